What follows belongs to an exercise in optimizing a design on an open flow for small area, a short achievable clock period and few clock cycles; a production flow would make more cautious choices. The RTL was checked by simulation tests, not by an equivalence proof against the original design. Order is by start time. A run may have started before the one above it ended, and the first run may already hold edits. Some runs may be left out. An edit can pass the tests and still lose a function that they never use.

==> design.v <==
`timescale 1ns / 1ps
module adder_v( a, b, y );
parameter WIDTH = 8;
input [WIDTH-1:0] a, b;
output [WIDTH-1:0] y;
assign y = a + b;
endmodule
`timescale 1ns / 1ps
module mux2x1_v(s, d0, d1, y);
parameter WIDTH = 8;
input wire s;
input wire [WIDTH-1:0] d0, d1;
output wire [WIDTH-1:0] y;
assign y = s ? d1 : d0;
endmodule
`timescale 1ns / 1ps
module flopr_v(clk, reset, d, q);
parameter WIDTH = 8;
input wire clk;
input wire reset;
input wire [WIDTH-1:0] d;
output wire [WIDTH-1:0] q;
reg [WIDTH-1:0] temp;
always@(posedge clk, posedge reset) begin
	if(reset) temp <= 0;
	else temp <= d;
end
assign q = temp;
endmodule
`timescale 1ns / 1ps
module flopenr_v(clk, reset, en, d, q);
parameter WIDTH = 8;
input wire clk;
input wire reset;
input wire en;
input wire [WIDTH-1:0] d;
output reg [WIDTH-1:0] q;
always@(posedge clk, posedge reset) begin
	if(reset) q <= 0;
	else if(en) q <= d;
end
endmodule
`timescale 1ns / 1ps
module extend_v(
	input wire [23:0] Instr,
	input wire [1:0] ImmSrc,
	output wire [31:0] ExtImm
);
reg [31:0] temp_ExtImm;
always@(*) begin
	case( ImmSrc )
		2'b00: temp_ExtImm = {24'b0,Instr[7:0]};
		2'b01: temp_ExtImm = {20'b0,Instr[11:0]};
		2'b10: temp_ExtImm = {{6{Instr[23]}}, Instr[23:0], 2'b00};
		default: temp_ExtImm = 32'b0;  
	endcase
end
assign ExtImm = temp_ExtImm;
endmodule
`timescale 1ns / 1ps
module regfile_v(
	input wire clk,
	input wire we3,
	input wire [3:0] ra1,
	input wire [3:0] ra2,
	input wire [3:0] wa3,
	input wire [31:0] wd3,
	input wire [31:0] r15,
	output wire [31:0] rd1,
	output wire [31:0] rd2
);
reg [31:0] rf[14:0];
always@(posedge clk) begin
	if( we3 ) rf[wa3] <= wd3;
end
assign rd1 = (ra1 == 4'b1111) ? r15 : rf[ra1];
assign rd2 = (ra2 == 4'b1111) ? r15 : rf[ra2];
endmodule
`timescale 1ns / 1ps
module alu_v(
    input wire [31:0] A,
    input wire [31:0] B,
    input wire [2:0] CtrlFunc,
    output wire [31:0] Result,
    output wire [3:0] Flags
	 );
reg [31:0] Result_temp;
wire [32:0] Sum;
wire Sub;
assign Sub = (CtrlFunc == 3'b010) | (CtrlFunc == 3'b100);
assign Sum = {1'b0, A} + {1'b0, (Sub ? ~B : B)} + {32'd0, Sub};
always@(*) begin
	case( CtrlFunc )
		3'b000: Result_temp = A & B;    
		3'b101: Result_temp = A | B;    
		3'b011: Result_temp = Sum[31:0];  
		3'b001: Result_temp = A ^ B;    
		3'b010: Result_temp = Sum[31:0];  
		3'b110: Result_temp = A * B;    
		3'b100: Result_temp = Sum[31:0];  
		default: Result_temp = Sum[31:0];
	endcase
end
assign Flags[3] = Result_temp[31];
assign Flags[2] = (Result_temp == 32'd0);
assign Flags[1] = Sum[32];
assign Flags[0] = (A[31] == (Sub ? ~B[31] : B[31])) & (Sum[31] != A[31]);
assign Result = Result_temp;
endmodule
`timescale 1ns / 1ps
module condcheck_v(
	input wire [3:0] Cond,
	input wire [3:0] Flags,
	output wire CondEx
);
wire neg, zero, carry, overflow, ge;
reg CondEx_temp;
assign {neg, zero, carry, overflow} = Flags;
assign ge = (neg == overflow);
always@(*) begin
	case( Cond )
		4'b0000: CondEx_temp = zero; 					 
		4'b0001: CondEx_temp = ~zero; 				 
		4'b0010: CondEx_temp = carry; 				 
		4'b0011: CondEx_temp = ~carry; 				 
		4'b0100: CondEx_temp = neg; 					 
		4'b0101: CondEx_temp = ~neg; 					 
		4'b0110: CondEx_temp = overflow; 			 
		4'b0111: CondEx_temp = ~overflow; 			 
		4'b1000: CondEx_temp = carry & ~zero; 		 
		4'b1001: CondEx_temp = ~(carry & ~zero); 	 
		4'b1010: CondEx_temp = ge; 					 
		4'b1011: CondEx_temp = ~ge; 					 
		4'b1100: CondEx_temp = ~zero & ge; 			 
		4'b1101: CondEx_temp = ~(~zero & ge); 		 
		4'b1110: CondEx_temp = 1'b1; 					 
		default: CondEx_temp = 1'b0; 					 
	endcase
end
assign CondEx = CondEx_temp;
endmodule
`timescale 1ns / 1ps
module condlogic_v(
	input wire clk,
	input wire reset,
	input wire [3:0] Cond,
	input wire [3:0] ALUFlags,
	input wire [1:0] FlagW,
	input wire PCS,
	input wire RegW,
	input wire MemW,
	output wire PCSrc,
	output wire RegWrite,
	output wire MemWrite
);
wire [1:0] FlagWrite;
wire [3:0] Flags;
wire CondEx;
flopenr_v #(2) flagreg1(clk, reset, FlagWrite[1],
							  ALUFlags[3:2], Flags[3:2]);
flopenr_v #(2) flagreg0(clk, reset, FlagWrite[0],
							  ALUFlags[1:0], Flags[1:0]);
condcheck_v cc(Cond, Flags, CondEx);
assign FlagWrite = FlagW & {2{CondEx}};
assign RegWrite = RegW & CondEx;
assign MemWrite = MemW & CondEx;
assign PCSrc = PCS & CondEx;
endmodule
`timescale 1ns / 1ps
module decoder_v(
	input wire [1:0] Op,
	input wire [5:0] Funct,
	input wire [3:0] Rd,
	output wire [1:0] FlagW,
	output wire PCS,
	output wire RegW,
	output wire MemW,
	output wire MemtoReg,
	output wire ALUSrc,
	output wire [1:0] ImmSrc,
	output wire [1:0] RegSrc,
	output wire [2:0] ALUControl
);
reg [9:0] controls;
wire Branch;
wire ALUOp;
wire NoWrite;
wire RegW_temp;
reg [2:0] ALUControl_temp;
reg [1:0] FlagW_temp;
always@(*) begin
	case( Op )
		2'b00: 	        
			controls = (Funct[5]) ? 10'b0000101001 : 10'b0000001001;
		2'b01:  	controls = (Funct[0]) ? 10'b0001111000 : 10'b1001110100;
		2'b10:	controls = 10'b0110100010;  
		default: controls = 10'b0000000000;  
	endcase
end
assign {RegSrc, ImmSrc, ALUSrc, MemtoReg,
	RegW_temp, MemW, Branch, ALUOp} = controls;
always@(*) begin
	if( ALUOp ) begin   
		case( Funct[4:1] )
			4'b0100: ALUControl_temp = 3'b011;  
			4'b0010: ALUControl_temp = 3'b010;  
			4'b0000: ALUControl_temp = 3'b000;  
			4'b1100: ALUControl_temp = 3'b101;  
			4'b0001: ALUControl_temp = 3'b110;  
			4'b1111: ALUControl_temp = 3'b100;  
			default: ALUControl_temp = 3'b011;  
		endcase
		FlagW_temp[1] = Funct[0];
		FlagW_temp[0] = Funct[0] &
				(ALUControl_temp==3'b011 | ALUControl_temp==3'b010 |
				 ALUControl_temp==3'b100);
	end 
	else begin
		ALUControl_temp = 3'b011;  
		FlagW_temp = 2'b00;  
	end
end
assign NoWrite = ALUOp & (Funct[4:1] == 4'b1111);
assign RegW = RegW_temp & ~NoWrite;
assign PCS = ((Rd==4'b1111) & RegW) | Branch;
assign ALUControl = ALUControl_temp;
assign FlagW = FlagW_temp;
endmodule
`timescale 1ns / 1ps
module controller_v(
	input wire clk,
	input wire reset,
	input wire [31:12] Instr,
	input wire [3:0] ALUFlags,
	output wire [1:0] RegSrc,
	output wire RegWrite,
	output wire [1:0] ImmSrc,
	output wire ALUSrc,
	output wire [2:0] ALUControl,
	output wire MemWrite,
	output wire MemtoReg,
	output wire PCSrc 
);
wire [1:0] FlagW;
wire PCS, RegW, MemW;
decoder_v dec( .Op(Instr[27:26]), 
					.Funct(Instr[25:20]), 
					.Rd(Instr[15:12]),
					.FlagW(FlagW), 
					.PCS(PCS), 
					.RegW(RegW), 
					.MemW(MemW),
					.MemtoReg(MemtoReg), 
					.ALUSrc(ALUSrc), 
					.ImmSrc(ImmSrc), 
					.RegSrc(RegSrc), 
					.ALUControl(ALUControl) );
condlogic_v cl( .clk(clk), 
					 .reset(reset), 
					 .Cond(Instr[31:28]), 
					 .ALUFlags(ALUFlags),
					 .FlagW(FlagW), 
					 .PCS(PCS), 
					 .RegW(RegW), 
					 .MemW(MemW), 
					 .PCSrc(PCSrc), 
					 .RegWrite(RegWrite), 
					 .MemWrite(MemWrite) );
endmodule
`timescale 1ns / 1ps
module datapath_v(
	input wire clk,
	input wire reset,
	input wire [1:0] RegSrc,
	input wire RegWrite,
	input wire [1:0] ImmSrc,
	input wire ALUSrc,
	input wire [2:0] ALUControl,
	input wire MemtoReg,
	input wire PCSrc,
	input wire [31:0] Instr,
	input wire [31:0] ReadData,
	output wire [3:0] ALUFlags,
	output wire [31:0] PC,
	output wire [31:0] ALUResult,
	output wire [31:0] WriteData
);
wire [31:0] PCNext, PCPlus4, PCPlus8;
wire [31:0] ExtImm, SrcA, SrcB, Result;
wire [3:0] RA1, RA2;
mux2x1_v #(32) pcmux(PCSrc, PCPlus4, Result, PCNext);
flopr_v #(32) pcreg(clk, reset, PCNext, PC);
adder_v #(32) pcadd1(PC, 32'b100, PCPlus4);
adder_v #(32) pcadd2(PCPlus4, 32'b100, PCPlus8);
mux2x1_v #(4) ra1mux(RegSrc[0], Instr[19:16], 4'b1111, RA1);
mux2x1_v #(4) ra2mux(RegSrc[1], Instr[3:0], Instr[15:12], RA2);
regfile_v rf(clk, RegWrite, RA1, RA2, 
			  Instr[15:12], Result, PCPlus8,
			  SrcA, WriteData);
mux2x1_v #(32) resmux(MemtoReg, ALUResult, ReadData, Result);
extend_v ext(Instr[23:0], ImmSrc, ExtImm);
mux2x1_v #(32) srcBmux(ALUSrc, WriteData, ExtImm, SrcB);
alu_v ALU(SrcA, SrcB, ALUControl, ALUResult, ALUFlags);
endmodule
`timescale 1ns / 1ps
module arm_v(
	input wire clk,
	input wire reset,
	input wire [31:0] Instr,
	input wire [31:0] ReadData,
	output wire MemWrite,
	output wire [31:0] PC,
	output wire [31:0] DataAdr,
	output wire [31:0] WriteData
);
wire [3:0] ALUFlags;
wire RegWrite, ALUSrc, MemtoReg, PCSrc;
wire [1:0] RegSrc, ImmSrc;
wire [2:0] ALUControl;
controller_v c( .clk(clk), 
					 .reset(reset), 
					 .Instr(Instr[31:12]), 
					 .ALUFlags(ALUFlags),
					 .RegSrc(RegSrc), 
					 .RegWrite(RegWrite),
					 .ImmSrc(ImmSrc), 
					 .ALUSrc(ALUSrc),
					 .ALUControl(ALUControl), 
					 .MemWrite(MemWrite), 
					 .MemtoReg(MemtoReg), 
					 .PCSrc(PCSrc) );
datapath_v dp( .clk(clk), 
					.reset(reset),					
					.RegSrc(RegSrc),
					.RegWrite(RegWrite), 
					.ImmSrc(ImmSrc), 
					.ALUSrc(ALUSrc), 
					.ALUControl(ALUControl),
					.MemtoReg(MemtoReg), 
					.PCSrc(PCSrc), 
					.ALUFlags(ALUFlags), 
					.PC(PC), 
					.Instr(Instr),
					.ALUResult(DataAdr), 
					.WriteData(WriteData), 
					.ReadData(ReadData) );
endmodule
==> run.sh <==
#!/bin/bash
# synth_recipe.tcl (not shown) runs the flow's synth.tcl, then flattens the netlist and writes it again
# the make line also repeats each setting of config.mk as NAME=value (left out here)
make -C /OpenROAD-flow-scripts/flow DESIGN_CONFIG=/design/flow/config.mk WORK_HOME=/design/flow/orfs CLKGATE_MAP_FILE= SYNTH_SCRIPT=/design/flow/synth_recipe.tcl finish
==> config.mk <==
export PLATFORM = sky130hd
export DESIGN_NAME = arm_v
export DESIGN_NICKNAME = arm_v
export VERILOG_FILES = /design/flow/design.v
export SDC_FILE = /design/flow/constraint.sdc
export NUM_CORES = 4
export LEC_CHECK = 0
export CAP_MARGIN = 20
export CORE_MARGIN = 2
export CORE_UTILIZATION = 40
export SLEW_MARGIN = 20
==> constraint.sdc <==
create_clock -name core_clock -period 20.0 [get_ports {clk}]
set_input_delay 4.0000 -clock core_clock [delete_from_list [all_inputs] [get_ports {clk}]]
set_output_delay 4.0000 -clock core_clock [all_outputs]
set_load 0.01 [all_outputs]
==> impl_metrics.yaml, run 1 <==
floorplan:
  core_region_area_mm2: 0.1164
  io_pins: 163
  placementRows: 125
  die_height_um: 346.7
  dieArea_mm2: 0.1202
  die_w_um: 346.7
  initial_core_util_pct: 40.38
layout:
  area.sequential_mm2: 0.01531
  drive_gt1_share_pct: 10.83
  utilization_pct: 46.25
  multi_input_area_mm2: 0.02882
  final_nets: 5699
  nFillCells: 11010
  syn_to_final_growth_pct: 14.55
setup_path:
  path_delay_family: "adder cells"
  max_stage_delay_ns: 0.59
  crit_path_start: "Instr[27]"
  crit_buf_inv: 10
  reg2reg_depth: 36
  reg2reg_slack_ns: 5.57
  worstReg2RegStart: "dp.pcreg.temp[3]"
  reg2reg_to: "c.cl.flagreg1.q[0]"
  startpoint_type: "primary input"
  critPathCapture: "DataAdr[31]"
  path_class: "in2out"
  crit_fanout: 79
  crit_slowest_cell: "mux4_2"
  cp.depth: 38
  cpMostUsedCell: "fa_1"
  cp_data_required_time_ns: 16.00
  end_kind: "output port"
  cp.arrival_ns: 15.78
hold_path:
  hp-class: "reg2reg"
global_routing:
  antenna_found_initial: 11
  grt_pass1_vias: 40010
  grt.total_usage_pct: 33.63
  grt_max_degree: 80
  grt-ovfl-total: 0
  grt_pass1_wl_mm: 291.4
sta:
  grt_setup_unrepaired: "false"
  drv_slew: 0
  slew_headroom_pct: 17.55
  fmax_ghz: 0.05056
  worst_slew_pin_slew_ns: 1.228
  hold_viol: 0
  min_period_ns: 19.78
  fin_crit_sh_pct: 98.89
  fin_skew_ns: 0.04370
  setup_viol: 0
  tns_ns: 0
synth:
  synth_edf_count: 480
  yosysWarnings: 7
  async_reset_ff_share_pct: 6.977
  yosysSeqAreaShare_pct: 32.60
  ys_seq_elements: 516
  syn-num-nets: 5501
  avgSynthCellArea_um2: 9.792
  ys.flop_type: "edfxtp_1"
  synth_area_mm2: 0.04698
  netlist_instances: 4798
  synth_cell_types: 103
clock_network:
  cts_max_path_buffers: 3
  cts_buffers: 53
  cts-htree-levels: 2
  cts.clk_slew.worst_paths_ns: 0.05
  worstSkewPairLatency_ns: 0.66
  root_buffer: "clkbuf_16"
  cts_tree: "done"
  cts.sinks: 516
route:
  wirelength_mm: 204.9
  drt_first_pass_iters: 8
  vias_per_cell: 6.202
  drc: 0
  num_vias: 40740
  post_drt_wl_per_cell_um: 31.20
  postRouteAntennaNets: 0
  dr.first_iter.drc_count: 5550
placement:
  hpwl_mm: 154.9
  gp_congestion: 1.011
  port_buffers: 162
run_status:
  outcome: "complete, no violations"
flow_run:
  maxCapViolations: 0
registers in the layout, indices dropped and copies added (netlist names):
name / cells
c.cl.flagreg1.q: 2
dp.pcreg.temp: 32
c.cl.flagreg0.q: 2
dp.rf.rf: 480
final cells by class:
| type | count | area share, % |
|---|---|---|
| diodes | 5 | 0.02325 |
| flip-flops and latches | 516 | 28.46 |
| clock buffers | 64 | 2.578 |
| clock inverters | 35 | 1.053 |
| inverters | 540 | 3.773 |
| well taps | 1524 | 3.543 |
| repair buffers | 432 | 7.028 |
| multi-input cells | 3453 | 53.55 |
worst min path at each step:
stage	start	endpoint	slack (ns)	cells past startpoint
2_1_floorplan	c.cl.flagreg1.q[0]	c.cl.flagreg1.q[0]	0.48	2
4_1_cts	c.cl.flagreg1.q[0]	c.cl.flagreg1.q[0]	0.54	2
6_report	c.cl.flagreg1.q[0]	c.cl.flagreg1.q[0]	0.53	2
3_5_place_dp	c.cl.flagreg1.q[0]	c.cl.flagreg1.q[0]	0.52	2
3_3_place_gp	c.cl.flagreg1.q[0]	c.cl.flagreg1.q[0]	0.52	2
5_1_grt	c.cl.flagreg1.q[1]	c.cl.flagreg1.q[1]	0.57	1
routing by layer:
layer	routed length (µm)	vias up	share of wire [%]	GRT usage, %
met5	78	-	0.038	0
li1	-	16950	-	-
met4	14500	14	7.1	19.42
met1	78040	20350	38	44.42
met3	25180	628	12	8.213
met2	87130	2804	43	50.33
per-stage QoR:
stage	std cells	cell area (µm²)	hold slack, ns	worst slack [ns]
after global routing	6564	53810	0.5750	0.001059
after floorplan	4798	46980	0.4751	1.419
after CTS	6558	53720	0.5361	0.07579
final	6569	53820	0.5333	0.2229
after detailed placement	6459	51760	0.5240	0.1402
after global placement	6459	51750	0.5170	0.4249
worst reg2reg max path: cells and delay by family, from the launching register on:
| kind | cells | cell delay [ns] |
|---|---|---|
| xor+xnor | 2 | 1.31 |
| buf+inv | 4 | 0.20 |
| fa+ha+maj | 10 | 4.20 |
| simple gates | 9 | 3.66 |
| compound gates | 11 | 4.34 |
| flops | 1 | 0.56 |
timing repair:
action | 4_1_cts | 5_1_grt
hold buffers | 0 | 0
gates resized for setup | 0 | 9
buffers inserted | 0 | 5
setup endpoints to repair | 0 | 4
logic make-up (layout without fill, tap and decap cells):
kind of cell | count (synthesis) | after routing | share of synthesized area [%]
compound gates | 783 | 783 | 11.63
xor+xnor | 176 | 176 | 3.537
fa+ha+maj | 637 | 637 | 23.50
buf+inv | 829 | 1071 | 6.812
flops | 516 | 516 | 32.60
mux | 288 | 288 | 7.518
other cells | 0 | 5 | 0
simple gates | 1569 | 1569 | 14.41
synthesized netlist by cell type (28+ instances only):
master	number	area, µm²
dfrtp_1	36	900.9
a21oi_1	194	970.9
xnor2_1	121	1060
ha_1	228	2853
nand3_1	144	720.7
a221oi_1	29	254.0
mux2_2	45	506.7
a311oi_1	48	420.4
inv_1	523	1963
nor2_1	469	1760
o21ai_0	105	525.5
fa_1	409	8188
buf_1	40	150.1
nand2_1	689	2586
and3_1	35	219.0
xor2_1	46	402.9
o221ai_1	28	245.2
mux2i_1	195	1952
edfxtp_1	480	14410
nor3_1	52	260.3
a31oi_1	34	212.7
buf_2	47	235.2
a21o_1	45	337.8
a211oi_1	62	465.5
a22oi_1	30	225.2
mux4_2	46	1036
clkbuf_1	195	732.0
cell usage in the layout, fill, tap and decap left out, types with 102 or more instances in the layout:
master,count
nand3_1,144
buf_4,259
nand2_1,688
a21oi_1,183
xnor2_1,121
fa_1,409
inv_1,522
edfxtp_1,480
nor2_1,452
ha_1,228
mux2i_1,190
o21ai_0,102
clkdlybuf4s50_1,160
Testbench counts, summed over its fixed seeds: cycles 28,262.
Power of run 1 is left out: the tool's default activity adds up to more than one toggle a clock period on the data nets, which glitch-free logic cannot reach.
==> run 2, diff against run 1 <==
==> design.v (replaced) <==
`timescale 1ns / 1ps
module alu_v(
	input wire [31:0] A,
	input wire [31:0] B,
	output wire [31:0] S,
	output wire [31:0] C
);
wire one0, two0, neg0;
wire [31:0] pp0;
wire one1, two1, neg1;
wire [29:0] pp1;
wire one2, two2, neg2;
wire [27:0] pp2;
wire one3, two3, neg3;
wire [25:0] pp3;
wire one4, two4, neg4;
wire [23:0] pp4;
wire one5, two5, neg5;
wire [21:0] pp5;
wire one6, two6, neg6;
wire [19:0] pp6;
wire one7, two7, neg7;
wire [17:0] pp7;
wire one8, two8, neg8;
wire [15:0] pp8;
wire one9, two9, neg9;
wire [13:0] pp9;
wire one10, two10, neg10;
wire [11:0] pp10;
wire one11, two11, neg11;
wire [9:0] pp11;
wire one12, two12, neg12;
wire [7:0] pp12;
wire one13, two13, neg13;
wire [5:0] pp13;
wire one14, two14, neg14;
wire [3:0] pp14;
wire one15, two15, neg15;
wire [1:0] pp15;
wire s1, c2;
wire s3, c4;
wire s5, c6;
wire s7, c8;
wire s9, c10;
wire s11, c12;
wire s13, c14;
wire s15, c16;
wire s17, c18;
wire s19, c20;
wire s21, c22;
wire s23, c24;
wire s25, c26;
wire s27, c28;
wire s29, c30;
wire s31, c32;
wire s33, c34;
wire s35, c36;
wire s37, c38;
wire s39, c40;
wire s41, c42;
wire s43, c44;
wire s45, c46;
wire s47, c48;
wire s49, c50;
wire s51, c52;
wire s53, c54;
wire s55, c56;
wire s57, c58;
wire s59, c60;
wire s61, c62;
wire s63, c64;
wire s65, c66;
wire s67, c68;
wire s69, c70;
wire s71, c72;
wire s73, c74;
wire s75, c76;
wire s77, c78;
wire s79, c80;
wire s81, c82;
wire s83, c84;
wire s85, c86;
wire s87, c88;
wire s89, c90;
wire s91, c92;
wire s93, c94;
wire s95, c96;
wire s97, c98;
wire s99, c100;
wire s101, c102;
wire s103, c104;
wire s105, c106;
wire s107, c108;
wire s109, c110;
wire s111, c112;
wire s113, c114;
wire s115, c116;
wire s117, c118;
wire s119, c120;
wire s121, c122;
wire s123, c124;
wire s125, c126;
wire s127, c128;
wire s129, c130;
wire s131, c132;
wire s133, c134;
wire s135, c136;
wire s137, c138;
wire s139, c140;
wire s141, c142;
wire s143, c144;
wire s145, c146;
wire s147, c148;
wire s149, c150;
wire s151, c152;
wire s153, c154;
wire s155, c156;
wire s157, c158;
wire s159, c160;
wire s161, c162;
wire s163, c164;
wire s165, c166;
wire s167, c168;
wire s169, c170;
wire s171, c172;
wire s173, c174;
wire s175, c176;
wire s177, c178;
wire s179, c180;
wire s181, c182;
wire s183, c184;
wire s185, c186;
wire s187, c188;
wire s189, c190;
wire s191, c192;
wire s193, c194;
wire s195, c196;
wire s197, c198;
wire s199, c200;
wire s201, c202;
wire s203, c204;
wire s205, c206;
wire s207, c208;
wire s209, c210;
wire s211, c212;
wire s213, c214;
wire s215, c216;
wire s217, c218;
wire s219, c220;
wire s221, c222;
wire s223, c224;
wire s225, c226;
wire s227, c228;
wire s229, c230;
wire s231, c232;
wire s233, c234;
wire s235, c236;
wire s237, c238;
wire s239, c240;
wire s241, c242;
wire s243, c244;
wire s245, c246;
wire s247, c248;
wire s249, c250;
wire s251, c252;
wire s253, c254;
wire s255, c256;
wire s257, c258;
wire s259, c260;
wire s261, c262;
wire s263, c264;
wire s265, c266;
wire s267, c268;
wire s269, c270;
wire s271, c272;
wire s273, c274;
wire s275, c276;
wire s277, c278;
wire s279, c280;
wire s281, c282;
wire s283, c284;
wire s285, c286;
wire s287, c288;
wire s289, c290;
wire s291, c292;
wire s293, c294;
wire s295, c296;
wire s297, c298;
wire s299, c300;
wire s301, c302;
wire s303, c304;
wire s305, c306;
wire s307, c308;
wire s309, c310;
wire s311, c312;
wire s313, c314;
wire s315, c316;
wire s317, c318;
wire s319, c320;
wire s321, c322;
wire s323, c324;
wire s325, c326;
wire s327, c328;
wire s329, c330;
wire s331, c332;
wire s333, c334;
wire s335, c336;
wire s337, c338;
wire s339, c340;
wire s341, c342;
wire s343, c344;
wire s345, c346;
wire s347, c348;
wire s349, c350;
wire s351, c352;
wire s353, c354;
wire s355, c356;
wire s357, c358;
wire s359, c360;
wire s361, c362;
wire s363, c364;
wire s365, c366;
wire s367, c368;
wire s369, c370;
wire s371, c372;
wire s373, c374;
wire s375, c376;
wire s377, c378;
wire s379, c380;
wire s381, c382;
wire s383, c384;
wire s385, c386;
wire s387, c388;
wire s389, c390;
wire s391, c392;
wire s393, c394;
wire s395, c396;
wire s397, c398;
wire s399, c400;
wire s401, c402;
wire s403, c404;
wire s405, c406;
wire s407, c408;
wire s409, c410;
wire s411, c412;
wire s413, c414;
wire s415, c416;
wire s417, c418;
wire s419, c420;
wire s421, c422;
wire s423, c424;
wire s425, c426;
wire s427, c428;
wire s429, c430;
wire s431, c432;
wire s433, c434;
wire s435, c436;
wire s437, c438;
wire s439, c440;
wire s441, c442;
wire s443, c444;
wire s445, c446;
wire s447, c448;
wire s449, c450;
wire s451, c452;
wire s453, c454;
wire s455, c456;
wire s457, c458;
wire s459, c460;
wire s461, c462;
wire s463, c464;
wire s465, c466;
wire s467, c468;
wire s469, c470;
wire s471, c472;
wire s473, c474;
wire s475, c476;
wire s477, c478;
wire s479, c480;
assign one0 = B[0] ^ 1'b0;
assign two0 = (B[1] & ~B[0] & ~1'b0) | (~B[1] & B[0] & 1'b0);
assign neg0 = B[1];
assign pp0[0] = (one0 & A[0]) ^ neg0;
assign pp0[1] = ((one0 & A[1]) | (two0 & A[0])) ^ neg0;
assign pp0[2] = ((one0 & A[2]) | (two0 & A[1])) ^ neg0;
assign pp0[3] = ((one0 & A[3]) | (two0 & A[2])) ^ neg0;
assign pp0[4] = ((one0 & A[4]) | (two0 & A[3])) ^ neg0;
assign pp0[5] = ((one0 & A[5]) | (two0 & A[4])) ^ neg0;
assign pp0[6] = ((one0 & A[6]) | (two0 & A[5])) ^ neg0;
assign pp0[7] = ((one0 & A[7]) | (two0 & A[6])) ^ neg0;
assign pp0[8] = ((one0 & A[8]) | (two0 & A[7])) ^ neg0;
assign pp0[9] = ((one0 & A[9]) | (two0 & A[8])) ^ neg0;
assign pp0[10] = ((one0 & A[10]) | (two0 & A[9])) ^ neg0;
assign pp0[11] = ((one0 & A[11]) | (two0 & A[10])) ^ neg0;
assign pp0[12] = ((one0 & A[12]) | (two0 & A[11])) ^ neg0;
assign pp0[13] = ((one0 & A[13]) | (two0 & A[12])) ^ neg0;
assign pp0[14] = ((one0 & A[14]) | (two0 & A[13])) ^ neg0;
assign pp0[15] = ((one0 & A[15]) | (two0 & A[14])) ^ neg0;
assign pp0[16] = ((one0 & A[16]) | (two0 & A[15])) ^ neg0;
assign pp0[17] = ((one0 & A[17]) | (two0 & A[16])) ^ neg0;
assign pp0[18] = ((one0 & A[18]) | (two0 & A[17])) ^ neg0;
assign pp0[19] = ((one0 & A[19]) | (two0 & A[18])) ^ neg0;
assign pp0[20] = ((one0 & A[20]) | (two0 & A[19])) ^ neg0;
assign pp0[21] = ((one0 & A[21]) | (two0 & A[20])) ^ neg0;
assign pp0[22] = ((one0 & A[22]) | (two0 & A[21])) ^ neg0;
assign pp0[23] = ((one0 & A[23]) | (two0 & A[22])) ^ neg0;
assign pp0[24] = ((one0 & A[24]) | (two0 & A[23])) ^ neg0;
assign pp0[25] = ((one0 & A[25]) | (two0 & A[24])) ^ neg0;
assign pp0[26] = ((one0 & A[26]) | (two0 & A[25])) ^ neg0;
assign pp0[27] = ((one0 & A[27]) | (two0 & A[26])) ^ neg0;
assign pp0[28] = ((one0 & A[28]) | (two0 & A[27])) ^ neg0;
assign pp0[29] = ((one0 & A[29]) | (two0 & A[28])) ^ neg0;
assign pp0[30] = ((one0 & A[30]) | (two0 & A[29])) ^ neg0;
assign pp0[31] = ((one0 & A[31]) | (two0 & A[30])) ^ neg0;
assign one1 = B[2] ^ B[1];
assign two1 = (B[3] & ~B[2] & ~B[1]) | (~B[3] & B[2] & B[1]);
assign neg1 = B[3];
assign pp1[0] = (one1 & A[0]) ^ neg1;
assign pp1[1] = ((one1 & A[1]) | (two1 & A[0])) ^ neg1;
assign pp1[2] = ((one1 & A[2]) | (two1 & A[1])) ^ neg1;
assign pp1[3] = ((one1 & A[3]) | (two1 & A[2])) ^ neg1;
assign pp1[4] = ((one1 & A[4]) | (two1 & A[3])) ^ neg1;
assign pp1[5] = ((one1 & A[5]) | (two1 & A[4])) ^ neg1;
assign pp1[6] = ((one1 & A[6]) | (two1 & A[5])) ^ neg1;
assign pp1[7] = ((one1 & A[7]) | (two1 & A[6])) ^ neg1;
assign pp1[8] = ((one1 & A[8]) | (two1 & A[7])) ^ neg1;
assign pp1[9] = ((one1 & A[9]) | (two1 & A[8])) ^ neg1;
assign pp1[10] = ((one1 & A[10]) | (two1 & A[9])) ^ neg1;
assign pp1[11] = ((one1 & A[11]) | (two1 & A[10])) ^ neg1;
assign pp1[12] = ((one1 & A[12]) | (two1 & A[11])) ^ neg1;
assign pp1[13] = ((one1 & A[13]) | (two1 & A[12])) ^ neg1;
assign pp1[14] = ((one1 & A[14]) | (two1 & A[13])) ^ neg1;
assign pp1[15] = ((one1 & A[15]) | (two1 & A[14])) ^ neg1;
assign pp1[16] = ((one1 & A[16]) | (two1 & A[15])) ^ neg1;
assign pp1[17] = ((one1 & A[17]) | (two1 & A[16])) ^ neg1;
assign pp1[18] = ((one1 & A[18]) | (two1 & A[17])) ^ neg1;
assign pp1[19] = ((one1 & A[19]) | (two1 & A[18])) ^ neg1;
assign pp1[20] = ((one1 & A[20]) | (two1 & A[19])) ^ neg1;
assign pp1[21] = ((one1 & A[21]) | (two1 & A[20])) ^ neg1;
assign pp1[22] = ((one1 & A[22]) | (two1 & A[21])) ^ neg1;
assign pp1[23] = ((one1 & A[23]) | (two1 & A[22])) ^ neg1;
assign pp1[24] = ((one1 & A[24]) | (two1 & A[23])) ^ neg1;
assign pp1[25] = ((one1 & A[25]) | (two1 & A[24])) ^ neg1;
assign pp1[26] = ((one1 & A[26]) | (two1 & A[25])) ^ neg1;
assign pp1[27] = ((one1 & A[27]) | (two1 & A[26])) ^ neg1;
assign pp1[28] = ((one1 & A[28]) | (two1 & A[27])) ^ neg1;
assign pp1[29] = ((one1 & A[29]) | (two1 & A[28])) ^ neg1;
assign one2 = B[4] ^ B[3];
assign two2 = (B[5] & ~B[4] & ~B[3]) | (~B[5] & B[4] & B[3]);
assign neg2 = B[5];
assign pp2[0] = (one2 & A[0]) ^ neg2;
assign pp2[1] = ((one2 & A[1]) | (two2 & A[0])) ^ neg2;
assign pp2[2] = ((one2 & A[2]) | (two2 & A[1])) ^ neg2;
assign pp2[3] = ((one2 & A[3]) | (two2 & A[2])) ^ neg2;
assign pp2[4] = ((one2 & A[4]) | (two2 & A[3])) ^ neg2;
assign pp2[5] = ((one2 & A[5]) | (two2 & A[4])) ^ neg2;
assign pp2[6] = ((one2 & A[6]) | (two2 & A[5])) ^ neg2;
assign pp2[7] = ((one2 & A[7]) | (two2 & A[6])) ^ neg2;
assign pp2[8] = ((one2 & A[8]) | (two2 & A[7])) ^ neg2;
assign pp2[9] = ((one2 & A[9]) | (two2 & A[8])) ^ neg2;
assign pp2[10] = ((one2 & A[10]) | (two2 & A[9])) ^ neg2;
assign pp2[11] = ((one2 & A[11]) | (two2 & A[10])) ^ neg2;
assign pp2[12] = ((one2 & A[12]) | (two2 & A[11])) ^ neg2;
assign pp2[13] = ((one2 & A[13]) | (two2 & A[12])) ^ neg2;
assign pp2[14] = ((one2 & A[14]) | (two2 & A[13])) ^ neg2;
assign pp2[15] = ((one2 & A[15]) | (two2 & A[14])) ^ neg2;
assign pp2[16] = ((one2 & A[16]) | (two2 & A[15])) ^ neg2;
assign pp2[17] = ((one2 & A[17]) | (two2 & A[16])) ^ neg2;
assign pp2[18] = ((one2 & A[18]) | (two2 & A[17])) ^ neg2;
assign pp2[19] = ((one2 & A[19]) | (two2 & A[18])) ^ neg2;
assign pp2[20] = ((one2 & A[20]) | (two2 & A[19])) ^ neg2;
assign pp2[21] = ((one2 & A[21]) | (two2 & A[20])) ^ neg2;
assign pp2[22] = ((one2 & A[22]) | (two2 & A[21])) ^ neg2;
assign pp2[23] = ((one2 & A[23]) | (two2 & A[22])) ^ neg2;
assign pp2[24] = ((one2 & A[24]) | (two2 & A[23])) ^ neg2;
assign pp2[25] = ((one2 & A[25]) | (two2 & A[24])) ^ neg2;
assign pp2[26] = ((one2 & A[26]) | (two2 & A[25])) ^ neg2;
assign pp2[27] = ((one2 & A[27]) | (two2 & A[26])) ^ neg2;
assign one3 = B[6] ^ B[5];
assign two3 = (B[7] & ~B[6] & ~B[5]) | (~B[7] & B[6] & B[5]);
assign neg3 = B[7];
assign pp3[0] = (one3 & A[0]) ^ neg3;
assign pp3[1] = ((one3 & A[1]) | (two3 & A[0])) ^ neg3;
assign pp3[2] = ((one3 & A[2]) | (two3 & A[1])) ^ neg3;
assign pp3[3] = ((one3 & A[3]) | (two3 & A[2])) ^ neg3;
assign pp3[4] = ((one3 & A[4]) | (two3 & A[3])) ^ neg3;
assign pp3[5] = ((one3 & A[5]) | (two3 & A[4])) ^ neg3;
assign pp3[6] = ((one3 & A[6]) | (two3 & A[5])) ^ neg3;
assign pp3[7] = ((one3 & A[7]) | (two3 & A[6])) ^ neg3;
assign pp3[8] = ((one3 & A[8]) | (two3 & A[7])) ^ neg3;
assign pp3[9] = ((one3 & A[9]) | (two3 & A[8])) ^ neg3;
assign pp3[10] = ((one3 & A[10]) | (two3 & A[9])) ^ neg3;
assign pp3[11] = ((one3 & A[11]) | (two3 & A[10])) ^ neg3;
assign pp3[12] = ((one3 & A[12]) | (two3 & A[11])) ^ neg3;
assign pp3[13] = ((one3 & A[13]) | (two3 & A[12])) ^ neg3;
assign pp3[14] = ((one3 & A[14]) | (two3 & A[13])) ^ neg3;
assign pp3[15] = ((one3 & A[15]) | (two3 & A[14])) ^ neg3;
assign pp3[16] = ((one3 & A[16]) | (two3 & A[15])) ^ neg3;
assign pp3[17] = ((one3 & A[17]) | (two3 & A[16])) ^ neg3;
assign pp3[18] = ((one3 & A[18]) | (two3 & A[17])) ^ neg3;
assign pp3[19] = ((one3 & A[19]) | (two3 & A[18])) ^ neg3;
assign pp3[20] = ((one3 & A[20]) | (two3 & A[19])) ^ neg3;
assign pp3[21] = ((one3 & A[21]) | (two3 & A[20])) ^ neg3;
assign pp3[22] = ((one3 & A[22]) | (two3 & A[21])) ^ neg3;
assign pp3[23] = ((one3 & A[23]) | (two3 & A[22])) ^ neg3;
assign pp3[24] = ((one3 & A[24]) | (two3 & A[23])) ^ neg3;
assign pp3[25] = ((one3 & A[25]) | (two3 & A[24])) ^ neg3;
assign one4 = B[8] ^ B[7];
assign two4 = (B[9] & ~B[8] & ~B[7]) | (~B[9] & B[8] & B[7]);
assign neg4 = B[9];
assign pp4[0] = (one4 & A[0]) ^ neg4;
assign pp4[1] = ((one4 & A[1]) | (two4 & A[0])) ^ neg4;
assign pp4[2] = ((one4 & A[2]) | (two4 & A[1])) ^ neg4;
assign pp4[3] = ((one4 & A[3]) | (two4 & A[2])) ^ neg4;
assign pp4[4] = ((one4 & A[4]) | (two4 & A[3])) ^ neg4;
assign pp4[5] = ((one4 & A[5]) | (two4 & A[4])) ^ neg4;
assign pp4[6] = ((one4 & A[6]) | (two4 & A[5])) ^ neg4;
assign pp4[7] = ((one4 & A[7]) | (two4 & A[6])) ^ neg4;
assign pp4[8] = ((one4 & A[8]) | (two4 & A[7])) ^ neg4;
assign pp4[9] = ((one4 & A[9]) | (two4 & A[8])) ^ neg4;
assign pp4[10] = ((one4 & A[10]) | (two4 & A[9])) ^ neg4;
assign pp4[11] = ((one4 & A[11]) | (two4 & A[10])) ^ neg4;
assign pp4[12] = ((one4 & A[12]) | (two4 & A[11])) ^ neg4;
assign pp4[13] = ((one4 & A[13]) | (two4 & A[12])) ^ neg4;
assign pp4[14] = ((one4 & A[14]) | (two4 & A[13])) ^ neg4;
assign pp4[15] = ((one4 & A[15]) | (two4 & A[14])) ^ neg4;
assign pp4[16] = ((one4 & A[16]) | (two4 & A[15])) ^ neg4;
assign pp4[17] = ((one4 & A[17]) | (two4 & A[16])) ^ neg4;
assign pp4[18] = ((one4 & A[18]) | (two4 & A[17])) ^ neg4;
assign pp4[19] = ((one4 & A[19]) | (two4 & A[18])) ^ neg4;
assign pp4[20] = ((one4 & A[20]) | (two4 & A[19])) ^ neg4;
assign pp4[21] = ((one4 & A[21]) | (two4 & A[20])) ^ neg4;
assign pp4[22] = ((one4 & A[22]) | (two4 & A[21])) ^ neg4;
assign pp4[23] = ((one4 & A[23]) | (two4 & A[22])) ^ neg4;
assign one5 = B[10] ^ B[9];
assign two5 = (B[11] & ~B[10] & ~B[9]) | (~B[11] & B[10] & B[9]);
assign neg5 = B[11];
assign pp5[0] = (one5 & A[0]) ^ neg5;
assign pp5[1] = ((one5 & A[1]) | (two5 & A[0])) ^ neg5;
assign pp5[2] = ((one5 & A[2]) | (two5 & A[1])) ^ neg5;
assign pp5[3] = ((one5 & A[3]) | (two5 & A[2])) ^ neg5;
assign pp5[4] = ((one5 & A[4]) | (two5 & A[3])) ^ neg5;
assign pp5[5] = ((one5 & A[5]) | (two5 & A[4])) ^ neg5;
assign pp5[6] = ((one5 & A[6]) | (two5 & A[5])) ^ neg5;
assign pp5[7] = ((one5 & A[7]) | (two5 & A[6])) ^ neg5;
assign pp5[8] = ((one5 & A[8]) | (two5 & A[7])) ^ neg5;
assign pp5[9] = ((one5 & A[9]) | (two5 & A[8])) ^ neg5;
assign pp5[10] = ((one5 & A[10]) | (two5 & A[9])) ^ neg5;
assign pp5[11] = ((one5 & A[11]) | (two5 & A[10])) ^ neg5;
assign pp5[12] = ((one5 & A[12]) | (two5 & A[11])) ^ neg5;
assign pp5[13] = ((one5 & A[13]) | (two5 & A[12])) ^ neg5;
assign pp5[14] = ((one5 & A[14]) | (two5 & A[13])) ^ neg5;
assign pp5[15] = ((one5 & A[15]) | (two5 & A[14])) ^ neg5;
assign pp5[16] = ((one5 & A[16]) | (two5 & A[15])) ^ neg5;
assign pp5[17] = ((one5 & A[17]) | (two5 & A[16])) ^ neg5;
assign pp5[18] = ((one5 & A[18]) | (two5 & A[17])) ^ neg5;
assign pp5[19] = ((one5 & A[19]) | (two5 & A[18])) ^ neg5;
assign pp5[20] = ((one5 & A[20]) | (two5 & A[19])) ^ neg5;
assign pp5[21] = ((one5 & A[21]) | (two5 & A[20])) ^ neg5;
assign one6 = B[12] ^ B[11];
assign two6 = (B[13] & ~B[12] & ~B[11]) | (~B[13] & B[12] & B[11]);
assign neg6 = B[13];
assign pp6[0] = (one6 & A[0]) ^ neg6;
assign pp6[1] = ((one6 & A[1]) | (two6 & A[0])) ^ neg6;
assign pp6[2] = ((one6 & A[2]) | (two6 & A[1])) ^ neg6;
assign pp6[3] = ((one6 & A[3]) | (two6 & A[2])) ^ neg6;
assign pp6[4] = ((one6 & A[4]) | (two6 & A[3])) ^ neg6;
assign pp6[5] = ((one6 & A[5]) | (two6 & A[4])) ^ neg6;
assign pp6[6] = ((one6 & A[6]) | (two6 & A[5])) ^ neg6;
assign pp6[7] = ((one6 & A[7]) | (two6 & A[6])) ^ neg6;
assign pp6[8] = ((one6 & A[8]) | (two6 & A[7])) ^ neg6;
assign pp6[9] = ((one6 & A[9]) | (two6 & A[8])) ^ neg6;
assign pp6[10] = ((one6 & A[10]) | (two6 & A[9])) ^ neg6;
assign pp6[11] = ((one6 & A[11]) | (two6 & A[10])) ^ neg6;
assign pp6[12] = ((one6 & A[12]) | (two6 & A[11])) ^ neg6;
assign pp6[13] = ((one6 & A[13]) | (two6 & A[12])) ^ neg6;
assign pp6[14] = ((one6 & A[14]) | (two6 & A[13])) ^ neg6;
assign pp6[15] = ((one6 & A[15]) | (two6 & A[14])) ^ neg6;
assign pp6[16] = ((one6 & A[16]) | (two6 & A[15])) ^ neg6;
assign pp6[17] = ((one6 & A[17]) | (two6 & A[16])) ^ neg6;
assign pp6[18] = ((one6 & A[18]) | (two6 & A[17])) ^ neg6;
assign pp6[19] = ((one6 & A[19]) | (two6 & A[18])) ^ neg6;
assign one7 = B[14] ^ B[13];
assign two7 = (B[15] & ~B[14] & ~B[13]) | (~B[15] & B[14] & B[13]);
assign neg7 = B[15];
assign pp7[0] = (one7 & A[0]) ^ neg7;
assign pp7[1] = ((one7 & A[1]) | (two7 & A[0])) ^ neg7;
assign pp7[2] = ((one7 & A[2]) | (two7 & A[1])) ^ neg7;
assign pp7[3] = ((one7 & A[3]) | (two7 & A[2])) ^ neg7;
assign pp7[4] = ((one7 & A[4]) | (two7 & A[3])) ^ neg7;
assign pp7[5] = ((one7 & A[5]) | (two7 & A[4])) ^ neg7;
assign pp7[6] = ((one7 & A[6]) | (two7 & A[5])) ^ neg7;
assign pp7[7] = ((one7 & A[7]) | (two7 & A[6])) ^ neg7;
assign pp7[8] = ((one7 & A[8]) | (two7 & A[7])) ^ neg7;
assign pp7[9] = ((one7 & A[9]) | (two7 & A[8])) ^ neg7;
assign pp7[10] = ((one7 & A[10]) | (two7 & A[9])) ^ neg7;
assign pp7[11] = ((one7 & A[11]) | (two7 & A[10])) ^ neg7;
assign pp7[12] = ((one7 & A[12]) | (two7 & A[11])) ^ neg7;
assign pp7[13] = ((one7 & A[13]) | (two7 & A[12])) ^ neg7;
assign pp7[14] = ((one7 & A[14]) | (two7 & A[13])) ^ neg7;
assign pp7[15] = ((one7 & A[15]) | (two7 & A[14])) ^ neg7;
assign pp7[16] = ((one7 & A[16]) | (two7 & A[15])) ^ neg7;
assign pp7[17] = ((one7 & A[17]) | (two7 & A[16])) ^ neg7;
assign one8 = B[16] ^ B[15];
assign two8 = (B[17] & ~B[16] & ~B[15]) | (~B[17] & B[16] & B[15]);
assign neg8 = B[17];
assign pp8[0] = (one8 & A[0]) ^ neg8;
assign pp8[1] = ((one8 & A[1]) | (two8 & A[0])) ^ neg8;
assign pp8[2] = ((one8 & A[2]) | (two8 & A[1])) ^ neg8;
assign pp8[3] = ((one8 & A[3]) | (two8 & A[2])) ^ neg8;
assign pp8[4] = ((one8 & A[4]) | (two8 & A[3])) ^ neg8;
assign pp8[5] = ((one8 & A[5]) | (two8 & A[4])) ^ neg8;
assign pp8[6] = ((one8 & A[6]) | (two8 & A[5])) ^ neg8;
assign pp8[7] = ((one8 & A[7]) | (two8 & A[6])) ^ neg8;
assign pp8[8] = ((one8 & A[8]) | (two8 & A[7])) ^ neg8;
assign pp8[9] = ((one8 & A[9]) | (two8 & A[8])) ^ neg8;
assign pp8[10] = ((one8 & A[10]) | (two8 & A[9])) ^ neg8;
assign pp8[11] = ((one8 & A[11]) | (two8 & A[10])) ^ neg8;
assign pp8[12] = ((one8 & A[12]) | (two8 & A[11])) ^ neg8;
assign pp8[13] = ((one8 & A[13]) | (two8 & A[12])) ^ neg8;
assign pp8[14] = ((one8 & A[14]) | (two8 & A[13])) ^ neg8;
assign pp8[15] = ((one8 & A[15]) | (two8 & A[14])) ^ neg8;
assign one9 = B[18] ^ B[17];
assign two9 = (B[19] & ~B[18] & ~B[17]) | (~B[19] & B[18] & B[17]);
assign neg9 = B[19];
assign pp9[0] = (one9 & A[0]) ^ neg9;
assign pp9[1] = ((one9 & A[1]) | (two9 & A[0])) ^ neg9;
assign pp9[2] = ((one9 & A[2]) | (two9 & A[1])) ^ neg9;
assign pp9[3] = ((one9 & A[3]) | (two9 & A[2])) ^ neg9;
assign pp9[4] = ((one9 & A[4]) | (two9 & A[3])) ^ neg9;
assign pp9[5] = ((one9 & A[5]) | (two9 & A[4])) ^ neg9;
assign pp9[6] = ((one9 & A[6]) | (two9 & A[5])) ^ neg9;
assign pp9[7] = ((one9 & A[7]) | (two9 & A[6])) ^ neg9;
assign pp9[8] = ((one9 & A[8]) | (two9 & A[7])) ^ neg9;
assign pp9[9] = ((one9 & A[9]) | (two9 & A[8])) ^ neg9;
assign pp9[10] = ((one9 & A[10]) | (two9 & A[9])) ^ neg9;
assign pp9[11] = ((one9 & A[11]) | (two9 & A[10])) ^ neg9;
assign pp9[12] = ((one9 & A[12]) | (two9 & A[11])) ^ neg9;
assign pp9[13] = ((one9 & A[13]) | (two9 & A[12])) ^ neg9;
assign one10 = B[20] ^ B[19];
assign two10 = (B[21] & ~B[20] & ~B[19]) | (~B[21] & B[20] & B[19]);
assign neg10 = B[21];
assign pp10[0] = (one10 & A[0]) ^ neg10;
assign pp10[1] = ((one10 & A[1]) | (two10 & A[0])) ^ neg10;
assign pp10[2] = ((one10 & A[2]) | (two10 & A[1])) ^ neg10;
assign pp10[3] = ((one10 & A[3]) | (two10 & A[2])) ^ neg10;
assign pp10[4] = ((one10 & A[4]) | (two10 & A[3])) ^ neg10;
assign pp10[5] = ((one10 & A[5]) | (two10 & A[4])) ^ neg10;
assign pp10[6] = ((one10 & A[6]) | (two10 & A[5])) ^ neg10;
assign pp10[7] = ((one10 & A[7]) | (two10 & A[6])) ^ neg10;
assign pp10[8] = ((one10 & A[8]) | (two10 & A[7])) ^ neg10;
assign pp10[9] = ((one10 & A[9]) | (two10 & A[8])) ^ neg10;
assign pp10[10] = ((one10 & A[10]) | (two10 & A[9])) ^ neg10;
assign pp10[11] = ((one10 & A[11]) | (two10 & A[10])) ^ neg10;
assign one11 = B[22] ^ B[21];
assign two11 = (B[23] & ~B[22] & ~B[21]) | (~B[23] & B[22] & B[21]);
assign neg11 = B[23];
assign pp11[0] = (one11 & A[0]) ^ neg11;
assign pp11[1] = ((one11 & A[1]) | (two11 & A[0])) ^ neg11;
assign pp11[2] = ((one11 & A[2]) | (two11 & A[1])) ^ neg11;
assign pp11[3] = ((one11 & A[3]) | (two11 & A[2])) ^ neg11;
assign pp11[4] = ((one11 & A[4]) | (two11 & A[3])) ^ neg11;
assign pp11[5] = ((one11 & A[5]) | (two11 & A[4])) ^ neg11;
assign pp11[6] = ((one11 & A[6]) | (two11 & A[5])) ^ neg11;
assign pp11[7] = ((one11 & A[7]) | (two11 & A[6])) ^ neg11;
assign pp11[8] = ((one11 & A[8]) | (two11 & A[7])) ^ neg11;
assign pp11[9] = ((one11 & A[9]) | (two11 & A[8])) ^ neg11;
assign one12 = B[24] ^ B[23];
assign two12 = (B[25] & ~B[24] & ~B[23]) | (~B[25] & B[24] & B[23]);
assign neg12 = B[25];
assign pp12[0] = (one12 & A[0]) ^ neg12;
assign pp12[1] = ((one12 & A[1]) | (two12 & A[0])) ^ neg12;
assign pp12[2] = ((one12 & A[2]) | (two12 & A[1])) ^ neg12;
assign pp12[3] = ((one12 & A[3]) | (two12 & A[2])) ^ neg12;
assign pp12[4] = ((one12 & A[4]) | (two12 & A[3])) ^ neg12;
assign pp12[5] = ((one12 & A[5]) | (two12 & A[4])) ^ neg12;
assign pp12[6] = ((one12 & A[6]) | (two12 & A[5])) ^ neg12;
assign pp12[7] = ((one12 & A[7]) | (two12 & A[6])) ^ neg12;
assign one13 = B[26] ^ B[25];
assign two13 = (B[27] & ~B[26] & ~B[25]) | (~B[27] & B[26] & B[25]);
assign neg13 = B[27];
assign pp13[0] = (one13 & A[0]) ^ neg13;
assign pp13[1] = ((one13 & A[1]) | (two13 & A[0])) ^ neg13;
assign pp13[2] = ((one13 & A[2]) | (two13 & A[1])) ^ neg13;
assign pp13[3] = ((one13 & A[3]) | (two13 & A[2])) ^ neg13;
assign pp13[4] = ((one13 & A[4]) | (two13 & A[3])) ^ neg13;
assign pp13[5] = ((one13 & A[5]) | (two13 & A[4])) ^ neg13;
assign one14 = B[28] ^ B[27];
assign two14 = (B[29] & ~B[28] & ~B[27]) | (~B[29] & B[28] & B[27]);
assign neg14 = B[29];
assign pp14[0] = (one14 & A[0]) ^ neg14;
assign pp14[1] = ((one14 & A[1]) | (two14 & A[0])) ^ neg14;
assign pp14[2] = ((one14 & A[2]) | (two14 & A[1])) ^ neg14;
assign pp14[3] = ((one14 & A[3]) | (two14 & A[2])) ^ neg14;
assign one15 = B[30] ^ B[29];
assign two15 = (B[31] & ~B[30] & ~B[29]) | (~B[31] & B[30] & B[29]);
assign neg15 = B[31];
assign pp15[0] = (one15 & A[0]) ^ neg15;
assign pp15[1] = ((one15 & A[1]) | (two15 & A[0])) ^ neg15;
assign s1 = pp0[24] ^ pp1[22];
assign c2 = pp0[24] & pp1[22];
assign s3 = pp0[25] ^ pp1[23];
assign c4 = pp0[25] & pp1[23];
assign s5 = pp0[26] ^ pp1[24] ^ pp2[22];
assign c6 = (pp0[26] & pp1[24]) | (pp0[26] & pp2[22]) | (pp1[24] & pp2[22]);
assign s7 = pp3[20] ^ pp4[18];
assign c8 = pp3[20] & pp4[18];
assign s9 = pp0[27] ^ pp1[25] ^ pp2[23];
assign c10 = (pp0[27] & pp1[25]) | (pp0[27] & pp2[23]) | (pp1[25] & pp2[23]);
assign s11 = pp3[21] ^ pp4[19];
assign c12 = pp3[21] & pp4[19];
assign s13 = pp0[28] ^ pp1[26] ^ pp2[24];
assign c14 = (pp0[28] & pp1[26]) | (pp0[28] & pp2[24]) | (pp1[26] & pp2[24]);
assign s15 = pp3[22] ^ pp4[20] ^ pp5[18];
assign c16 = (pp3[22] & pp4[20]) | (pp3[22] & pp5[18]) | (pp4[20] & pp5[18]);
assign s17 = pp6[16] ^ pp7[14];
assign c18 = pp6[16] & pp7[14];
assign s19 = pp0[29] ^ pp1[27] ^ pp2[25];
assign c20 = (pp0[29] & pp1[27]) | (pp0[29] & pp2[25]) | (pp1[27] & pp2[25]);
assign s21 = pp3[23] ^ pp4[21] ^ pp5[19];
assign c22 = (pp3[23] & pp4[21]) | (pp3[23] & pp5[19]) | (pp4[21] & pp5[19]);
assign s23 = pp6[17] ^ pp7[15];
assign c24 = pp6[17] & pp7[15];
assign s25 = pp0[30] ^ pp1[28] ^ pp2[26];
assign c26 = (pp0[30] & pp1[28]) | (pp0[30] & pp2[26]) | (pp1[28] & pp2[26]);
assign s27 = pp3[24] ^ pp4[22] ^ pp5[20];
assign c28 = (pp3[24] & pp4[22]) | (pp3[24] & pp5[20]) | (pp4[22] & pp5[20]);
assign s29 = pp6[18] ^ pp7[16] ^ pp8[14];
assign c30 = (pp6[18] & pp7[16]) | (pp6[18] & pp8[14]) | (pp7[16] & pp8[14]);
assign s31 = pp9[12] ^ pp10[10];
assign c32 = pp9[12] & pp10[10];
assign s33 = pp0[31] ^ pp1[29] ^ pp2[27];
assign c34 = (pp0[31] & pp1[29]) | (pp0[31] & pp2[27]) | (pp1[29] & pp2[27]);
assign s35 = pp3[25] ^ pp4[23] ^ pp5[21];
assign c36 = (pp3[25] & pp4[23]) | (pp3[25] & pp5[21]) | (pp4[23] & pp5[21]);
assign s37 = pp6[19] ^ pp7[17] ^ pp8[15];
assign c38 = (pp6[19] & pp7[17]) | (pp6[19] & pp8[15]) | (pp7[17] & pp8[15]);
assign s39 = pp9[13] ^ pp10[11];
assign c40 = pp9[13] & pp10[11];
assign s41 = pp0[16] ^ pp1[14];
assign c42 = pp0[16] & pp1[14];
assign s43 = pp0[17] ^ pp1[15];
assign c44 = pp0[17] & pp1[15];
assign s45 = pp0[18] ^ pp1[16] ^ pp2[14];
assign c46 = (pp0[18] & pp1[16]) | (pp0[18] & pp2[14]) | (pp1[16] & pp2[14]);
assign s47 = pp3[12] ^ pp4[10];
assign c48 = pp3[12] & pp4[10];
assign s49 = pp0[19] ^ pp1[17] ^ pp2[15];
assign c50 = (pp0[19] & pp1[17]) | (pp0[19] & pp2[15]) | (pp1[17] & pp2[15]);
assign s51 = pp3[13] ^ pp4[11];
assign c52 = pp3[13] & pp4[11];
assign s53 = pp0[20] ^ pp1[18] ^ pp2[16];
assign c54 = (pp0[20] & pp1[18]) | (pp0[20] & pp2[16]) | (pp1[18] & pp2[16]);
assign s55 = pp3[14] ^ pp4[12] ^ pp5[10];
assign c56 = (pp3[14] & pp4[12]) | (pp3[14] & pp5[10]) | (pp4[12] & pp5[10]);
assign s57 = pp6[8] ^ pp7[6];
assign c58 = pp6[8] & pp7[6];
assign s59 = pp0[21] ^ pp1[19] ^ pp2[17];
assign c60 = (pp0[21] & pp1[19]) | (pp0[21] & pp2[17]) | (pp1[19] & pp2[17]);
assign s61 = pp3[15] ^ pp4[13] ^ pp5[11];
assign c62 = (pp3[15] & pp4[13]) | (pp3[15] & pp5[11]) | (pp4[13] & pp5[11]);
assign s63 = pp6[9] ^ pp7[7];
assign c64 = pp6[9] & pp7[7];
assign s65 = pp0[22] ^ pp1[20] ^ pp2[18];
assign c66 = (pp0[22] & pp1[20]) | (pp0[22] & pp2[18]) | (pp1[20] & pp2[18]);
assign s67 = pp3[16] ^ pp4[14] ^ pp5[12];
assign c68 = (pp3[16] & pp4[14]) | (pp3[16] & pp5[12]) | (pp4[14] & pp5[12]);
assign s69 = pp6[10] ^ pp7[8] ^ pp8[6];
assign c70 = (pp6[10] & pp7[8]) | (pp6[10] & pp8[6]) | (pp7[8] & pp8[6]);
assign s71 = pp9[4] ^ pp10[2];
assign c72 = pp9[4] & pp10[2];
assign s73 = pp0[23] ^ pp1[21] ^ pp2[19];
assign c74 = (pp0[23] & pp1[21]) | (pp0[23] & pp2[19]) | (pp1[21] & pp2[19]);
assign s75 = pp3[17] ^ pp4[15] ^ pp5[13];
assign c76 = (pp3[17] & pp4[15]) | (pp3[17] & pp5[13]) | (pp4[15] & pp5[13]);
assign s77 = pp6[11] ^ pp7[9] ^ pp8[7];
assign c78 = (pp6[11] & pp7[9]) | (pp6[11] & pp8[7]) | (pp7[9] & pp8[7]);
assign s79 = pp9[5] ^ pp10[3];
assign c80 = pp9[5] & pp10[3];
assign s81 = s1 ^ pp2[20] ^ pp3[18];
assign c82 = (s1 & pp2[20]) | (s1 & pp3[18]) | (pp2[20] & pp3[18]);
assign s83 = pp4[16] ^ pp5[14] ^ pp6[12];
assign c84 = (pp4[16] & pp5[14]) | (pp4[16] & pp6[12]) | (pp5[14] & pp6[12]);
assign s85 = pp7[10] ^ pp8[8] ^ pp9[6];
assign c86 = (pp7[10] & pp8[8]) | (pp7[10] & pp9[6]) | (pp8[8] & pp9[6]);
assign s87 = pp10[4] ^ pp11[2] ^ pp12[0];
assign c88 = (pp10[4] & pp11[2]) | (pp10[4] & pp12[0]) | (pp11[2] & pp12[0]);
assign s89 = s3 ^ pp2[21] ^ pp3[19];
assign c90 = (s3 & pp2[21]) | (s3 & pp3[19]) | (pp2[21] & pp3[19]);
assign s91 = pp4[17] ^ pp5[15] ^ pp6[13];
assign c92 = (pp4[17] & pp5[15]) | (pp4[17] & pp6[13]) | (pp5[15] & pp6[13]);
assign s93 = pp7[11] ^ pp8[9] ^ pp9[7];
assign c94 = (pp7[11] & pp8[9]) | (pp7[11] & pp9[7]) | (pp8[9] & pp9[7]);
assign s95 = pp10[5] ^ pp11[3] ^ pp12[1];
assign c96 = (pp10[5] & pp11[3]) | (pp10[5] & pp12[1]) | (pp11[3] & pp12[1]);
assign s97 = s5 ^ s7 ^ pp5[16];
assign c98 = (s5 & s7) | (s5 & pp5[16]) | (s7 & pp5[16]);
assign s99 = pp6[14] ^ pp7[12] ^ pp8[10];
assign c100 = (pp6[14] & pp7[12]) | (pp6[14] & pp8[10]) | (pp7[12] & pp8[10]);
assign s101 = pp9[8] ^ pp10[6] ^ pp11[4];
assign c102 = (pp9[8] & pp10[6]) | (pp9[8] & pp11[4]) | (pp10[6] & pp11[4]);
assign s103 = pp12[2] ^ pp13[0] ^ neg13;
assign c104 = (pp12[2] & pp13[0]) | (pp12[2] & neg13) | (pp13[0] & neg13);
assign s105 = s9 ^ s11 ^ pp5[17];
assign c106 = (s9 & s11) | (s9 & pp5[17]) | (s11 & pp5[17]);
assign s107 = pp6[15] ^ pp7[13] ^ pp8[11];
assign c108 = (pp6[15] & pp7[13]) | (pp6[15] & pp8[11]) | (pp7[13] & pp8[11]);
assign s109 = pp9[9] ^ pp10[7] ^ pp11[5];
assign c110 = (pp9[9] & pp10[7]) | (pp9[9] & pp11[5]) | (pp10[7] & pp11[5]);
assign s111 = pp12[3] ^ pp13[1] ^ c6;
assign c112 = (pp12[3] & pp13[1]) | (pp12[3] & c6) | (pp13[1] & c6);
assign s113 = s13 ^ s15 ^ s17;
assign c114 = (s13 & s15) | (s13 & s17) | (s15 & s17);
assign s115 = pp8[12] ^ pp9[10] ^ pp10[8];
assign c116 = (pp8[12] & pp9[10]) | (pp8[12] & pp10[8]) | (pp9[10] & pp10[8]);
assign s117 = pp11[6] ^ pp12[4] ^ pp13[2];
assign c118 = (pp11[6] & pp12[4]) | (pp11[6] & pp13[2]) | (pp12[4] & pp13[2]);
assign s119 = pp14[0] ^ neg14 ^ c10;
assign c120 = (pp14[0] & neg14) | (pp14[0] & c10) | (neg14 & c10);
assign s121 = s19 ^ s21 ^ s23;
assign c122 = (s19 & s21) | (s19 & s23) | (s21 & s23);
assign s123 = pp8[13] ^ pp9[11] ^ pp10[9];
assign c124 = (pp8[13] & pp9[11]) | (pp8[13] & pp10[9]) | (pp9[11] & pp10[9]);
assign s125 = pp11[7] ^ pp12[5] ^ pp13[3];
assign c126 = (pp11[7] & pp12[5]) | (pp11[7] & pp13[3]) | (pp12[5] & pp13[3]);
assign s127 = pp14[1] ^ c14 ^ c16;
assign c128 = (pp14[1] & c14) | (pp14[1] & c16) | (c14 & c16);
assign s129 = s25 ^ s27 ^ s29;
assign c130 = (s25 & s27) | (s25 & s29) | (s27 & s29);
assign s131 = s31 ^ pp11[8] ^ pp12[6];
assign c132 = (s31 & pp11[8]) | (s31 & pp12[6]) | (pp11[8] & pp12[6]);
assign s133 = pp13[4] ^ pp14[2] ^ pp15[0];
assign c134 = (pp13[4] & pp14[2]) | (pp13[4] & pp15[0]) | (pp14[2] & pp15[0]);
assign s135 = neg15 ^ c20 ^ c22;
assign c136 = (neg15 & c20) | (neg15 & c22) | (c20 & c22);
assign s137 = s33 ^ s35 ^ s37;
assign c138 = (s33 & s35) | (s33 & s37) | (s35 & s37);
assign s139 = s39 ^ pp11[9] ^ pp12[7];
assign c140 = (s39 & pp11[9]) | (s39 & pp12[7]) | (pp11[9] & pp12[7]);
assign s141 = pp13[5] ^ pp14[3] ^ pp15[1];
assign c142 = (pp13[5] & pp14[3]) | (pp13[5] & pp15[1]) | (pp14[3] & pp15[1]);
assign s143 = c26 ^ c28 ^ c30;
assign c144 = (c26 & c28) | (c26 & c30) | (c28 & c30);
assign s145 = pp0[10] ^ pp1[8];
assign c146 = pp0[10] & pp1[8];
assign s147 = pp0[11] ^ pp1[9];
assign c148 = pp0[11] & pp1[9];
assign s149 = pp0[12] ^ pp1[10] ^ pp2[8];
assign c150 = (pp0[12] & pp1[10]) | (pp0[12] & pp2[8]) | (pp1[10] & pp2[8]);
assign s151 = pp3[6] ^ pp4[4];
assign c152 = pp3[6] & pp4[4];
assign s153 = pp0[13] ^ pp1[11] ^ pp2[9];
assign c154 = (pp0[13] & pp1[11]) | (pp0[13] & pp2[9]) | (pp1[11] & pp2[9]);
assign s155 = pp3[7] ^ pp4[5];
assign c156 = pp3[7] & pp4[5];
assign s157 = pp0[14] ^ pp1[12] ^ pp2[10];
assign c158 = (pp0[14] & pp1[12]) | (pp0[14] & pp2[10]) | (pp1[12] & pp2[10]);
assign s159 = pp3[8] ^ pp4[6] ^ pp5[4];
assign c160 = (pp3[8] & pp4[6]) | (pp3[8] & pp5[4]) | (pp4[6] & pp5[4]);
assign s161 = pp6[2] ^ pp7[0];
assign c162 = pp6[2] & pp7[0];
assign s163 = pp0[15] ^ pp1[13] ^ pp2[11];
assign c164 = (pp0[15] & pp1[13]) | (pp0[15] & pp2[11]) | (pp1[13] & pp2[11]);
assign s165 = pp3[9] ^ pp4[7] ^ pp5[5];
assign c166 = (pp3[9] & pp4[7]) | (pp3[9] & pp5[5]) | (pp4[7] & pp5[5]);
assign s167 = pp6[3] ^ pp7[1];
assign c168 = pp6[3] & pp7[1];
assign s169 = s41 ^ pp2[12] ^ pp3[10];
assign c170 = (s41 & pp2[12]) | (s41 & pp3[10]) | (pp2[12] & pp3[10]);
assign s171 = pp4[8] ^ pp5[6] ^ pp6[4];
assign c172 = (pp4[8] & pp5[6]) | (pp4[8] & pp6[4]) | (pp5[6] & pp6[4]);
assign s173 = pp7[2] ^ pp8[0] ^ neg8;
assign c174 = (pp7[2] & pp8[0]) | (pp7[2] & neg8) | (pp8[0] & neg8);
assign s175 = s43 ^ pp2[13] ^ pp3[11];
assign c176 = (s43 & pp2[13]) | (s43 & pp3[11]) | (pp2[13] & pp3[11]);
assign s177 = pp4[9] ^ pp5[7] ^ pp6[5];
assign c178 = (pp4[9] & pp5[7]) | (pp4[9] & pp6[5]) | (pp5[7] & pp6[5]);
assign s179 = pp7[3] ^ pp8[1] ^ c42;
assign c180 = (pp7[3] & pp8[1]) | (pp7[3] & c42) | (pp8[1] & c42);
assign s181 = s45 ^ s47 ^ pp5[8];
assign c182 = (s45 & s47) | (s45 & pp5[8]) | (s47 & pp5[8]);
assign s183 = pp6[6] ^ pp7[4] ^ pp8[2];
assign c184 = (pp6[6] & pp7[4]) | (pp6[6] & pp8[2]) | (pp7[4] & pp8[2]);
assign s185 = pp9[0] ^ neg9 ^ c44;
assign c186 = (pp9[0] & neg9) | (pp9[0] & c44) | (neg9 & c44);
assign s187 = s49 ^ s51 ^ pp5[9];
assign c188 = (s49 & s51) | (s49 & pp5[9]) | (s51 & pp5[9]);
assign s189 = pp6[7] ^ pp7[5] ^ pp8[3];
assign c190 = (pp6[7] & pp7[5]) | (pp6[7] & pp8[3]) | (pp7[5] & pp8[3]);
assign s191 = pp9[1] ^ c46 ^ c48;
assign c192 = (pp9[1] & c46) | (pp9[1] & c48) | (c46 & c48);
assign s193 = s53 ^ s55 ^ s57;
assign c194 = (s53 & s55) | (s53 & s57) | (s55 & s57);
assign s195 = pp8[4] ^ pp9[2] ^ pp10[0];
assign c196 = (pp8[4] & pp9[2]) | (pp8[4] & pp10[0]) | (pp9[2] & pp10[0]);
assign s197 = neg10 ^ c50 ^ c52;
assign c198 = (neg10 & c50) | (neg10 & c52) | (c50 & c52);
assign s199 = s59 ^ s61 ^ s63;
assign c200 = (s59 & s61) | (s59 & s63) | (s61 & s63);
assign s201 = pp8[5] ^ pp9[3] ^ pp10[1];
assign c202 = (pp8[5] & pp9[3]) | (pp8[5] & pp10[1]) | (pp9[3] & pp10[1]);
assign s203 = c54 ^ c56 ^ c58;
assign c204 = (c54 & c56) | (c54 & c58) | (c56 & c58);
assign s205 = s65 ^ s67 ^ s69;
assign c206 = (s65 & s67) | (s65 & s69) | (s67 & s69);
assign s207 = s71 ^ pp11[0] ^ neg11;
assign c208 = (s71 & pp11[0]) | (s71 & neg11) | (pp11[0] & neg11);
assign s209 = c60 ^ c62 ^ c64;
assign c210 = (c60 & c62) | (c60 & c64) | (c62 & c64);
assign s211 = s73 ^ s75 ^ s77;
assign c212 = (s73 & s75) | (s73 & s77) | (s75 & s77);
assign s213 = s79 ^ pp11[1] ^ c66;
assign c214 = (s79 & pp11[1]) | (s79 & c66) | (pp11[1] & c66);
assign s215 = c68 ^ c70 ^ c72;
assign c216 = (c68 & c70) | (c68 & c72) | (c70 & c72);
assign s217 = s81 ^ s83 ^ s85;
assign c218 = (s81 & s83) | (s81 & s85) | (s83 & s85);
assign s219 = s87 ^ neg12 ^ c74;
assign c220 = (s87 & neg12) | (s87 & c74) | (neg12 & c74);
assign s221 = c76 ^ c78 ^ c80;
assign c222 = (c76 & c78) | (c76 & c80) | (c78 & c80);
assign s223 = s89 ^ s91 ^ s93;
assign c224 = (s89 & s91) | (s89 & s93) | (s91 & s93);
assign s225 = s95 ^ c2 ^ c82;
assign c226 = (s95 & c2) | (s95 & c82) | (c2 & c82);
assign s227 = c84 ^ c86 ^ c88;
assign c228 = (c84 & c86) | (c84 & c88) | (c86 & c88);
assign s229 = s97 ^ s99 ^ s101;
assign c230 = (s97 & s99) | (s97 & s101) | (s99 & s101);
assign s231 = s103 ^ c4 ^ c90;
assign c232 = (s103 & c4) | (s103 & c90) | (c4 & c90);
assign s233 = c92 ^ c94 ^ c96;
assign c234 = (c92 & c94) | (c92 & c96) | (c94 & c96);
assign s235 = s105 ^ s107 ^ s109;
assign c236 = (s105 & s107) | (s105 & s109) | (s107 & s109);
assign s237 = s111 ^ c8 ^ c98;
assign c238 = (s111 & c8) | (s111 & c98) | (c8 & c98);
assign s239 = c100 ^ c102 ^ c104;
assign c240 = (c100 & c102) | (c100 & c104) | (c102 & c104);
assign s241 = s113 ^ s115 ^ s117;
assign c242 = (s113 & s115) | (s113 & s117) | (s115 & s117);
assign s243 = s119 ^ c12 ^ c106;
assign c244 = (s119 & c12) | (s119 & c106) | (c12 & c106);
assign s245 = c108 ^ c110 ^ c112;
assign c246 = (c108 & c110) | (c108 & c112) | (c110 & c112);
assign s247 = s121 ^ s123 ^ s125;
assign c248 = (s121 & s123) | (s121 & s125) | (s123 & s125);
assign s249 = s127 ^ c18 ^ c114;
assign c250 = (s127 & c18) | (s127 & c114) | (c18 & c114);
assign s251 = c116 ^ c118 ^ c120;
assign c252 = (c116 & c118) | (c116 & c120) | (c118 & c120);
assign s253 = s129 ^ s131 ^ s133;
assign c254 = (s129 & s131) | (s129 & s133) | (s131 & s133);
assign s255 = s135 ^ c24 ^ c122;
assign c256 = (s135 & c24) | (s135 & c122) | (c24 & c122);
assign s257 = c124 ^ c126 ^ c128;
assign c258 = (c124 & c126) | (c124 & c128) | (c126 & c128);
assign s259 = s137 ^ s139 ^ s141;
assign c260 = (s137 & s139) | (s137 & s141) | (s139 & s141);
assign s261 = s143 ^ c32 ^ c130;
assign c262 = (s143 & c32) | (s143 & c130) | (c32 & c130);
assign s263 = c132 ^ c134 ^ c136;
assign c264 = (c132 & c134) | (c132 & c136) | (c134 & c136);
assign s265 = pp0[6] ^ pp1[4];
assign c266 = pp0[6] & pp1[4];
assign s267 = pp0[7] ^ pp1[5];
assign c268 = pp0[7] & pp1[5];
assign s269 = pp0[8] ^ pp1[6] ^ pp2[4];
assign c270 = (pp0[8] & pp1[6]) | (pp0[8] & pp2[4]) | (pp1[6] & pp2[4]);
assign s271 = pp3[2] ^ pp4[0];
assign c272 = pp3[2] & pp4[0];
assign s273 = pp0[9] ^ pp1[7] ^ pp2[5];
assign c274 = (pp0[9] & pp1[7]) | (pp0[9] & pp2[5]) | (pp1[7] & pp2[5]);
assign s275 = pp3[3] ^ pp4[1];
assign c276 = pp3[3] & pp4[1];
assign s277 = s145 ^ pp2[6] ^ pp3[4];
assign c278 = (s145 & pp2[6]) | (s145 & pp3[4]) | (pp2[6] & pp3[4]);
assign s279 = pp4[2] ^ pp5[0] ^ neg5;
assign c280 = (pp4[2] & pp5[0]) | (pp4[2] & neg5) | (pp5[0] & neg5);
assign s281 = s147 ^ pp2[7] ^ pp3[5];
assign c282 = (s147 & pp2[7]) | (s147 & pp3[5]) | (pp2[7] & pp3[5]);
assign s283 = pp4[3] ^ pp5[1] ^ c146;
assign c284 = (pp4[3] & pp5[1]) | (pp4[3] & c146) | (pp5[1] & c146);
assign s285 = s149 ^ s151 ^ pp5[2];
assign c286 = (s149 & s151) | (s149 & pp5[2]) | (s151 & pp5[2]);
assign s287 = pp6[0] ^ neg6 ^ c148;
assign c288 = (pp6[0] & neg6) | (pp6[0] & c148) | (neg6 & c148);
assign s289 = s153 ^ s155 ^ pp5[3];
assign c290 = (s153 & s155) | (s153 & pp5[3]) | (s155 & pp5[3]);
assign s291 = pp6[1] ^ c150 ^ c152;
assign c292 = (pp6[1] & c150) | (pp6[1] & c152) | (c150 & c152);
assign s293 = s157 ^ s159 ^ s161;
assign c294 = (s157 & s159) | (s157 & s161) | (s159 & s161);
assign s295 = neg7 ^ c154 ^ c156;
assign c296 = (neg7 & c154) | (neg7 & c156) | (c154 & c156);
assign s297 = s163 ^ s165 ^ s167;
assign c298 = (s163 & s165) | (s163 & s167) | (s165 & s167);
assign s299 = c158 ^ c160 ^ c162;
assign c300 = (c158 & c160) | (c158 & c162) | (c160 & c162);
assign s301 = s169 ^ s171 ^ s173;
assign c302 = (s169 & s171) | (s169 & s173) | (s171 & s173);
assign s303 = c164 ^ c166 ^ c168;
assign c304 = (c164 & c166) | (c164 & c168) | (c166 & c168);
assign s305 = s175 ^ s177 ^ s179;
assign c306 = (s175 & s177) | (s175 & s179) | (s177 & s179);
assign s307 = c170 ^ c172 ^ c174;
assign c308 = (c170 & c172) | (c170 & c174) | (c172 & c174);
assign s309 = s181 ^ s183 ^ s185;
assign c310 = (s181 & s183) | (s181 & s185) | (s183 & s185);
assign s311 = c176 ^ c178 ^ c180;
assign c312 = (c176 & c178) | (c176 & c180) | (c178 & c180);
assign s313 = s187 ^ s189 ^ s191;
assign c314 = (s187 & s189) | (s187 & s191) | (s189 & s191);
assign s315 = c182 ^ c184 ^ c186;
assign c316 = (c182 & c184) | (c182 & c186) | (c184 & c186);
assign s317 = s193 ^ s195 ^ s197;
assign c318 = (s193 & s195) | (s193 & s197) | (s195 & s197);
assign s319 = c188 ^ c190 ^ c192;
assign c320 = (c188 & c190) | (c188 & c192) | (c190 & c192);
assign s321 = s199 ^ s201 ^ s203;
assign c322 = (s199 & s201) | (s199 & s203) | (s201 & s203);
assign s323 = c194 ^ c196 ^ c198;
assign c324 = (c194 & c196) | (c194 & c198) | (c196 & c198);
assign s325 = s205 ^ s207 ^ s209;
assign c326 = (s205 & s207) | (s205 & s209) | (s207 & s209);
assign s327 = c200 ^ c202 ^ c204;
assign c328 = (c200 & c202) | (c200 & c204) | (c202 & c204);
assign s329 = s211 ^ s213 ^ s215;
assign c330 = (s211 & s213) | (s211 & s215) | (s213 & s215);
assign s331 = c206 ^ c208 ^ c210;
assign c332 = (c206 & c208) | (c206 & c210) | (c208 & c210);
assign s333 = s217 ^ s219 ^ s221;
assign c334 = (s217 & s219) | (s217 & s221) | (s219 & s221);
assign s335 = c212 ^ c214 ^ c216;
assign c336 = (c212 & c214) | (c212 & c216) | (c214 & c216);
assign s337 = s223 ^ s225 ^ s227;
assign c338 = (s223 & s225) | (s223 & s227) | (s225 & s227);
assign s339 = c218 ^ c220 ^ c222;
assign c340 = (c218 & c220) | (c218 & c222) | (c220 & c222);
assign s341 = s229 ^ s231 ^ s233;
assign c342 = (s229 & s231) | (s229 & s233) | (s231 & s233);
assign s343 = c224 ^ c226 ^ c228;
assign c344 = (c224 & c226) | (c224 & c228) | (c226 & c228);
assign s345 = s235 ^ s237 ^ s239;
assign c346 = (s235 & s237) | (s235 & s239) | (s237 & s239);
assign s347 = c230 ^ c232 ^ c234;
assign c348 = (c230 & c232) | (c230 & c234) | (c232 & c234);
assign s349 = s241 ^ s243 ^ s245;
assign c350 = (s241 & s243) | (s241 & s245) | (s243 & s245);
assign s351 = c236 ^ c238 ^ c240;
assign c352 = (c236 & c238) | (c236 & c240) | (c238 & c240);
assign s353 = s247 ^ s249 ^ s251;
assign c354 = (s247 & s249) | (s247 & s251) | (s249 & s251);
assign s355 = c242 ^ c244 ^ c246;
assign c356 = (c242 & c244) | (c242 & c246) | (c244 & c246);
assign s357 = s253 ^ s255 ^ s257;
assign c358 = (s253 & s255) | (s253 & s257) | (s255 & s257);
assign s359 = c248 ^ c250 ^ c252;
assign c360 = (c248 & c250) | (c248 & c252) | (c250 & c252);
assign s361 = s259 ^ s261 ^ s263;
assign c362 = (s259 & s261) | (s259 & s263) | (s261 & s263);
assign s363 = c254 ^ c256 ^ c258;
assign c364 = (c254 & c256) | (c254 & c258) | (c256 & c258);
assign s365 = pp0[4] ^ pp1[2];
assign c366 = pp0[4] & pp1[2];
assign s367 = pp0[5] ^ pp1[3];
assign c368 = pp0[5] & pp1[3];
assign s369 = s265 ^ pp2[2] ^ pp3[0];
assign c370 = (s265 & pp2[2]) | (s265 & pp3[0]) | (pp2[2] & pp3[0]);
assign s371 = s267 ^ pp2[3] ^ pp3[1];
assign c372 = (s267 & pp2[3]) | (s267 & pp3[1]) | (pp2[3] & pp3[1]);
assign s373 = s269 ^ s271 ^ neg4;
assign c374 = (s269 & s271) | (s269 & neg4) | (s271 & neg4);
assign s375 = s273 ^ s275 ^ c270;
assign c376 = (s273 & s275) | (s273 & c270) | (s275 & c270);
assign s377 = s277 ^ s279 ^ c274;
assign c378 = (s277 & s279) | (s277 & c274) | (s279 & c274);
assign s379 = s281 ^ s283 ^ c278;
assign c380 = (s281 & s283) | (s281 & c278) | (s283 & c278);
assign s381 = s285 ^ s287 ^ c282;
assign c382 = (s285 & s287) | (s285 & c282) | (s287 & c282);
assign s383 = s289 ^ s291 ^ c286;
assign c384 = (s289 & s291) | (s289 & c286) | (s291 & c286);
assign s385 = s293 ^ s295 ^ c290;
assign c386 = (s293 & s295) | (s293 & c290) | (s295 & c290);
assign s387 = s297 ^ s299 ^ c294;
assign c388 = (s297 & s299) | (s297 & c294) | (s299 & c294);
assign s389 = s301 ^ s303 ^ c298;
assign c390 = (s301 & s303) | (s301 & c298) | (s303 & c298);
assign s391 = s305 ^ s307 ^ c302;
assign c392 = (s305 & s307) | (s305 & c302) | (s307 & c302);
assign s393 = s309 ^ s311 ^ c306;
assign c394 = (s309 & s311) | (s309 & c306) | (s311 & c306);
assign s395 = s313 ^ s315 ^ c310;
assign c396 = (s313 & s315) | (s313 & c310) | (s315 & c310);
assign s397 = s317 ^ s319 ^ c314;
assign c398 = (s317 & s319) | (s317 & c314) | (s319 & c314);
assign s399 = s321 ^ s323 ^ c318;
assign c400 = (s321 & s323) | (s321 & c318) | (s323 & c318);
assign s401 = s325 ^ s327 ^ c322;
assign c402 = (s325 & s327) | (s325 & c322) | (s327 & c322);
assign s403 = s329 ^ s331 ^ c326;
assign c404 = (s329 & s331) | (s329 & c326) | (s331 & c326);
assign s405 = s333 ^ s335 ^ c330;
assign c406 = (s333 & s335) | (s333 & c330) | (s335 & c330);
assign s407 = s337 ^ s339 ^ c334;
assign c408 = (s337 & s339) | (s337 & c334) | (s339 & c334);
assign s409 = s341 ^ s343 ^ c338;
assign c410 = (s341 & s343) | (s341 & c338) | (s343 & c338);
assign s411 = s345 ^ s347 ^ c342;
assign c412 = (s345 & s347) | (s345 & c342) | (s347 & c342);
assign s413 = s349 ^ s351 ^ c346;
assign c414 = (s349 & s351) | (s349 & c346) | (s351 & c346);
assign s415 = s353 ^ s355 ^ c350;
assign c416 = (s353 & s355) | (s353 & c350) | (s355 & c350);
assign s417 = s357 ^ s359 ^ c354;
assign c418 = (s357 & s359) | (s357 & c354) | (s359 & c354);
assign s419 = s361 ^ s363 ^ c358;
assign c420 = (s361 & s363) | (s361 & c358) | (s363 & c358);
assign s421 = pp0[2] ^ pp1[0];
assign c422 = pp0[2] & pp1[0];
assign s423 = pp0[3] ^ pp1[1];
assign c424 = pp0[3] & pp1[1];
assign s425 = s365 ^ pp2[0] ^ neg2;
assign c426 = (s365 & pp2[0]) | (s365 & neg2) | (pp2[0] & neg2);
assign s427 = s367 ^ pp2[1] ^ c366;
assign c428 = (s367 & pp2[1]) | (s367 & c366) | (pp2[1] & c366);
assign s429 = s369 ^ neg3 ^ c368;
assign c430 = (s369 & neg3) | (s369 & c368) | (neg3 & c368);
assign s431 = s371 ^ c266 ^ c370;
assign c432 = (s371 & c266) | (s371 & c370) | (c266 & c370);
assign s433 = s373 ^ c268 ^ c372;
assign c434 = (s373 & c268) | (s373 & c372) | (c268 & c372);
assign s435 = s375 ^ c272 ^ c374;
assign c436 = (s375 & c272) | (s375 & c374) | (c272 & c374);
assign s437 = s377 ^ c276 ^ c376;
assign c438 = (s377 & c276) | (s377 & c376) | (c276 & c376);
assign s439 = s379 ^ c280 ^ c378;
assign c440 = (s379 & c280) | (s379 & c378) | (c280 & c378);
assign s441 = s381 ^ c284 ^ c380;
assign c442 = (s381 & c284) | (s381 & c380) | (c284 & c380);
assign s443 = s383 ^ c288 ^ c382;
assign c444 = (s383 & c288) | (s383 & c382) | (c288 & c382);
assign s445 = s385 ^ c292 ^ c384;
assign c446 = (s385 & c292) | (s385 & c384) | (c292 & c384);
assign s447 = s387 ^ c296 ^ c386;
assign c448 = (s387 & c296) | (s387 & c386) | (c296 & c386);
assign s449 = s389 ^ c300 ^ c388;
assign c450 = (s389 & c300) | (s389 & c388) | (c300 & c388);
assign s451 = s391 ^ c304 ^ c390;
assign c452 = (s391 & c304) | (s391 & c390) | (c304 & c390);
assign s453 = s393 ^ c308 ^ c392;
assign c454 = (s393 & c308) | (s393 & c392) | (c308 & c392);
assign s455 = s395 ^ c312 ^ c394;
assign c456 = (s395 & c312) | (s395 & c394) | (c312 & c394);
assign s457 = s397 ^ c316 ^ c396;
assign c458 = (s397 & c316) | (s397 & c396) | (c316 & c396);
assign s459 = s399 ^ c320 ^ c398;
assign c460 = (s399 & c320) | (s399 & c398) | (c320 & c398);
assign s461 = s401 ^ c324 ^ c400;
assign c462 = (s401 & c324) | (s401 & c400) | (c324 & c400);
assign s463 = s403 ^ c328 ^ c402;
assign c464 = (s403 & c328) | (s403 & c402) | (c328 & c402);
assign s465 = s405 ^ c332 ^ c404;
assign c466 = (s405 & c332) | (s405 & c404) | (c332 & c404);
assign s467 = s407 ^ c336 ^ c406;
assign c468 = (s407 & c336) | (s407 & c406) | (c336 & c406);
assign s469 = s409 ^ c340 ^ c408;
assign c470 = (s409 & c340) | (s409 & c408) | (c340 & c408);
assign s471 = s411 ^ c344 ^ c410;
assign c472 = (s411 & c344) | (s411 & c410) | (c344 & c410);
assign s473 = s413 ^ c348 ^ c412;
assign c474 = (s413 & c348) | (s413 & c412) | (c348 & c412);
assign s475 = s415 ^ c352 ^ c414;
assign c476 = (s415 & c352) | (s415 & c414) | (c352 & c414);
assign s477 = s417 ^ c356 ^ c416;
assign c478 = (s417 & c356) | (s417 & c416) | (c356 & c416);
assign s479 = s419 ^ c360 ^ c418;
assign c480 = (s419 & c360) | (s419 & c418) | (c360 & c418);
assign S = {s479, s477, s475, s473, s471, s469, s467, s465, s463, s461, s459, s457, s455, s453, s451, s449, s447, s445, s443, s441, s439, s437, s435, s433, s431, s429, s427, s425, s423, s421, pp0[1], pp0[0]};
assign C = {c478, c476, c474, c472, c470, c468, c466, c464, c462, c460, c458, c456, c454, c452, c450, c448, c446, c444, c442, c440, c438, c436, c434, c432, c430, c428, c426, c424, c422, neg1, 1'b0, neg0};
endmodule
`timescale 1ns / 1ps
module arm_v(
	input wire clk,
	input wire reset,
	input wire [31:0] Instr,
	input wire [31:0] ReadData,
	output wire MemWrite,
	output wire [31:0] PC,
	output wire [31:0] DataAdr,
	output wire [31:0] WriteData
);
reg  [31:0] pcF;             
reg         vD;
reg  [31:0] irD;
reg  [31:0] A, B;            
reg         xWr;             
reg         xPc;             
reg         xLd;             
reg         xMul1;           
reg         xSub, xAnd, xOrr;
reg         xNZ, xCV;        
reg         xMemW;
reg  [3:0]  xRd;
reg  [3:0]  flags;           
reg  [31:0] rf [0:14];
wire [31:0] Bx  = xSub ? ~B : B;
wire [32:0] sum = {1'b0, A} + {1'b0, Bx} + {32'd0, xSub};
wire [31:0] alu = xAnd ? (A & B) : (xOrr ? (A | B) : sum[31:0]);
wire [31:0] res = xLd ? ReadData : alu;
wire fN = alu[31];
wire fZ = (alu == 32'd0);
wire fC = sum[32];
wire fV = (A[31] == Bx[31]) & (sum[31] != A[31]);
wire [3:0] flagsN = { xNZ ? fN : flags[3], xNZ ? fZ : flags[2],
                      xCV ? fC : flags[1], xCV ? fV : flags[0] };
wire [31:0] mS, mC;
alu_v mul( .A(A), .B(B), .S(mS), .C(mC) );
wire xPcEff = xPc & ~xMul1;
wire [3:0] cond = irD[31:28];
wire [1:0] op   = irD[27:26];
wire       dI   = irD[25];
wire [3:0] cmd  = irD[24:21];
wire       dS   = irD[20];
wire [3:0] rn   = irD[19:16];
wire [3:0] rd   = irD[15:12];
wire [3:0] rm   = irD[3:0];
wire dDP  = (op == 2'b00);
wire dMem = (op == 2'b01);
wire dBr  = (op == 2'b10);
wire dLdr = dMem & irD[20];
wire dStr = dMem & ~irD[20];
wire cMul = (cmd == 4'b0001);
wire cCmp = (cmd == 4'b1111);
wire cSub = (cmd == 4'b0010);
wire cAnd = (cmd == 4'b0000);
wire cOrr = (cmd == 4'b1100);
wire dRegW = (dDP & ~cCmp) | dLdr;
wire [3:0] rb = dStr ? rd : rm;
wire useRn = dDP | dMem;
wire useRb = (dDP & ~dI) | dStr;
wire gN = flagsN[3], gZ = flagsN[2], gC = flagsN[1], gV = flagsN[0];
reg condD;
always @(*) begin
	case (cond)
		4'b0000: condD = gZ;
		4'b0001: condD = ~gZ;
		4'b0010: condD = gC;
		4'b0011: condD = ~gC;
		4'b0100: condD = gN;
		4'b0101: condD = ~gN;
		4'b0110: condD = gV;
		4'b0111: condD = ~gV;
		4'b1000: condD = gC & ~gZ;
		4'b1001: condD = ~(gC & ~gZ);
		4'b1010: condD = (gN == gV);
		4'b1011: condD = (gN != gV);
		4'b1100: condD = ~gZ & (gN == gV);
		4'b1101: condD = ~(~gZ & (gN == gV));
		4'b1110: condD = 1'b1;
		default: condD = 1'b0;
	endcase
end
wire [31:0] pcF4 = pcF + 32'd4;
wire [31:0] rnRf = (rn == 4'd15) ? pcF4 : rf[rn];
wire [31:0] rbRf = (rb == 4'd15) ? pcF4 : rf[rb];
wire fwdA = xWr & (xRd == rn);
wire fwdB = xWr & (xRd == rb);
wire [31:0] adr  = rnRf + {20'd0, irD[11:0]};
wire [31:0] aNew = dMem ? adr : (fwdA ? alu : rnRf);
wire [31:0] bNew = (dDP & dI) ? {24'd0, irD[7:0]} : (fwdB ? alu : rbRf);
wire stall = vD & ( xMul1
                  | (xWr & xLd & ((useRn & (rn == xRd)) | (useRb & (rb == xRd))))
                  | (xWr & dMem & (rn == xRd)) );
wire advD  = vD & ~stall & ~xPcEff;
wire brTk  = vD & dBr & condD & ~xMul1 & ~xPcEff;
wire [31:0] target = pcF4 + {{6{irD[23]}}, irD[23:0], 2'b00};
always @(posedge clk, posedge reset) begin
	if (reset) begin
		pcF   <= 32'd0;
		vD    <= 1'b0;
		xWr   <= 1'b0;
		xPc   <= 1'b0;
		xMul1 <= 1'b0;
		xNZ   <= 1'b0;
		xCV   <= 1'b0;
		xMemW <= 1'b0;
		flags <= 4'd0;
	end else begin
		if (xPcEff) begin
			pcF <= res;
			vD  <= 1'b0;
		end else if (!stall) begin
			if (brTk) begin
				pcF <= target;
				vD  <= 1'b0;
			end else begin
				pcF <= pcF4;
				vD  <= 1'b1;
			end
		end
		if (~xMul1) begin
			if (xNZ) flags[3:2] <= {fN, fZ};
			if (xCV) flags[1:0] <= {fC, fV};
		end
		if (xMul1) begin
			xMul1 <= 1'b0;
		end else if (advD) begin
			xWr   <= dRegW & condD & (rd != 4'd15);
			xPc   <= dRegW & condD & (rd == 4'd15);
			xMul1 <= dDP & cMul & condD;
			xNZ   <= dDP & dS & condD;
			xCV   <= dDP & dS & condD & ~(cMul | cAnd | cOrr);
			xMemW <= dStr & condD;
		end else begin
			xWr   <= 1'b0;
			xPc   <= 1'b0;
			xNZ   <= 1'b0;
			xCV   <= 1'b0;
			xMemW <= 1'b0;
		end
	end
end
always @(posedge clk) begin
	if (~stall) irD <= Instr;
	if (xMul1) begin
		A <= mS;
		B <= mC;
	end else if (advD) begin
		A    <= aNew;
		B    <= bNew;
		xRd  <= rd;
		xLd  <= dLdr;
		xSub <= dDP & (cSub | cCmp);
		xAnd <= dDP & cAnd;
		xOrr <= dDP & cOrr;
	end
	if (xWr & ~xMul1) rf[xRd] <= res;
end
assign PC        = pcF;
assign DataAdr   = A;
assign WriteData = B;
assign MemWrite  = xMemW;
endmodule
==> impl_metrics.yaml, run 2 <==
route:
  post_drt_wl_per_cell_um: 26.85
  vias_per_cell: 6.225
  wirelength_mm: 212.7
  drt_first_pass_iters: 6
  postRouteAntennaNets: 0
  drc: 0
  num_vias: 49320
  dr.first_iter.drc_count: 5757
setup_path:
  cp.arrival_ns: 7.52
  startpoint_type: "register"
  path_delay_family: "compound AO/OA/AOI/OAI gates"
  crit_slowest_cell: "o311ai_1"
  cpMostUsedCell: "nand3_1"
  max_stage_delay_ns: 0.89
  crit_fanout: 27
  cp_cell_sequence: "buf_4 -> ha_1 -> nand2_1 -> o21bai_1 -> nand3_1 -> o2bb2ai_1 -> o31a_1 -> o311ai_1 -> nand3_1 -> or4b_1 -> nor4b_2 -> a2111oi_1 -> and3_1 -> a31oi_4 -> inv_2 -> and2_1 -> o32a_1"
  cp_data_required_time_ns: 20.52
  end_kind: "register"
  path_class: "reg2reg"
  crit_buf_inv: 2
clock_network:
  cts_max_path_buffers: 3
  cts_tree: "done"
  worstSkewPairLatency_ns: 0.64
  cts_buffers: 72
  postCtsSetupBuffers: 0
  cts.clk_slew.worst_paths_ns: 0.07
  cts.repair.resized: 0
  cts.sinks: 631
  hold_buffers: 0
  cts-htree-levels: 3
  root_buffer: "clkbuf_16"
synth:
  synth_top_area_share_pct: 31.97
  async_reset_ff_share_pct: 6.815
  ys_seq_elements: 631
  yosysWarnings: 1
  netlist_instances: 6289
  avgSynthCellArea_um2: 8.707
  yosysSeqAreaShare_pct: 34.12
  synth_cell_types: 90
  synth_most_common_cell: "nand2_1"
  synth_common_cells: "nand2_1, o21ai_0, edfxtp_1"
  yosys.area.top_type: "edfxtp_1"
  synthTopCellsByArea: "edfxtp_1, nand2_1, fa_1"
  syn-num-nets: 6650
  ys.flop_type: "edfxtp_1"
  synth_area_mm2: 0.05476
  synth_edf_count: 583
layout:
  final_cell_mix: "nand2_1, o21ai_0, edfxtp_1"
  nFillCells: 12920
  area.sequential_mm2: 0.01870
  largest_reg_flops: 480
  stdcell_area_mm2: 0.06031
  utilization_pct: 44.46
  final_common_cell: "nand2_1"
  multi_input_area_mm2: 0.03303
  largest_register: "rf"
  drive_gt1_share_pct: 8.662
  syn_to_final_growth_pct: 10.14
  final_nets: 6448
global_routing:
  grt_max_degree: 172
  grt.total_usage_pct: 29.57
  antenna_found_initial: 15
  grt_pass1_wl_mm: 310.0
  grt-ovfl-total: 0
  grt_pass1_vias: 45260
sta:
  fin_crit_sh_pct: 34.98
  grt_setup_unrepaired: "false"
  fin_skew_ns: 0.03511
  tns_ns: 0
  min_period_ns: 6.997
  worst_slew_pin_slew_ns: 1.199
  setup_viol: 0
  fmax_ghz: 0.1429
  hold_viol: 0
  drv_slew: 0
  slew_headroom_pct: 19.21
floorplan:
  dieArea_mm2: 0.1399
  io_pins: 163
  placementRows: 135
  core_region_area_mm2: 0.1356
  die_height_um: 374.0
  initial_core_util_pct: 40.37
  die_w_um: 374.0
placement:
  hpwl_mm: 146.4
  gp_congestion: 1.005
  placed_cell_area_mm2: 0.05787
  port_buffers: 162
run_status:
  outcome: "complete, no violations"
flow_run:
  maxCapViolations: 0
hold_path:
  hp-class: "reg2reg"
==> run 2: cell types whose count changed in the layout (fill, tap and decap cells not counted), moves of 184 or more <==
cell	delta
inv_1	-279
fa_1	-218
maj3_1	+184
nand2_1	+421
a21oi_1	+304
o21ai_0	+509
==> run 2: final timing paths <==
kind	start	endpoint	slack (ns)	depth (start not counted)
min reg2reg	flags[1]	flags[1]	0.49	2
min in group asynchronous	reset	xMemW	3.88	3
max in group asynchronous	reset	pcF[1]	15.62	3
min	flags[1]	flags[1]	0.49	2
max reg2reg	A[12]	pcF[30]	13.00	17
max	A[12]	pcF[30]	13.00	17
==> run 2: area by class of cell <==
cell class | instances | area share [%]
Clock inverter | 46 | 0.9647
Antenna cell | 1 | 0.004149
Clock buffer | 83 | 3.056
Inverter | 247 | 1.537
Sequential cell | 631 | 31.00
Multi-Input combinational cell | 4798 | 54.77
Timing Repair Buffer | 337 | 4.967
Tap cell | 1781 | 3.695
==> run 2: per-layer routing <==
metal / track usage, % / share of wire, %
met5: 0 / 0.050
met4: 13.05 / 5.0
met3: 6.004 / 9.8
met2: 46.44 / 45
met1: 39.46 / 40
==> run 2: kinds of logic (layout without fill, tap and decap cells) <==
kind of cell	count (synthesis)	after routing	synth area share, %
and+or+nand+nor	2068	2068	15.91
AOI/OAI and AO/OA	1759	1759	19.37
buffers and inverters	860	713	5.982
DFF	631	631	34.12
adders and majority gates	479	479	12.72
muxes	250	250	8.027
xor gates and xnor gates	242	242	3.871
other	0	1	0
==> run 2: metrics by stage <==
stage | instances | hold slack (ns) | worst slack [ns]
6_report | 7924 | 0.4912 | 13.00
5_1_grt | 7923 | 0.5177 | 12.82
3_5_place_dp | 7794 | 0.4799 | 13.22
3_3_place_gp | 7793 | 0.4722 | 13.33
2_1_floorplan | 6289 | 0.4496 | 13.82
4_1_cts | 7923 | 0.4937 | 13.04
==> run 2: worst min-delay path, delay by kind of cell (launching register included) <==
kind,cells,cell delay (ns)
AND/OR/NAND/NOR,1,0.05
AO/OA/AOI/OAI,1,0.06
flip-flops,1,0.35
Testbench counts for the RTL of run 2, summed over its fixed seeds: cycles 33,642.
Power of run 2 is left out for the same reason.
==> run 3, diff against run 2 <==
--- a/design.v
+++ b/design.v
@@ -263,19 +263,33 @@
 wire s447, c448;
 wire s449, c450;
-wire s451, c452;
-wire s453, c454;
-wire s455, c456;
-wire s457, c458;
-wire s459, c460;
-wire s461, c462;
-wire s463, c464;
-wire s465, c466;
-wire s467, c468;
-wire s469, c470;
-wire s471, c472;
-wire s473, c474;
-wire s475, c476;
-wire s477, c478;
-wire s479, c480;
+wire x451;
+wire x452;
+wire x453;
+wire x454;
+wire x455;
+wire x456;
+wire x457;
+wire x458;
+wire x459;
+wire x460;
+wire x461;
+wire x462;
+wire x463;
+wire x464;
+wire x465;
+wire x466;
+wire x467;
+wire x468;
+wire x469;
+wire x470;
+wire x471;
+wire x472;
+wire x473;
+wire x474;
+wire x475;
+wire x476;
+wire x477;
+wire x478;
+wire x479;
 assign one0 = B[0] ^ 1'b0;
 assign two0 = (B[1] & ~B[0] & ~1'b0) | (~B[1] & B[0] & 1'b0);
@@ -630,454 +644,453 @@
 assign s31 = pp9[12] ^ pp10[10];
 assign c32 = pp9[12] & pp10[10];
-assign s33 = pp0[31] ^ pp1[29] ^ pp2[27];
-assign c34 = (pp0[31] & pp1[29]) | (pp0[31] & pp2[27]) | (pp1[29] & pp2[27]);
-assign s35 = pp3[25] ^ pp4[23] ^ pp5[21];
-assign c36 = (pp3[25] & pp4[23]) | (pp3[25] & pp5[21]) | (pp4[23] & pp5[21]);
-assign s37 = pp6[19] ^ pp7[17] ^ pp8[15];
-assign c38 = (pp6[19] & pp7[17]) | (pp6[19] & pp8[15]) | (pp7[17] & pp8[15]);
-assign s39 = pp9[13] ^ pp10[11];
-assign c40 = pp9[13] & pp10[11];
-assign s41 = pp0[16] ^ pp1[14];
-assign c42 = pp0[16] & pp1[14];
-assign s43 = pp0[17] ^ pp1[15];
-assign c44 = pp0[17] & pp1[15];
-assign s45 = pp0[18] ^ pp1[16] ^ pp2[14];
-assign c46 = (pp0[18] & pp1[16]) | (pp0[18] & pp2[14]) | (pp1[16] & pp2[14]);
-assign s47 = pp3[12] ^ pp4[10];
-assign c48 = pp3[12] & pp4[10];
-assign s49 = pp0[19] ^ pp1[17] ^ pp2[15];
-assign c50 = (pp0[19] & pp1[17]) | (pp0[19] & pp2[15]) | (pp1[17] & pp2[15]);
-assign s51 = pp3[13] ^ pp4[11];
-assign c52 = pp3[13] & pp4[11];
-assign s53 = pp0[20] ^ pp1[18] ^ pp2[16];
-assign c54 = (pp0[20] & pp1[18]) | (pp0[20] & pp2[16]) | (pp1[18] & pp2[16]);
-assign s55 = pp3[14] ^ pp4[12] ^ pp5[10];
-assign c56 = (pp3[14] & pp4[12]) | (pp3[14] & pp5[10]) | (pp4[12] & pp5[10]);
-assign s57 = pp6[8] ^ pp7[6];
-assign c58 = pp6[8] & pp7[6];
-assign s59 = pp0[21] ^ pp1[19] ^ pp2[17];
-assign c60 = (pp0[21] & pp1[19]) | (pp0[21] & pp2[17]) | (pp1[19] & pp2[17]);
-assign s61 = pp3[15] ^ pp4[13] ^ pp5[11];
-assign c62 = (pp3[15] & pp4[13]) | (pp3[15] & pp5[11]) | (pp4[13] & pp5[11]);
-assign s63 = pp6[9] ^ pp7[7];
-assign c64 = pp6[9] & pp7[7];
-assign s65 = pp0[22] ^ pp1[20] ^ pp2[18];
-assign c66 = (pp0[22] & pp1[20]) | (pp0[22] & pp2[18]) | (pp1[20] & pp2[18]);
-assign s67 = pp3[16] ^ pp4[14] ^ pp5[12];
-assign c68 = (pp3[16] & pp4[14]) | (pp3[16] & pp5[12]) | (pp4[14] & pp5[12]);
-assign s69 = pp6[10] ^ pp7[8] ^ pp8[6];
-assign c70 = (pp6[10] & pp7[8]) | (pp6[10] & pp8[6]) | (pp7[8] & pp8[6]);
-assign s71 = pp9[4] ^ pp10[2];
-assign c72 = pp9[4] & pp10[2];
-assign s73 = pp0[23] ^ pp1[21] ^ pp2[19];
-assign c74 = (pp0[23] & pp1[21]) | (pp0[23] & pp2[19]) | (pp1[21] & pp2[19]);
-assign s75 = pp3[17] ^ pp4[15] ^ pp5[13];
-assign c76 = (pp3[17] & pp4[15]) | (pp3[17] & pp5[13]) | (pp4[15] & pp5[13]);
-assign s77 = pp6[11] ^ pp7[9] ^ pp8[7];
-assign c78 = (pp6[11] & pp7[9]) | (pp6[11] & pp8[7]) | (pp7[9] & pp8[7]);
-assign s79 = pp9[5] ^ pp10[3];
-assign c80 = pp9[5] & pp10[3];
-assign s81 = s1 ^ pp2[20] ^ pp3[18];
-assign c82 = (s1 & pp2[20]) | (s1 & pp3[18]) | (pp2[20] & pp3[18]);
-assign s83 = pp4[16] ^ pp5[14] ^ pp6[12];
-assign c84 = (pp4[16] & pp5[14]) | (pp4[16] & pp6[12]) | (pp5[14] & pp6[12]);
-assign s85 = pp7[10] ^ pp8[8] ^ pp9[6];
-assign c86 = (pp7[10] & pp8[8]) | (pp7[10] & pp9[6]) | (pp8[8] & pp9[6]);
-assign s87 = pp10[4] ^ pp11[2] ^ pp12[0];
-assign c88 = (pp10[4] & pp11[2]) | (pp10[4] & pp12[0]) | (pp11[2] & pp12[0]);
-assign s89 = s3 ^ pp2[21] ^ pp3[19];
-assign c90 = (s3 & pp2[21]) | (s3 & pp3[19]) | (pp2[21] & pp3[19]);
-assign s91 = pp4[17] ^ pp5[15] ^ pp6[13];
-assign c92 = (pp4[17] & pp5[15]) | (pp4[17] & pp6[13]) | (pp5[15] & pp6[13]);
-assign s93 = pp7[11] ^ pp8[9] ^ pp9[7];
-assign c94 = (pp7[11] & pp8[9]) | (pp7[11] & pp9[7]) | (pp8[9] & pp9[7]);
-assign s95 = pp10[5] ^ pp11[3] ^ pp12[1];
-assign c96 = (pp10[5] & pp11[3]) | (pp10[5] & pp12[1]) | (pp11[3] & pp12[1]);
-assign s97 = s5 ^ s7 ^ pp5[16];
-assign c98 = (s5 & s7) | (s5 & pp5[16]) | (s7 & pp5[16]);
-assign s99 = pp6[14] ^ pp7[12] ^ pp8[10];
-assign c100 = (pp6[14] & pp7[12]) | (pp6[14] & pp8[10]) | (pp7[12] & pp8[10]);
-assign s101 = pp9[8] ^ pp10[6] ^ pp11[4];
-assign c102 = (pp9[8] & pp10[6]) | (pp9[8] & pp11[4]) | (pp10[6] & pp11[4]);
-assign s103 = pp12[2] ^ pp13[0] ^ neg13;
-assign c104 = (pp12[2] & pp13[0]) | (pp12[2] & neg13) | (pp13[0] & neg13);
-assign s105 = s9 ^ s11 ^ pp5[17];
-assign c106 = (s9 & s11) | (s9 & pp5[17]) | (s11 & pp5[17]);
-assign s107 = pp6[15] ^ pp7[13] ^ pp8[11];
-assign c108 = (pp6[15] & pp7[13]) | (pp6[15] & pp8[11]) | (pp7[13] & pp8[11]);
-assign s109 = pp9[9] ^ pp10[7] ^ pp11[5];
-assign c110 = (pp9[9] & pp10[7]) | (pp9[9] & pp11[5]) | (pp10[7] & pp11[5]);
-assign s111 = pp12[3] ^ pp13[1] ^ c6;
-assign c112 = (pp12[3] & pp13[1]) | (pp12[3] & c6) | (pp13[1] & c6);
-assign s113 = s13 ^ s15 ^ s17;
-assign c114 = (s13 & s15) | (s13 & s17) | (s15 & s17);
-assign s115 = pp8[12] ^ pp9[10] ^ pp10[8];
-assign c116 = (pp8[12] & pp9[10]) | (pp8[12] & pp10[8]) | (pp9[10] & pp10[8]);
-assign s117 = pp11[6] ^ pp12[4] ^ pp13[2];
-assign c118 = (pp11[6] & pp12[4]) | (pp11[6] & pp13[2]) | (pp12[4] & pp13[2]);
-assign s119 = pp14[0] ^ neg14 ^ c10;
-assign c120 = (pp14[0] & neg14) | (pp14[0] & c10) | (neg14 & c10);
-assign s121 = s19 ^ s21 ^ s23;
-assign c122 = (s19 & s21) | (s19 & s23) | (s21 & s23);
-assign s123 = pp8[13] ^ pp9[11] ^ pp10[9];
-assign c124 = (pp8[13] & pp9[11]) | (pp8[13] & pp10[9]) | (pp9[11] & pp10[9]);
-assign s125 = pp11[7] ^ pp12[5] ^ pp13[3];
-assign c126 = (pp11[7] & pp12[5]) | (pp11[7] & pp13[3]) | (pp12[5] & pp13[3]);
-assign s127 = pp14[1] ^ c14 ^ c16;
-assign c128 = (pp14[1] & c14) | (pp14[1] & c16) | (c14 & c16);
-assign s129 = s25 ^ s27 ^ s29;
-assign c130 = (s25 & s27) | (s25 & s29) | (s27 & s29);
-assign s131 = s31 ^ pp11[8] ^ pp12[6];
-assign c132 = (s31 & pp11[8]) | (s31 & pp12[6]) | (pp11[8] & pp12[6]);
-assign s133 = pp13[4] ^ pp14[2] ^ pp15[0];
-assign c134 = (pp13[4] & pp14[2]) | (pp13[4] & pp15[0]) | (pp14[2] & pp15[0]);
-assign s135 = neg15 ^ c20 ^ c22;
-assign c136 = (neg15 & c20) | (neg15 & c22) | (c20 & c22);
-assign s137 = s33 ^ s35 ^ s37;
-assign c138 = (s33 & s35) | (s33 & s37) | (s35 & s37);
-assign s139 = s39 ^ pp11[9] ^ pp12[7];
-assign c140 = (s39 & pp11[9]) | (s39 & pp12[7]) | (pp11[9] & pp12[7]);
-assign s141 = pp13[5] ^ pp14[3] ^ pp15[1];
-assign c142 = (pp13[5] & pp14[3]) | (pp13[5] & pp15[1]) | (pp14[3] & pp15[1]);
-assign s143 = c26 ^ c28 ^ c30;
-assign c144 = (c26 & c28) | (c26 & c30) | (c28 & c30);
-assign s145 = pp0[10] ^ pp1[8];
-assign c146 = pp0[10] & pp1[8];
-assign s147 = pp0[11] ^ pp1[9];
-assign c148 = pp0[11] & pp1[9];
-assign s149 = pp0[12] ^ pp1[10] ^ pp2[8];
-assign c150 = (pp0[12] & pp1[10]) | (pp0[12] & pp2[8]) | (pp1[10] & pp2[8]);
-assign s151 = pp3[6] ^ pp4[4];
-assign c152 = pp3[6] & pp4[4];
-assign s153 = pp0[13] ^ pp1[11] ^ pp2[9];
-assign c154 = (pp0[13] & pp1[11]) | (pp0[13] & pp2[9]) | (pp1[11] & pp2[9]);
-assign s155 = pp3[7] ^ pp4[5];
-assign c156 = pp3[7] & pp4[5];
-assign s157 = pp0[14] ^ pp1[12] ^ pp2[10];
-assign c158 = (pp0[14] & pp1[12]) | (pp0[14] & pp2[10]) | (pp1[12] & pp2[10]);
-assign s159 = pp3[8] ^ pp4[6] ^ pp5[4];
-assign c160 = (pp3[8] & pp4[6]) | (pp3[8] & pp5[4]) | (pp4[6] & pp5[4]);
-assign s161 = pp6[2] ^ pp7[0];
-assign c162 = pp6[2] & pp7[0];
-assign s163 = pp0[15] ^ pp1[13] ^ pp2[11];
-assign c164 = (pp0[15] & pp1[13]) | (pp0[15] & pp2[11]) | (pp1[13] & pp2[11]);
-assign s165 = pp3[9] ^ pp4[7] ^ pp5[5];
-assign c166 = (pp3[9] & pp4[7]) | (pp3[9] & pp5[5]) | (pp4[7] & pp5[5]);
-assign s167 = pp6[3] ^ pp7[1];
-assign c168 = pp6[3] & pp7[1];
-assign s169 = s41 ^ pp2[12] ^ pp3[10];
-assign c170 = (s41 & pp2[12]) | (s41 & pp3[10]) | (pp2[12] & pp3[10]);
-assign s171 = pp4[8] ^ pp5[6] ^ pp6[4];
-assign c172 = (pp4[8] & pp5[6]) | (pp4[8] & pp6[4]) | (pp5[6] & pp6[4]);
-assign s173 = pp7[2] ^ pp8[0] ^ neg8;
-assign c174 = (pp7[2] & pp8[0]) | (pp7[2] & neg8) | (pp8[0] & neg8);
-assign s175 = s43 ^ pp2[13] ^ pp3[11];
-assign c176 = (s43 & pp2[13]) | (s43 & pp3[11]) | (pp2[13] & pp3[11]);
-assign s177 = pp4[9] ^ pp5[7] ^ pp6[5];
-assign c178 = (pp4[9] & pp5[7]) | (pp4[9] & pp6[5]) | (pp5[7] & pp6[5]);
-assign s179 = pp7[3] ^ pp8[1] ^ c42;
-assign c180 = (pp7[3] & pp8[1]) | (pp7[3] & c42) | (pp8[1] & c42);
-assign s181 = s45 ^ s47 ^ pp5[8];
-assign c182 = (s45 & s47) | (s45 & pp5[8]) | (s47 & pp5[8]);
-assign s183 = pp6[6] ^ pp7[4] ^ pp8[2];
-assign c184 = (pp6[6] & pp7[4]) | (pp6[6] & pp8[2]) | (pp7[4] & pp8[2]);
-assign s185 = pp9[0] ^ neg9 ^ c44;
-assign c186 = (pp9[0] & neg9) | (pp9[0] & c44) | (neg9 & c44);
-assign s187 = s49 ^ s51 ^ pp5[9];
-assign c188 = (s49 & s51) | (s49 & pp5[9]) | (s51 & pp5[9]);
-assign s189 = pp6[7] ^ pp7[5] ^ pp8[3];
-assign c190 = (pp6[7] & pp7[5]) | (pp6[7] & pp8[3]) | (pp7[5] & pp8[3]);
-assign s191 = pp9[1] ^ c46 ^ c48;
-assign c192 = (pp9[1] & c46) | (pp9[1] & c48) | (c46 & c48);
-assign s193 = s53 ^ s55 ^ s57;
-assign c194 = (s53 & s55) | (s53 & s57) | (s55 & s57);
-assign s195 = pp8[4] ^ pp9[2] ^ pp10[0];
-assign c196 = (pp8[4] & pp9[2]) | (pp8[4] & pp10[0]) | (pp9[2] & pp10[0]);
-assign s197 = neg10 ^ c50 ^ c52;
-assign c198 = (neg10 & c50) | (neg10 & c52) | (c50 & c52);
-assign s199 = s59 ^ s61 ^ s63;
-assign c200 = (s59 & s61) | (s59 & s63) | (s61 & s63);
-assign s201 = pp8[5] ^ pp9[3] ^ pp10[1];
-assign c202 = (pp8[5] & pp9[3]) | (pp8[5] & pp10[1]) | (pp9[3] & pp10[1]);
-assign s203 = c54 ^ c56 ^ c58;
-assign c204 = (c54 & c56) | (c54 & c58) | (c56 & c58);
-assign s205 = s65 ^ s67 ^ s69;
-assign c206 = (s65 & s67) | (s65 & s69) | (s67 & s69);
-assign s207 = s71 ^ pp11[0] ^ neg11;
-assign c208 = (s71 & pp11[0]) | (s71 & neg11) | (pp11[0] & neg11);
-assign s209 = c60 ^ c62 ^ c64;
-assign c210 = (c60 & c62) | (c60 & c64) | (c62 & c64);
-assign s211 = s73 ^ s75 ^ s77;
-assign c212 = (s73 & s75) | (s73 & s77) | (s75 & s77);
-assign s213 = s79 ^ pp11[1] ^ c66;
-assign c214 = (s79 & pp11[1]) | (s79 & c66) | (pp11[1] & c66);
-assign s215 = c68 ^ c70 ^ c72;
-assign c216 = (c68 & c70) | (c68 & c72) | (c70 & c72);
-assign s217 = s81 ^ s83 ^ s85;
-assign c218 = (s81 & s83) | (s81 & s85) | (s83 & s85);
-assign s219 = s87 ^ neg12 ^ c74;
-assign c220 = (s87 & neg12) | (s87 & c74) | (neg12 & c74);
-assign s221 = c76 ^ c78 ^ c80;
-assign c222 = (c76 & c78) | (c76 & c80) | (c78 & c80);
-assign s223 = s89 ^ s91 ^ s93;
-assign c224 = (s89 & s91) | (s89 & s93) | (s91 & s93);
-assign s225 = s95 ^ c2 ^ c82;
-assign c226 = (s95 & c2) | (s95 & c82) | (c2 & c82);
-assign s227 = c84 ^ c86 ^ c88;
-assign c228 = (c84 & c86) | (c84 & c88) | (c86 & c88);
-assign s229 = s97 ^ s99 ^ s101;
-assign c230 = (s97 & s99) | (s97 & s101) | (s99 & s101);
-assign s231 = s103 ^ c4 ^ c90;
-assign c232 = (s103 & c4) | (s103 & c90) | (c4 & c90);
-assign s233 = c92 ^ c94 ^ c96;
-assign c234 = (c92 & c94) | (c92 & c96) | (c94 & c96);
-assign s235 = s105 ^ s107 ^ s109;
-assign c236 = (s105 & s107) | (s105 & s109) | (s107 & s109);
-assign s237 = s111 ^ c8 ^ c98;
-assign c238 = (s111 & c8) | (s111 & c98) | (c8 & c98);
-assign s239 = c100 ^ c102 ^ c104;
-assign c240 = (c100 & c102) | (c100 & c104) | (c102 & c104);
-assign s241 = s113 ^ s115 ^ s117;
-assign c242 = (s113 & s115) | (s113 & s117) | (s115 & s117);
-assign s243 = s119 ^ c12 ^ c106;
-assign c244 = (s119 & c12) | (s119 & c106) | (c12 & c106);
-assign s245 = c108 ^ c110 ^ c112;
-assign c246 = (c108 & c110) | (c108 & c112) | (c110 & c112);
-assign s247 = s121 ^ s123 ^ s125;
-assign c248 = (s121 & s123) | (s121 & s125) | (s123 & s125);
-assign s249 = s127 ^ c18 ^ c114;
-assign c250 = (s127 & c18) | (s127 & c114) | (c18 & c114);
-assign s251 = c116 ^ c118 ^ c120;
-assign c252 = (c116 & c118) | (c116 & c120) | (c118 & c120);
-assign s253 = s129 ^ s131 ^ s133;
-assign c254 = (s129 & s131) | (s129 & s133) | (s131 & s133);
-assign s255 = s135 ^ c24 ^ c122;
-assign c256 = (s135 & c24) | (s135 & c122) | (c24 & c122);
-assign s257 = c124 ^ c126 ^ c128;
-assign c258 = (c124 & c126) | (c124 & c128) | (c126 & c128);
-assign s259 = s137 ^ s139 ^ s141;
-assign c260 = (s137 & s139) | (s137 & s141) | (s139 & s141);
-assign s261 = s143 ^ c32 ^ c130;
-assign c262 = (s143 & c32) | (s143 & c130) | (c32 & c130);
-assign s263 = c132 ^ c134 ^ c136;
-assign c264 = (c132 & c134) | (c132 & c136) | (c134 & c136);
-assign s265 = pp0[6] ^ pp1[4];
-assign c266 = pp0[6] & pp1[4];
-assign s267 = pp0[7] ^ pp1[5];
-assign c268 = pp0[7] & pp1[5];
-assign s269 = pp0[8] ^ pp1[6] ^ pp2[4];
-assign c270 = (pp0[8] & pp1[6]) | (pp0[8] & pp2[4]) | (pp1[6] & pp2[4]);
-assign s271 = pp3[2] ^ pp4[0];
-assign c272 = pp3[2] & pp4[0];
-assign s273 = pp0[9] ^ pp1[7] ^ pp2[5];
-assign c274 = (pp0[9] & pp1[7]) | (pp0[9] & pp2[5]) | (pp1[7] & pp2[5]);
-assign s275 = pp3[3] ^ pp4[1];
-assign c276 = pp3[3] & pp4[1];
-assign s277 = s145 ^ pp2[6] ^ pp3[4];
-assign c278 = (s145 & pp2[6]) | (s145 & pp3[4]) | (pp2[6] & pp3[4]);
-assign s279 = pp4[2] ^ pp5[0] ^ neg5;
-assign c280 = (pp4[2] & pp5[0]) | (pp4[2] & neg5) | (pp5[0] & neg5);
-assign s281 = s147 ^ pp2[7] ^ pp3[5];
-assign c282 = (s147 & pp2[7]) | (s147 & pp3[5]) | (pp2[7] & pp3[5]);
-assign s283 = pp4[3] ^ pp5[1] ^ c146;
-assign c284 = (pp4[3] & pp5[1]) | (pp4[3] & c146) | (pp5[1] & c146);
-assign s285 = s149 ^ s151 ^ pp5[2];
-assign c286 = (s149 & s151) | (s149 & pp5[2]) | (s151 & pp5[2]);
-assign s287 = pp6[0] ^ neg6 ^ c148;
-assign c288 = (pp6[0] & neg6) | (pp6[0] & c148) | (neg6 & c148);
-assign s289 = s153 ^ s155 ^ pp5[3];
-assign c290 = (s153 & s155) | (s153 & pp5[3]) | (s155 & pp5[3]);
-assign s291 = pp6[1] ^ c150 ^ c152;
-assign c292 = (pp6[1] & c150) | (pp6[1] & c152) | (c150 & c152);
-assign s293 = s157 ^ s159 ^ s161;
-assign c294 = (s157 & s159) | (s157 & s161) | (s159 & s161);
-assign s295 = neg7 ^ c154 ^ c156;
-assign c296 = (neg7 & c154) | (neg7 & c156) | (c154 & c156);
-assign s297 = s163 ^ s165 ^ s167;
-assign c298 = (s163 & s165) | (s163 & s167) | (s165 & s167);
-assign s299 = c158 ^ c160 ^ c162;
-assign c300 = (c158 & c160) | (c158 & c162) | (c160 & c162);
-assign s301 = s169 ^ s171 ^ s173;
-assign c302 = (s169 & s171) | (s169 & s173) | (s171 & s173);
-assign s303 = c164 ^ c166 ^ c168;
-assign c304 = (c164 & c166) | (c164 & c168) | (c166 & c168);
-assign s305 = s175 ^ s177 ^ s179;
-assign c306 = (s175 & s177) | (s175 & s179) | (s177 & s179);
-assign s307 = c170 ^ c172 ^ c174;
-assign c308 = (c170 & c172) | (c170 & c174) | (c172 & c174);
-assign s309 = s181 ^ s183 ^ s185;
-assign c310 = (s181 & s183) | (s181 & s185) | (s183 & s185);
-assign s311 = c176 ^ c178 ^ c180;
-assign c312 = (c176 & c178) | (c176 & c180) | (c178 & c180);
-assign s313 = s187 ^ s189 ^ s191;
-assign c314 = (s187 & s189) | (s187 & s191) | (s189 & s191);
-assign s315 = c182 ^ c184 ^ c186;
-assign c316 = (c182 & c184) | (c182 & c186) | (c184 & c186);
-assign s317 = s193 ^ s195 ^ s197;
-assign c318 = (s193 & s195) | (s193 & s197) | (s195 & s197);
-assign s319 = c188 ^ c190 ^ c192;
-assign c320 = (c188 & c190) | (c188 & c192) | (c190 & c192);
-assign s321 = s199 ^ s201 ^ s203;
-assign c322 = (s199 & s201) | (s199 & s203) | (s201 & s203);
-assign s323 = c194 ^ c196 ^ c198;
-assign c324 = (c194 & c196) | (c194 & c198) | (c196 & c198);
-assign s325 = s205 ^ s207 ^ s209;
-assign c326 = (s205 & s207) | (s205 & s209) | (s207 & s209);
-assign s327 = c200 ^ c202 ^ c204;
-assign c328 = (c200 & c202) | (c200 & c204) | (c202 & c204);
-assign s329 = s211 ^ s213 ^ s215;
-assign c330 = (s211 & s213) | (s211 & s215) | (s213 & s215);
-assign s331 = c206 ^ c208 ^ c210;
-assign c332 = (c206 & c208) | (c206 & c210) | (c208 & c210);
-assign s333 = s217 ^ s219 ^ s221;
-assign c334 = (s217 & s219) | (s217 & s221) | (s219 & s221);
-assign s335 = c212 ^ c214 ^ c216;
-assign c336 = (c212 & c214) | (c212 & c216) | (c214 & c216);
-assign s337 = s223 ^ s225 ^ s227;
-assign c338 = (s223 & s225) | (s223 & s227) | (s225 & s227);
-assign s339 = c218 ^ c220 ^ c222;
-assign c340 = (c218 & c220) | (c218 & c222) | (c220 & c222);
-assign s341 = s229 ^ s231 ^ s233;
-assign c342 = (s229 & s231) | (s229 & s233) | (s231 & s233);
-assign s343 = c224 ^ c226 ^ c228;
-assign c344 = (c224 & c226) | (c224 & c228) | (c226 & c228);
-assign s345 = s235 ^ s237 ^ s239;
-assign c346 = (s235 & s237) | (s235 & s239) | (s237 & s239);
-assign s347 = c230 ^ c232 ^ c234;
-assign c348 = (c230 & c232) | (c230 & c234) | (c232 & c234);
-assign s349 = s241 ^ s243 ^ s245;
-assign c350 = (s241 & s243) | (s241 & s245) | (s243 & s245);
-assign s351 = c236 ^ c238 ^ c240;
-assign c352 = (c236 & c238) | (c236 & c240) | (c238 & c240);
-assign s353 = s247 ^ s249 ^ s251;
-assign c354 = (s247 & s249) | (s247 & s251) | (s249 & s251);
-assign s355 = c242 ^ c244 ^ c246;
-assign c356 = (c242 & c244) | (c242 & c246) | (c244 & c246);
-assign s357 = s253 ^ s255 ^ s257;
-assign c358 = (s253 & s255) | (s253 & s257) | (s255 & s257);
-assign s359 = c248 ^ c250 ^ c252;
-assign c360 = (c248 & c250) | (c248 & c252) | (c250 & c252);
-assign s361 = s259 ^ s261 ^ s263;
-assign c362 = (s259 & s261) | (s259 & s263) | (s261 & s263);
-assign s363 = c254 ^ c256 ^ c258;
-assign c364 = (c254 & c256) | (c254 & c258) | (c256 & c258);
-assign s365 = pp0[4] ^ pp1[2];
-assign c366 = pp0[4] & pp1[2];
-assign s367 = pp0[5] ^ pp1[3];
-assign c368 = pp0[5] & pp1[3];
-assign s369 = s265 ^ pp2[2] ^ pp3[0];
-assign c370 = (s265 & pp2[2]) | (s265 & pp3[0]) | (pp2[2] & pp3[0]);
-assign s371 = s267 ^ pp2[3] ^ pp3[1];
-assign c372 = (s267 & pp2[3]) | (s267 & pp3[1]) | (pp2[3] & pp3[1]);
-assign s373 = s269 ^ s271 ^ neg4;
-assign c374 = (s269 & s271) | (s269 & neg4) | (s271 & neg4);
-assign s375 = s273 ^ s275 ^ c270;
-assign c376 = (s273 & s275) | (s273 & c270) | (s275 & c270);
-assign s377 = s277 ^ s279 ^ c274;
-assign c378 = (s277 & s279) | (s277 & c274) | (s279 & c274);
-assign s379 = s281 ^ s283 ^ c278;
-assign c380 = (s281 & s283) | (s281 & c278) | (s283 & c278);
-assign s381 = s285 ^ s287 ^ c282;
-assign c382 = (s285 & s287) | (s285 & c282) | (s287 & c282);
-assign s383 = s289 ^ s291 ^ c286;
-assign c384 = (s289 & s291) | (s289 & c286) | (s291 & c286);
-assign s385 = s293 ^ s295 ^ c290;
-assign c386 = (s293 & s295) | (s293 & c290) | (s295 & c290);
-assign s387 = s297 ^ s299 ^ c294;
-assign c388 = (s297 & s299) | (s297 & c294) | (s299 & c294);
-assign s389 = s301 ^ s303 ^ c298;
-assign c390 = (s301 & s303) | (s301 & c298) | (s303 & c298);
-assign s391 = s305 ^ s307 ^ c302;
-assign c392 = (s305 & s307) | (s305 & c302) | (s307 & c302);
-assign s393 = s309 ^ s311 ^ c306;
-assign c394 = (s309 & s311) | (s309 & c306) | (s311 & c306);
-assign s395 = s313 ^ s315 ^ c310;
-assign c396 = (s313 & s315) | (s313 & c310) | (s315 & c310);
-assign s397 = s317 ^ s319 ^ c314;
-assign c398 = (s317 & s319) | (s317 & c314) | (s319 & c314);
-assign s399 = s321 ^ s323 ^ c318;
-assign c400 = (s321 & s323) | (s321 & c318) | (s323 & c318);
-assign s401 = s325 ^ s327 ^ c322;
-assign c402 = (s325 & s327) | (s325 & c322) | (s327 & c322);
-assign s403 = s329 ^ s331 ^ c326;
-assign c404 = (s329 & s331) | (s329 & c326) | (s331 & c326);
-assign s405 = s333 ^ s335 ^ c330;
-assign c406 = (s333 & s335) | (s333 & c330) | (s335 & c330);
-assign s407 = s337 ^ s339 ^ c334;
-assign c408 = (s337 & s339) | (s337 & c334) | (s339 & c334);
-assign s409 = s341 ^ s343 ^ c338;
-assign c410 = (s341 & s343) | (s341 & c338) | (s343 & c338);
-assign s411 = s345 ^ s347 ^ c342;
-assign c412 = (s345 & s347) | (s345 & c342) | (s347 & c342);
-assign s413 = s349 ^ s351 ^ c346;
-assign c414 = (s349 & s351) | (s349 & c346) | (s351 & c346);
-assign s415 = s353 ^ s355 ^ c350;
-assign c416 = (s353 & s355) | (s353 & c350) | (s355 & c350);
-assign s417 = s357 ^ s359 ^ c354;
-assign c418 = (s357 & s359) | (s357 & c354) | (s359 & c354);
-assign s419 = s361 ^ s363 ^ c358;
-assign c420 = (s361 & s363) | (s361 & c358) | (s363 & c358);
-assign s421 = pp0[2] ^ pp1[0];
-assign c422 = pp0[2] & pp1[0];
-assign s423 = pp0[3] ^ pp1[1];
-assign c424 = pp0[3] & pp1[1];
-assign s425 = s365 ^ pp2[0] ^ neg2;
-assign c426 = (s365 & pp2[0]) | (s365 & neg2) | (pp2[0] & neg2);
-assign s427 = s367 ^ pp2[1] ^ c366;
-assign c428 = (s367 & pp2[1]) | (s367 & c366) | (pp2[1] & c366);
-assign s429 = s369 ^ neg3 ^ c368;
-assign c430 = (s369 & neg3) | (s369 & c368) | (neg3 & c368);
-assign s431 = s371 ^ c266 ^ c370;
-assign c432 = (s371 & c266) | (s371 & c370) | (c266 & c370);
-assign s433 = s373 ^ c268 ^ c372;
-assign c434 = (s373 & c268) | (s373 & c372) | (c268 & c372);
-assign s435 = s375 ^ c272 ^ c374;
-assign c436 = (s375 & c272) | (s375 & c374) | (c272 & c374);
-assign s437 = s377 ^ c276 ^ c376;
-assign c438 = (s377 & c276) | (s377 & c376) | (c276 & c376);
-assign s439 = s379 ^ c280 ^ c378;
-assign c440 = (s379 & c280) | (s379 & c378) | (c280 & c378);
-assign s441 = s381 ^ c284 ^ c380;
-assign c442 = (s381 & c284) | (s381 & c380) | (c284 & c380);
-assign s443 = s383 ^ c288 ^ c382;
-assign c444 = (s383 & c288) | (s383 & c382) | (c288 & c382);
-assign s445 = s385 ^ c292 ^ c384;
-assign c446 = (s385 & c292) | (s385 & c384) | (c292 & c384);
-assign s447 = s387 ^ c296 ^ c386;
-assign c448 = (s387 & c296) | (s387 & c386) | (c296 & c386);
-assign s449 = s389 ^ c300 ^ c388;
-assign c450 = (s389 & c300) | (s389 & c388) | (c300 & c388);
-assign s451 = s391 ^ c304 ^ c390;
-assign c452 = (s391 & c304) | (s391 & c390) | (c304 & c390);
-assign s453 = s393 ^ c308 ^ c392;
-assign c454 = (s393 & c308) | (s393 & c392) | (c308 & c392);
-assign s455 = s395 ^ c312 ^ c394;
-assign c456 = (s395 & c312) | (s395 & c394) | (c312 & c394);
-assign s457 = s397 ^ c316 ^ c396;
-assign c458 = (s397 & c316) | (s397 & c396) | (c316 & c396);
-assign s459 = s399 ^ c320 ^ c398;
-assign c460 = (s399 & c320) | (s399 & c398) | (c320 & c398);
-assign s461 = s401 ^ c324 ^ c400;
-assign c462 = (s401 & c324) | (s401 & c400) | (c324 & c400);
-assign s463 = s403 ^ c328 ^ c402;
-assign c464 = (s403 & c328) | (s403 & c402) | (c328 & c402);
-assign s465 = s405 ^ c332 ^ c404;
-assign c466 = (s405 & c332) | (s405 & c404) | (c332 & c404);
-assign s467 = s407 ^ c336 ^ c406;
-assign c468 = (s407 & c336) | (s407 & c406) | (c336 & c406);
-assign s469 = s409 ^ c340 ^ c408;
-assign c470 = (s409 & c340) | (s409 & c408) | (c340 & c408);
-assign s471 = s411 ^ c344 ^ c410;
-assign c472 = (s411 & c344) | (s411 & c410) | (c344 & c410);
-assign s473 = s413 ^ c348 ^ c412;
-assign c474 = (s413 & c348) | (s413 & c412) | (c348 & c412);
-assign s475 = s415 ^ c352 ^ c414;
-assign c476 = (s415 & c352) | (s415 & c414) | (c352 & c414);
-assign s477 = s417 ^ c356 ^ c416;
-assign c478 = (s417 & c356) | (s417 & c416) | (c356 & c416);
-assign s479 = s419 ^ c360 ^ c418;
-assign c480 = (s419 & c360) | (s419 & c418) | (c360 & c418);
-assign S = {s479, s477, s475, s473, s471, s469, s467, s465, s463, s461, s459, s457, s455, s453, s451, s449, s447, s445, s443, s441, s439, s437, s435, s433, s431, s429, s427, s425, s423, s421, pp0[1], pp0[0]};
-assign C = {c478, c476, c474, c472, c470, c468, c466, c464, c462, c460, c458, c456, c454, c452, c450, c448, c446, c444, c442, c440, c438, c436, c434, c432, c430, c428, c426, c424, c422, neg1, 1'b0, neg0};
+assign s33 = pp0[16] ^ pp1[14];
+assign c34 = pp0[16] & pp1[14];
+assign s35 = pp0[17] ^ pp1[15];
+assign c36 = pp0[17] & pp1[15];
+assign s37 = pp0[18] ^ pp1[16] ^ pp2[14];
+assign c38 = (pp0[18] & pp1[16]) | (pp0[18] & pp2[14]) | (pp1[16] & pp2[14]);
+assign s39 = pp3[12] ^ pp4[10];
+assign c40 = pp3[12] & pp4[10];
+assign s41 = pp0[19] ^ pp1[17] ^ pp2[15];
+assign c42 = (pp0[19] & pp1[17]) | (pp0[19] & pp2[15]) | (pp1[17] & pp2[15]);
+assign s43 = pp3[13] ^ pp4[11];
+assign c44 = pp3[13] & pp4[11];
+assign s45 = pp0[20] ^ pp1[18] ^ pp2[16];
+assign c46 = (pp0[20] & pp1[18]) | (pp0[20] & pp2[16]) | (pp1[18] & pp2[16]);
+assign s47 = pp3[14] ^ pp4[12] ^ pp5[10];
+assign c48 = (pp3[14] & pp4[12]) | (pp3[14] & pp5[10]) | (pp4[12] & pp5[10]);
+assign s49 = pp6[8] ^ pp7[6];
+assign c50 = pp6[8] & pp7[6];
+assign s51 = pp0[21] ^ pp1[19] ^ pp2[17];
+assign c52 = (pp0[21] & pp1[19]) | (pp0[21] & pp2[17]) | (pp1[19] & pp2[17]);
+assign s53 = pp3[15] ^ pp4[13] ^ pp5[11];
+assign c54 = (pp3[15] & pp4[13]) | (pp3[15] & pp5[11]) | (pp4[13] & pp5[11]);
+assign s55 = pp6[9] ^ pp7[7];
+assign c56 = pp6[9] & pp7[7];
+assign s57 = pp0[22] ^ pp1[20] ^ pp2[18];
+assign c58 = (pp0[22] & pp1[20]) | (pp0[22] & pp2[18]) | (pp1[20] & pp2[18]);
+assign s59 = pp3[16] ^ pp4[14] ^ pp5[12];
+assign c60 = (pp3[16] & pp4[14]) | (pp3[16] & pp5[12]) | (pp4[14] & pp5[12]);
+assign s61 = pp6[10] ^ pp7[8] ^ pp8[6];
+assign c62 = (pp6[10] & pp7[8]) | (pp6[10] & pp8[6]) | (pp7[8] & pp8[6]);
+assign s63 = pp9[4] ^ pp10[2];
+assign c64 = pp9[4] & pp10[2];
+assign s65 = pp0[23] ^ pp1[21] ^ pp2[19];
+assign c66 = (pp0[23] & pp1[21]) | (pp0[23] & pp2[19]) | (pp1[21] & pp2[19]);
+assign s67 = pp3[17] ^ pp4[15] ^ pp5[13];
+assign c68 = (pp3[17] & pp4[15]) | (pp3[17] & pp5[13]) | (pp4[15] & pp5[13]);
+assign s69 = pp6[11] ^ pp7[9] ^ pp8[7];
+assign c70 = (pp6[11] & pp7[9]) | (pp6[11] & pp8[7]) | (pp7[9] & pp8[7]);
+assign s71 = pp9[5] ^ pp10[3];
+assign c72 = pp9[5] & pp10[3];
+assign s73 = s1 ^ pp2[20] ^ pp3[18];
+assign c74 = (s1 & pp2[20]) | (s1 & pp3[18]) | (pp2[20] & pp3[18]);
+assign s75 = pp4[16] ^ pp5[14] ^ pp6[12];
+assign c76 = (pp4[16] & pp5[14]) | (pp4[16] & pp6[12]) | (pp5[14] & pp6[12]);
+assign s77 = pp7[10] ^ pp8[8] ^ pp9[6];
+assign c78 = (pp7[10] & pp8[8]) | (pp7[10] & pp9[6]) | (pp8[8] & pp9[6]);
+assign s79 = pp10[4] ^ pp11[2] ^ pp12[0];
+assign c80 = (pp10[4] & pp11[2]) | (pp10[4] & pp12[0]) | (pp11[2] & pp12[0]);
+assign s81 = s3 ^ pp2[21] ^ pp3[19];
+assign c82 = (s3 & pp2[21]) | (s3 & pp3[19]) | (pp2[21] & pp3[19]);
+assign s83 = pp4[17] ^ pp5[15] ^ pp6[13];
+assign c84 = (pp4[17] & pp5[15]) | (pp4[17] & pp6[13]) | (pp5[15] & pp6[13]);
+assign s85 = pp7[11] ^ pp8[9] ^ pp9[7];
+assign c86 = (pp7[11] & pp8[9]) | (pp7[11] & pp9[7]) | (pp8[9] & pp9[7]);
+assign s87 = pp10[5] ^ pp11[3] ^ pp12[1];
+assign c88 = (pp10[5] & pp11[3]) | (pp10[5] & pp12[1]) | (pp11[3] & pp12[1]);
+assign s89 = s5 ^ s7 ^ pp5[16];
+assign c90 = (s5 & s7) | (s5 & pp5[16]) | (s7 & pp5[16]);
+assign s91 = pp6[14] ^ pp7[12] ^ pp8[10];
+assign c92 = (pp6[14] & pp7[12]) | (pp6[14] & pp8[10]) | (pp7[12] & pp8[10]);
+assign s93 = pp9[8] ^ pp10[6] ^ pp11[4];
+assign c94 = (pp9[8] & pp10[6]) | (pp9[8] & pp11[4]) | (pp10[6] & pp11[4]);
+assign s95 = pp12[2] ^ pp13[0] ^ neg13;
+assign c96 = (pp12[2] & pp13[0]) | (pp12[2] & neg13) | (pp13[0] & neg13);
+assign s97 = s9 ^ s11 ^ pp5[17];
+assign c98 = (s9 & s11) | (s9 & pp5[17]) | (s11 & pp5[17]);
+assign s99 = pp6[15] ^ pp7[13] ^ pp8[11];
+assign c100 = (pp6[15] & pp7[13]) | (pp6[15] & pp8[11]) | (pp7[13] & pp8[11]);
+assign s101 = pp9[9] ^ pp10[7] ^ pp11[5];
+assign c102 = (pp9[9] & pp10[7]) | (pp9[9] & pp11[5]) | (pp10[7] & pp11[5]);
+assign s103 = pp12[3] ^ pp13[1] ^ c6;
+assign c104 = (pp12[3] & pp13[1]) | (pp12[3] & c6) | (pp13[1] & c6);
+assign s105 = s13 ^ s15 ^ s17;
+assign c106 = (s13 & s15) | (s13 & s17) | (s15 & s17);
+assign s107 = pp8[12] ^ pp9[10] ^ pp10[8];
+assign c108 = (pp8[12] & pp9[10]) | (pp8[12] & pp10[8]) | (pp9[10] & pp10[8]);
+assign s109 = pp11[6] ^ pp12[4] ^ pp13[2];
+assign c110 = (pp11[6] & pp12[4]) | (pp11[6] & pp13[2]) | (pp12[4] & pp13[2]);
+assign s111 = pp14[0] ^ neg14 ^ c10;
+assign c112 = (pp14[0] & neg14) | (pp14[0] & c10) | (neg14 & c10);
+assign s113 = s19 ^ s21 ^ s23;
+assign c114 = (s19 & s21) | (s19 & s23) | (s21 & s23);
+assign s115 = pp8[13] ^ pp9[11] ^ pp10[9];
+assign c116 = (pp8[13] & pp9[11]) | (pp8[13] & pp10[9]) | (pp9[11] & pp10[9]);
+assign s117 = pp11[7] ^ pp12[5] ^ pp13[3];
+assign c118 = (pp11[7] & pp12[5]) | (pp11[7] & pp13[3]) | (pp12[5] & pp13[3]);
+assign s119 = pp14[1] ^ c14 ^ c16;
+assign c120 = (pp14[1] & c14) | (pp14[1] & c16) | (c14 & c16);
+assign s121 = s25 ^ s27 ^ s29;
+assign c122 = (s25 & s27) | (s25 & s29) | (s27 & s29);
+assign s123 = s31 ^ pp11[8] ^ pp12[6];
+assign c124 = (s31 & pp11[8]) | (s31 & pp12[6]) | (pp11[8] & pp12[6]);
+assign s125 = pp13[4] ^ pp14[2] ^ pp15[0];
+assign c126 = (pp13[4] & pp14[2]) | (pp13[4] & pp15[0]) | (pp14[2] & pp15[0]);
+assign s127 = neg15 ^ c20 ^ c22;
+assign c128 = (neg15 & c20) | (neg15 & c22) | (c20 & c22);
+assign s129 = pp0[10] ^ pp1[8];
+assign c130 = pp0[10] & pp1[8];
+assign s131 = pp0[11] ^ pp1[9];
+assign c132 = pp0[11] & pp1[9];
+assign s133 = pp0[12] ^ pp1[10] ^ pp2[8];
+assign c134 = (pp0[12] & pp1[10]) | (pp0[12] & pp2[8]) | (pp1[10] & pp2[8]);
+assign s135 = pp3[6] ^ pp4[4];
+assign c136 = pp3[6] & pp4[4];
+assign s137 = pp0[13] ^ pp1[11] ^ pp2[9];
+assign c138 = (pp0[13] & pp1[11]) | (pp0[13] & pp2[9]) | (pp1[11] & pp2[9]);
+assign s139 = pp3[7] ^ pp4[5];
+assign c140 = pp3[7] & pp4[5];
+assign s141 = pp0[14] ^ pp1[12] ^ pp2[10];
+assign c142 = (pp0[14] & pp1[12]) | (pp0[14] & pp2[10]) | (pp1[12] & pp2[10]);
+assign s143 = pp3[8] ^ pp4[6] ^ pp5[4];
+assign c144 = (pp3[8] & pp4[6]) | (pp3[8] & pp5[4]) | (pp4[6] & pp5[4]);
+assign s145 = pp6[2] ^ pp7[0];
+assign c146 = pp6[2] & pp7[0];
+assign s147 = pp0[15] ^ pp1[13] ^ pp2[11];
+assign c148 = (pp0[15] & pp1[13]) | (pp0[15] & pp2[11]) | (pp1[13] & pp2[11]);
+assign s149 = pp3[9] ^ pp4[7] ^ pp5[5];
+assign c150 = (pp3[9] & pp4[7]) | (pp3[9] & pp5[5]) | (pp4[7] & pp5[5]);
+assign s151 = pp6[3] ^ pp7[1];
+assign c152 = pp6[3] & pp7[1];
+assign s153 = s33 ^ pp2[12] ^ pp3[10];
+assign c154 = (s33 & pp2[12]) | (s33 & pp3[10]) | (pp2[12] & pp3[10]);
+assign s155 = pp4[8] ^ pp5[6] ^ pp6[4];
+assign c156 = (pp4[8] & pp5[6]) | (pp4[8] & pp6[4]) | (pp5[6] & pp6[4]);
+assign s157 = pp7[2] ^ pp8[0] ^ neg8;
+assign c158 = (pp7[2] & pp8[0]) | (pp7[2] & neg8) | (pp8[0] & neg8);
+assign s159 = s35 ^ pp2[13] ^ pp3[11];
+assign c160 = (s35 & pp2[13]) | (s35 & pp3[11]) | (pp2[13] & pp3[11]);
+assign s161 = pp4[9] ^ pp5[7] ^ pp6[5];
+assign c162 = (pp4[9] & pp5[7]) | (pp4[9] & pp6[5]) | (pp5[7] & pp6[5]);
+assign s163 = pp7[3] ^ pp8[1] ^ c34;
+assign c164 = (pp7[3] & pp8[1]) | (pp7[3] & c34) | (pp8[1] & c34);
+assign s165 = s37 ^ s39 ^ pp5[8];
+assign c166 = (s37 & s39) | (s37 & pp5[8]) | (s39 & pp5[8]);
+assign s167 = pp6[6] ^ pp7[4] ^ pp8[2];
+assign c168 = (pp6[6] & pp7[4]) | (pp6[6] & pp8[2]) | (pp7[4] & pp8[2]);
+assign s169 = pp9[0] ^ neg9 ^ c36;
+assign c170 = (pp9[0] & neg9) | (pp9[0] & c36) | (neg9 & c36);
+assign s171 = s41 ^ s43 ^ pp5[9];
+assign c172 = (s41 & s43) | (s41 & pp5[9]) | (s43 & pp5[9]);
+assign s173 = pp6[7] ^ pp7[5] ^ pp8[3];
+assign c174 = (pp6[7] & pp7[5]) | (pp6[7] & pp8[3]) | (pp7[5] & pp8[3]);
+assign s175 = pp9[1] ^ c38 ^ c40;
+assign c176 = (pp9[1] & c38) | (pp9[1] & c40) | (c38 & c40);
+assign s177 = s45 ^ s47 ^ s49;
+assign c178 = (s45 & s47) | (s45 & s49) | (s47 & s49);
+assign s179 = pp8[4] ^ pp9[2] ^ pp10[0];
+assign c180 = (pp8[4] & pp9[2]) | (pp8[4] & pp10[0]) | (pp9[2] & pp10[0]);
+assign s181 = neg10 ^ c42 ^ c44;
+assign c182 = (neg10 & c42) | (neg10 & c44) | (c42 & c44);
+assign s183 = s51 ^ s53 ^ s55;
+assign c184 = (s51 & s53) | (s51 & s55) | (s53 & s55);
+assign s185 = pp8[5] ^ pp9[3] ^ pp10[1];
+assign c186 = (pp8[5] & pp9[3]) | (pp8[5] & pp10[1]) | (pp9[3] & pp10[1]);
+assign s187 = c46 ^ c48 ^ c50;
+assign c188 = (c46 & c48) | (c46 & c50) | (c48 & c50);
+assign s189 = s57 ^ s59 ^ s61;
+assign c190 = (s57 & s59) | (s57 & s61) | (s59 & s61);
+assign s191 = s63 ^ pp11[0] ^ neg11;
+assign c192 = (s63 & pp11[0]) | (s63 & neg11) | (pp11[0] & neg11);
+assign s193 = c52 ^ c54 ^ c56;
+assign c194 = (c52 & c54) | (c52 & c56) | (c54 & c56);
+assign s195 = s65 ^ s67 ^ s69;
+assign c196 = (s65 & s67) | (s65 & s69) | (s67 & s69);
+assign s197 = s71 ^ pp11[1] ^ c58;
+assign c198 = (s71 & pp11[1]) | (s71 & c58) | (pp11[1] & c58);
+assign s199 = c60 ^ c62 ^ c64;
+assign c200 = (c60 & c62) | (c60 & c64) | (c62 & c64);
+assign s201 = s73 ^ s75 ^ s77;
+assign c202 = (s73 & s75) | (s73 & s77) | (s75 & s77);
+assign s203 = s79 ^ neg12 ^ c66;
+assign c204 = (s79 & neg12) | (s79 & c66) | (neg12 & c66);
+assign s205 = c68 ^ c70 ^ c72;
+assign c206 = (c68 & c70) | (c68 & c72) | (c70 & c72);
+assign s207 = s81 ^ s83 ^ s85;
+assign c208 = (s81 & s83) | (s81 & s85) | (s83 & s85);
+assign s209 = s87 ^ c2 ^ c74;
+assign c210 = (s87 & c2) | (s87 & c74) | (c2 & c74);
+assign s211 = c76 ^ c78 ^ c80;
+assign c212 = (c76 & c78) | (c76 & c80) | (c78 & c80);
+assign s213 = s89 ^ s91 ^ s93;
+assign c214 = (s89 & s91) | (s89 & s93) | (s91 & s93);
+assign s215 = s95 ^ c4 ^ c82;
+assign c216 = (s95 & c4) | (s95 & c82) | (c4 & c82);
+assign s217 = c84 ^ c86 ^ c88;
+assign c218 = (c84 & c86) | (c84 & c88) | (c86 & c88);
+assign s219 = s97 ^ s99 ^ s101;
+assign c220 = (s97 & s99) | (s97 & s101) | (s99 & s101);
+assign s221 = s103 ^ c8 ^ c90;
+assign c222 = (s103 & c8) | (s103 & c90) | (c8 & c90);
+assign s223 = c92 ^ c94 ^ c96;
+assign c224 = (c92 & c94) | (c92 & c96) | (c94 & c96);
+assign s225 = s105 ^ s107 ^ s109;
+assign c226 = (s105 & s107) | (s105 & s109) | (s107 & s109);
+assign s227 = s111 ^ c12 ^ c98;
+assign c228 = (s111 & c12) | (s111 & c98) | (c12 & c98);
+assign s229 = c100 ^ c102 ^ c104;
+assign c230 = (c100 & c102) | (c100 & c104) | (c102 & c104);
+assign s231 = s113 ^ s115 ^ s117;
+assign c232 = (s113 & s115) | (s113 & s117) | (s115 & s117);
+assign s233 = s119 ^ c18 ^ c106;
+assign c234 = (s119 & c18) | (s119 & c106) | (c18 & c106);
+assign s235 = c108 ^ c110 ^ c112;
+assign c236 = (c108 & c110) | (c108 & c112) | (c110 & c112);
+assign s237 = s121 ^ s123 ^ s125;
+assign c238 = (s121 & s123) | (s121 & s125) | (s123 & s125);
+assign s239 = s127 ^ c24 ^ c114;
+assign c240 = (s127 & c24) | (s127 & c114) | (c24 & c114);
+assign s241 = c116 ^ c118 ^ c120;
+assign c242 = (c116 & c118) | (c116 & c120) | (c118 & c120);
+assign s243 = pp0[6] ^ pp1[4];
+assign c244 = pp0[6] & pp1[4];
+assign s245 = pp0[7] ^ pp1[5];
+assign c246 = pp0[7] & pp1[5];
+assign s247 = pp0[8] ^ pp1[6] ^ pp2[4];
+assign c248 = (pp0[8] & pp1[6]) | (pp0[8] & pp2[4]) | (pp1[6] & pp2[4]);
+assign s249 = pp3[2] ^ pp4[0];
+assign c250 = pp3[2] & pp4[0];
+assign s251 = pp0[9] ^ pp1[7] ^ pp2[5];
+assign c252 = (pp0[9] & pp1[7]) | (pp0[9] & pp2[5]) | (pp1[7] & pp2[5]);
+assign s253 = pp3[3] ^ pp4[1];
+assign c254 = pp3[3] & pp4[1];
+assign s255 = s129 ^ pp2[6] ^ pp3[4];
+assign c256 = (s129 & pp2[6]) | (s129 & pp3[4]) | (pp2[6] & pp3[4]);
+assign s257 = pp4[2] ^ pp5[0] ^ neg5;
+assign c258 = (pp4[2] & pp5[0]) | (pp4[2] & neg5) | (pp5[0] & neg5);
+assign s259 = s131 ^ pp2[7] ^ pp3[5];
+assign c260 = (s131 & pp2[7]) | (s131 & pp3[5]) | (pp2[7] & pp3[5]);
+assign s261 = pp4[3] ^ pp5[1] ^ c130;
+assign c262 = (pp4[3] & pp5[1]) | (pp4[3] & c130) | (pp5[1] & c130);
+assign s263 = s133 ^ s135 ^ pp5[2];
+assign c264 = (s133 & s135) | (s133 & pp5[2]) | (s135 & pp5[2]);
+assign s265 = pp6[0] ^ neg6 ^ c132;
+assign c266 = (pp6[0] & neg6) | (pp6[0] & c132) | (neg6 & c132);
+assign s267 = s137 ^ s139 ^ pp5[3];
+assign c268 = (s137 & s139) | (s137 & pp5[3]) | (s139 & pp5[3]);
+assign s269 = pp6[1] ^ c134 ^ c136;
+assign c270 = (pp6[1] & c134) | (pp6[1] & c136) | (c134 & c136);
+assign s271 = s141 ^ s143 ^ s145;
+assign c272 = (s141 & s143) | (s141 & s145) | (s143 & s145);
+assign s273 = neg7 ^ c138 ^ c140;
+assign c274 = (neg7 & c138) | (neg7 & c140) | (c138 & c140);
+assign s275 = s147 ^ s149 ^ s151;
+assign c276 = (s147 & s149) | (s147 & s151) | (s149 & s151);
+assign s277 = c142 ^ c144 ^ c146;
+assign c278 = (c142 & c144) | (c142 & c146) | (c144 & c146);
+assign s279 = s153 ^ s155 ^ s157;
+assign c280 = (s153 & s155) | (s153 & s157) | (s155 & s157);
+assign s281 = c148 ^ c150 ^ c152;
+assign c282 = (c148 & c150) | (c148 & c152) | (c150 & c152);
+assign s283 = s159 ^ s161 ^ s163;
+assign c284 = (s159 & s161) | (s159 & s163) | (s161 & s163);
+assign s285 = c154 ^ c156 ^ c158;
+assign c286 = (c154 & c156) | (c154 & c158) | (c156 & c158);
+assign s287 = s165 ^ s167 ^ s169;
+assign c288 = (s165 & s167) | (s165 & s169) | (s167 & s169);
+assign s289 = c160 ^ c162 ^ c164;
+assign c290 = (c160 & c162) | (c160 & c164) | (c162 & c164);
+assign s291 = s171 ^ s173 ^ s175;
+assign c292 = (s171 & s173) | (s171 & s175) | (s173 & s175);
+assign s293 = c166 ^ c168 ^ c170;
+assign c294 = (c166 & c168) | (c166 & c170) | (c168 & c170);
+assign s295 = s177 ^ s179 ^ s181;
+assign c296 = (s177 & s179) | (s177 & s181) | (s179 & s181);
+assign s297 = c172 ^ c174 ^ c176;
+assign c298 = (c172 & c174) | (c172 & c176) | (c174 & c176);
+assign s299 = s183 ^ s185 ^ s187;
+assign c300 = (s183 & s185) | (s183 & s187) | (s185 & s187);
+assign s301 = c178 ^ c180 ^ c182;
+assign c302 = (c178 & c180) | (c178 & c182) | (c180 & c182);
+assign s303 = s189 ^ s191 ^ s193;
+assign c304 = (s189 & s191) | (s189 & s193) | (s191 & s193);
+assign s305 = c184 ^ c186 ^ c188;
+assign c306 = (c184 & c186) | (c184 & c188) | (c186 & c188);
+assign s307 = s195 ^ s197 ^ s199;
+assign c308 = (s195 & s197) | (s195 & s199) | (s197 & s199);
+assign s309 = c190 ^ c192 ^ c194;
+assign c310 = (c190 & c192) | (c190 & c194) | (c192 & c194);
+assign s311 = s201 ^ s203 ^ s205;
+assign c312 = (s201 & s203) | (s201 & s205) | (s203 & s205);
+assign s313 = c196 ^ c198 ^ c200;
+assign c314 = (c196 & c198) | (c196 & c200) | (c198 & c200);
+assign s315 = s207 ^ s209 ^ s211;
+assign c316 = (s207 & s209) | (s207 & s211) | (s209 & s211);
+assign s317 = c202 ^ c204 ^ c206;
+assign c318 = (c202 & c204) | (c202 & c206) | (c204 & c206);
+assign s319 = s213 ^ s215 ^ s217;
+assign c320 = (s213 & s215) | (s213 & s217) | (s215 & s217);
+assign s321 = c208 ^ c210 ^ c212;
+assign c322 = (c208 & c210) | (c208 & c212) | (c210 & c212);
+assign s323 = s219 ^ s221 ^ s223;
+assign c324 = (s219 & s221) | (s219 & s223) | (s221 & s223);
+assign s325 = c214 ^ c216 ^ c218;
+assign c326 = (c214 & c216) | (c214 & c218) | (c216 & c218);
+assign s327 = s225 ^ s227 ^ s229;
+assign c328 = (s225 & s227) | (s225 & s229) | (s227 & s229);
+assign s329 = c220 ^ c222 ^ c224;
+assign c330 = (c220 & c222) | (c220 & c224) | (c222 & c224);
+assign s331 = s231 ^ s233 ^ s235;
+assign c332 = (s231 & s233) | (s231 & s235) | (s233 & s235);
+assign s333 = c226 ^ c228 ^ c230;
+assign c334 = (c226 & c228) | (c226 & c230) | (c228 & c230);
+assign s335 = s237 ^ s239 ^ s241;
+assign c336 = (s237 & s239) | (s237 & s241) | (s239 & s241);
+assign s337 = c232 ^ c234 ^ c236;
+assign c338 = (c232 & c234) | (c232 & c236) | (c234 & c236);
+assign s339 = pp0[4] ^ pp1[2];
+assign c340 = pp0[4] & pp1[2];
+assign s341 = pp0[5] ^ pp1[3];
+assign c342 = pp0[5] & pp1[3];
+assign s343 = s243 ^ pp2[2] ^ pp3[0];
+assign c344 = (s243 & pp2[2]) | (s243 & pp3[0]) | (pp2[2] & pp3[0]);
+assign s345 = s245 ^ pp2[3] ^ pp3[1];
+assign c346 = (s245 & pp2[3]) | (s245 & pp3[1]) | (pp2[3] & pp3[1]);
+assign s347 = s247 ^ s249 ^ neg4;
+assign c348 = (s247 & s249) | (s247 & neg4) | (s249 & neg4);
+assign s349 = s251 ^ s253 ^ c248;
+assign c350 = (s251 & s253) | (s251 & c248) | (s253 & c248);
+assign s351 = s255 ^ s257 ^ c252;
+assign c352 = (s255 & s257) | (s255 & c252) | (s257 & c252);
+assign s353 = s259 ^ s261 ^ c256;
+assign c354 = (s259 & s261) | (s259 & c256) | (s261 & c256);
+assign s355 = s263 ^ s265 ^ c260;
+assign c356 = (s263 & s265) | (s263 & c260) | (s265 & c260);
+assign s357 = s267 ^ s269 ^ c264;
+assign c358 = (s267 & s269) | (s267 & c264) | (s269 & c264);
+assign s359 = s271 ^ s273 ^ c268;
+assign c360 = (s271 & s273) | (s271 & c268) | (s273 & c268);
+assign s361 = s275 ^ s277 ^ c272;
+assign c362 = (s275 & s277) | (s275 & c272) | (s277 & c272);
+assign s363 = s279 ^ s281 ^ c276;
+assign c364 = (s279 & s281) | (s279 & c276) | (s281 & c276);
+assign s365 = s283 ^ s285 ^ c280;
+assign c366 = (s283 & s285) | (s283 & c280) | (s285 & c280);
+assign s367 = s287 ^ s289 ^ c284;
+assign c368 = (s287 & s289) | (s287 & c284) | (s289 & c284);
+assign s369 = s291 ^ s293 ^ c288;
+assign c370 = (s291 & s293) | (s291 & c288) | (s293 & c288);
+assign s371 = s295 ^ s297 ^ c292;
+assign c372 = (s295 & s297) | (s295 & c292) | (s297 & c292);
+assign s373 = s299 ^ s301 ^ c296;
+assign c374 = (s299 & s301) | (s299 & c296) | (s301 & c296);
+assign s375 = s303 ^ s305 ^ c300;
+assign c376 = (s303 & s305) | (s303 & c300) | (s305 & c300);
+assign s377 = s307 ^ s309 ^ c304;
+assign c378 = (s307 & s309) | (s307 & c304) | (s309 & c304);
+assign s379 = s311 ^ s313 ^ c308;
+assign c380 = (s311 & s313) | (s311 & c308) | (s313 & c308);
+assign s381 = s315 ^ s317 ^ c312;
+assign c382 = (s315 & s317) | (s315 & c312) | (s317 & c312);
+assign s383 = s319 ^ s321 ^ c316;
+assign c384 = (s319 & s321) | (s319 & c316) | (s321 & c316);
+assign s385 = s323 ^ s325 ^ c320;
+assign c386 = (s323 & s325) | (s323 & c320) | (s325 & c320);
+assign s387 = s327 ^ s329 ^ c324;
+assign c388 = (s327 & s329) | (s327 & c324) | (s329 & c324);
+assign s389 = s331 ^ s333 ^ c328;
+assign c390 = (s331 & s333) | (s331 & c328) | (s333 & c328);
+assign s391 = s335 ^ s337 ^ c332;
+assign c392 = (s335 & s337) | (s335 & c332) | (s337 & c332);
+assign s393 = pp0[2] ^ pp1[0];
+assign c394 = pp0[2] & pp1[0];
+assign s395 = pp0[3] ^ pp1[1];
+assign c396 = pp0[3] & pp1[1];
+assign s397 = s339 ^ pp2[0] ^ neg2;
+assign c398 = (s339 & pp2[0]) | (s339 & neg2) | (pp2[0] & neg2);
+assign s399 = s341 ^ pp2[1] ^ c340;
+assign c400 = (s341 & pp2[1]) | (s341 & c340) | (pp2[1] & c340);
+assign s401 = s343 ^ neg3 ^ c342;
+assign c402 = (s343 & neg3) | (s343 & c342) | (neg3 & c342);
+assign s403 = s345 ^ c244 ^ c344;
+assign c404 = (s345 & c244) | (s345 & c344) | (c244 & c344);
+assign s405 = s347 ^ c246 ^ c346;
+assign c406 = (s347 & c246) | (s347 & c346) | (c246 & c346);
+assign s407 = s349 ^ c250 ^ c348;
+assign c408 = (s349 & c250) | (s349 & c348) | (c250 & c348);
+assign s409 = s351 ^ c254 ^ c350;
+assign c410 = (s351 & c254) | (s351 & c350) | (c254 & c350);
+assign s411 = s353 ^ c258 ^ c352;
+assign c412 = (s353 & c258) | (s353 & c352) | (c258 & c352);
+assign s413 = s355 ^ c262 ^ c354;
+assign c414 = (s355 & c262) | (s355 & c354) | (c262 & c354);
+assign s415 = s357 ^ c266 ^ c356;
+assign c416 = (s357 & c266) | (s357 & c356) | (c266 & c356);
+assign s417 = s359 ^ c270 ^ c358;
+assign c418 = (s359 & c270) | (s359 & c358) | (c270 & c358);
+assign s419 = s361 ^ c274 ^ c360;
+assign c420 = (s361 & c274) | (s361 & c360) | (c274 & c360);
+assign s421 = s363 ^ c278 ^ c362;
+assign c422 = (s363 & c278) | (s363 & c362) | (c278 & c362);
+assign s423 = s365 ^ c282 ^ c364;
+assign c424 = (s365 & c282) | (s365 & c364) | (c282 & c364);
+assign s425 = s367 ^ c286 ^ c366;
+assign c426 = (s367 & c286) | (s367 & c366) | (c286 & c366);
+assign s427 = s369 ^ c290 ^ c368;
+assign c428 = (s369 & c290) | (s369 & c368) | (c290 & c368);
+assign s429 = s371 ^ c294 ^ c370;
+assign c430 = (s371 & c294) | (s371 & c370) | (c294 & c370);
+assign s431 = s373 ^ c298 ^ c372;
+assign c432 = (s373 & c298) | (s373 & c372) | (c298 & c372);
+assign s433 = s375 ^ c302 ^ c374;
+assign c434 = (s375 & c302) | (s375 & c374) | (c302 & c374);
+assign s435 = s377 ^ c306 ^ c376;
+assign c436 = (s377 & c306) | (s377 & c376) | (c306 & c376);
+assign s437 = s379 ^ c310 ^ c378;
+assign c438 = (s379 & c310) | (s379 & c378) | (c310 & c378);
+assign s439 = s381 ^ c314 ^ c380;
+assign c440 = (s381 & c314) | (s381 & c380) | (c314 & c380);
+assign s441 = s383 ^ c318 ^ c382;
+assign c442 = (s383 & c318) | (s383 & c382) | (c318 & c382);
+assign s443 = s385 ^ c322 ^ c384;
+assign c444 = (s385 & c322) | (s385 & c384) | (c322 & c384);
+assign s445 = s387 ^ c326 ^ c386;
+assign c446 = (s387 & c326) | (s387 & c386) | (c326 & c386);
+assign s447 = s389 ^ c330 ^ c388;
+assign c448 = (s389 & c330) | (s389 & c388) | (c330 & c388);
+assign s449 = s391 ^ c334 ^ c390;
+assign c450 = (s391 & c334) | (s391 & c390) | (c334 & c390);
+assign x451 = pp0[31] ^ pp1[29];
+assign x452 = pp2[27] ^ pp3[25];
+assign x453 = pp4[23] ^ pp5[21];
+assign x454 = pp6[19] ^ pp7[17];
+assign x455 = pp8[15] ^ pp9[13];
+assign x456 = pp10[11] ^ pp11[9];
+assign x457 = pp12[7] ^ pp13[5];
+assign x458 = pp14[3] ^ pp15[1];
+assign x459 = c32 ^ x451;
+assign x460 = x452 ^ x453;
+assign x461 = x454 ^ x455;
+assign x462 = x456 ^ x457;
+assign x463 = x458 ^ c26;
+assign x464 = c28 ^ c30;
+assign x465 = c126 ^ x459;
+assign x466 = x460 ^ x461;
+assign x467 = x462 ^ c124;
+assign x468 = x463 ^ x464;
+assign x469 = x465 ^ x466;
+assign x470 = c122 ^ c128;
+assign x471 = x467 ^ x468;
+assign x472 = x469 ^ x470;
+assign x473 = x471 ^ c238;
+assign x474 = c240 ^ c242;
+assign x475 = x472 ^ x473;
+assign x476 = x474 ^ c336;
+assign x477 = c338 ^ x475;
+assign x478 = x476 ^ x477;
+assign x479 = c392 ^ x478;
+assign S = {c450, s449, s447, s445, s443, s441, s439, s437, s435, s433, s431, s429, s427, s425, s423, s421, s419, s417, s415, s413, s411, s409, s407, s405, s403, s401, s399, s397, s395, s393, pp0[1], pp0[0]};
+assign C = {x479, c448, c446, c444, c442, c440, c438, c436, c434, c432, c430, c428, c426, c424, c422, c420, c418, c416, c414, c412, c410, c408, c406, c404, c402, c400, c398, c396, c394, neg1, 1'b0, neg0};
 endmodule
 `timescale 1ns / 1ps
@@ -1096,4 +1109,5 @@
 reg  [31:0] irD;
 reg  [31:0] A, B;            
+reg  [31:0] mA, mB;          
 reg         xWr;             
 reg         xPc;             
@@ -1108,14 +1122,20 @@
 wire [31:0] Bx  = xSub ? ~B : B;
 wire [32:0] sum = {1'b0, A} + {1'b0, Bx} + {32'd0, xSub};
-wire [31:0] alu = xAnd ? (A & B) : (xOrr ? (A | B) : sum[31:0]);
+wire [31:0] lg  = xAnd ? (A & B) : (A | B);
+wire        xLg = xAnd | xOrr;
+wire [31:0] alu = xLg ? lg : sum[31:0];
 wire [31:0] res = xLd ? ReadData : alu;
+wire p31 = A[31] ^ Bx[31];
+wire c31 = sum[31] ^ p31;
+wire c32 = sum[32];
+wire [31:0] zt  = {A[30:0] | Bx[30:0], xSub};
+wire        zAdd = &(~(A ^ Bx ^ zt));
+wire        zLg  = ~|lg;
 wire fN = alu[31];
-wire fZ = (alu == 32'd0);
-wire fC = sum[32];
-wire fV = (A[31] == Bx[31]) & (sum[31] != A[31]);
-wire [3:0] flagsN = { xNZ ? fN : flags[3], xNZ ? fZ : flags[2],
-                      xCV ? fC : flags[1], xCV ? fV : flags[0] };
+wire fZ = xLg ? zLg : zAdd;
+wire fC = c32;
+wire fV = c31 ^ c32;
 wire [31:0] mS, mC;
-alu_v mul( .A(A), .B(B), .S(mS), .C(mC) );
+alu_v mul( .A(mA), .B(mB), .S(mS), .C(mC) );
 wire xPcEff = xPc & ~xMul1;
 wire [3:0] cond = irD[31:28];
@@ -1141,26 +1161,38 @@
 wire useRn = dDP | dMem;
 wire useRb = (dDP & ~dI) | dStr;
-wire gN = flagsN[3], gZ = flagsN[2], gC = flagsN[1], gV = flagsN[0];
-reg condD;
-always @(*) begin
-	case (cond)
-		4'b0000: condD = gZ;
-		4'b0001: condD = ~gZ;
-		4'b0010: condD = gC;
-		4'b0011: condD = ~gC;
-		4'b0100: condD = gN;
-		4'b0101: condD = ~gN;
-		4'b0110: condD = gV;
-		4'b0111: condD = ~gV;
-		4'b1000: condD = gC & ~gZ;
-		4'b1001: condD = ~(gC & ~gZ);
-		4'b1010: condD = (gN == gV);
-		4'b1011: condD = (gN != gV);
-		4'b1100: condD = ~gZ & (gN == gV);
-		4'b1101: condD = ~(~gZ & (gN == gV));
-		4'b1110: condD = 1'b1;
-		default: condD = 1'b0;
+function automatic cc(input [3:0] c, input n, input z, input cy, input v);
+	case (c)
+		4'b0000: cc = z;
+		4'b0001: cc = ~z;
+		4'b0010: cc = cy;
+		4'b0011: cc = ~cy;
+		4'b0100: cc = n;
+		4'b0101: cc = ~n;
+		4'b0110: cc = v;
+		4'b0111: cc = ~v;
+		4'b1000: cc = cy & ~z;
+		4'b1001: cc = ~(cy & ~z);
+		4'b1010: cc = (n == v);
+		4'b1011: cc = (n != v);
+		4'b1100: cc = ~z & (n == v);
+		4'b1101: cc = ~(~z & (n == v));
+		4'b1110: cc = 1'b1;
+		default: cc = 1'b0;
 	endcase
-end
+endfunction
+wire eZ  = xNZ ? fZ : flags[2];
+wire eN0 = xNZ ? (xLg ? lg[31] : p31)  : flags[3];    
+wire eN1 = xNZ ? (xLg ? lg[31] : ~p31) : flags[3];    
+wire eC0 = xCV ? 1'b0 : flags[1];
+wire eC1 = xCV ? 1'b1 : flags[1];
+wire eV00 = xCV ? 1'b0 : flags[0];
+wire eV01 = xCV ? 1'b1 : flags[0];
+wire eV10 = xCV ? 1'b1 : flags[0];
+wire eV11 = xCV ? 1'b0 : flags[0];
+wire cd00 = cc(cond, eN0, eZ, eC0, eV00);
+wire cd01 = cc(cond, eN0, eZ, eC1, eV01);
+wire cd10 = cc(cond, eN1, eZ, eC0, eV10);
+wire cd11 = cc(cond, eN1, eZ, eC1, eV11);
+wire condD = c31 ? (c32 ? cd11 : cd10) : (c32 ? cd01 : cd00);
 wire [31:0] pcF4 = pcF + 32'd4;
 wire [31:0] rnRf = (rn == 4'd15) ? pcF4 : rf[rn];
@@ -1175,5 +1207,5 @@
                   | (xWr & dMem & (rn == xRd)) );
 wire advD  = vD & ~stall & ~xPcEff;
-wire brTk  = vD & dBr & condD & ~xMul1 & ~xPcEff;
+wire brOk  = vD & dBr & ~(&irD[23:0]) & ~xMul1 & ~xPcEff;
 wire [31:0] target = pcF4 + {{6{irD[23]}}, irD[23:0], 2'b00};
 always @(posedge clk, posedge reset) begin
@@ -1193,11 +1225,6 @@
 			vD  <= 1'b0;
 		end else if (!stall) begin
-			if (brTk) begin
-				pcF <= target;
-				vD  <= 1'b0;
-			end else begin
-				pcF <= pcF4;
-				vD  <= 1'b1;
-			end
+			pcF <= (condD & brOk) ? target : pcF4;
+			vD  <= ~(condD & brOk);
 		end
 		if (~xMul1) begin
@@ -1225,4 +1252,6 @@
 always @(posedge clk) begin
 	if (~stall) irD <= Instr;
+	mA <= aNew;
+	mB <= bNew;
 	if (xMul1) begin
 		A <= mS;
==> flow/run.sh (new file) <==
#!/bin/bash
# The standard layout, with timing repair aiming below the design's clock period:
# repair_timing treats paths with less than SETUP_SLACK_MARGIN ns of slack as violating.
set -euo pipefail
bash standard.sh synth > synth.log 2>&1
bash standard.sh SETUP_SLACK_MARGIN=14.8 finish > layout.log 2>&1
==> standard.sh (new file) <==
#!/bin/bash
# synth_recipe.tcl (not shown) runs the flow's synth.tcl, then flattens the netlist and writes it again
# the make line also repeats each setting of config.mk as NAME=value (left out here)
make -C /OpenROAD-flow-scripts/flow DESIGN_CONFIG=/design/flow/config.mk WORK_HOME=/design/flow/orfs CLKGATE_MAP_FILE= SYNTH_SCRIPT=/design/flow/synth_recipe.tcl "${@:-finish}"
removed: run.sh
==> impl_metrics.yaml, run 3 <==
route:
  dr.first_iter.drc_count: 7825
  post_drt_wl_per_cell_um: 27.57
  wirelength_mm: 234.5
  num_vias: 53300
  postRouteAntennaNets: 0
  vias_per_cell: 6.269
  drt_first_pass_iters: 9
  drc: 0
floorplan:
  io_pins: 163
  placementRows: 139
  die_height_um: 383.2
  core_region_area_mm2: 0.1431
  initial_core_util_pct: 40.19
  die_w_um: 383.2
  dieArea_mm2: 0.1469
layout:
  final_cell_mix: "nand2_1, edfxtp_1, o21ai_0"
  final_common_cell: "nand2_1"
  largest_reg_flops: 480
  final_nets: 6927
  drive_gt1_share_pct: 13.90
  largest_register: "rf"
  syn_to_final_growth_pct: 14.60
  final_cells: 8503
clock_network:
  cts.clk_slew.worst_paths_ns: 0.06
  cts-htree-levels: 3
  root_buffer: "clkbuf_16"
  cts_max_path_buffers: 3
  cts_buffers: 76
  cts_tree: "done"
  hold_buffers: 0
  worstSkewPairLatency_ns: 0.67
  cts.sinks: 695
hold_path:
  hp-class: "reg2reg"
  holdPathStages: 1
global_routing:
  grtUsageMet2_pct: 45.01
  grt-ovfl-total: 0
  use_met1_pct: 41.45
  grt-busiest-layer: "met2"
  grt_pass1_wl_mm: 329.3
  antenna_found_initial: 6
  grt_pass1_vias: 47820
  grt_max_degree: 128
  grt.total_usage_pct: 30.23
  grtUsageMet3_pct: 6.866
placement:
  gp_congestion: 1.017
  pre_cts_slack_ns: 13.42
  place_inst: 8163
  hpwl_mm: 150.7
  port_buffers: 162
synth:
  async_reset_ff_share_pct: 6.187
  netlist_instances: 6589
  avgSynthCellArea_um2: 8.731
  yosysWarnings: 1
  synth_cell_types: 90
  synth_area_mm2: 0.05753
  synthTopCellsByArea: "edfxtp_1, nand2_1, fa_1"
  synth_edf_count: 583
  ys_seq_elements: 695
  syn-num-nets: 6979
  synth_common_cells: "nand2_1, o21ai_0, edfxtp_1"
  ys.flop_type: "edfxtp_1"
  yosysSeqAreaShare_pct: 34.70
  synth_most_common_cell: "nand2_1"
  synth_top_area_share_pct: 30.43
  yosys.area.top_type: "edfxtp_1"
sta:
  slew_headroom_pct: 14.24
  min_period_ns: 5.424
  hold_ws_ns: 0.5073
  fin_skew_ns: 0.03330
  setup_slack_ns: 14.58
  hold_viol: 0
  fin_crit_sh_pct: 27.12
  tns_ns: 0
  drv_slew: 0
  setup_viol: 0
  grt_setup_unrepaired: "true"
  fmax_ghz: 0.1844
  worst_slew_pin_slew_ns: 1.275
setup_path:
  cp.depth: 1
  cp_data_required_time_ns: 16.00
  crit_slowest_cell: "edfxtp_1"
  path_delay_family: "flip-flops"
  max_stage_delay_ns: 0.55
  reg2reg_depth: 12
  end_kind: "output port"
  startpoint_type: "register"
  cp.arrival_ns: 1.42
  path_class: "reg2out"
  crit_buf_inv: 1
  cp_cell_sequence: "buf_2"
  crit_fanout: 4
run_status:
  outcome: "complete, no violations"
flow_run:
  maxCapViolations: 0
==> run 3: cell count changes in the layout (fill, tap and decap cells not counted), moves of 37 or more <==
cell and change:
clkdlybuf4s50_1 -97, a21oi_1 -87, nand2_1 +86, buf_6 +79, buf_4 +65, o211ai_1 -46, o22ai_1 +41, o21ai_0 -40
inv_1 +38, buf_2 +37
==> run 3: cells by family (layout without fill, tap and decap cells) <==
| logic type | count (synthesis) | after routing | synth area share [%] |
|---|---|---|---|
| flip-flops | 695 | 695 | 34.70 |
| AO/OA/AOI/OAI | 1704 | 1704 | 18.04 |
| other | 0 | 1 | 0 |
| buffers and inverters | 914 | 924 | 6.175 |
| XOR/XNOR | 255 | 255 | 3.921 |
| adder cells (fa/ha/maj) | 521 | 521 | 12.97 |
| AND/OR/NAND/NOR | 2229 | 2229 | 16.53 |
| multiplexers | 271 | 271 | 7.662 |
==> run 3: path summary, 6_finish.rpt <==
check,from,endpoint,slack (ns)
setup / recovery,A[14],DataAdr[14],14.58
hold / removal,flags[3],flags[3],0.51
setup reg to reg,irD[20],B[8],14.79
hold reg to reg,flags[3],flags[3],0.51
max in group asynchronous,reset,pcF[20],15.64
min in group asynchronous,reset,pcF[12],3.85
==> run 3: timing repair <==
item                       4_1_cts  5_1_grt
setup endpoints to repair      218      179
cloned                           6       10
pin swaps                        0       18
resized for setup              552      136
setup buffers                  116       66
==> run 3: cell type report <==
| type | count | area, µm² |
|---|---|---|
| Fill cell | 13540 | 77210 |
| Tap cell | 1903 | 2381 |
| Clock inverter | 53 | 583.1 |
| Sequential cell | 695 | 20150 |
| Multi-Input combinational cell | 4980 | 34540 |
| Clock buffer | 87 | 1964 |
| Timing Repair Buffer | 494 | 5206 |
| Inverter | 290 | 1100 |
| Antenna cell | 1 | 2.502 |
==> run 3: through the flow <==
stage / utilization [%] / cell area (µm²)
after global placement: 42.19 / 60390
final: 46.06 / 65930
after detailed placement: 42.23 / 60440
after global routing: 46.06 / 65920
after floorplan: - / 57620
after CTS: 45.00 / 64410
==> run 3: layer usage <==
metal  vias up  routed length, µm
met5         -                  0
met4         0              13690
met3       579              28570
met2      3263             100400
met1     26060              91790
li1      23410                  -
Testbench counts for the RTL of run 3, summed over its fixed seeds: cycles 33,391.
Power of run 3 is left out for the same reason.
==> run 4, diff against run 3 <==
--- a/design.v
+++ b/design.v
@@ -1,40 +1,97 @@
 `timescale 1ns / 1ps
+module booth_enc(
+	input wire [31:0] B,
+	output wire [15:0] ONE,
+	output wire [15:0] TWO,
+	output wire [15:0] NEG
+);
+assign ONE[0] = B[0] ^ 1'b0;
+assign TWO[0] = (B[1] & ~B[0] & ~1'b0) | (~B[1] & B[0] & 1'b0);
+assign NEG[0] = B[1];
+assign ONE[1] = B[2] ^ B[1];
+assign TWO[1] = (B[3] & ~B[2] & ~B[1]) | (~B[3] & B[2] & B[1]);
+assign NEG[1] = B[3];
+assign ONE[2] = B[4] ^ B[3];
+assign TWO[2] = (B[5] & ~B[4] & ~B[3]) | (~B[5] & B[4] & B[3]);
+assign NEG[2] = B[5];
+assign ONE[3] = B[6] ^ B[5];
+assign TWO[3] = (B[7] & ~B[6] & ~B[5]) | (~B[7] & B[6] & B[5]);
+assign NEG[3] = B[7];
+assign ONE[4] = B[8] ^ B[7];
+assign TWO[4] = (B[9] & ~B[8] & ~B[7]) | (~B[9] & B[8] & B[7]);
+assign NEG[4] = B[9];
+assign ONE[5] = B[10] ^ B[9];
+assign TWO[5] = (B[11] & ~B[10] & ~B[9]) | (~B[11] & B[10] & B[9]);
+assign NEG[5] = B[11];
+assign ONE[6] = B[12] ^ B[11];
+assign TWO[6] = (B[13] & ~B[12] & ~B[11]) | (~B[13] & B[12] & B[11]);
+assign NEG[6] = B[13];
+assign ONE[7] = B[14] ^ B[13];
+assign TWO[7] = (B[15] & ~B[14] & ~B[13]) | (~B[15] & B[14] & B[13]);
+assign NEG[7] = B[15];
+assign ONE[8] = B[16] ^ B[15];
+assign TWO[8] = (B[17] & ~B[16] & ~B[15]) | (~B[17] & B[16] & B[15]);
+assign NEG[8] = B[17];
+assign ONE[9] = B[18] ^ B[17];
+assign TWO[9] = (B[19] & ~B[18] & ~B[17]) | (~B[19] & B[18] & B[17]);
+assign NEG[9] = B[19];
+assign ONE[10] = B[20] ^ B[19];
+assign TWO[10] = (B[21] & ~B[20] & ~B[19]) | (~B[21] & B[20] & B[19]);
+assign NEG[10] = B[21];
+assign ONE[11] = B[22] ^ B[21];
+assign TWO[11] = (B[23] & ~B[22] & ~B[21]) | (~B[23] & B[22] & B[21]);
+assign NEG[11] = B[23];
+assign ONE[12] = B[24] ^ B[23];
+assign TWO[12] = (B[25] & ~B[24] & ~B[23]) | (~B[25] & B[24] & B[23]);
+assign NEG[12] = B[25];
+assign ONE[13] = B[26] ^ B[25];
+assign TWO[13] = (B[27] & ~B[26] & ~B[25]) | (~B[27] & B[26] & B[25]);
+assign NEG[13] = B[27];
+assign ONE[14] = B[28] ^ B[27];
+assign TWO[14] = (B[29] & ~B[28] & ~B[27]) | (~B[29] & B[28] & B[27]);
+assign NEG[14] = B[29];
+assign ONE[15] = B[30] ^ B[29];
+assign TWO[15] = (B[31] & ~B[30] & ~B[29]) | (~B[31] & B[30] & B[29]);
+assign NEG[15] = B[31];
+endmodule
 module alu_v(
 	input wire [31:0] A,
-	input wire [31:0] B,
+	input wire [15:0] ONE,
+	input wire [15:0] TWO,
+	input wire [15:0] NEG,
 	output wire [31:0] S,
 	output wire [31:0] C
 );
-wire one0, two0, neg0;
+wire one0 = ONE[0], two0 = TWO[0], neg0 = NEG[0];
 wire [31:0] pp0;
-wire one1, two1, neg1;
+wire one1 = ONE[1], two1 = TWO[1], neg1 = NEG[1];
 wire [29:0] pp1;
-wire one2, two2, neg2;
+wire one2 = ONE[2], two2 = TWO[2], neg2 = NEG[2];
 wire [27:0] pp2;
-wire one3, two3, neg3;
+wire one3 = ONE[3], two3 = TWO[3], neg3 = NEG[3];
 wire [25:0] pp3;
-wire one4, two4, neg4;
+wire one4 = ONE[4], two4 = TWO[4], neg4 = NEG[4];
 wire [23:0] pp4;
-wire one5, two5, neg5;
+wire one5 = ONE[5], two5 = TWO[5], neg5 = NEG[5];
 wire [21:0] pp5;
-wire one6, two6, neg6;
+wire one6 = ONE[6], two6 = TWO[6], neg6 = NEG[6];
 wire [19:0] pp6;
-wire one7, two7, neg7;
+wire one7 = ONE[7], two7 = TWO[7], neg7 = NEG[7];
 wire [17:0] pp7;
-wire one8, two8, neg8;
+wire one8 = ONE[8], two8 = TWO[8], neg8 = NEG[8];
 wire [15:0] pp8;
-wire one9, two9, neg9;
+wire one9 = ONE[9], two9 = TWO[9], neg9 = NEG[9];
 wire [13:0] pp9;
-wire one10, two10, neg10;
+wire one10 = ONE[10], two10 = TWO[10], neg10 = NEG[10];
 wire [11:0] pp10;
-wire one11, two11, neg11;
+wire one11 = ONE[11], two11 = TWO[11], neg11 = NEG[11];
 wire [9:0] pp11;
-wire one12, two12, neg12;
+wire one12 = ONE[12], two12 = TWO[12], neg12 = NEG[12];
 wire [7:0] pp12;
-wire one13, two13, neg13;
+wire one13 = ONE[13], two13 = TWO[13], neg13 = NEG[13];
 wire [5:0] pp13;
-wire one14, two14, neg14;
+wire one14 = ONE[14], two14 = TWO[14], neg14 = NEG[14];
 wire [3:0] pp14;
-wire one15, two15, neg15;
+wire one15 = ONE[15], two15 = TWO[15], neg15 = NEG[15];
 wire [1:0] pp15;
 wire s1, c2;
@@ -263,36 +320,4 @@
 wire s447, c448;
 wire s449, c450;
-wire x451;
-wire x452;
-wire x453;
-wire x454;
-wire x455;
-wire x456;
-wire x457;
-wire x458;
-wire x459;
-wire x460;
-wire x461;
-wire x462;
-wire x463;
-wire x464;
-wire x465;
-wire x466;
-wire x467;
-wire x468;
-wire x469;
-wire x470;
-wire x471;
-wire x472;
-wire x473;
-wire x474;
-wire x475;
-wire x476;
-wire x477;
-wire x478;
-wire x479;
-assign one0 = B[0] ^ 1'b0;
-assign two0 = (B[1] & ~B[0] & ~1'b0) | (~B[1] & B[0] & 1'b0);
-assign neg0 = B[1];
 assign pp0[0] = (one0 & A[0]) ^ neg0;
 assign pp0[1] = ((one0 & A[1]) | (two0 & A[0])) ^ neg0;
@@ -327,7 +352,4 @@
 assign pp0[30] = ((one0 & A[30]) | (two0 & A[29])) ^ neg0;
 assign pp0[31] = ((one0 & A[31]) | (two0 & A[30])) ^ neg0;
-assign one1 = B[2] ^ B[1];
-assign two1 = (B[3] & ~B[2] & ~B[1]) | (~B[3] & B[2] & B[1]);
-assign neg1 = B[3];
 assign pp1[0] = (one1 & A[0]) ^ neg1;
 assign pp1[1] = ((one1 & A[1]) | (two1 & A[0])) ^ neg1;
@@ -360,7 +382,4 @@
 assign pp1[28] = ((one1 & A[28]) | (two1 & A[27])) ^ neg1;
 assign pp1[29] = ((one1 & A[29]) | (two1 & A[28])) ^ neg1;
-assign one2 = B[4] ^ B[3];
-assign two2 = (B[5] & ~B[4] & ~B[3]) | (~B[5] & B[4] & B[3]);
-assign neg2 = B[5];
 assign pp2[0] = (one2 & A[0]) ^ neg2;
 assign pp2[1] = ((one2 & A[1]) | (two2 & A[0])) ^ neg2;
@@ -391,7 +410,4 @@
 assign pp2[26] = ((one2 & A[26]) | (two2 & A[25])) ^ neg2;
 assign pp2[27] = ((one2 & A[27]) | (two2 & A[26])) ^ neg2;
-assign one3 = B[6] ^ B[5];
-assign two3 = (B[7] & ~B[6] & ~B[5]) | (~B[7] & B[6] & B[5]);
-assign neg3 = B[7];
 assign pp3[0] = (one3 & A[0]) ^ neg3;
 assign pp3[1] = ((one3 & A[1]) | (two3 & A[0])) ^ neg3;
@@ -420,7 +436,4 @@
 assign pp3[24] = ((one3 & A[24]) | (two3 & A[23])) ^ neg3;
 assign pp3[25] = ((one3 & A[25]) | (two3 & A[24])) ^ neg3;
-assign one4 = B[8] ^ B[7];
-assign two4 = (B[9] & ~B[8] & ~B[7]) | (~B[9] & B[8] & B[7]);
-assign neg4 = B[9];
 assign pp4[0] = (one4 & A[0]) ^ neg4;
 assign pp4[1] = ((one4 & A[1]) | (two4 & A[0])) ^ neg4;
@@ -447,7 +460,4 @@
 assign pp4[22] = ((one4 & A[22]) | (two4 & A[21])) ^ neg4;
 assign pp4[23] = ((one4 & A[23]) | (two4 & A[22])) ^ neg4;
-assign one5 = B[10] ^ B[9];
-assign two5 = (B[11] & ~B[10] & ~B[9]) | (~B[11] & B[10] & B[9]);
-assign neg5 = B[11];
 assign pp5[0] = (one5 & A[0]) ^ neg5;
 assign pp5[1] = ((one5 & A[1]) | (two5 & A[0])) ^ neg5;
@@ -472,7 +482,4 @@
 assign pp5[20] = ((one5 & A[20]) | (two5 & A[19])) ^ neg5;
 assign pp5[21] = ((one5 & A[21]) | (two5 & A[20])) ^ neg5;
-assign one6 = B[12] ^ B[11];
-assign two6 = (B[13] & ~B[12] & ~B[11]) | (~B[13] & B[12] & B[11]);
-assign neg6 = B[13];
 assign pp6[0] = (one6 & A[0]) ^ neg6;
 assign pp6[1] = ((one6 & A[1]) | (two6 & A[0])) ^ neg6;
@@ -495,7 +502,4 @@
 assign pp6[18] = ((one6 & A[18]) | (two6 & A[17])) ^ neg6;
 assign pp6[19] = ((one6 & A[19]) | (two6 & A[18])) ^ neg6;
-assign one7 = B[14] ^ B[13];
-assign two7 = (B[15] & ~B[14] & ~B[13]) | (~B[15] & B[14] & B[13]);
-assign neg7 = B[15];
 assign pp7[0] = (one7 & A[0]) ^ neg7;
 assign pp7[1] = ((one7 & A[1]) | (two7 & A[0])) ^ neg7;
@@ -516,7 +520,4 @@
 assign pp7[16] = ((one7 & A[16]) | (two7 & A[15])) ^ neg7;
 assign pp7[17] = ((one7 & A[17]) | (two7 & A[16])) ^ neg7;
-assign one8 = B[16] ^ B[15];
-assign two8 = (B[17] & ~B[16] & ~B[15]) | (~B[17] & B[16] & B[15]);
-assign neg8 = B[17];
 assign pp8[0] = (one8 & A[0]) ^ neg8;
 assign pp8[1] = ((one8 & A[1]) | (two8 & A[0])) ^ neg8;
@@ -535,7 +536,4 @@
 assign pp8[14] = ((one8 & A[14]) | (two8 & A[13])) ^ neg8;
 assign pp8[15] = ((one8 & A[15]) | (two8 & A[14])) ^ neg8;
-assign one9 = B[18] ^ B[17];
-assign two9 = (B[19] & ~B[18] & ~B[17]) | (~B[19] & B[18] & B[17]);
-assign neg9 = B[19];
 assign pp9[0] = (one9 & A[0]) ^ neg9;
 assign pp9[1] = ((one9 & A[1]) | (two9 & A[0])) ^ neg9;
@@ -552,7 +550,4 @@
 assign pp9[12] = ((one9 & A[12]) | (two9 & A[11])) ^ neg9;
 assign pp9[13] = ((one9 & A[13]) | (two9 & A[12])) ^ neg9;
-assign one10 = B[20] ^ B[19];
-assign two10 = (B[21] & ~B[20] & ~B[19]) | (~B[21] & B[20] & B[19]);
-assign neg10 = B[21];
 assign pp10[0] = (one10 & A[0]) ^ neg10;
 assign pp10[1] = ((one10 & A[1]) | (two10 & A[0])) ^ neg10;
@@ -567,7 +562,4 @@
 assign pp10[10] = ((one10 & A[10]) | (two10 & A[9])) ^ neg10;
 assign pp10[11] = ((one10 & A[11]) | (two10 & A[10])) ^ neg10;
-assign one11 = B[22] ^ B[21];
-assign two11 = (B[23] & ~B[22] & ~B[21]) | (~B[23] & B[22] & B[21]);
-assign neg11 = B[23];
 assign pp11[0] = (one11 & A[0]) ^ neg11;
 assign pp11[1] = ((one11 & A[1]) | (two11 & A[0])) ^ neg11;
@@ -580,7 +572,4 @@
 assign pp11[8] = ((one11 & A[8]) | (two11 & A[7])) ^ neg11;
 assign pp11[9] = ((one11 & A[9]) | (two11 & A[8])) ^ neg11;
-assign one12 = B[24] ^ B[23];
-assign two12 = (B[25] & ~B[24] & ~B[23]) | (~B[25] & B[24] & B[23]);
-assign neg12 = B[25];
 assign pp12[0] = (one12 & A[0]) ^ neg12;
 assign pp12[1] = ((one12 & A[1]) | (two12 & A[0])) ^ neg12;
@@ -591,7 +580,4 @@
 assign pp12[6] = ((one12 & A[6]) | (two12 & A[5])) ^ neg12;
 assign pp12[7] = ((one12 & A[7]) | (two12 & A[6])) ^ neg12;
-assign one13 = B[26] ^ B[25];
-assign two13 = (B[27] & ~B[26] & ~B[25]) | (~B[27] & B[26] & B[25]);
-assign neg13 = B[27];
 assign pp13[0] = (one13 & A[0]) ^ neg13;
 assign pp13[1] = ((one13 & A[1]) | (two13 & A[0])) ^ neg13;
@@ -600,14 +586,8 @@
 assign pp13[4] = ((one13 & A[4]) | (two13 & A[3])) ^ neg13;
 assign pp13[5] = ((one13 & A[5]) | (two13 & A[4])) ^ neg13;
-assign one14 = B[28] ^ B[27];
-assign two14 = (B[29] & ~B[28] & ~B[27]) | (~B[29] & B[28] & B[27]);
-assign neg14 = B[29];
 assign pp14[0] = (one14 & A[0]) ^ neg14;
 assign pp14[1] = ((one14 & A[1]) | (two14 & A[0])) ^ neg14;
 assign pp14[2] = ((one14 & A[2]) | (two14 & A[1])) ^ neg14;
 assign pp14[3] = ((one14 & A[3]) | (two14 & A[2])) ^ neg14;
-assign one15 = B[30] ^ B[29];
-assign two15 = (B[31] & ~B[30] & ~B[29]) | (~B[31] & B[30] & B[29]);
-assign neg15 = B[31];
 assign pp15[0] = (one15 & A[0]) ^ neg15;
 assign pp15[1] = ((one15 & A[1]) | (two15 & A[0])) ^ neg15;
@@ -1062,35 +1042,6 @@
 assign s449 = s391 ^ c334 ^ c390;
 assign c450 = (s391 & c334) | (s391 & c390) | (c334 & c390);
-assign x451 = pp0[31] ^ pp1[29];
-assign x452 = pp2[27] ^ pp3[25];
-assign x453 = pp4[23] ^ pp5[21];
-assign x454 = pp6[19] ^ pp7[17];
-assign x455 = pp8[15] ^ pp9[13];
-assign x456 = pp10[11] ^ pp11[9];
-assign x457 = pp12[7] ^ pp13[5];
-assign x458 = pp14[3] ^ pp15[1];
-assign x459 = c32 ^ x451;
-assign x460 = x452 ^ x453;
-assign x461 = x454 ^ x455;
-assign x462 = x456 ^ x457;
-assign x463 = x458 ^ c26;
-assign x464 = c28 ^ c30;
-assign x465 = c126 ^ x459;
-assign x466 = x460 ^ x461;
-assign x467 = x462 ^ c124;
-assign x468 = x463 ^ x464;
-assign x469 = x465 ^ x466;
-assign x470 = c122 ^ c128;
-assign x471 = x467 ^ x468;
-assign x472 = x469 ^ x470;
-assign x473 = x471 ^ c238;
-assign x474 = c240 ^ c242;
-assign x475 = x472 ^ x473;
-assign x476 = x474 ^ c336;
-assign x477 = c338 ^ x475;
-assign x478 = x476 ^ x477;
-assign x479 = c392 ^ x478;
-assign S = {c450, s449, s447, s445, s443, s441, s439, s437, s435, s433, s431, s429, s427, s425, s423, s421, s419, s417, s415, s413, s411, s409, s407, s405, s403, s401, s399, s397, s395, s393, pp0[1], pp0[0]};
-assign C = {x479, c448, c446, c444, c442, c440, c438, c436, c434, c432, c430, c428, c426, c424, c422, c420, c418, c416, c414, c412, c410, c408, c406, c404, c402, c400, c398, c396, c394, neg1, 1'b0, neg0};
+assign S = {(pp0[31] ^ pp1[29] ^ pp2[27] ^ pp3[25] ^ pp4[23] ^ pp5[21] ^ pp6[19] ^ pp7[17] ^ pp8[15] ^ pp9[13] ^ pp10[11] ^ pp11[9] ^ pp12[7] ^ pp13[5] ^ pp14[3] ^ pp15[1]), s449, s447, s445, s443, s441, s439, s437, s435, s433, s431, s429, s427, s425, s423, s421, s419, s417, s415, s413, s411, s409, s407, s405, s403, s401, s399, s397, s395, s393, pp0[1], pp0[0]};
+assign C = {(c26 ^ c28 ^ c30 ^ c32 ^ c122 ^ c124 ^ c126 ^ c128 ^ c238 ^ c240 ^ c242 ^ c336 ^ c338 ^ c392 ^ c450), c448, c446, c444, c442, c440, c438, c436, c434, c432, c430, c428, c426, c424, c422, c420, c418, c416, c414, c412, c410, c408, c406, c404, c402, c400, c398, c396, c394, neg1, 1'b0, neg0};
 endmodule
 `timescale 1ns / 1ps
@@ -1109,5 +1060,6 @@
 reg  [31:0] irD;
 reg  [31:0] A, B;            
-reg  [31:0] mA, mB;          
+reg  [31:0] mA;              
+reg  [15:0] mOne, mTwo, mNeg;
 reg         xWr;             
 reg         xPc;             
@@ -1120,6 +1072,28 @@
 reg  [3:0]  flags;           
 reg  [31:0] rf [0:14];
+function automatic [32:0] bkadd(input [31:0] a, input [31:0] b, input cin);
+	reg [31:0] g, p, gg, pp;
+	integer d, i;
+	begin
+		g  = a & b;
+		p  = a ^ b;
+		gg = g;
+		pp = p;
+		gg[0] = g[0] | (p[0] & cin);
+		for (d = 1; d < 32; d = d * 2)
+			for (i = 2 * d - 1; i < 32; i = i + 2 * d) begin
+				gg[i] = gg[i] | (pp[i] & gg[i - d]);
+				pp[i] = pp[i] & pp[i - d];
+			end
+		for (d = 8; d >= 1; d = d / 2)
+			for (i = 3 * d - 1; i < 32; i = i + 2 * d) begin
+				gg[i] = gg[i] | (pp[i] & gg[i - d]);
+				pp[i] = pp[i] & pp[i - d];
+			end
+		bkadd = {gg[31], p ^ {gg[30:0], cin}};
+	end
+endfunction
 wire [31:0] Bx  = xSub ? ~B : B;
-wire [32:0] sum = {1'b0, A} + {1'b0, Bx} + {32'd0, xSub};
+wire [32:0] sum = bkadd(A, Bx, xSub);
 wire [31:0] lg  = xAnd ? (A & B) : (A | B);
 wire        xLg = xAnd | xOrr;
@@ -1137,5 +1111,5 @@
 wire fV = c31 ^ c32;
 wire [31:0] mS, mC;
-alu_v mul( .A(mA), .B(mB), .S(mS), .C(mC) );
+alu_v mul( .A(mA), .ONE(mOne), .TWO(mTwo), .NEG(mNeg), .S(mS), .C(mC) );
 wire xPcEff = xPc & ~xMul1;
 wire [3:0] cond = irD[31:28];
@@ -1195,12 +1169,26 @@
 wire cd11 = cc(cond, eN1, eZ, eC1, eV11);
 wire condD = c31 ? (c32 ? cd11 : cd10) : (c32 ? cd01 : cd00);
-wire [31:0] pcF4 = pcF + 32'd4;
-wire [31:0] rnRf = (rn == 4'd15) ? pcF4 : rf[rn];
-wire [31:0] rbRf = (rb == 4'd15) ? pcF4 : rf[rb];
+wire [32:0] pcF4s = bkadd(pcF, 32'd4, 1'b0);
+wire [31:0] pcF4 = pcF4s[31:0];
+wire [15:0] rnOH = 16'd1 << rn;
+wire [15:0] rbOH = 16'd1 << rb;
+reg  [31:0] rnRf, rbRf;
+integer k;
+always @(*) begin
+	rnRf = {32{rnOH[15]}} & pcF4;
+	rbRf = {32{rbOH[15]}} & pcF4;
+	for (k = 0; k < 15; k = k + 1) begin
+		rnRf = rnRf | ({32{rnOH[k]}} & rf[k]);
+		rbRf = rbRf | ({32{rbOH[k]}} & rf[k]);
+	end
+end
 wire fwdA = xWr & (xRd == rn);
 wire fwdB = xWr & (xRd == rb);
-wire [31:0] adr  = rnRf + {20'd0, irD[11:0]};
+wire [32:0] adrs = bkadd(rnRf, {20'd0, irD[11:0]}, 1'b0);
+wire [31:0] adr  = adrs[31:0];
 wire [31:0] aNew = dMem ? adr : (fwdA ? alu : rnRf);
 wire [31:0] bNew = (dDP & dI) ? {24'd0, irD[7:0]} : (fwdB ? alu : rbRf);
+wire [15:0] eOne, eTwo, eNeg;
+booth_enc benc( .B(bNew), .ONE(eOne), .TWO(eTwo), .NEG(eNeg) );
 wire stall = vD & ( xMul1
                   | (xWr & xLd & ((useRn & (rn == xRd)) | (useRb & (rb == xRd))))
@@ -1208,5 +1196,6 @@
 wire advD  = vD & ~stall & ~xPcEff;
 wire brOk  = vD & dBr & ~(&irD[23:0]) & ~xMul1 & ~xPcEff;
-wire [31:0] target = pcF4 + {{6{irD[23]}}, irD[23:0], 2'b00};
+wire [32:0] tgts = bkadd(pcF4, {{6{irD[23]}}, irD[23:0], 2'b00}, 1'b0);
+wire [31:0] target = tgts[31:0];
 always @(posedge clk, posedge reset) begin
 	if (reset) begin
@@ -1253,11 +1242,10 @@
 	if (~stall) irD <= Instr;
 	mA <= aNew;
-	mB <= bNew;
-	if (xMul1) begin
-		A <= mS;
-		B <= mC;
-	end else if (advD) begin
-		A    <= aNew;
-		B    <= bNew;
+	mOne <= eOne;
+	mTwo <= eTwo;
+	mNeg <= eNeg;
+	A <= xMul1 ? mS : aNew;
+	B <= xMul1 ? mC : bNew;
+	if (~xMul1 & advD) begin
 		xRd  <= rd;
 		xLd  <= dLdr;
--- a/config.mk
+++ b/config.mk
@@ -6,4 +6,5 @@
 export NUM_CORES = 4
 export LEC_CHECK = 0
+export ABC_AREA = 1
 export CAP_MARGIN = 20
 export CORE_MARGIN = 2
==> impl_metrics.yaml, run 4 <==
layout:
  nFillCells: 10950
  final_nets: 5975
  final_common_cell: "nand2_1"
  largest_register: "rf"
  syn_to_final_growth_pct: 19.95
  drive_gt1_share_pct: 16.68
  largest_reg_flops: 480
  area.sequential_mm2: 0.01986
  final_cell_mix: "nand2_1, inv_1, edfxtp_1"
  multi_input_area_mm2: 0.02444
synth:
  synthTopCellsByArea: "edfxtp_1, fa_1, nand2_1"
  synth_edf_count: 520
  syn-num-nets: 5630
  synth_xor_area_share_pct: 7.696
  yosysSeqAreaShare_pct: 41.65
  synth-simple-area-share_pct: 15.49
  synth.mux.area_fraction_pct: 0.07188
  yosys.area_share.adder_pct: 13.66
  avgSynthCellArea_um2: 9.063
  ys_seq_elements: 707
  synth_top_family_by_area: "simple AND/OR/NAND/NOR gates"
  synth_most_common_cell: "nand2_1"
  ys.flop_type: "edfxtp_1"
  synth_top_area_share_pct: 33.22
  yosys.area.top_type: "edfxtp_1"
  synth_common_cells: "nand2_1, inv_1, edfxtp_1"
  synth_area_mm2: 0.04700
  yosysWarnings: 1
  synth_compound_gate_area_share_pct: 13.15
  netlist_instances: 5186
  synth_cell_types: 70
  async_reset_ff_share_pct: 6.082
setup_path:
  crit_fanout: 2
  max_stage_delay_ns: 0.43
  end_kind: "output port"
  crit_path_start: "pcF[1]"
  crit_buf_inv: 1
  reg2reg_slack_ns: 14.91
  reg2reg_to: "A[31]"
  path_class: "reg2out"
  path_delay_family: "flip-flops"
  cp_cell_sequence: "buf_2"
  cp_data_required_time_ns: 16.00
  reg2reg_depth: 30
  cp.depth: 1
  worstReg2RegStart: "irD[17]"
  critPathCapture: "PC[1]"
  cp.arrival_ns: 1.27
  startpoint_type: "register"
  crit_slowest_cell: "dfrtp_1"
global_routing:
  grt_max_degree: 67
  grtUsageMet2_pct: 50.25
  grt.total_usage_pct: 35.25
  grt-ovfl-total: 0
  antenna_found_initial: 16
  use_met1_pct: 45.88
  grt_pass1_vias: 40380
  grtUsageMet3_pct: 11.51
  grt-busiest-layer: "met2"
  grt_pass1_wl_mm: 301.7
route:
  postRouteAntennaNets: 0
  dr.first_iter.drc_count: 7110
  num_vias: 43560
  vias_per_cell: 6.110
  drt_first_pass_iters: 9
  wirelength_mm: 220.2
  post_drt_wl_per_cell_um: 30.88
  drc: 0
clock_network:
  cts_tree: "done"
  root_buffer: "clkbuf_16"
  cts-htree-levels: 3
  worstSkewPairLatency_ns: 0.70
  cts.sinks: 707
  cts.clk_slew.worst_paths_ns: 0.06
  cts_buffers: 78
  cts_max_path_buffers: 3
placement:
  port_buffers: 162
  gp_congestion: 1.050
  hpwl_mm: 153.3
sta:
  fin_crit_sh_pct: 26.33
  tns_ns: 0
  grt_setup_unrepaired: "true"
  slew_headroom_pct: 19.50
  fmax_ghz: 0.1899
  setup_viol: 0
  fin_skew_ns: 0.05153
  min_period_ns: 5.266
  worst_slew_pin_slew_ns: 1.199
  hold_ws_ns: 0.5081
  hold_viol: 0
  drv_slew: 0
floorplan:
  io_pins: 163
  die_w_um: 346.8
  core_region_area_mm2: 0.1164
  placementRows: 125
  dieArea_mm2: 0.1203
  initial_core_util_pct: 40.39
  die_height_um: 346.8
run_status:
  outcome: "complete, no violations"
flow_run:
  maxCapViolations: 0
hold_path:
  hp-class: "reg2reg"
## run 4: cell types whose count changed after synthesis, sizes merged, moves of 222 or more
cell / delta
o21ai: -346
a21oi: -319
nor2: -269
xor2: +222
inv: +430
o22ai: +224
clkbuf: -329
## run 4: worst min path at each step
stage	startpoint	end	slack [ns]	cells past startpoint
after floorplan	flags[3]	flags[3]	0.45	2
after global placement	flags[3]	flags[3]	0.48	2
after detailed placement	flags[1]	flags[1]	0.48	2
after CTS	flags[1]	flags[1]	0.51	2
after global routing	flags[1]	flags[1]	0.53	2
final	flags[1]	flags[1]	0.51	2
## run 4: timing repair
action                     in CTS  in global routing
hold endpoints to repair        0                  0
hold buffers                    0                  0
gates resized for setup       705                213
pin swaps                       4                 45
setup buffers                 123                 83
cloned                          4                  7
setup endpoints to repair     212                200
## run 4: layer usage
layer	vias up	routed length, µm
met3	747	32130
met4	10	17370
met2	3509	89890
li1	18230	-
met5	-	64
met1	21060	80720
## run 4: kinds of logic (layout without fill, tap and decap cells)
group / count (synthesis) / in the layout
flops: 707 / 707
xor+xnor: 413 / 413
mux: 3 / 3
simple gates: 1734 / 1734
fa+ha+maj: 378 / 378
compound gates: 961 / 961
buf+inv: 990 / 1398
other cells: 0 / 12
## run 4: cell type report
cell class,instances,area share [%]
multi-input cells,3489,43.35
flip-flops and latches,707,35.23
repair buffers,506,7.899
inverters,745,5.315
clock buffers,94,3.604
well taps,1524,3.382
clock inverters,49,1.125
diodes,12,0.05327
repair inverters,4,0.03551
## run 4: metrics by stage
step / util [%] / worst slack (ns) / instances / cell area (µm²)
4_1_cts: 47.02 / 14.72 / 7028 / 54710
5_1_grt: 48.43 / 14.72 / 7120 / 56350
3_5_place_dp: 43.45 / 13.42 / 6758 / 50560
2_1_floorplan: - / 14.81 / 5186 / 47000
3_3_place_gp: 43.45 / 13.54 / 6758 / 50560
6_report: 48.45 / 14.73 / 7130 / 56380
Testbench counts for the RTL of run 4, summed over its fixed seeds: cycles 33,391.
Power of run 4 is left out for the same reason.
==> run 5, diff against run 4 <==
--- a/config.mk
+++ b/config.mk
@@ -10,3 +10,5 @@
 export CORE_MARGIN = 2
 export CORE_UTILIZATION = 40
+export CTS_CLUSTER_DIAMETER = 100
+export CTS_CLUSTER_SIZE = 25
 export SLEW_MARGIN = 20
==> impl_metrics.yaml, run 5 <==
run_status:
  outcome: "complete, no violations"
route:
  dr.first_iter.drc_count: 7384
  vias_per_cell: 6.128
  drt_first_pass_iters: 9
  drc: 0
  wirelength_mm: 218.7
  num_vias: 43080
  post_drt_wl_per_cell_um: 31.11
  postRouteAntennaNets: 0
clock_network:
  cts-htree-levels: 2
  cts_buffers: 36
  cts_max_path_buffers: 3
  cts.clk_slew.worst_paths_ns: 0.10
  root_buffer: "clkbuf_16"
  hold_buffers: 0
  cts_tree: "done"
  worstSkewPairLatency_ns: 0.67
  cts.sinks: 707
global_routing:
  grt-ovfl-total: 0
  grt_pass1_wl_mm: 299.9
  grt_pass1_vias: 39740
  grt_max_degree: 67
  antenna_found_initial: 17
  grt.total_usage_pct: 34.99
synth:
  synth_cell_types: 70
  synth_top_family_by_area: "simple AND/OR/NAND/NOR gates"
  ys.flop_type: "edfxtp_1"
  yosys.area.top_type: "edfxtp_1"
  synth-simple-area-share_pct: 15.49
  synth.mux.area_fraction_pct: 0.07188
  synthTopCellsByArea: "edfxtp_1, fa_1, nand2_1"
  syn-num-nets: 5630
  synth_most_common_cell: "nand2_1"
  avgSynthCellArea_um2: 9.063
  synth_top_area_share_pct: 33.22
  netlist_instances: 5186
  synth_edf_count: 520
  yosys.area_share.adder_pct: 13.66
  ys_seq_elements: 707
  synth_compound_gate_area_share_pct: 13.15
  async_reset_ff_share_pct: 6.082
  synth_xor_area_share_pct: 7.696
  synth_area_mm2: 0.04700
  synth_common_cells: "nand2_1, inv_1, edfxtp_1"
  yosysWarnings: 1
  yosysSeqAreaShare_pct: 41.65
floorplan:
  placementRows: 125
  die_height_um: 346.8
  io_pins: 163
  die_w_um: 346.8
  initial_core_util_pct: 40.39
  core_region_area_mm2: 0.1164
  dieArea_mm2: 0.1203
sta:
  drv_slew: 0
  grt_setup_unrepaired: "true"
  min_period_ns: 5.304
  slew_headroom_pct: 20.56
  hold_viol: 0
  setup_viol: 0
  worst_slew_pin_slew_ns: 1.184
  fin_skew_ns: 0.05140
  tns_ns: 0
  fmax_ghz: 0.1886
  fin_crit_sh_pct: 26.52
flow_run:
  maxCapViolations: 0
layout:
  utilization_pct: 46.95
  final_nets: 5918
  drive_gt1_share_pct: 15.40
  largest_reg_flops: 480
  largest_register: "rf"
  syn_to_final_growth_pct: 16.23
  nFillCells: 11060
  final_cell_mix: "nand2_1, inv_1, edfxtp_1"
  final_common_cell: "nand2_1"
setup_path:
  cp.arrival_ns: 1.30
  crit_fanout: 3
  startpoint_type: "register"
  reg2reg_depth: 29
  cp_data_required_time_ns: 16.00
  end_kind: "output port"
  path_class: "reg2out"
placement:
  hpwl_mm: 153.3
  gp_congestion: 1.050
  port_buffers: 162
hold_path:
  holdPathStages: 2
  hp-class: "reg2reg"
## run 5: cell counts after synthesis
Identical to the previous run, type by type.
## run 5: per-layer routing
metal  vias up  share of wire (%)  GRT usage (%)
met5         -               0.10              0
met4        12                7.7          21.85
met3       704                 14          10.28
met2      3428                 41          50.12
met1     20870                 37          46.30
li1      18070                  -              -
## run 5: cell families after synthesis
| group | after synthesis |
|---|---|
| buf+inv | 990 |
| fa+ha+maj | 378 |
| xor+xnor | 413 |
| flops | 707 |
| compound gates | 961 |
| simple gates | 1734 |
| mux | 3 |
## run 5: layout make-up
class                           count  area (µm²)  area share [%]
Multi-Input combinational cell   3489       24390           44.65
Sequential cell                   707       19870           36.37
Timing Repair Buffer              491        4324           7.916
Inverter                          745        2988           5.469
Tap cell                         1524        1907           3.491
Clock buffer                       46       938.4           1.718
Clock inverter                     12       157.7          0.2886
Antenna cell                       12       30.03         0.05497
Timing Repair inverter              4       20.02         0.03665
## run 5: worst paths after layout
| kind | from | endpoint | slack [ns] |
|---|---|---|---|
| worst max-delay path | pcF[2] | PC[2] | 14.70 |
| worst min-delay path | flags[1] | flags[1] | 0.52 |
| worst max register to register | irD[19] | A[31] | 14.85 |
| worst min register to register | flags[1] | flags[1] | 0.52 |
| max in group asynchronous | reset | pcF[0] | 15.57 |
| min in group asynchronous | reset | pcF[21] | 3.88 |
## run 5: critical path: stages, from the launching register on
cell	delay, ns
dfrtp_1	0.42
buf_6	0.13
buf_6	0.12
## run 5: metrics by stage
step	hold WS, ns	cell area [µm²]	instances	setup slack [ns]
2_1_floorplan	0.4451	47000	5186	14.81
3_3_place_gp	0.4830	50560	6758	13.54
3_5_place_dp	0.4845	50560	6758	13.42
4_1_cts	0.5158	53090	6943	14.73
5_1_grt	0.5444	54600	7020	14.66
6_report	0.5196	54630	7030	14.70
## run 5: timing repair
action | 4_1_cts | 5_1_grt
pin swaps | 2 | 41
cloned | 4 | 7
setup buffers | 123 | 68
endpoints found under the hold margin | 0 | 0
resized for setup | 689 | 212
endpoints found under the setup margin | 212 | 196
Power of run 5 is left out for the same reason.
==> run 6, diff against run 5 <==
--- a/config.mk
+++ b/config.mk
@@ -9,6 +9,6 @@
 export CAP_MARGIN = 20
 export CORE_MARGIN = 2
-export CORE_UTILIZATION = 40
+export CORE_UTILIZATION = 60
 export CTS_CLUSTER_DIAMETER = 100
-export CTS_CLUSTER_SIZE = 25
+export CTS_CLUSTER_SIZE = 20
 export SLEW_MARGIN = 20
==> impl_metrics.yaml, run 6 <==
sta:
  fin_skew_ns: 0.04736
  hold_viol: 0
  setup_viol: 0
  worst_slew_pin_slew_ns: 1.318
  tns_ns: 0
  drv_slew: 0
  min_period_ns: 5.283
  fin_crit_sh_pct: 26.42
  grt_setup_unrepaired: "true"
  slew_headroom_pct: 11.82
  fmax_ghz: 0.1893
route:
  vias_per_cell: 6.784
  postRouteAntennaNets: 0
  drt_first_pass_iters: 9
  drc: 0
  post_drt_wl_per_cell_um: 32.12
  num_vias: 44670
  dr.first_iter.drc_count: 7756
  wirelength_mm: 211.5
hold_path:
  hp-class: "reg2reg"
  whs_endpoint: "flags[1]"
  hold_start: "flags[1]"
  holdPathStages: 2
setup_path:
  cp_cell_sequence: "buf_6 -> buf_6"
  reg2reg_depth: 30
  path_delay_family: "flip-flops"
  cp.arrival_ns: 1.28
  reg2reg_to: "A[30]"
  max_stage_delay_ns: 0.40
  crit_slowest_cell: "dfrtp_1"
  reg2reg_slack_ns: 14.79
  end_kind: "output port"
  worstReg2RegStart: "irD[16]"
  path_class: "reg2out"
  crit_fanout: 2
  crit_buf_inv: 2
  cp_data_required_time_ns: 16.00
  startpoint_type: "register"
  cpMostUsedCell: "buf_6"
clock_network:
  cts-htree-levels: 2
  root_buffer: "clkbuf_16"
  cts.clk_slew.worst_paths_ns: 0.09
  cts_buffers: 42
  worstSkewPairLatency_ns: 0.65
  cts_max_path_buffers: 3
  cts.sinks: 707
  cts_tree: "done"
layout:
  syn_to_final_growth_pct: 15.17
  drive_gt1_share_pct: 15.91
  final_nets: 5952
  largest_register: "rf"
  final_cell_mix: "nand2_1, inv_1, edfxtp_1"
  largest_reg_flops: 480
  final_common_cell: "nand2_1"
global_routing:
  grt.total_usage_pct: 50.85
  grt_max_degree: 82
  grt-ovfl-total: 0
  antenna_found_initial: 15
  grt_pass1_wl_mm: 292.8
  grt_pass1_vias: 41350
synth:
  synth_top_area_share_pct: 33.22
  netlist_instances: 5186
  synth_edf_count: 520
  yosysWarnings: 1
  synth_cell_types: 70
  ys_seq_elements: 707
  synth_most_common_cell: "nand2_1"
  async_reset_ff_share_pct: 6.082
  synth_area_mm2: 0.04700
  ys.flop_type: "edfxtp_1"
  avgSynthCellArea_um2: 9.063
  synth_common_cells: "nand2_1, inv_1, edfxtp_1"
  yosys.area.top_type: "edfxtp_1"
  syn-num-nets: 5630
  synthTopCellsByArea: "edfxtp_1, fa_1, nand2_1"
  yosysSeqAreaShare_pct: 41.65
floorplan:
  core_region_area_mm2: 0.07747
  dieArea_mm2: 0.08059
  placementRows: 102
  die_w_um: 283.9
  die_height_um: 283.9
  initial_core_util_pct: 60.67
  io_pins: 163
placement:
  gp_congestion: 1.046
  hpwl_mm: 140.7
  port_buffers: 162
flow_run:
  maxCapViolations: 0
run_status:
  outcome: "complete, no violations"
run 6: cell types whose count changed in the layout (fill, tap and decap cells not counted), sizes merged, moves of 2 or more:
| cell | delta |
|---|---|
| clkbuf | +13 |
| inv | -6 |
| nand2 | +2 |
| clkinv | -11 |
| clkinvlp | +18 |
| diode | +2 |
| bufbuf | -2 |
| buf | +21 |
run 6: what timing repair did:
action	CTS	global route
hold buffers	0	0
endpoints found under the setup margin	221	160
pin swaps	7	39
cloned	6	11
setup buffers	128	94
resized for setup	631	230
run 6: per-layer routing:
layer	vias to the layer above	global-route usage (%)	wire [µm]
li1	18160	-	-
met2	4285	74.68	89100
met5	-	0	13
met1	20860	58.90	65810
met3	1357	16.86	30810
met4	2	46.64	25750
run 6: cell type report:
| type | count | area [µm²] |
|---|---|---|
| multi-input cells | 3492 | 24400 |
| fillers | 6125 | 23340 |
| flip-flops and latches | 707 | 19850 |
| repair buffers | 511 | 4213 |
| inverters | 745 | 3042 |
| well taps | 1040 | 1301 |
| clock buffers | 59 | 1125 |
| clock inverters | 7 | 123.9 |
| repair inverters | 9 | 45.04 |
| diodes | 14 | 35.03 |
run 6: worst register-to-register path, delay by kind of cell (launching register included):
kind | cells | cell delay [ns]
flops | 1 | 0.52
simple gates | 18 | 2.61
fa+ha+maj | 3 | 0.82
buf+inv | 4 | 0.53
compound gates | 5 | 0.63
run 6: logic make-up (layout without fill, tap and decap cells):
kind of cell,after synthesis,after routing,synth area share (%)
AOI/OAI and AO/OA,961,961,13.15
xor gates and xnor gates,413,413,7.696
adders and majority gates,378,378,13.66
buffers and inverters,990,1331,8.287
DFF,707,707,41.65
muxes,3,3,0.07187
other,0,14,0
and+or+nand+nor,1734,1737,15.49
run 6: worst max path at each step:
stage,from,end,cells past startpoint
2_1_floorplan,mNeg[7],B[31],17
3_3_place_gp,irD[19],A[31],30
4_1_cts,pcF[2],PC[2],1
3_5_place_dp,irD[19],A[30],28
6_report,pcF[3],PC[3],2
5_1_grt,irD[16],A[30],30
run 6: metrics by stage:
| step | util, % | instances | hold WS (ns) | instance area (µm²) | worst slack, ns |
|---|---|---|---|---|---|
| floorplan | - | 5186 | 0.4451 | 47000 | 14.81 |
| CTS | 67.56 | 6464 | 0.5417 | 52340 | 14.74 |
| detailed placement | 64.41 | 6264 | 0.5224 | 49890 | 13.41 |
| finish | 69.87 | 6584 | 0.5302 | 54130 | 14.72 |
| global placement | 64.41 | 6264 | 0.4759 | 49890 | 13.53 |
| global route | 69.83 | 6570 | 0.5669 | 54090 | 14.70 |
Power of run 6 is left out for the same reason.
==> run 7, diff against run 6 <==
--- a/design.v
+++ b/design.v
@@ -1060,6 +1060,5 @@
 reg  [31:0] irD;
 reg  [31:0] A, B;            
-reg  [31:0] mA;              
-reg  [15:0] mOne, mTwo, mNeg;
+reg  [15:0] mOne, mTwo;      
 reg         xWr;             
 reg         xPc;             
@@ -1111,5 +1110,6 @@
 wire fV = c31 ^ c32;
 wire [31:0] mS, mC;
-alu_v mul( .A(mA), .ONE(mOne), .TWO(mTwo), .NEG(mNeg), .S(mS), .C(mC) );
+alu_v mul( .A(A), .ONE(mOne), .TWO(mTwo), .NEG({B[31], B[29], B[27], B[25], B[23], B[21], B[19], B[17],
+                                            B[15], B[13], B[11], B[9], B[7], B[5], B[3], B[1]}), .S(mS), .C(mC) );
 wire xPcEff = xPc & ~xMul1;
 wire [3:0] cond = irD[31:28];
@@ -1241,8 +1241,6 @@
 always @(posedge clk) begin
 	if (~stall) irD <= Instr;
-	mA <= aNew;
 	mOne <= eOne;
 	mTwo <= eTwo;
-	mNeg <= eNeg;
 	A <= xMul1 ? mS : aNew;
 	B <= xMul1 ? mC : bNew;
==> impl_metrics.yaml, run 7 <==
sta:
  drv_slew: 0
  fin_skew_ns: 0.06132
  fin_crit_sh_pct: 26.61
  fmax_ghz: 0.1879
  worst_slew_pin_slew_ns: 1.228
  grt_setup_unrepaired: "true"
  min_period_ns: 5.321
  slew_headroom_pct: 17.25
  hold_ws_ns: 0.5053
  hold_viol: 0
  setup_slack_ns: 14.68
  tns_ns: 0
  setup_viol: 0
layout:
  drive_gt1_share_pct: 14.71
  final_common_cell: "nand2_1"
  final_nets: 5882
  largest_reg_flops: 480
  syn_to_final_growth_pct: 14.91
  largest_register: "rf"
  final_cell_mix: "nand2_1, inv_1, edfxtp_1"
route:
  num_vias: 43610
  post_drt_wl_per_cell_um: 31.44
  wirelength_mm: 204.4
  dr.first_iter.drc_count: 7438
  vias_per_cell: 6.706
  postRouteAntennaNets: 0
  drt_first_pass_iters: 9
  drc: 0
floorplan:
  initial_core_util_pct: 60.69
  core_region_area_mm2: 0.07608
  die_height_um: 281.4
  dieArea_mm2: 0.07918
  placementRows: 101
  die_w_um: 281.4
  io_pins: 163
synth:
  synth_most_common_cell: "nand2_1"
  netlist_instances: 5157
  synth_edf_count: 521
  synthTopCellsByArea: "edfxtp_1, fa_1, nand2_1"
  syn-num-nets: 5601
  yosysWarnings: 1
  avgSynthCellArea_um2: 8.953
  yosysSeqAreaShare_pct: 40.34
  async_reset_ff_share_pct: 6.525
  ys.flop_type: "edfxtp_1"
  synth_cell_types: 74
  synth_area_mm2: 0.04617
  ys_seq_elements: 659
  synth_common_cells: "nand2_1, inv_1, edfxtp_1"
  synth_top_area_share_pct: 33.89
  yosys.area.top_type: "edfxtp_1"
setup_path:
  startpoint_type: "register"
  end_kind: "output port"
  worstReg2RegStart: "irD[27]"
  cp.arrival_ns: 1.32
  crit_fanout: 2
  crit_path_start: "A[22]"
  reg2reg_depth: 15
  cp_data_required_time_ns: 16.00
  path_class: "reg2out"
global_routing:
  grt-ovfl-total: 0
  grt_pass1_vias: 41040
  grt_max_degree: 60
  antenna_found_initial: 9
  grt_pass1_wl_mm: 284.5
  grt.total_usage_pct: 50.93
hold_path:
  hp-class: "reg2reg"
  holdPathStages: 0
  hold_start: "irD[14]"
placement:
  gp_congestion: 1.091
  port_buffers: 162
  pre_cts_slack_ns: 13.40
  hpwl_mm: 134.3
clock_network:
  worstSkewPairLatency_ns: 0.67
  cts_tree: "done"
  cts_max_path_buffers: 3
  cts-htree-levels: 2
  cts_buffers: 41
  root_buffer: "clkbuf_16"
  cts.clk_slew.worst_paths_ns: 0.10
  cts.sinks: 659
flow_run:
  maxCapViolations: 0
run_status:
  outcome: "complete, no violations"
==> run 7: cell types whose count changed in the layout (fill, tap and decap cells not counted), moves of 23 or more <==
cell and change:
buf_4 -24, buf_6 +24, o21ai_0 +25, nand2_1 -125, a21oi_1 +44, o21ai_1 +39
dfxtp_1 -23, nor2_1 +27
==> run 7: worst max-delay path, stage by stage, from the launching register on <==
cell and delay (ns):
dfxtp_4 0.38, buf_4 0.15, buf_2 0.13
==> run 7: logic make-up (layout without fill, tap and decap cells) <==
family,Yosys count,after routing,share of synthesized area [%]
xor gates and xnor gates,399,399,7.599
and+or+nand+nor,1641,1642,15.05
other,0,12,0
AOI/OAI and AO/OA,1048,1048,14.10
buffers and inverters,1019,1321,8.694
DFF,659,659,40.34
adders and majority gates,378,378,13.90
muxes,13,13,0.3144
==> run 7: final timing paths <==
path                                    end  slack, ns
worst max-delay path            DataAdr[22]      14.68
worst min-delay path                 xRd[2]       0.51
worst max register to register     mTwo[13]      14.78
worst min register to register       xRd[2]       0.51
max in group asynchronous             xMul1      15.62
min in group asynchronous           pcF[24]       3.85
==> run 7: metrics by stage <==
step	util [%]	instances	cell area [µm²]
3_5_place_dp	64.52	6217	49080
4_1_cts	67.86	6413	51620
3_3_place_gp	64.52	6217	49080
5_1_grt	69.70	6491	53030
2_1_floorplan	-	5157	46170
6_report	69.74	6502	53050
==> run 7: repair_timing <==
item	CTS	global route
pin swaps	7	36
gates cloned	5	1
setup buffers	126	75
hold buffers	0	0
setup endpoints to repair	238	146
resized for setup	613	185
==> run 7: cell type report <==
type,count,area [µm²]
sequential,659,18840
multi-input combinational,3480,24290
tap,1030,1289
clock inverter,7,127.6
timing repair buffer,503,4382
clock buffer,58,1125
inverter,753,2970
fill,5970,23020
antenna,12,30.03
==> run 7: routing by layer <==
| layer | track usage (%) | wire length [µm] |
|---|---|---|
| met1 | 60.47 | 65370 |
| met2 | 73.29 | 84440 |
| met3 | 18.56 | 32460 |
| met4 | 43.82 | 22150 |
| met5 | 0 | 24 |
Testbench counts for the RTL of run 7, summed over its fixed seeds: cycles 33,391.
Power of run 7 is left out for the same reason.
==> run 8, diff against run 7 <==
--- a/config.mk
+++ b/config.mk
@@ -9,5 +9,5 @@
 export CAP_MARGIN = 20
 export CORE_MARGIN = 2
-export CORE_UTILIZATION = 60
+export CORE_UTILIZATION = 40
 export CTS_CLUSTER_DIAMETER = 100
 export CTS_CLUSTER_SIZE = 20
==> impl_metrics.yaml, run 8 <==
synth:
  synthTopCellsByArea: "edfxtp_1, fa_1, nand2_1"
  yosysWarnings: 1
  syn-num-nets: 5601
  synth_edf_count: 521
  async_reset_ff_share_pct: 6.525
  yosys.area.top_type: "edfxtp_1"
  synth_most_common_cell: "nand2_1"
  synth_common_cells: "nand2_1, inv_1, edfxtp_1"
  ys.flop_type: "edfxtp_1"
  synth_area_mm2: 0.04617
  synth_top_area_share_pct: 33.89
  ys_seq_elements: 659
  netlist_instances: 5157
  synth_cell_types: 74
  avgSynthCellArea_um2: 8.953
  yosysSeqAreaShare_pct: 40.34
clock_network:
  root_buffer: "clkbuf_16"
  worstSkewPairLatency_ns: 0.67
  cts_max_path_buffers: 3
  cts.sinks: 659
  cts.clk_slew.worst_paths_ns: 0.10
  cts_tree: "done"
  cts_buffers: 43
  cts-htree-levels: 2
setup_path:
  reg2reg_slack_ns: 14.75
  crit_fanout: 2
  crit_path_start: "pcF[10]"
  startpoint_type: "register"
  cp.arrival_ns: 1.28
  path_delay_family: "flip-flops"
  crit_slowest_cell: "dfrtp_2"
  critPathCapture: "PC[10]"
  cp.depth: 1
  cp_cell_sequence: "buf_6"
  end_kind: "output port"
  crit_buf_inv: 1
  path_class: "reg2out"
  max_stage_delay_ns: 0.47
  reg2reg_depth: 31
  reg2reg_to: "A[31]"
  worstReg2RegStart: "irD[17]"
  cp_data_required_time_ns: 16.00
global_routing:
  grt_pass1_wl_mm: 292.3
  grt.total_usage_pct: 34.83
  antenna_found_initial: 11
  grt-ovfl-total: 0
  grt_pass1_vias: 39940
  grt_max_degree: 59
sta:
  slew_headroom_pct: 12.35
  worst_slew_pin_slew_ns: 1.301
  min_period_ns: 5.278
  drv_slew: 0
  fmax_ghz: 0.1895
  setup_viol: 0
  fin_crit_sh_pct: 26.39
  hold_viol: 0
  tns_ns: 0
  fin_skew_ns: 0.03215
  grt_setup_unrepaired: "true"
floorplan:
  placementRows: 124
  io_pins: 163
  core_region_area_mm2: 0.1143
  die_w_um: 343.7
  initial_core_util_pct: 40.38
  dieArea_mm2: 0.1182
  die_height_um: 343.7
hold_path:
  hp-class: "reg2reg"
route:
  drc: 0
  dr.first_iter.drc_count: 6918
  postRouteAntennaNets: 0
  vias_per_cell: 6.114
  num_vias: 42730
  post_drt_wl_per_cell_um: 30.51
  drt_first_pass_iters: 9
  wirelength_mm: 213.2
layout:
  nFillCells: 10810
  area.sequential_mm2: 0.01887
  final_nets: 5896
  final_cells: 6989
  multi_input_area_mm2: 0.02436
  syn_to_final_growth_pct: 17.02
  drive_gt1_share_pct: 15.40
  final_common_cell: "nand2_1"
  utilization_pct: 47.25
  largest_reg_flops: 480
  stdcell_area_mm2: 0.05403
  final_cell_mix: "nand2_1, inv_1, edfxtp_1"
  largest_register: "rf"
placement:
  gp_congestion: 1.032
  port_buffers: 162
  place_inst: 6697
  placed_cell_area_mm2: 0.04967
  hpwl_mm: 142.6
run_status:
  outcome: "complete, no violations"
flow_run:
  maxCapViolations: 0
## run 8: worst min path at each step
stage               slack, ns  cells after the start        to  startpoint
finish                   0.51                      2  flags[3]    flags[3]
detailed placement       0.48                      2  flags[3]    flags[3]
floorplan                0.45                      2  flags[3]    flags[3]
CTS                      0.50                      2  flags[3]    flags[3]
global route             0.53                      2  flags[3]    flags[3]
global placement         0.46                      2  flags[3]    flags[3]
## run 8: logic make-up (layout without fill, tap and decap cells)
logic type               after synthesis  count (layout)  synth area share [%]
AO/OA/AOI/OAI                       1048            1048                 14.10
buffers and inverters               1019            1336                 8.694
flip-flops                           659             659                 40.34
AND/OR/NAND/NOR                     1641            1642                 15.05
other                                  0               2                     0
XOR/XNOR                             399             399                 7.599
adder cells (fa/ha/maj)              378             378                 13.90
multiplexers                          13              13                0.3144
## run 8: timing repair
item	4_1_cts	5_1_grt
endpoints found under the setup margin	248	97
pin swaps	9	42
gates resized for setup	691	175
cloned	8	5
buffers inserted	131	78
hold buffers	0	0
## run 8: final cells by class
class,count,share of cell area [%]
multi-input cells,3480,45.08
flip-flops and latches,659,34.92
repair buffers,510,8.430
inverters,753,5.551
well taps,1512,3.502
clock buffers,56,2.082
clock inverters,12,0.3728
repair inverters,5,0.05095
diodes,2,0.009263
## run 8: metrics by stage
step,setup slack [ns],hold WS [ns]
4_1_cts,14.69,0.5046
3_5_place_dp,13.23,0.4831
5_1_grt,14.53,0.5318
3_3_place_gp,13.36,0.4639
6_report,14.72,0.5062
2_1_floorplan,14.85,0.4451
## run 8: metal layers
layer / track usage [%] / routed length, µm
met2: 52.96 / 91360
met3: 8.355 / 27080
met4: 23.95 / 19560
met5: 0 / 54
met1: 43.85 / 75180
Power of run 8 is left out for the same reason.
==> run 9, diff against run 8 <==
--- a/config.mk
+++ b/config.mk
@@ -9,5 +9,5 @@
 export CAP_MARGIN = 20
 export CORE_MARGIN = 2
-export CORE_UTILIZATION = 40
+export CORE_UTILIZATION = 50
 export CTS_CLUSTER_DIAMETER = 100
 export CTS_CLUSTER_SIZE = 20
==> impl_metrics.yaml, run 9 <==
clock_network:
  cts-htree-levels: 2
  cts.sinks: 659
  cts.clk_slew.worst_paths_ns: 0.10
  cts_tree: "done"
  cts_max_path_buffers: 3
  hold_buffers: 0
  worstSkewPairLatency_ns: 0.68
  cts_buffers: 43
  root_buffer: "clkbuf_16"
synth:
  synthTopCellsByArea: "edfxtp_1, fa_1, nand2_1"
  synth_cell_types: 74
  yosysWarnings: 1
  async_reset_ff_share_pct: 6.525
  yosys.area.top_type: "edfxtp_1"
  ys_seq_elements: 659
  synth_common_cells: "nand2_1, inv_1, edfxtp_1"
  synth_edf_count: 521
  avgSynthCellArea_um2: 8.953
  synth_most_common_cell: "nand2_1"
  syn-num-nets: 5601
  synth_area_mm2: 0.04617
  netlist_instances: 5157
  synth_top_area_share_pct: 33.89
  yosysSeqAreaShare_pct: 40.34
  ys.flop_type: "edfxtp_1"
layout:
  syn_to_final_growth_pct: 15.47
  final_cells: 6669
  largest_register: "rf"
  largest_reg_flops: 480
  final_nets: 5899
  final_common_cell: "nand2_1"
  final_cell_mix: "nand2_1, inv_1, edfxtp_1"
  nFillCells: 8176
  area.sequential_mm2: 0.01888
  drive_gt1_share_pct: 15.05
  multi_input_area_mm2: 0.02418
  utilization_pct: 58.25
run_status:
  outcome: "complete, no violations"
placement:
  hpwl_mm: 144.0
  gp_congestion: 1.087
  place_inst: 6370
  port_buffers: 162
route:
  wirelength_mm: 215.7
  post_drt_wl_per_cell_um: 32.34
  drt_first_pass_iters: 8
  vias_per_cell: 6.467
  dr.first_iter.drc_count: 6296
  postRouteAntennaNets: 0
  num_vias: 43130
  drc: 0
floorplan:
  initial_core_util_pct: 50.44
  dieArea_mm2: 0.09478
  io_pins: 163
  placementRows: 111
  core_region_area_mm2: 0.09152
  die_height_um: 307.9
  die_w_um: 307.9
setup_path:
  crit_fanout: 4
  startpoint_type: "register"
  cp_data_required_time_ns: 16.00
  cp.arrival_ns: 1.39
  path_class: "reg2out"
  end_kind: "output port"
hold_path:
  hp-class: "reg2reg"
global_routing:
  antenna_found_initial: 12
  grt_max_degree: 60
  grt_pass1_wl_mm: 296.7
  grt-ovfl-total: 0
  grt.total_usage_pct: 44.54
  grt_pass1_vias: 40170
sta:
  setup_viol: 0
  fin_crit_sh_pct: 26.94
  hold_ws_ns: 0.5032
  fin_skew_ns: 0.03185
  hold_viol: 0
  fmax_ghz: 0.1856
  min_period_ns: 5.389
  worst_slew_pin_slew_ns: 1.219
  slew_headroom_pct: 18.13
  drv_slew: 0
  tns_ns: 0
  grt_setup_unrepaired: "true"
flow_run:
  maxCapViolations: 0
-- run 9: cell counts after synthesis --
No cell type changed its count.
-- run 9: logic make-up after synthesis --
| group | share of synthesized area (%) |
|---|---|
| AO/OA/AOI/OAI | 14.10 |
| flip-flops | 40.34 |
| adder cells (fa/ha/maj) | 13.90 |
| XOR/XNOR | 7.599 |
| buffers and inverters | 8.694 |
| multiplexers | 0.3144 |
| AND/OR/NAND/NOR | 15.05 |
-- run 9: metal layers --
metal  GRT usage [%]  share of wire, %  vias to the layer above
met1           54.58                35                    20760
met5               0             0.035                        -
met3           12.05                13                      953
met4           33.36               9.6                       12
li1                -                 -                    18040
met2           67.31                43                     3367
-- run 9: final timing paths --
check                                    end  startpoint  slack, ns  cells past startpoint
max in group asynchronous              xMul1       reset      15.65                      3
worst max register to register         A[31]     irD[17]      14.71                     27
worst min-delay path                flags[3]    flags[3]       0.50                      2
min in group asynchronous            pcF[31]       reset       3.82                      3
worst max-delay path            WriteData[5]    register      14.61                      2
worst min register to register      flags[3]    flags[3]       0.50                      2
-- run 9: worst max-delay path, cell delays in order, from the launching register on --
cell and delay [ns]:
edfxtp_1 0.43, buf_12 0.17, buf_8 0.13
-- run 9: layout make-up --
cell class	count	share of cell area, %
inverter	753	5.645
multi-input combinational	3480	45.36
timing repair buffer	508	8.255
clock inverter	12	0.3168
tap	1186	2.784
antenna	3	0.01408
clock buffer	58	2.124
timing repair inverter	10	0.09388
sequential	659	35.41
-- run 9: metrics by stage --
step / cell area (µm²) / setup slack [ns]
2_1_floorplan: 46170 / 14.85
5_1_grt: 53300 / 14.58
3_5_place_dp: 49240 / 13.12
4_1_cts: 52100 / 14.59
6_report: 53310 / 14.61
3_3_place_gp: 49240 / 13.26
-- run 9: timing repair --
action | in CTS | in global routing
gates cloned | 6 | 7
resized for setup | 692 | 132
pin swaps | 8 | 29
setup endpoints to repair | 230 | 142
buffers inserted | 130 | 83
Power of run 9 is left out for the same reason.

-- port drivers added, routing unchanged --
The results above use ideal ports. As a check the final layouts listed here were re-extracted and re-timed, cells and wires unchanged. Step 1, drivers: a clkbuf_16 drives clk and a buf_2 each remaining input, both assumed. Step 2, shift: input delay + t, output delay - t, t = (earliest + latest rising clock arrival at the registers) / 2. This alone moves slack from input paths to output paths. Slacks: no drivers / after step 1 / after step 2; pairs: no drivers / after step 1.
run | shift t [ns] | setup slack, ns | pins driven straight from the clock port
run 1 | 0.706 | 0.223 / 0.009 / 0.009 | 1
run 2 | 0.692 | 13.003 / 12.947 / 13.003 | 1
run 3 | 0.724 | 14.576 / 14.507 / 14.309 | 1
run 4 | 0.744 | 14.734 / 14.664 / 14.130 | 1
run 5 | 0.716 | 14.696 / 14.625 / 14.157 | 1
run 6 | 0.705 | 14.717 / 14.643 / 14.098 | 1
run 7 | 0.711 | 14.679 / 14.603 / 14.185 | 1
run 8 | 0.729 | 14.722 / 14.649 / 14.141 | 1
run 9 | 0.732 | 14.612 / 14.542 / 14.091 | 1
After both steps setup and hold are still met in every run listed. The setup slack of run 6, which loses most, moves by -0.074 ns with the drivers and by -0.619 ns with both steps.
